This is an optimization exercise on Yosys and OpenROAD, whose aim is small area, not a production implementation. RTL that was checked went through simulation tests only; none was proved equivalent to the original. Runs are listed by start time; runs that overlapped did not see each other's results, and the first one shown may already differ from the original design. Some runs may be left out. An edit can pass the tests and still lose a function that they never use. For runs 2, 7, 8 and 18, only the layout was checked, not whether the RTL still works. The clock cells of runs 14 to 23 come from the design's own scripts or RTL, not from TritonCTS. The clock port is modelled as an ideal driver, which makes a skipped or thinned clock tree look cheaper than it is; a real chip needs a root buffer or a tree. No activity file was given, so power comes from the tool's default toggle rates.

File: flow/config.mk
export PLATFORM = sky130hd
export DESIGN_NAME = ds18b20
export DESIGN_NICKNAME = ds18b20
export VERILOG_FILES = /design/flow/design.v
export SDC_FILE = /design/flow/constraint.sdc
export NUM_CORES = 4
export LEC_CHECK = 0
export CAP_MARGIN = 20
export CORE_MARGIN = 2
export CORE_UTILIZATION = 40
export SLEW_MARGIN = 20
File: flow/constraint.sdc
create_clock -name core_clock -period 10.0 [get_ports {CLOCK_50}]
set_input_delay 2.0000 -clock core_clock [delete_from_list [all_inputs] [get_ports {CLOCK_50}]]
set_output_delay 2.0000 -clock core_clock [all_outputs]
set_load 0.01 [all_outputs]
File: flow/design.v
`timescale 1ns / 1ps
module ds18b20_drive(
  input         clk,
  input         rst,
  input         one_wire_in,           
  output        one_wire_low,          
  output [15:0] temperature
);
reg [5:0] cnt;
always @ (posedge clk or posedge rst)
  if (rst)
    cnt <= 0;
  else
    if (cnt == 49)
      cnt <= 0;
    else
      cnt <= cnt + 1'b1;
wire tick_1us = (cnt == 25);
reg [19:0] cnt_1us;
reg cnt_1us_clear;
always @ (posedge clk or posedge rst)
  if (rst)
    cnt_1us <= 0;
  else if (tick_1us)
  begin
    if (cnt_1us_clear)
      cnt_1us <= 0;
    else
      cnt_1us <= cnt_1us + 1'b1;
  end
parameter S00     = 5'h00;
parameter S0      = 5'h01;
parameter S1      = 5'h03;
parameter S2      = 5'h02;
parameter S3      = 5'h06;
parameter S4      = 5'h07;
parameter S5      = 5'h05;
parameter S6      = 5'h04;
parameter S7      = 5'h0C;
parameter WRITE0  = 5'h0D;
parameter WRITE1  = 5'h0F;
parameter WRITE00 = 5'h0E;
parameter WRITE01 = 5'h0A;
parameter READ0   = 5'h0B;
parameter READ1   = 5'h09;
parameter READ2   = 5'h08;
parameter READ3   = 5'h18;
reg [4:0] state;
reg one_wire_buf;
reg [15:0] temperature_buf;
reg [5:0] step;
reg [3:0] bit_valid;
wire one_wire = one_wire_in;
always @(posedge clk, posedge rst)
begin
  if (rst)
  begin
    one_wire_buf    <= 1'b1;
    step            <= 0;
    state           <= S00;
    cnt_1us_clear   <= 0;
    temperature_buf <= 16'h001F;
    bit_valid       <= 0;
  end
  else if (tick_1us)
  begin
    case (state)
      S00 : begin
              temperature_buf <= 16'h001F;
              state           <= S0;
            end
      S0 :  begin
              cnt_1us_clear <= 1;
              one_wire_buf  <= 0;
              state         <= S1;
            end
      S1 :  begin
              cnt_1us_clear <= 0;
              if (cnt_1us == 500)
              begin
                cnt_1us_clear <= 1;
                one_wire_buf  <= 1'b1;
                state         <= S2;
              end
            end
      S2 :  begin
              cnt_1us_clear <= 0;
              if (cnt_1us == 100)
              begin
                cnt_1us_clear <= 1;
                state         <= S3;
              end
            end
      S3 :  if (~one_wire)
              state <= S4;
            else if (one_wire)
              state <= S0;
      S4 :  begin
              cnt_1us_clear <= 0;
              if (cnt_1us == 400)
              begin
                cnt_1us_clear <= 1;
                state         <= S5;
              end
            end
      S5 :  begin
              if      (step == 0)        
              begin
                step  <= step + 1'b1;
                state <= WRITE0;
              end
              else if (step == 1)
              begin
                step  <= step + 1'b1;
                state <= WRITE0;
              end
              else if (step == 2)
              begin
                one_wire_buf <= 0;
                step         <= step + 1'b1;
                state        <= WRITE01;
              end
              else if (step == 3)
              begin
                one_wire_buf <= 0;
                step         <= step + 1'b1;
                state        <= WRITE01;
              end
              else if (step == 4)
              begin
                step  <= step + 1'b1;
                state <= WRITE0;
              end
              else if (step == 5)
              begin
                step  <= step + 1'b1;
                state <= WRITE0;
              end
              else if (step == 6)
              begin
                one_wire_buf <= 0;
                step         <= step + 1'b1;
                state        <= WRITE01;
              end
              else if (step == 7)
              begin
                one_wire_buf <= 0;
                step         <= step + 1'b1;
                state        <= WRITE01;
              end
              else if (step == 8)        
              begin
                step  <= step + 1'b1;
                state <= WRITE0;
              end
              else if (step == 9)
              begin
                step  <= step + 1'b1;
                state <= WRITE0;
              end
              else if (step == 10)
              begin
                one_wire_buf <= 0;
                step         <= step + 1'b1;
                state        <= WRITE01;
              end
              else if (step == 11)
              begin
                step  <= step + 1'b1;
                state <= WRITE0;
              end
              else if (step == 12)
              begin
                step  <= step + 1'b1;
                state <= WRITE0;
              end
              else if (step == 13)
              begin
                step  <= step + 1'b1;
                state <= WRITE0;
              end
              else if (step == 14)
              begin
                one_wire_buf <= 0;
                step         <= step + 1'b1;
                state        <= WRITE01;
              end
              else if (step == 15)
              begin
                step  <= step + 1'b1;
                state <= WRITE0;
              end
              else if (step == 16)
              begin
                one_wire_buf <= 1'b1;
                step         <= step + 1'b1;
                state        <= S6;
              end
              else if (step == 17)       
              begin
                step  <= step + 1'b1;
                state <= WRITE0;
              end
              else if (step == 18)
              begin
                step  <= step + 1'b1;
                state <= WRITE0;
              end
              else if (step == 19)
              begin
                one_wire_buf <= 0;
                step         <= step + 1'b1;
                state        <= WRITE01;
              end
              else if (step == 20)
              begin
                step  <= step + 1'b1;
                state <= WRITE01;
                one_wire_buf <= 0;
              end
              else if (step == 21)
              begin
                step  <= step + 1'b1;
                state <= WRITE0;
              end
              else if (step == 22)
              begin
                step  <= step + 1'b1;
                state <= WRITE0;
              end
              else if (step == 23)
              begin
                one_wire_buf <= 0;
                step         <= step + 1'b1;
                state        <= WRITE01;
              end
              else if (step == 24)
              begin
                one_wire_buf <= 0;
                step         <= step + 1'b1;
                state        <= WRITE01;
              end
              else if (step == 25)       
              begin
                step  <= step + 1'b1;
                state <= WRITE0;
              end
              else if (step == 26)
              begin
                one_wire_buf <= 0;
                step         <= step + 1'b1;
                state        <= WRITE01;
              end
              else if (step == 27)
              begin
                one_wire_buf <= 0;
                step         <= step + 1'b1;
                state        <= WRITE01;
              end
              else if (step == 28)
              begin
                one_wire_buf <= 0;
                step         <= step + 1'b1;
                state        <= WRITE01;
              end
              else if (step == 29)
              begin
                one_wire_buf <= 0;
                step         <= step + 1'b1;
                state        <= WRITE01;
              end
              else if (step == 30)
              begin
                one_wire_buf <= 0;
                step         <= step + 1'b1;
                state        <= WRITE01;
              end
              else if (step == 31)
              begin
                step  <= step + 1'b1;
                state <= WRITE0;
              end
              else if (step == 32)
              begin
                one_wire_buf <= 0;
                step         <= step + 1'b1;
                state        <= WRITE01;
              end
              else if (step == 33)
              begin
                step  <= step + 1'b1;
                state <= S7;
              end
            end
      S6 :  begin
              cnt_1us_clear <= 0;
              if (cnt_1us == 20000 | one_wire)   
              begin
                cnt_1us_clear <= 1;
                state         <= S0;
              end
            end
      S7 :  begin
              if      (step == 34)
              begin
                bit_valid    <= 0;
                one_wire_buf <= 0;
                step         <= step + 1'b1;
                state        <= READ0;
              end
              else if (step == 35)
              begin
                bit_valid    <= bit_valid + 1'b1;
                one_wire_buf <= 0;
                step         <= step + 1'b1;
                state        <= READ0;
              end
              else if (step == 36)
              begin
                bit_valid    <= bit_valid + 1'b1;
                one_wire_buf <= 0;
                step         <= step + 1'b1;
                state        <= READ0;
              end
              else if (step == 37)
              begin
                bit_valid    <= bit_valid + 1'b1;
                one_wire_buf <= 0;
                step         <= step + 1'b1;
                state        <= READ0;
              end
              else if (step == 38)
              begin
                bit_valid    <= bit_valid + 1'b1;
                one_wire_buf <= 0;
                step         <= step + 1'b1;
                state        <= READ0;
              end
              else if (step == 39)
              begin
                bit_valid    <= bit_valid + 1'b1;
                one_wire_buf <= 0;
                step         <= step + 1'b1;
                state        <= READ0;
              end
              else if (step == 40)
              begin
                bit_valid    <= bit_valid + 1'b1;
                one_wire_buf <= 0;
                step         <= step + 1'b1;
                state        <= READ0;
              end
              else if (step == 41)
              begin
                bit_valid    <= bit_valid + 1'b1;
                one_wire_buf <= 0;
                step         <= step + 1'b1;
                state        <= READ0;
              end
              else if (step == 42)
              begin
                bit_valid    <= bit_valid + 1'b1;
                one_wire_buf <= 0;
                step         <= step + 1'b1;
                state        <= READ0;
              end
              else if (step == 43)
              begin
                bit_valid    <= bit_valid + 1'b1;
                one_wire_buf <= 0;
                step         <= step + 1'b1;
                state        <= READ0;
              end
              else if (step == 44)
              begin
                bit_valid    <= bit_valid + 1'b1;
                one_wire_buf <= 0;
                step         <= step + 1'b1;
                state        <= READ0;
              end
              else if (step == 45)
              begin
                bit_valid    <= bit_valid + 1'b1;
                one_wire_buf <= 0;
                step         <= step + 1'b1;
                state        <= READ0;
              end
              else if (step == 46)
              begin
                bit_valid    <= bit_valid + 1'b1;
                one_wire_buf <= 0;
                step         <= step + 1'b1;
                state        <= READ0;
              end
              else if (step == 47)
              begin
                bit_valid    <= bit_valid + 1'b1;
                one_wire_buf <= 0;
                step         <= step + 1'b1;
                state        <= READ0;
              end
              else if (step == 48)
              begin
                bit_valid    <= bit_valid + 1'b1;
                one_wire_buf <= 0;
                step         <= step + 1'b1;
                state        <= READ0;
              end
              else if (step == 49)
              begin
                bit_valid    <= bit_valid + 1'b1;
                one_wire_buf <= 0;
                step         <= step + 1'b1;
                state        <= READ0;
              end
              else if (step == 50)
              begin
                step  <= 0;
                state <= S0;
              end
            end
      WRITE0 :
            begin
              cnt_1us_clear <= 0;
              one_wire_buf  <= 0;
              if (cnt_1us == 80)
              begin
                cnt_1us_clear <= 1;
                one_wire_buf  <= 1'b1;
                state         <= WRITE00;
              end
            end
      WRITE00 :
              state <= S5;
      WRITE01 :
              state <= WRITE1;
      WRITE1 :
            begin
              cnt_1us_clear <= 0;
              one_wire_buf  <= 1'b1;
              if (cnt_1us == 80)
              begin
                cnt_1us_clear <= 1;
                state         <= S5;
              end
            end
      READ0 : state <= READ1;
      READ1 :
            begin
              cnt_1us_clear <= 0;
              one_wire_buf  <= 1'b1;
              if (cnt_1us == 10)
              begin
                cnt_1us_clear <= 1;
                state         <= READ2;
              end
            end
      READ2 :
            begin
              temperature_buf[bit_valid] <= one_wire;
              state                      <= READ3;
            end
      READ3 :
            begin
              cnt_1us_clear <= 0;
              if (cnt_1us == 55)
              begin
                cnt_1us_clear <= 1;
                state         <= S7;
              end
            end
      default : state <= S00;
    endcase
  end
end
assign one_wire_low = ~one_wire_buf;
reg [15:4] reg_temperature;
assign temperature[3 : 0] = (temperature_buf[3:0] * 10) >> 4;
assign temperature[15: 4] =  reg_temperature[15:4] ;
  wire[2:0] c_in;
  wire[2:0] c_out;
  reg [3:0] dec_sreg0;
  reg [3:0] dec_sreg1;
  reg [3:0] dec_sreg2;
  wire[3:0] next_sreg0,next_sreg1,next_sreg2;
  reg [3:0] bit_cnt;
  reg [7:0] bin_sreg;
wire load=~|bit_cnt;
wire convert_ready= (bit_cnt==4'h9);
wire convert_end= (bit_cnt==4'ha);
always @ (posedge clk or posedge rst)
begin
  if(rst) bit_cnt<=4'h0;
  else if(convert_end) bit_cnt<=4'h0;
  else bit_cnt<=bit_cnt+4'h1;
end
always @ (posedge clk or posedge rst)
begin
  if(rst) bin_sreg<=8'h0;
  else if(load) bin_sreg<=temperature_buf[11:4];
  else bin_sreg <={bin_sreg[6:0],1'b0};
end
assign c_in[0] =bin_sreg[7];
assign c_in[1] =(dec_sreg0>=5);
assign c_in[2] =(dec_sreg1>=5);
assign c_out[0]=c_in[1];
assign c_out[1]=c_in[2];
assign c_out[2]=(dec_sreg2>=5);
assign next_sreg0=c_out[0]? ({dec_sreg0[2:0],c_in[0]}+4'h6):({dec_sreg0[2:0],c_in[0]});
assign next_sreg1=c_out[1]? ({dec_sreg1[2:0],c_in[1]}+4'h6):({dec_sreg1[2:0],c_in[1]});
assign next_sreg2=c_out[2]? ({dec_sreg2[2:0],c_in[2]}+4'h6):({dec_sreg2[2:0],c_in[2]});
always @ (posedge clk or posedge rst)
begin
  if(rst)
    begin
      dec_sreg0<=4'h0;
      dec_sreg1<=4'h0;
      dec_sreg2<=4'h0;
    end
  else if(load)
    begin
      dec_sreg0<=4'h0;
      dec_sreg1<=4'h0;
      dec_sreg2<=4'h0;
    end
  else
    begin
      dec_sreg0<=next_sreg0;
      dec_sreg1<=next_sreg1;
      dec_sreg2<=next_sreg2;
    end
end
always @ (posedge clk or posedge rst)
begin
  if(rst)
    reg_temperature[15:4]<=12'h0;
  else if(convert_ready)
    begin
      reg_temperature[7:4]<=dec_sreg0;
      reg_temperature[11:8]<=dec_sreg1;
      reg_temperature[15:12]<=dec_sreg2;
    end
end
endmodule
`timescale 1ns / 1ps
module seg_drive(
  input         i_clk,
  input         i_rst,
  input  [3:0]  i_turn_off,
  input  [3:0]  i_dp,
  input  [15:0] i_data,
  output [7:0]  o_seg,
  output [3:0]  o_sel
);
reg [10:0] cnt;
always @ (posedge i_clk or posedge i_rst)
  if (i_rst)
    cnt <= 0;
  else cnt <= cnt + 1'b1;
reg [2:0]  seg7_addr;
always @ (posedge i_clk or posedge i_rst)
  if (i_rst)
    seg7_addr <= 0;
  else if (cnt == 11'h3FF)
    seg7_addr <= seg7_addr + 1'b1;
reg [3:0] o_sel_r;
always @ (seg7_addr)
	begin
        o_sel_r = 4'b1111;
  case (seg7_addr)
    0 : o_sel_r = 4'b1110;
    1 : o_sel_r = 4'b1101;
    2 : o_sel_r = 4'b1011;
    3 : o_sel_r = 4'b0111;
  endcase
  end
reg turn_off_r;
always @ (seg7_addr or i_turn_off)
begin
        turn_off_r = 1'b0;
  case (seg7_addr)
    0 : turn_off_r = i_turn_off[0];
    1 : turn_off_r = i_turn_off[1];
    2 : turn_off_r = i_turn_off[2];
    3 : turn_off_r = i_turn_off[3];
  endcase
end
reg dp_r;
always @ (seg7_addr or i_dp)
  begin
        dp_r = 1'b0;
  case (seg7_addr)
    0 : dp_r = i_dp[0];
    1 : dp_r = i_dp[1];
    2 : dp_r = i_dp[2];
    3 : dp_r = i_dp[3];
  endcase
  end
reg [3:0] seg_data_r;
always @ (seg7_addr or i_data)
  begin
        seg_data_r = 4'b0000;
  case (seg7_addr)
    0 : seg_data_r = i_data[3:0];
    1 : seg_data_r = i_data[7:4];
    2 : seg_data_r = i_data[11:8];
    3 : seg_data_r = i_data[15:12];
  endcase
  end
reg [7:0] o_seg_r;
always @ (posedge i_clk or posedge i_rst)
  if (i_rst)
    o_seg_r <= 8'hFF;
  else
    if(turn_off_r)
      o_seg_r <= 8'hFF;
    else
      if(!dp_r)
      begin
        case(seg_data_r)
          4'h0 : o_seg_r <= 8'hC0;
          4'h1 : o_seg_r <= 8'hF9;
          4'h2 : o_seg_r <= 8'hA4;
          4'h3 : o_seg_r <= 8'hB0;
          4'h4 : o_seg_r <= 8'h99;
          4'h5 : o_seg_r <= 8'h92;
          4'h6 : o_seg_r <= 8'h82;
          4'h7 : o_seg_r <= 8'hF8;
          4'h8 : o_seg_r <= 8'h80;
          4'h9 : o_seg_r <= 8'h90;
          4'hA : o_seg_r <= 8'hFE;
          4'hB : o_seg_r <= 8'hFD;
          4'hC : o_seg_r <= 8'hFB;
          4'hD : o_seg_r <= 8'hF7;
          4'hE : o_seg_r <= 8'hEF;
          4'hF : o_seg_r <= 8'hDF;
        endcase
      end
      else
      begin
        case(seg_data_r)
          4'h0 : o_seg_r <= 8'hC0 ^ 8'h80;
          4'h1 : o_seg_r <= 8'hF9 ^ 8'h80;
          4'h2 : o_seg_r <= 8'hA4 ^ 8'h80;
          4'h3 : o_seg_r <= 8'hB0 ^ 8'h80;
          4'h4 : o_seg_r <= 8'h99 ^ 8'h80;
          4'h5 : o_seg_r <= 8'h92 ^ 8'h80;
          4'h6 : o_seg_r <= 8'h82 ^ 8'h80;
          4'h7 : o_seg_r <= 8'hF8 ^ 8'h80;
          4'h8 : o_seg_r <= 8'h80 ^ 8'h80;
          4'h9 : o_seg_r <= 8'h90 ^ 8'h80;
          4'hA : o_seg_r <= 8'hFE ^ 8'h80;
          4'hB : o_seg_r <= 8'hFD ^ 8'h80;
          4'hC : o_seg_r <= 8'hFB ^ 8'h80;
          4'hD : o_seg_r <= 8'hF7 ^ 8'h80;
          4'hE : o_seg_r <= 8'hEF ^ 8'h80;
          4'hF : o_seg_r <= 8'hDF ^ 8'h80;
        endcase
      end
assign o_sel = o_sel_r;
assign o_seg = o_seg_r;
endmodule
`timescale 1ns / 1ps
module ds18b20(
  input        CLOCK_50,
  input        Q_KEY ,
  input        ds_in,        
  output       ds_pull_low,  
  output [7:0] SEG7_SEG,
  output [3:0] SEG7_SEL
);
wire [15:0] t_buf_inside;
ds18b20_drive ds18b20_inside(
  .clk(CLOCK_50),
  .rst(Q_KEY),
  .one_wire_in(ds_in),
  .one_wire_low(ds_pull_low),
  .temperature(t_buf_inside)
);
wire [3:0] dp_in,turn_off_in;
assign dp_in = 4'b0010;
assign turn_off_in =4'b0000;
seg_drive seg7_u0(
  .i_clk            (CLOCK_50),
  .i_rst            (Q_KEY),
  .i_turn_off       (turn_off_in),
  .i_dp             (dp_in),
  .i_data           (t_buf_inside),
  .o_seg            (SEG7_SEG),
  .o_sel            (SEG7_SEL)
);
endmodule
File: flow/run.sh
#!/bin/bash
# synth_recipe.tcl (not shown) runs the flow's synth.tcl, then flattens the netlist and writes it again
# the make line also repeats each setting of config.mk as NAME=value (left out here)
make -C /OpenROAD-flow-scripts/flow DESIGN_CONFIG=/design/flow/config.mk WORK_HOME=/design/flow/orfs CLKGATE_MAP_FILE= SYNTH_SCRIPT=/design/flow/synth_recipe.tcl finish
==> results of run 1 <==
-- cell usage after synthesis, drive strengths merged (4+ instances only) --
cell type	count	share of area, %
a41oi	4	0.50
nand4	12	1.1
ha	36	6.5
buf	14	1.3
and3	12	1.1
o211ai	4	0.43
dfstp	14	5.3
o21ai	67	4.8
nor2b	11	0.99
clkbuf	27	1.7
mux2	23	3.8
nor2	70	3.8
nand2b	13	1.2
o21a	5	0.54
nor3	22	1.9
inv	31	1.7
xnor2	17	2.1
xor2	13	1.6
nand3	35	2.5
nand3b	9	0.97
and2	7	0.63
dfrtp	99	36
a21boi	7	0.75
nor4	6	0.97
nor3b	5	0.54
a21oi	54	3.9
mux2i	4	0.58
a22oi	6	0.65
o22ai	6	0.63
or3	13	1.2
nand2	61	3.3
-- state kept, by name, indices dropped and copies added, names as in the netlist, 5 cells and up --
| signal | count |
|---|---|
| ds18b20_inside.bin_sreg | 8 |
| ds18b20_inside.temperature_buf | 12 |
| ds18b20_inside.state | 5 |
| ds18b20_inside.cnt | 6 |
| seg7_u0.cnt | 11 |
| ds18b20_inside.cnt_1us | 20 |
| ds18b20_inside.reg_temperature | 12 |
| seg7_u0.o_seg_r | 8 |
| ds18b20_inside.step | 6 |
-- kinds of logic (layout without fill, tap and decap cells) --
group	count (synthesis)	count (layout)	share of synthesized area, %
compound gates	191	191	17.1
xor+xnor	30	30	3.77
fa+ha+maj	37	37	6.76
buf+inv	73	83	4.74
flops	113	113	40.9
mux	28	28	4.73
simple gates	291	291	22.0
-- critical path, delay by kind of cell, from the launching register on --
family	cells	cell delay (ns)
buf+inv	2	0.70
simple gates	1	0.37
flops	1	0.55
fa+ha+maj	1	0.29
-- stage by stage --
| stage | hold slack (ns) | worst slack [ns] | cell area, um^2 |
|---|---|---|---|
| floorplan | 0.438 | 5.04 | 6960 |
| global placement | 0.453 | 6.20 | 7220 |
| detailed placement | 0.460 | 6.13 | 7220 |
| CTS | 0.471 | 5.68 | 7810 |
| global route | 0.481 | 5.57 | 7810 |
| finish | 0.470 | 5.68 | 7810 |
-- layout by cell type (no fill, tap or decap), drive strengths merged, types with 15 or more instances in the layout --
cell type,netlist,layout
nor3,22,22
clkbuf,27,18
inv,31,36
xnor2,17,17
nand3,35,35
o21ai,67,67
clkdlybuf4s50,0,15
a21oi,54,54
nand2,61,61
nor2,70,70
dfrtp,99,99
ha,36,36
mux2,23,23
-- metal layers --
metal  GRT usage (%)  routed length, um  up-vias
li1                -                  -     2721
met1            22.9               6970     2748
met2            29.2               7370      126
met3            3.47                536       20
met4            5.61                197        0
met5               0                  0        -
-- worst max-delay path by stage --
stage                                    start                         end  cells after the start  slack [ns]
after global placement    seg7_u0.seg7_addr[2]                 SEG7_SEL[2]                      4        6.20
after CTS                 seg7_u0.seg7_addr[2]                 SEG7_SEL[2]                      4        5.68
final                     seg7_u0.seg7_addr[2]                 SEG7_SEL[2]                      4        5.68
after detailed placement  seg7_u0.seg7_addr[2]                 SEG7_SEL[2]                      4        6.13
after floorplan                          Q_KEY  ds18b20_inside.bin_sreg[0]                      1        5.04
after global routing      seg7_u0.seg7_addr[2]                 SEG7_SEL[2]                      4        5.57
-- layout make-up --
type	count	area (um^2)	area share, %
multi-input combinational	577	3790	48.6
sequential	113	2850	36.4
clock buffer	18	439	5.62
tap	225	282	3.60
timing repair buffer	19	180	2.31
clock inverter	14	151	1.94
inverter	32	123	1.57
==> flow_summary.ini, run 1 <==
[cells_and_area]
drive_above_1_share_pct = 11.8
areaGrowthSynthToFinish_pct = 12.2
utilization_pct = 45.5
nNetsFinal = 800
final_cells = 998
n_antenna_cell = 0
fillerInstances = 1660

[min_path]
holdPathStages = 1
holdPathEnd = seg7_u0.cnt[8]
min_from = seg7_u0.cnt[8]
hold_path_class = register to register

[clock_tree]
clock-root-buffer = clkbuf_16
cts_resized = 0
clock_sinks = 113
htree_levels = 4
cts_tree = yes
cts_made_buffers = 17
insertion_delay_ns = 0.42
ctsHoldBuffers = 0
path_clk_slew_ns = 0.06
clock_path_buffers = 2
postCtsSetupBuffers = 0

[yosys]
syn_area_per_cell_um2 = 9.13
synthCells = 763
syn_nets = 803
ys_seq_area_share_pct = 40.9
synth_warnings = 2
mappedNetlistArea_mm2 = 0.00696
synthDistinctLibCells = 75
ys_ff_latch = 113
synth_top_flop_cell = dfrtp_1
synth_edf_count = 0
async_flop_share_pct = 100

[drt]
first_pass_iters = 5
vias = 5615
drc_errors = 0
wire_per_inst_um = 15.1
ant_nets = 0
vias_per_cell = 5.63
drt_iter0_drc = 307
totalWireLength_um = 15100

[placed_design]
dp_cells = 966
gp_congestion = 0.913
hpwl_um = 10500
io_buffers = 15

[floorplan]
fp.dieArea_mm2 = 0.0185
boundaryPins = 16
rows = 48
core_mm2 = 0.0172
start_util_pct = 40.5
fp.dieH_um = 136
die_w_um = 136

[grt]
grt_pass1_vias = 5490
grt_first_pass_wirelength_um = 26300
grt_util_all_layers_pct = 17.5
grt_overflow = 0
grt_max_degree = 75
antenna_found_initial = 0

[timing]
tns_ns = 0
min_period_over_period_pct = 43.2
fmax_mhz = 231
slew_headroom_pct = 32.3
drv_slew = 0
clock_skew_ns = 0.00989
rsz0062_at_grt = false
worst_pin_slew_ns = 1.01
finalSetupViolCount = 0
hold_violations = 0
fin_crit_ns = 4.32

[setup_path]
r2r_end = seg7_u0.o_seg_r[0]
worstRegToRegCells = 10
max_stage_delay_ns = 0.55
r2r-start = ds18b20_inside.temperature_buf[3]
cp_data_required_time_ns = 8.00
crit_path_top_delay_cell = dfrtp_1
cp.arrival_ns = 2.32
worst_setup_path_start_kind = register
path_class = register to output port
cp-end-kind = output port
critPathMaxFanout = 14
rrSetupSlack_ns = 6.66
worstPathCellList = inv_1 -> ha_1 -> or3_1 -> clkdlybuf4s50_1

[run]
cap_violations = 0

[status]
outcome = no timing/DRC/antenna violations
Power of run 1 is not shown: the default activity estimate is doubtful for this run.
==> run 2, diff against run 1 <==
==> flow/design.v (replaced) <==
`timescale 1ns / 1ps
module ds18b20(
  input        CLOCK_50,
  input        Q_KEY ,
  input        ds_in,        
  output       ds_pull_low,  
  output [7:0] SEG7_SEG,
  output [3:0] SEG7_SEL
);
wire clk = CLOCK_50;
wire rst = Q_KEY;
reg [13:0] scan;
reg [4:0]  c25;
reg [3:0]  bc;
always @(posedge clk or posedge rst)
  if (rst) begin
    scan <= 14'd1024;
    c25  <= 5'd0;
    bc   <= 4'd0;
  end else begin
    scan <= scan + 1'b1;
    c25  <= (c25 == 5'd24) ? 5'd0 : c25 + 1'b1;
    bc   <= (bc == 4'd10) ? 4'd0 : bc + 1'b1;
  end
wire tick = (c25 == 5'd0) & scan[0];
reg        rs, cv;
reg [5:0]  s;
reg [14:0] c;
reg        pl;             
reg [3:0]  t_lo;           
reg [7:0]  d;              
reg        v;              
wire [31:0] cmd = 32'hBECC44CC;
wire wbit = cmd[s[4:0]];
wire rd   = s[5];
wire [14:0] c1 = c + 1'b1;
always @(posedge clk or posedge rst)
  if (rst) begin
    rs <= 1'b1;
    cv <= 1'b0;
    s  <= 6'd0;
    c  <= 15'h7FFF;
    pl <= 1'b0;
  end else if (tick) begin
    c <= c1;
    if (rs) begin
      if (c == 15'd0)   pl <= 1'b1;
      if (c == 15'd502) pl <= 1'b0;
      if (c == 15'd605 && ds_in) c <= 15'd0;
      if (c == 15'd1007) begin
        rs <= 1'b0;
        c  <= 15'd0;
      end
    end else if (cv) begin
      if ((c != 15'd0 && ds_in) || c == 15'd20002) begin
        cv <= 1'b0;
        rs <= 1'b1;
        c  <= 15'd0;
      end
    end else if (!rd) begin
      if (wbit) begin
        if (c == 15'd0) pl <= 1'b1;
        if (c == 15'd2) pl <= 1'b0;
      end else begin
        if (c == 15'd1)  pl <= 1'b1;
        if (c == 15'd82) pl <= 1'b0;
      end
      if (c == 15'd83) begin
        s <= s + 1'b1;
        c <= (s == 6'd31) ? 15'h7FFF : 15'd0;
        if (s == 6'd15) cv <= 1'b1;
      end
    end else begin
      if (c == 15'd0) pl <= 1'b1;
      if (c == 15'd2) pl <= 1'b0;
      if (c == 15'd71) begin
        if (s == 6'd47) begin
          s  <= 6'd0;
          rs <= 1'b1;
          c  <= 15'h7FFF;
        end else begin
          s <= s + 1'b1;
          c <= 15'd0;
        end
      end
    end
  end
assign ds_pull_low = pl;
wire rd_sample = tick & ~rs & ~cv & rd & (c == 15'd14);
wire after_sample = ~rs & ~cv & rd & (c >= 15'd15) & (c <= 15'd71);
wire commit = after_sample & (bc == 4'd9) & (c25 >= 5'd10);
always @(posedge clk or posedge rst)
  if (rst) begin
    t_lo <= 4'hF;
    d    <= 8'h01;
  end else begin
    if (rd_sample && s[3:2] == 2'b00) t_lo[s[1:0]] <= ds_in;
    if (commit && s[3:0] >= 4'd4 && s[3:0] <= 4'd11) d[s[3:0] - 4'd4] <= v;
  end
always @(posedge clk)
  if (rd_sample) v <= ds_in;
wire [2:0] addr = scan[13:11];
reg [3:0] sel;
always @(*) begin
  sel = 4'b1111;
  if (!addr[2]) sel[addr[1:0]] = 1'b0;
end
assign SEG7_SEL = sel;
wire [7:0] frac10 = {4'd0, t_lo} * 8'd10;
wire [3:0] frac = frac10[7:4];
wire [3:0] ones = d % 8'd10;
wire [3:0] tens = (d / 8'd10) % 8'd10;
wire [3:0] hund = d / 8'd100;
reg [3:0] digit;
always @(*)
  case (addr)
    3'd0: digit = frac;
    3'd1: digit = ones;
    3'd2: digit = tens;
    3'd3: digit = hund;
    default: digit = 4'd0;
  endcase
reg [3:0] dq;        
reg       dpq;       
always @(posedge clk or posedge rst)
  if (rst) begin
    dq  <= 4'hF;
    dpq <= 1'b1;
  end else begin
    dq  <= digit;
    dpq <= (addr != 3'd1);
  end
reg [6:0] seg;
always @(*)
  case (dq)
    4'd0: seg = 7'h40;
    4'd1: seg = 7'h79;
    4'd2: seg = 7'h24;
    4'd3: seg = 7'h30;
    4'd4: seg = 7'h19;
    4'd5: seg = 7'h12;
    4'd6: seg = 7'h02;
    4'd7: seg = 7'h78;
    4'd8: seg = 7'h00;
    4'd9: seg = 7'h10;
    default: seg = 7'h7F;
  endcase
assign SEG7_SEG = {dpq, seg};
endmodule
==> run 2 against run 1 <==
  * Still clean
  * First-iteration DRC count is 20% higher
  * Die area is 26% lower
  * Utilization is 0.89 points lower
  * Worst setup slack better by 0.14 ns
  * Sequential share of layout area is 6.6 points lower
  * Register-to-register slack better by 0.10 ns
  * Via count is 24% lower
  * Final cell count is 23% lower
  * Critical path depth is 2 higher
  * Synthesized area is 27% lower
==> flow_summary.ini, run 2 <==
[status]
outcome = no timing/DRC/antenna violations

[timing]
min_period_over_period_pct = 41.8
slew_headroom_pct = 41.4
worst_pin_slew_ns = 0.879
whs_ns = 0.464
rsz0062_at_grt = false
clock_skew_ns = 0.00683
hold_violations = 0
fmax_mhz = 239
tns_ns = 0
fin_crit_ns = 4.18
drv_slew = 0
finalSetupViolCount = 0

[floorplan]
die_w_um = 117
rows = 41
fp.dieH_um = 117
boundaryPins = 16
core_mm2 = 0.0125
start_util_pct = 40.5
fp.dieArea_mm2 = 0.0136

[grt]
grt_pass1_vias = 4128
antenna_found_initial = 0
grt_util_all_layers_pct = 17.6
grt_first_pass_wirelength_um = 19500
grt_max_degree = 65
grt_overflow = 0

[cells_and_area]
largest_reg_flops = 15
utilization_pct = 44.6
areaGrowthSynthToFinish_pct = 10.2
layout_common_cells = 87 x nand2_1, 49 x o21ai_0, 37 x dfrtp_1, 34 x nor2_1, 30 x inv_1
fillerInstances = 1232
largestRegisters = c: 15 flops, scan: 14 flops, d: 8 flops
ff_latch_area_mm2 = 0.00167
multi_input_area_mm2 = 0.00311
drive_above_1_share_pct = 13.2
n_antenna_cell = 0
nNetsFinal = 626
regMostFlops = c
layout_commonest_cell = nand2_1

[setup_path]
path_class = register to output port
cp.arrival_ns = 2.18
critPathMaxFanout = 5
cp-end-kind = output port
worst_setup_path_start_kind = register
rrSetupSlack_ns = 6.76
cp_data_required_time_ns = 8.00

[yosys]
synth_warnings = 1
yosys-top-cells-area = dfrtp_1 18%, dfstp_2 14%, ha_1 7.2%
ys_top_cells_by_count = 87 x nand2_1, 49 x o21ai_0, 37 x dfrtp_1
synthDistinctLibCells = 83
mappedNetlistArea_mm2 = 0.00507
yosysTopAreaCell = dfrtp_1
synthCells = 598
yosysMostFrequentCell = nand2_1
ys_ff_latch = 65
synth_top_flop_cell = dfrtp_1
async_flop_share_pct = 98.5
syn_nets = 631
synth_edf_count = 1
synth_top_cell_area_share_pct = 18.3
syn_area_per_cell_um2 = 8.47
ys_seq_area_share_pct = 32.9

[drt]
drc_errors = 0
totalWireLength_um = 11000
wire_per_inst_um = 14.3
ant_nets = 0
drt_iter0_drc = 369
vias = 4266
first_pass_iters = 5
vias_per_cell = 5.54

[clock_tree]
htree_levels = 3
path_clk_slew_ns = 0.06
cts_resized = 0
clock_sinks = 65
ctsHoldBuffers = 0
postCtsSetupBuffers = 0
insertion_delay_ns = 0.33
cts_tree = yes
clock-root-buffer = clkbuf_16
cts_made_buffers = 9
clock_path_buffers = 2

[placed_design]
io_buffers = 15
hpwl_um = 7910
gp_congestion = 0.822

[min_path]
hold_path_class = register to register

[run]
cap_violations = 0
[run 2: changes by cell type after synthesis, moves of 5 or more]
cell,previous run,this run
dfrtp_1,99,37
ha_1,36,29
or3_1,12,7
o21ai_0,66,49
a21oi_1,54,24
nand3_1,35,26
mux2_2,21,3
a21boi_0,7,2
clkbuf_1,23,16
nor2_1,70,34
dfstp_2,14,27
nor2b_1,11,5
nand2_1,61,87
[run 2: worst paths after layout]
kind | from | to | cells past startpoint
max | dq[1] | SEG7_SEG[3] | 6
min | scan[8] | scan[8] | 1
max reg2reg | d[6] | dq[2] | 11
min reg2reg | scan[8] | scan[8] | 1
max in group asynchronous | Q_KEY | d[2] | 3
min in group asynchronous | Q_KEY | scan[0] | 3
[run 2: cell type report]
type | instances | area share, %
multi-input cells | 467 | 55.7
clock inverters | 7 | 1.46
clock buffers | 9 | 4.03
flip-flops and latches | 65 | 29.8
inverters | 33 | 2.22
well taps | 172 | 3.85
repair buffers | 17 | 2.91
[run 2: logic make-up after synthesis]
group	Yosys count	synth area share, %
AO/OA/AOI/OAI	143	20.3
XOR/XNOR	31	5.36
adder cells (fa/ha/maj)	30	7.56
buffers and inverters	66	5.88
flip-flops	65	32.9
multiplexers	9	1.88
AND/OR/NAND/NOR	254	26.2
[run 2: per-stage QoR]
stage | cells | cell area (um^2) | worst slack [ns]
floorplan | 598 | 5070 | 6.45
global placement | 753 | 5270 | 6.14
detailed placement | 754 | 5280 | 6.09
CTS | 770 | 5580 | 5.80
global route | 770 | 5580 | 5.71
finish | 770 | 5580 | 5.82
[run 2: worst max-delay path: stages, from the launching register on]
cell and delay [ns]:
dfstp_2 0.56, inv_1 0.10, ha_1 0.19, or2_2 0.26, a21oi_1 0.19, a31oi_1 0.06
clkdlybuf4s50_1 0.48
[run 2: layer usage]
layer | share of wire, % | global-route usage, %
met1 | 49 | 24.3
met2 | 46 | 28.4
met3 | 4.3 | 3.58
met4 | 1.1 | 4.47
met5 | 0 | 0
Power of run 2 is not shown: the default activity estimate is doubtful for this run.
==> run 3, diff against run 2 <==
==> flow/design.v (replaced) <==
`timescale 1ns / 1ps
module ds18b20(
  input        CLOCK_50,
  input        Q_KEY ,
  input        ds_in,        
  output       ds_pull_low,  
  output [7:0] SEG7_SEG,
  output [3:0] SEG7_SEL
);
wire clk = CLOCK_50;
wire rst = Q_KEY;
reg [13:0] scan;
reg [4:0]  c25;
reg [3:0]  bc;
wire [13:0] scan_nx = scan + 1'b1;
always @(posedge clk or posedge rst)
  if (rst) begin
    scan <= 14'd1023;
    c25  <= 5'd0;
    bc   <= 4'd0;
  end else begin
    scan <= scan_nx;
    c25  <= (c25 == 5'd24) ? 5'd0 : c25 + 1'b1;
    bc   <= (bc == 4'd10) ? 4'd0 : bc + 1'b1;
  end
wire tick = (c25 == 5'd0) & ~scan[0];
reg        rs, cv;
reg [5:0]  s;
reg [9:0]  c;
reg        pl;             
reg [3:0]  t_lo;           
reg [7:0]  d;              
reg        v;              
wire [31:0] cmd = 32'hBECC44CC;
wire wbit = cmd[s[4:0]];
wire rd   = s[5];
wire wr   = ~rs & ~cv & ~rd;
wire rdsl = ~rs & ~cv & rd;
wire [15:0] sc_nx = {s, c} + 1'b1;
always @(posedge clk or posedge rst)
  if (rst) begin
    rs <= 1'b1;
    cv <= 1'b0;
    s  <= 6'd63;
    c  <= 10'd1023;
    pl <= 1'b0;
  end else if (tick) begin
    {s, c} <= sc_nx;
    if (rs) begin
      if (c == 10'd0)   pl <= 1'b1;
      if (c == 10'd502) pl <= 1'b0;
      if ((c == 10'd605 && ds_in) || c == 10'd1007) c <= 10'd0;
      if (c == 10'd1007) begin
        rs <= 1'b0;
        s  <= s;
      end
      if (c == 10'd605 && ds_in) s <= s;
    end else if (cv) begin
      if ((ds_in && (s[5] | s[4])) || (s[5] && s[1:0] == 2'b11 && c == 10'd545)) begin
        cv <= 1'b0;
        rs <= 1'b1;
        s  <= 6'd16;
        c  <= 10'd0;
      end
    end else if (!rd) begin
      if (wbit) begin
        if (c == 10'd0) pl <= 1'b1;
        if (c == 10'd2) pl <= 1'b0;
      end else begin
        if (c == 10'd1)  pl <= 1'b1;
        if (c == 10'd82) pl <= 1'b0;
      end
      if (c == 10'd82) begin
        s <= s;
        if (s[3:0] == 4'd15) begin
          c <= 10'd1022;
          if (s[4]) s <= 6'd47;
          else      cv <= 1'b1;
        end else
          c <= 10'd1023;
      end
    end else begin
      if (c == 10'd0) pl <= 1'b1;
      if (c == 10'd2) pl <= 1'b0;
      if (c == 10'd70) begin
        s <= s;
        if (s[3:0] == 4'd15) begin
          rs <= 1'b1;
          c  <= 10'd1022;
        end else
          c <= 10'd1023;
      end
    end
  end
assign ds_pull_low = pl;
wire sample  = tick & rdsl & (c == 10'd14);
wire written = rdsl & (c == 10'd15);
wire commit  = written & (bc == 4'd10) & (c25 >= 5'd11);
always @(posedge clk)
  if (sample) v <= ds_in;
always @(posedge clk or posedge rst)
  if (rst) begin
    t_lo <= 4'hF;
    d    <= 8'h01;
  end else begin
    if (written && s[3:2] == 2'b00) t_lo[s[1:0]] <= v;
    if (commit && s[3:0] >= 4'd4 && s[3:0] <= 4'd11) d[s[3:0] - 4'd4] <= v;
  end
wire [2:0] addr_nx = scan_nx[13:11];    
wire [2:0] addr    = scan[13:11];       
reg [3:0] sel;
always @(*) begin
  sel = 4'b1111;
  if (!addr_nx[2]) sel[addr_nx[1:0]] = 1'b0;
end
assign SEG7_SEL = sel;
wire [7:0] frac10 = {4'd0, t_lo} * 8'd10;
wire [3:0] frac = frac10[7:4];
wire [3:0] ones = d % 8'd10;
wire [3:0] tens = (d / 8'd10) % 8'd10;
wire [3:0] hund = d / 8'd100;
reg [3:0] digit;
always @(*)
  case (addr)
    3'd0: digit = frac;
    3'd1: digit = ones;
    3'd2: digit = tens;
    3'd3: digit = hund;
    default: digit = 4'd0;
  endcase
reg blank;           
always @(posedge clk or posedge rst)
  if (rst) blank <= 1'b1;
  else     blank <= 1'b0;
reg [6:0] seg;
always @(*)
  case (digit)
    4'd0: seg = 7'h40;
    4'd1: seg = 7'h79;
    4'd2: seg = 7'h24;
    4'd3: seg = 7'h30;
    4'd4: seg = 7'h19;
    4'd5: seg = 7'h12;
    4'd6: seg = 7'h02;
    4'd7: seg = 7'h78;
    4'd8: seg = 7'h00;
    4'd9: seg = 7'h10;
    default: seg = 7'h7F;
  endcase
assign SEG7_SEG = blank ? 8'hFF : {addr != 3'd1, seg};
endmodule
--- a/flow/config.mk
+++ b/flow/config.mk
@@ -6,4 +6,5 @@
 export NUM_CORES = 4
 export LEC_CHECK = 0
+export ABC_AREA = 1
 export CAP_MARGIN = 20
 export CORE_MARGIN = 2
==> run 3 against run 2 <==
  * Still clean on timing, DRC and antenna
  * First-iteration DRC count is 59% lower
  * Non-clock buffer count decreased by 1
  * Worst setup slack worse by 2.3 ns
  * Via count is 5.8% lower
  * Critical endpoint is now SEG7_SEG[0]
==> flow_summary.ini, run 3 <==
[grt]
antenna_found_initial = 0
grt_max_degree = 56
grt_util_all_layers_pct = 17.4
grt_first_pass_wirelength_um = 17200
grt_pass1_vias = 3952
grt_overflow = 0

[timing]
drv_slew = 0
whs_ns = 0.470
slew_headroom_pct = 53.6
fin_crit_ns = 6.47
rsz0062_at_grt = false
worst_pin_slew_ns = 0.696
hold_violations = 0
min_period_over_period_pct = 64.7
clock_skew_ns = 0.00980
tns_ns = 0
finalSetupViolCount = 0
fmax_mhz = 154

[setup_path]
r2r-start = c[2]
cp-end-kind = output port
worstRegToRegCells = 12
worst_setup_path_start_kind = register
crit_path_top_delay_cell = clkdlybuf4s50_1
cp.arrival_ns = 4.47
path_class = register to output port
critPathMaxFanout = 7
cp_data_required_time_ns = 8.00
rrSetupSlack_ns = 7.39
r2r_end = s[5]
max_stage_delay_ns = 0.51
worst_path_most_repeated_cell = nand2_1

[clock_tree]
clock_sinks = 56
cts_resized = 0
clock-root-buffer = clkbuf_16
cts_made_buffers = 5
htree_levels = 2
cts_tree = yes
clock_path_buffers = 2
path_clk_slew_ns = 0.08
postCtsSetupBuffers = 0
insertion_delay_ns = 0.30
ctsHoldBuffers = 0

[yosys]
synth_edf_count = 1
synth_top_flop_cell = dfstp_2
syn_area_per_cell_um2 = 7.18
synthDistinctLibCells = 46
syn_nets = 660
yosysTopAreaCell = dfstp_2
ys_seq_area_share_pct = 32.1
synth_top_cell_area_share_pct = 19.2
ys_ff_latch = 56
ys_top_cells_by_count = 120 x nand2_1, 97 x inv_1, 65 x nand3_1
yosys-top-cells-area = dfstp_2 19%, dfrtp_1 12%, nand2_1 10%
async_flop_share_pct = 98.2
mappedNetlistArea_mm2 = 0.00451
synth_warnings = 1
yosysMostFrequentCell = nand2_1
synthCells = 628

[cells_and_area]
n_antenna_cell = 0
final_cells = 789
regMostFlops = scan
largest_reg_flops = 14
areaGrowthSynthToFinish_pct = 10.4
layout_commonest_cell = nand2_1
fillerInstances = 1113
drive_above_1_share_pct = 13.4
layout_common_cells = 120 x nand2_1, 96 x inv_1, 65 x nand3_1, 57 x nor2_1, 40 x o21ai_0
largestRegisters = scan: 14 flops, c: 10 flops, d: 8 flops
nNetsFinal = 680

[floorplan]
core_mm2 = 0.0109
die_w_um = 110
fp.dieH_um = 110
rows = 38
fp.dieArea_mm2 = 0.0121
start_util_pct = 41.2
boundaryPins = 16

[drt]
wire_per_inst_um = 12.5
ant_nets = 0
drt_iter0_drc = 153
totalWireLength_um = 9900
drc_errors = 0
vias_per_cell = 5.09
vias = 4019
first_pass_iters = 5

[placed_design]
dp_cells = 781
io_buffers = 15
gp_congestion = 0.900
hpwl_um = 7840

[run]
cap_violations = 0

[min_path]
min_from = t_lo[0]
hold_path_class = register to register
holdPathStages = 2
holdPathEnd = t_lo[0]

[status]
outcome = no timing/DRC/antenna violations
[run 3: cells by family after synthesis]
kind of cell | synth area share (%)
fa+ha+maj | 8.21
flops | 32.1
simple gates | 32.7
xor+xnor | 5.05
buf+inv | 8.74
other cells | 0.0832
compound gates | 13.1
[run 3: area by class of cell]
type | count | area (um^2) | area share [%]
repair buffers | 16 | 158 | 3.17
flip-flops and latches | 56 | 1450 | 29.1
multi-input cells | 467 | 2670 | 53.6
clock inverters | 3 | 21.3 | 0.427
clock buffers | 5 | 125 | 2.51
inverters | 102 | 383 | 7.69
well taps | 140 | 175 | 3.52
[run 3: critical path: cells and delay by family (launching register included)]
family / cells / cell delay (ns)
and+or+nand+nor: 22 / 2.24
buffers and inverters: 3 / 0.69
DFF: 1 / 0.44
adders and majority gates: 2 / 0.42
AOI/OAI and AO/OA: 2 / 0.38
[run 3: worst max path at each step]
stage                        to  startpoint  slack [ns]
global placement    SEG7_SEG[0]    scan[11]        4.17
global route        SEG7_SEG[0]        d[7]        3.19
finish              SEG7_SEG[0]        d[7]        3.53
detailed placement  SEG7_SEG[0]        d[7]        3.93
floorplan           SEG7_SEG[0]    scan[11]        4.78
CTS                 SEG7_SEG[0]        d[7]        3.58
[run 3: layer usage]
metal	routed length (um)	share of wire, %	vias to the layer above	track usage (%)
met1	4540	46	1860	20.4
li1	-	-	2094	-
met4	208	2.1	0	5.18
met5	0	0	-	0
met2	4970	50	43	32.9
met3	180	1.8	22	2.41
[run 3: metrics by stage]
step                utilization (%)  area [um^2]  worst slack [ns]
global route                   45.5         4980              3.19
global placement               44.2         4830              4.17
finish                         45.5         4980              3.53
floorplan                         -         4510              4.78
detailed placement             44.2         4830              3.93
CTS                            45.5         4980              3.58
Power of run 3 is not shown: the default activity estimate is doubtful for this run.
==> run 4, diff against run 3 <==
--- a/flow/config.mk
+++ b/flow/config.mk
@@ -9,4 +9,4 @@
 export CAP_MARGIN = 20
 export CORE_MARGIN = 2
-export CORE_UTILIZATION = 40
+export CORE_UTILIZATION = 75
 export SLEW_MARGIN = 20
==> run 4 against run 3 <==
  * Utilization up 37 points
  * Synthesized area did not move
  * Final area down 2.6%
  * Critical path type unchanged
  * Critical endpoint unchanged
==> flow_summary.ini, run 4 <==
[yosys]
synth_warnings = 1
syn_nets = 660
synth_edf_count = 1
synth_simple_gate_area_share_pct = 32.7
yosys-top-cells-area = dfstp_2 19%, dfrtp_1 12%, nand2_1 10%
synthCells = 628
ys_top_cells_by_count = 120 x nand2_1, 97 x inv_1, 65 x nand3_1
async_flop_share_pct = 98.2
synth-xor-area-share_pct = 5.05
synthMuxAreaShare_pct = 0
ys_seq_area_share_pct = 32.1
synth_top_cell_area_share_pct = 19.2
synth_top_flop_cell = dfstp_2
yosysTopAreaCell = dfstp_2
yosysMostFrequentCell = nand2_1
syn_area_per_cell_um2 = 7.18
mappedNetlistArea_mm2 = 0.00451
synthDistinctLibCells = 46
synth-compound-area-share_pct = 13.1
synth-adder-area-share_pct = 8.21
ys_ff_latch = 56
synth_top_family_by_area = simple AND/OR/NAND/NOR gates

[drt]
drc_errors = 0
drt_iter0_drc = 233
vias = 4273
ant_nets = 0
vias_per_cell = 5.90
totalWireLength_um = 10100
first_pass_iters = 7
wire_per_inst_um = 14.0

[placed_design]
place_area_mm2 = 0.00475
gp_congestion = 0.947
io_buffers = 15
dp_worst_setup_slack_ns = 3.96
hpwl_um = 7880

[cells_and_area]
regMostFlops = scan
nNetsFinal = 680
fin_area_mm2 = 0.00485
n_antenna_cell = 0
largestRegisters = scan: 14 flops, c: 10 flops, d: 8 flops
utilization_pct = 82.8
drive_above_1_share_pct = 13.4
layout_common_cells = 120 x nand2_1, 96 x inv_1, 65 x nand3_1, 57 x nor2_1, 40 x o21ai_0
layout_commonest_cell = nand2_1
areaGrowthSynthToFinish_pct = 7.46
largest_reg_flops = 14

[min_path]
hold_path_class = register to register

[setup_path]
cp_data_required_time_ns = 8.00
cp.arrival_ns = 4.43
critPathMaxFanout = 10
crit_path_top_delay_cell = clkdlybuf4s50_1
path_class = register to output port
worst_path_most_repeated_cell = nand2_2
cp-end-kind = output port
critical-path-top-delay-family = simple AND/OR/NAND/NOR gates
worst_setup_path_start_kind = register
crit_buf_inv = 3
max_stage_delay_ns = 0.50

[grt]
grt_max_degree = 46
grt_first_pass_wirelength_um = 16700
antenna_found_initial = 0
grt_pass1_vias = 3975
grt_util_all_layers_pct = 31.5
grt_overflow = 0

[floorplan]
die_w_um = 81.5
rows = 28
fp.dieH_um = 81.5
fp.dieArea_mm2 = 0.00665
boundaryPins = 16
core_mm2 = 0.00585
start_util_pct = 77.1

[run]
cap_violations = 0

[clock_tree]
path_clk_slew_ns = 0.11
ctsHoldBuffers = 0
htree_levels = 2
clock_sinks = 56
insertion_delay_ns = 0.32
cts_made_buffers = 5
clock_path_buffers = 2
cts_resized = 0
cts_tree = yes
postCtsSetupBuffers = 0
clock-root-buffer = clkbuf_8

[timing]
min_period_over_period_pct = 64.3
tns_ns = 0
fin_crit_ns = 6.43
clock_skew_ns = 0.00735
hold_violations = 0
worst_pin_slew_ns = 0.608
finalSetupViolCount = 0
rsz0062_at_grt = false
slew_headroom_pct = 59.1
postLayoutSetupSlackWorst_ns = 3.57
drv_slew = 0
fmax_mhz = 156

[status]
outcome = no timing/DRC/antenna violations
-- run 4: cell counts after synthesis --
Identical to the previous run, type by type.
-- run 4: routing by layer --
metal	track usage [%]	wire, um	up-vias
met5	0	0	-
met4	11.5	181	0
met3	3.63	394	24
met2	59.6	5310	143
met1	36.2	4250	2013
li1	-	-	2093
-- run 4: worst paths after layout --
kind / from / endpoint / slack [ns] / cells past startpoint
max in group asynchronous: Q_KEY / s[2] / 7.27 / 3
min in group asynchronous: Q_KEY / scan[10] / 1.90 / 2
min reg2reg: scan[10] / scan[10] / 0.48 / 1
max: scan[11] / SEG7_SEG[0] / 3.57 / 30
min: scan[10] / scan[10] / 0.48 / 1
max reg2reg: c[4] / s[5] / 7.27 / 12
-- run 4: layout make-up --
type / count / area [um^2]
clock buffer: 5 / 68.8
clock inverter: 3 / 27.5
fill: 384 / 1000
inverter: 102 / 383
multi-input combinational: 467 / 2670
sequential: 56 / 1450
tap: 75 / 93.8
timing repair buffer: 16 / 158
-- run 4: kinds of logic after synthesis --
family	count (synthesis)
other	1
DFF	56
and+or+nand+nor	312
adders and majority gates	29
xor gates and xnor gates	26
buffers and inverters	105
AOI/OAI and AO/OA	99
-- run 4: stage by stage --
step	hold slack (ns)	instances
after global placement	0.460	716
after floorplan	0.441	628
after detailed placement	0.461	716
after CTS	0.483	724
after global routing	0.493	724
final	0.478	724
Power of run 4 is not shown: the default activity estimate is doubtful for this run.
==> run 5, diff against run 4 <==
==> flow/flow/run.sh (new file) <==
#!/bin/bash
# Layout flow: the standard flow, with one change to synthesis: the ABC
# technology-mapping step uses an area-only script (flow/area.abc) instead of
# ORFS's script, whose buffering and up-sizing steps add area. Everything
# else (yosys passes, flop mapping, flatten and rename, floorplan, power grid,
# placement, CTS, routing) is the standard flow.
set -euo pipefail
W=$(pwd)
FD=$W/flow

# synthesis core: ORFS's synth.tcl with the abc call pointed at our script
sed "s#log_cmd abc {\*}\$abc_args#log_cmd abc -script $FD/area.abc {*}[lrange \$abc_args 2 end]#" \
  "$FLOW_HOME/scripts/synth.tcl" > $W/my_synth_core.tcl
grep -q "area.abc" $W/my_synth_core.tcl

# The standard flow's synthesis script, sourcing the modified core
sed "s#source \$::env(SCRIPTS_DIR)/synth.tcl#source $W/my_synth_core.tcl#" \
  $W/synth_recipe.tcl > $W/my_synth.tcl
grep -q "my_synth_core.tcl" $W/my_synth.tcl

# The standard flow, with the synthesis script swapped
sed "s#SYNTH_SCRIPT=[^ ]*synth_recipe.tcl#SYNTH_SCRIPT=$W/my_synth.tcl#" standard.sh > $W/my_standard.sh
grep -q "my_synth.tcl" $W/my_standard.sh

bash $W/my_standard.sh finish > $W/flow_make.log 2>&1
==> flow/flow/area.abc (new file) <==
strash
&get -n
&deepsyn -T 20
&put
dch
amap
==> flow/standard.sh (new file) <==
#!/bin/bash
# synth_recipe.tcl (not shown) runs the flow's synth.tcl, then flattens the netlist and writes it again
# the make line also repeats each setting of config.mk as NAME=value (left out here)
make -C /OpenROAD-flow-scripts/flow DESIGN_CONFIG=/design/flow/config.mk WORK_HOME=/design/flow/orfs CLKGATE_MAP_FILE= SYNTH_SCRIPT=/design/flow/synth_recipe.tcl "${@:-finish}"
--- a/flow/config.mk
+++ b/flow/config.mk
@@ -9,4 +9,4 @@
 export CAP_MARGIN = 20
 export CORE_MARGIN = 2
-export CORE_UTILIZATION = 75
+export CORE_UTILIZATION = 40
 export SLEW_MARGIN = 20
removed: flow/run.sh
==> run 5 against run 4 <==
  * Sequential share of layout area grew 4.3 points
  * Die area grew 55%
  * Utilization shrank 37 points
  * Highest routed layer unchanged
  * Clock-buffer cell count is the same
  * Final area shrank 13%
  * Final cell count shrank 12%
  * Worst setup slack lost 1.7 ns
  * Synthesized cell count shrank 23%
  * Flip-flop and latch count is the same
  * First-iteration DRC count shrank 48%
  * Global-route usage shrank 13 points
  * Register-to-register slack lost 0.64 ns
  * Critical endpoint is now SEG7_SEG[4]
==> flow_summary.ini, run 5 <==
[status]
outcome = no timing/DRC/antenna violations

[setup_path]
cp.arrival_ns = 6.15
critPathLaunch = d[6]
path_class = register to output port
cp_data_required_time_ns = 8.00
worst_setup_path_start_kind = register
cp-end-kind = output port
r2r-start = c[2]
critPathMaxFanout = 5

[drt]
drt_iter0_drc = 121
vias_per_cell = 5.34
first_pass_iters = 4
totalWireLength_um = 8780
vias = 3409
drc_errors = 0
wire_per_inst_um = 13.8
ant_nets = 0

[floorplan]
boundaryPins = 16
start_util_pct = 41.3
core_mm2 = 0.00924
die_w_um = 102
fp.dieH_um = 102
rows = 35
fp.dieArea_mm2 = 0.0103

[timing]
drv_slew = 0
fin_crit_ns = 8.15
hold_violations = 0
finalSetupViolCount = 0
tns_ns = 0
clock_skew_ns = 0.00988
rsz0062_at_grt = false
worst_pin_slew_ns = 0.725
slew_headroom_pct = 51.3
min_period_over_period_pct = 81.5
fmax_mhz = 123

[grt]
grt_max_degree = 56
grt_pass1_vias = 3335
grt_first_pass_wirelength_um = 15400
grt_overflow = 0
antenna_found_initial = 0
grt_util_all_layers_pct = 18.5

[yosys]
synth_top_cell_area_share_pct = 22.7
yosysTopAreaCell = dfstp_2
ys_top_cells_by_count = 84 x clkinv_1, 75 x nor2_1, 40 x o21ai_0
yosys-top-cells-area = dfstp_2 23%, dfrtp_1 14%, ha_1 9.2%
mappedNetlistArea_mm2 = 0.00381
synthDistinctLibCells = 42
yosysMostFrequentCell = clkinv_1
syn_nets = 516
synth_edf_count = 1
synth_warnings = 1
ys_ff_latch = 56
syn_area_per_cell_um2 = 7.88
async_flop_share_pct = 98.2
ys_seq_area_share_pct = 37.9
synth_top_flop_cell = dfstp_2
synthCells = 484

[clock_tree]
cts_resized = 0
clock_sinks = 56
postCtsSetupBuffers = 0
cts_tree = yes
clock_path_buffers = 2
cts_made_buffers = 5
clock-root-buffer = clkbuf_8
insertion_delay_ns = 0.32
htree_levels = 2
ctsHoldBuffers = 0
path_clk_slew_ns = 0.11

[cells_and_area]
nNetsFinal = 540
fin_area_mm2 = 0.00424
fillerInstances = 949
drive_above_1_share_pct = 8.64
areaGrowthSynthToFinish_pct = 11.0
regMostFlops = scan
largestRegisters = scan: 14 flops, c: 10 flops, d: 8 flops
layout_common_cells = 83 x clkinv_1, 75 x nor2_1, 40 x o21ai_0, 34 x nand2_1, 33 x dfstp_2
layout_commonest_cell = clkinv_1
largest_reg_flops = 14
n_antenna_cell = 0

[placed_design]
gp_congestion = 0.923
io_buffers = 15
place_area_mm2 = 0.00414
hpwl_um = 6720

[min_path]
min_from = scan[0]
hold_path_class = register to register

[run]
cap_violations = 0
-- run 5: path summary, 6_finish.rpt --
check	cells past startpoint	slack, ns	end
hold / removal	1	0.47	scan[0]
setup / recovery	27	1.86	SEG7_SEG[4]
max in group asynchronous	3	7.36	d[7]
min in group asynchronous	3	2.19	bc[3]
hold reg to reg	1	0.47	scan[0]
setup reg to reg	10	6.63	d[4]
-- run 5: cell families after synthesis --
logic type	count (synthesis)	synth area share, %
other	1	0.0983
adders and majority gates	29	9.71
AOI/OAI and AO/OA	125	21.0
DFF	56	37.9
buffers and inverters	84	8.26
and+or+nand+nor	189	23.0
-- run 5: through the flow --
stage	instances	hold WS, ns	util (%)	setup WS (ns)
global route	638	0.493	45.8	1.23
CTS	638	0.471	45.8	1.98
detailed placement	630	0.442	44.8	2.37
global placement	630	0.440	44.8	2.74
floorplan	484	0.426	-	3.54
finish	638	0.466	45.8	1.86
-- run 5: routing by layer --
layer	vias to the layer above	track usage, %	wire, um
met5	-	0	0
met4	0	5.41	109
met3	11	2.83	227
met2	53	30.6	4210
met1	1598	25.0	4230
li1	1747	-	-
-- run 5: area by class of cell --
type	count	area [um^2]	area share, %
Clock buffer	5	68.8	1.62
Clock inverter	3	25.0	0.591
Inverter	84	315	7.44
Multi-Input combinational cell	344	2050	48.4
Sequential cell	56	1450	34.2
Tap cell	129	161	3.81
Timing Repair Buffer	17	165	3.90
-- run 5: critical path: stages (launching register included) --
cell	delay [ns]
dfrtp_1	0.44
clkinv_1	0.09
nor2_1	0.08
o21ai_0	0.22
o21ai_0	0.20
nand2_1	0.15
nand3_1	0.08
o21ai_0	0.23
clkinv_1	0.18
nand2_1	0.14
nor2_1	0.07
a211oi_1	0.38
clkinv_1	0.23
ha_1	0.25
a311oi_1	0.25
o22ai_1	0.14
o22ai_1	0.31
clkinv_1	0.10
o21ai_0	0.15
o221ai_1	0.19
o22ai_1	0.20
a221oi_1	0.10
nor2_1	0.26
clkinv_1	0.20
ha_1	0.24
or2_0	0.22
a31oi_1	0.18
clkdlybuf4s50_1	0.56
Power of run 5 is not shown: the default activity estimate is doubtful for this run.
==> run 6, diff against run 5 <==
--- a/flow/design.v
+++ b/flow/design.v
@@ -25,4 +25,15 @@
   end
 wire tick = (c25 == 5'd0) & ~scan[0];
+function [9:0] T;
+  input integer k;
+  integer i;
+  reg [9:0] x;
+  begin
+    x = 10'd0;
+    for (i = 0; i < (k + 1023) % 1023; i = i + 1)
+      x = {x[8:0], ~(x[9] ^ x[6])};
+    T = x;
+  end
+endfunction
 reg        rs, cv;
 reg [5:0]  s;
@@ -37,5 +48,7 @@
 wire wr   = ~rs & ~cv & ~rd;
 wire rdsl = ~rs & ~cv & rd;
-wire [15:0] sc_nx = {s, c} + 1'b1;
+wire       wrap = (c == T(-1));
+wire [9:0] c_nx = {c[8:0], ~(c[9] ^ c[6])};
+wire [5:0] s_nx = s + wrap;
 always @(posedge clk or posedge rst)
   if (rst) begin
@@ -43,57 +56,52 @@
     cv <= 1'b0;
     s  <= 6'd63;
-    c  <= 10'd1023;
+    c  <= T(-1);
     pl <= 1'b0;
   end else if (tick) begin
-    {s, c} <= sc_nx;
+    s <= s_nx;
+    c <= c_nx;
     if (rs) begin
-      if (c == 10'd0)   pl <= 1'b1;
-      if (c == 10'd502) pl <= 1'b0;
-      if ((c == 10'd605 && ds_in) || c == 10'd1007) c <= 10'd0;
-      if (c == 10'd1007) begin
-        rs <= 1'b0;
-        s  <= s;
-      end
-      if (c == 10'd605 && ds_in) s <= s;
+      if (c == T(0))   pl <= 1'b1;
+      if (c == T(502)) pl <= 1'b0;
+      if ((c == T(605) && ds_in) || c == T(1007)) c <= T(0);
+      if (c == T(1007)) rs <= 1'b0;
     end else if (cv) begin
-      if ((ds_in && (s[5] | s[4])) || (s[5] && s[1:0] == 2'b11 && c == 10'd545)) begin
+      if ((ds_in && (s[5] | s[4])) || (s[5] && s[1:0] == 2'b11 && c == T(564))) begin
         cv <= 1'b0;
         rs <= 1'b1;
         s  <= 6'd16;
-        c  <= 10'd0;
+        c  <= T(0);
       end
     end else if (!rd) begin
       if (wbit) begin
-        if (c == 10'd0) pl <= 1'b1;
-        if (c == 10'd2) pl <= 1'b0;
+        if (c == T(0)) pl <= 1'b1;
+        if (c == T(2)) pl <= 1'b0;
       end else begin
-        if (c == 10'd1)  pl <= 1'b1;
-        if (c == 10'd82) pl <= 1'b0;
+        if (c == T(1))  pl <= 1'b1;
+        if (c == T(82)) pl <= 1'b0;
       end
-      if (c == 10'd82) begin
-        s <= s;
+      if (c == T(82)) begin
         if (s[3:0] == 4'd15) begin
-          c <= 10'd1022;
+          c <= T(-2);
           if (s[4]) s <= 6'd47;
           else      cv <= 1'b1;
         end else
-          c <= 10'd1023;
+          c <= T(-1);
       end
     end else begin
-      if (c == 10'd0) pl <= 1'b1;
-      if (c == 10'd2) pl <= 1'b0;
-      if (c == 10'd70) begin
-        s <= s;
+      if (c == T(0)) pl <= 1'b1;
+      if (c == T(2)) pl <= 1'b0;
+      if (c == T(70)) begin
         if (s[3:0] == 4'd15) begin
           rs <= 1'b1;
-          c  <= 10'd1022;
+          c  <= T(-2);
         end else
-          c <= 10'd1023;
+          c <= T(-1);
       end
     end
   end
 assign ds_pull_low = pl;
-wire sample  = tick & rdsl & (c == 10'd14);
-wire written = rdsl & (c == 10'd15);
+wire sample  = tick & rdsl & (c == T(14));
+wire written = rdsl & (c == T(15));
 wire commit  = written & (bc == 4'd10) & (c25 >= 5'd11);
 always @(posedge clk)
@@ -117,7 +125,21 @@
 wire [7:0] frac10 = {4'd0, t_lo} * 8'd10;
 wire [3:0] frac = frac10[7:4];
-wire [3:0] ones = d % 8'd10;
-wire [3:0] tens = (d / 8'd10) % 8'd10;
-wire [3:0] hund = d / 8'd100;
+function [3:0] a3(input [3:0] x);
+  case (x)
+    4'd5: a3 = 4'd8; 4'd6: a3 = 4'd9; 4'd7: a3 = 4'd10; 4'd8: a3 = 4'd11; 4'd9: a3 = 4'd12;
+    4'd0, 4'd1, 4'd2, 4'd3, 4'd4: a3 = x;
+    default: a3 = 4'bxxxx;
+  endcase
+endfunction
+wire [3:0] q1 = a3({1'b0, d[7:5]});
+wire [3:0] q2 = a3({q1[2:0], d[4]});
+wire [3:0] q3 = a3({q2[2:0], d[3]});
+wire [3:0] q4 = a3({q3[2:0], d[2]});
+wire [3:0] r1 = a3({1'b0, q1[3], q2[3], q3[3]});
+wire [3:0] q5 = a3({q4[2:0], d[1]});
+wire [3:0] r2 = a3({r1[2:0], q4[3]});
+wire [3:0] ones = {q5[2:0], d[0]};
+wire [3:0] tens = {r2[2:0], q5[3]};
+wire [3:0] hund = {2'b0, r1[3], r2[3]};
 reg [3:0] digit;
 always @(*)
--- a/flow/flow/run.sh
+++ b/flow/flow/run.sh
@@ -23,3 +23,3 @@
 grep -q "my_synth.tcl" $W/my_standard.sh
 
-bash $W/my_standard.sh finish > $W/flow_make.log 2>&1
+bash $W/my_standard.sh finish BUFFER_PORTS_ARGS="-buffer_cell sky130_fd_sc_hd__buf_1" > $W/flow_make.log 2>&1
==> run 6 against run 5 <==
  * Synthesized cell count down 8.1%
  * Wire length down 11%
  * Worst setup slack better by 1.8 ns
  * Via count down 5.8%
==> flow_summary.ini, run 6 <==
[cells_and_area]
n_antenna_cell = 0
areaGrowthSynthToFinish_pct = 8.55
regMostFlops = scan
largestRegisters = scan: 14 flops, c: 10 flops, d: 8 flops
final_cells = 578
layout_commonest_cell = clkinv_1
fillerInstances = 831
layout_common_cells = 84 x clkinv_1, 54 x nor2_1, 38 x o21ai_0, 31 x dfrtp_1, 25 x nand2_1
largest_reg_flops = 14
drive_above_1_share_pct = 7.66
nNetsFinal = 497

[yosys]
ys_ff_latch = 56
synth_top_flop_cell = dfrtp_1
synth_warnings = 1
ys_seq_area_share_pct = 39.9
ys_top_cells_by_count = 85 x clkinv_1, 54 x nor2_1, 38 x o21ai_0
synthDistinctLibCells = 42
async_flop_share_pct = 98.2
yosysMostFrequentCell = clkinv_1
syn_nets = 473
yosys-top-cells-area = dfrtp_1 22%, dfstp_2 18%, clkinv_1 8.9%
synth_edf_count = 1
yosysTopAreaCell = dfrtp_1
synth_top_cell_area_share_pct = 21.6
syn_area_per_cell_um2 = 8.09
synthCells = 445
mappedNetlistArea_mm2 = 0.00360

[drt]
drc_errors = 0
drt_iter0_drc = 148
vias = 3212
first_pass_iters = 5
ant_nets = 0
wire_per_inst_um = 13.6
totalWireLength_um = 7840
vias_per_cell = 5.56

[setup_path]
worst_setup_path_start_kind = register
path_class = register to output port
cp-end-kind = output port
critPathMaxFanout = 6
cp.arrival_ns = 4.39
cp_data_required_time_ns = 8.00

[clock_tree]
clock_sinks = 56
htree_levels = 2
clock_path_buffers = 2
path_clk_slew_ns = 0.10
cts_resized = 0
postCtsSetupBuffers = 0
insertion_delay_ns = 0.32
clock-root-buffer = clkbuf_8
cts_made_buffers = 5
ctsHoldBuffers = 0
cts_tree = yes

[timing]
min_period_over_period_pct = 63.9
finalSetupViolCount = 0
fmax_mhz = 156
clock_skew_ns = 0.00740
worst_pin_slew_ns = 0.765
slew_headroom_pct = 48.5
drv_slew = 0
fin_crit_ns = 6.39
hold_violations = 0
tns_ns = 0
rsz0062_at_grt = false

[grt]
grt_pass1_vias = 2872
grt_max_degree = 56
grt_util_all_layers_pct = 16.4
grt_first_pass_wirelength_um = 13300
antenna_found_initial = 0
grt_overflow = 0

[min_path]
hold_path_class = register to register

[status]
outcome = no timing/DRC/antenna violations

[power]
irDropWorstVdd_uv = 48.1
p_seq_share_pct = 62.1
finalPower_mw = 0.367
pwr-share-clk_pct = 35.6
swShare_pct = 23.4
power.leakage_nw = 1.46
internal_power_mw = 0.281
p_switching_mw = 0.0858
p_per_area_mw_per_mm2 = 94.0
power_frac_comb_pct = 2.3

[floorplan]
die_w_um = 98.9
fp.dieH_um = 98.9
core_mm2 = 0.00872
boundaryPins = 16
rows = 34
start_util_pct = 41.3
fp.dieArea_mm2 = 0.00977

[placed_design]
gp_congestion = 0.916
dp_cells = 570
io_buffers = 15
hpwl_um = 5990

[run]
cap_violations = 0
==> run 6: cell types whose count changed after synthesis, sizes merged, moves of 5 or more <==
cell / change
nor2: -21
a21oi: -9
a31oi: +9
dfrtp: +9
dfstp: -9
nand2: -9
or2: -9
nor3: +8
a211oi: -5
o32ai: +5
==> run 6: layer usage <==
layer  global-route usage [%]  routed length, um  vias to the layer above
met5                        0                  0                        -
met4                     4.53                134                        0
met3                     3.33                335                       12
met2                     25.9               3590                       84
met1                     23.0               3780                     1488
li1                         -                  -                     1628
==> run 6: final timing paths <==
| kind | endpoint | cells after the start | slack, ns | start |
|---|---|---|---|---|
| worst max-delay path | SEG7_SEG[4] | 19 | 3.61 | d[7] |
| worst min-delay path | c25[0] | 1 | 0.47 | c25[0] |
| worst max register to register | scan[12] | 14 | 6.70 | scan[0] |
| worst min register to register | c25[0] | 1 | 0.47 | c25[0] |
| max in group asynchronous | bc[1] | 3 | 7.73 | Q_KEY |
| min in group asynchronous | c[4] | 3 | 1.83 | Q_KEY |
==> run 6: final cells by class <==
| type | count | area (um^2) | share of cell area [%] |
|---|---|---|---|
| flip-flops and latches | 56 | 1440 | 36.8 |
| multi-input cells | 304 | 1850 | 47.4 |
| clock buffers | 5 | 68.8 | 1.76 |
| inverters | 85 | 319 | 8.17 |
| clock inverters | 3 | 26.3 | 0.672 |
| repair buffers | 17 | 71.3 | 1.83 |
| well taps | 108 | 135 | 3.46 |
==> run 6: logic make-up (layout without fill, tap and decap cells) <==
group                    Yosys count  after routing  synth area share, %
AND/OR/NAND/NOR                  161            161                 21.5
AO/OA/AOI/OAI                    116            116                 20.5
buffers and inverters             85            110                 8.86
flip-flops                        56             56                 39.9
adder cells (fa/ha/maj)           25             25                 8.90
other                              1              1                0.104
XOR/XNOR                           1              1                0.243
==> run 6: critical path, stage by stage (launching register included) <==
cell and delay (ns):
dfrtp_1 0.46, clkinv_1 0.11, nor2_1 0.29, clkinv_1 0.20, o21ai_0 0.28, nor2_1 0.07
nor2_1 0.11, o2111ai_1 0.18, clkinv_1 0.13, nand2_1 0.07, a31oi_1 0.21, o221ai_1 0.18
a31oi_1 0.25, a21oi_1 0.10, o21ai_0 0.48, clkinv_1 0.25, ha_1 0.28, o22ai_1 0.14
o22a_1 0.15, buf_1 0.15
==> run 6: metrics by stage <==
step	hold slack, ns	setup slack [ns]	util, %	area [um^2]
after floorplan	0.426	4.73	-	3600
after CTS	0.481	3.62	44.8	3910
after detailed placement	0.467	3.98	43.7	3810
final	0.474	3.61	44.8	3910
after global placement	0.456	4.16	43.7	3810
after global routing	0.503	3.01	44.8	3910
==> run 6: power by group through the flow <==
stage	clock network (mW)	registers (mW)	logic, mW
detailed placement	0	0.232	0.00891
finish	0.131	0.228	0.00845
floorplan	0	0.232	0.00578
CTS	0.137	0.228	0.00891
global placement	0	0.232	0.00889
global route	0.146	0.228	0.0100
==> run 7, diff against run 6 <==
--- a/flow/design.v
+++ b/flow/design.v
@@ -10,19 +10,35 @@
 wire clk = CLOCK_50;
 wire rst = Q_KEY;
-reg [13:0] scan;
-reg [4:0]  c25;
+function [10:0] U;
+  input integer k;
+  integer i;
+  reg [10:0] x;
+  begin
+    x = 11'd0;
+    for (i = 0; i < k % 2048; i = i + 1)
+      x = {x[9:0], x[10] ^ x[8] ^ (x[9:0] == 10'd0)};
+    U = x;
+  end
+endfunction
+reg [10:0] sl;
+reg [2:0]  pos;
+reg [5:0]  c50;
 reg [3:0]  bc;
-wire [13:0] scan_nx = scan + 1'b1;
+wire       sl_z   = (sl[9:0] == 10'd0);
+wire       step   = sl[10] & sl_z;           
+wire [2:0] pos_nx = pos + step;
 always @(posedge clk or posedge rst)
   if (rst) begin
-    scan <= 14'd1023;
-    c25  <= 5'd0;
-    bc   <= 4'd0;
+    sl  <= U(1023);
+    pos <= 3'd0;
+    c50 <= 6'd0;
+    bc  <= 4'd0;
   end else begin
-    scan <= scan_nx;
-    c25  <= (c25 == 5'd24) ? 5'd0 : c25 + 1'b1;
-    bc   <= (bc == 4'd10) ? 4'd0 : bc + 1'b1;
+    sl  <= {sl[9:0], sl[10] ^ sl[8] ^ sl_z};
+    pos <= pos_nx;
+    c50 <= (c50 == 6'd49) ? 6'd0 : c50 + 1'b1;
+    bc  <= (bc == 4'd10) ? 4'd0 : bc + 1'b1;
   end
-wire tick = (c25 == 5'd0) & ~scan[0];
+wire tick = (c50 == 6'd25);
 function [9:0] T;
   input integer k;
@@ -104,5 +120,5 @@
 wire sample  = tick & rdsl & (c == T(14));
 wire written = rdsl & (c == T(15));
-wire commit  = written & (bc == 4'd10) & (c25 >= 5'd11);
+wire commit  = written & (bc == 4'd10) & (c50 >= 6'd36);
 always @(posedge clk)
   if (sample) v <= ds_in;
@@ -115,6 +131,6 @@
     if (commit && s[3:0] >= 4'd4 && s[3:0] <= 4'd11) d[s[3:0] - 4'd4] <= v;
   end
-wire [2:0] addr_nx = scan_nx[13:11];    
-wire [2:0] addr    = scan[13:11];       
+wire [2:0] addr_nx = pos_nx;           
+wire [2:0] addr    = pos;              
 reg [3:0] sel;
 always @(*) begin
@@ -168,5 +184,5 @@
     4'd8: seg = 7'h00;
     4'd9: seg = 7'h10;
-    default: seg = 7'h7F;
+    default: seg = 7'bxxxxxxx;
   endcase
 assign SEG7_SEG = blank ? 8'hFF : {addr != 3'd1, seg};
--- a/flow/flow/run.sh
+++ b/flow/flow/run.sh
@@ -23,3 +23,3 @@
 grep -q "my_synth.tcl" $W/my_standard.sh
 
-bash $W/my_standard.sh finish BUFFER_PORTS_ARGS="-buffer_cell sky130_fd_sc_hd__buf_1" > $W/flow_make.log 2>&1
+bash $W/my_standard.sh finish BUFFER_PORTS_ARGS="-buffer_cell sky130_fd_sc_hd__buf_1" CTS_ARGS="-sink_clustering_enable -repair_clock_nets -dont_use_dummy_load" > $W/flow_make.log 2>&1
==> flow/flow/area.abc (replaced) <==
strash
&get -n
&deepsyn -T 60
&put
dch
amap
--- a/flow/config.mk
+++ b/flow/config.mk
@@ -9,4 +9,4 @@
 export CAP_MARGIN = 20
 export CORE_MARGIN = 2
-export CORE_UTILIZATION = 40
+export CORE_UTILIZATION = 70
 export SLEW_MARGIN = 20
==> run 7 against run 6 <==
  * Hold slack worse by 0.12 ns
  * Largest cell class unchanged
  * Sequential power up 2%
  * Power rose by 8.1%
  * Largest power group unchanged
  * Synthesized cell count fell by 7.9%
  * Highest routed layer unchanged
  * Critical endpoint is now SEG7_SEG[3]
  * Worst setup slack worse by 0.029 ns
  * Synthesized area fell by 5.6%
  * Still clean on timing, DRC and antenna
  * Maximum frequency is 0.46% lower
  * Clock power increased by about 20%
  * Global-route usage increased by 16 points
==> flow_summary.ini, run 7 <==
[status]
outcome = no timing/DRC/antenna violations

[power]
finalPower_mw = 0.397
power.leakage_nw = 1.40
p_seq_share_pct = 58.6
p_per_area_mw_per_mm2 = 109
pwr-share-clk_pct = 39.6
swShare_pct = 21.1
irDropWorstVdd_uv = 113
p_switching_mw = 0.0838
power_frac_comb_pct = 1.9
internal_power_mw = 0.313

[floorplan]
rows = 25
fp.dieH_um = 73.7
boundaryPins = 16
die_w_um = 73.7
start_util_pct = 72.5
core_mm2 = 0.00469
fp.dieArea_mm2 = 0.00543

[clock_tree]
htree_levels = 3
clock_path_buffers = 2
clock_sinks = 57
cts_made_buffers = 9
path_clk_slew_ns = 0.07
cts_tree = yes
cts_resized = 0
insertion_delay_ns = 0.34
ctsHoldBuffers = 0
postCtsSetupBuffers = 0
clock-root-buffer = clkbuf_8

[grt]
antenna_found_initial = 0
grt_max_degree = 57
grt_pass1_vias = 2925
grt_first_pass_wirelength_um = 13200
grt_util_all_layers_pct = 32.0
grt_overflow = 0

[cells_and_area]
areaGrowthSynthToFinish_pct = 7.55
drive_above_1_share_pct = 7.36
layout_common_cells = 72 x clkinv_1, 43 x nor2_1, 43 x o21ai_0, 41 x nand2_1, 35 x dfrtp_1
largest_reg_flops = 11
largestRegisters = sl: 11 flops, c: 10 flops, d: 8 flops
n_antenna_cell = 0
fin_area_mm2 = 0.00366
regMostFlops = sl
nNetsFinal = 466
fillerInstances = 322
layout_commonest_cell = clkinv_1

[yosys]
yosysTopAreaCell = dfrtp_1
async_flop_share_pct = 98.2
ys_top_cells_by_count = 73 x clkinv_1, 43 x nor2_1, 43 x o21ai_0
synth_warnings = 1
synth_top_cell_area_share_pct = 25.8
synthCells = 410
synth_edf_count = 1
synth_top_flop_cell = dfrtp_1
syn_area_per_cell_um2 = 8.29
syn_nets = 439
yosysMostFrequentCell = clkinv_1
mappedNetlistArea_mm2 = 0.00340
ys_ff_latch = 57
yosys-top-cells-area = dfrtp_1 26%, dfstp_2 16%, ha_1 9.2%
ys_seq_area_share_pct = 42.9
synthDistinctLibCells = 36

[setup_path]
cp-end-kind = output port
cp_data_required_time_ns = 8.00
critical-path-top-delay-family = compound AO/OA/AOI/OAI gates
max_stage_delay_ns = 0.43
critPathLaunch = d[7]
cp.arrival_ns = 4.42
r2r-start = s[2]
worst_setup_path_start_kind = register
crit_buf_inv = 6
crit_path_top_delay_cell = ha_1
path_class = register to output port
worstPathCellList = clkinv_1 -> nor2_1 -> nor2_1 -> clkinv_1 -> nand2_1 -> o21ai_0 -> o21ai_0 -> a221oi_1 -> nand2_1 -> o21ai_0 -> clkinv_1 -> nor2_1 -> o221ai_1 -> nor2_1 -> nand2_1 -> o21ai_0 -> clkinv_1 -> o221ai_1 -> o311ai_0 -> ha_1 -> clkinv_1 -> o21ai_0 -> buf_1
critPathMaxFanout = 5

[timing]
slew_headroom_pct = 30.1
fin_crit_ns = 6.42
hold_violations = 0
worst_pin_slew_ns = 1.04
tns_ns = 0
fmax_mhz = 156
clock_skew_ns = 0.0234
whs_ns = 0.353
drv_slew = 0
finalSetupViolCount = 0
rsz0062_at_grt = false
min_period_over_period_pct = 64.2

[drt]
drc_errors = 0
drt_iter0_drc = 353
first_pass_iters = 5
vias = 3121
vias_per_cell = 6.38
ant_nets = 0
wire_per_inst_um = 16.1
totalWireLength_um = 7850

[min_path]
min_from = sl[5]
hold_path_class = register to register

[placed_design]
io_buffers = 15
place_area_mm2 = 0.00353
gp_congestion = 0.924
hpwl_um = 5810

[run]
cap_violations = 0
## run 7: final cells by class
class / count / area, um^2 / share of cell area, %
repair buffers: 16 / 63.8 / 1.75
clock buffers: 9 / 124 / 3.39
flip-flops and latches: 57 / 1460 / 39.9
well taps: 54 / 67.6 / 1.85
inverters: 73 / 275 / 7.53
multi-input cells: 280 / 1670 / 45.6
## run 7: final timing paths
path | slack [ns] | depth (start not counted) | end
setup / recovery | 3.58 | 23 | SEG7_SEG[3]
hold / removal | 0.35 | 0 | sl[6]
setup reg to reg | 7.11 | 8 | d[5]
hold reg to reg | 0.35 | 0 | sl[6]
max in group asynchronous | 7.61 | 2 | d[3]
min in group asynchronous | 1.83 | 2 | sl[2]
## run 7: kinds of logic (layout without fill, tap and decap cells)
family                     after synthesis  after routing  synth area share, %
buffers and inverters                   73             98                 8.06
DFF                                     57             57                 42.9
AOI/OAI and AO/OA                       99             99                 17.6
adders and majority gates               26             26                 9.79
and+or+nand+nor                        154            154                 21.6
other                                    1              1                0.110
## run 7: power by group through the flow
stage	Combinational, mW	Clock (mW)	Sequential [mW]
final	0.00744	0.157	0.232
after global routing	0.00879	0.170	0.232
after CTS	0.00765	0.159	0.232
after detailed placement	0.00763	0	0.236
after global placement	0.00737	0	0.236
after floorplan	0.00507	0	0.236
## run 7: per-stage QoR
| step | util, % | instances | setup WS [ns] |
|---|---|---|---|
| final | 77.9 | 489 | 3.58 |
| after global routing | 77.9 | 489 | 3.07 |
| after CTS | 77.9 | 489 | 3.62 |
| after detailed placement | 75.3 | 480 | 3.99 |
| after global placement | 75.3 | 480 | 4.24 |
| after floorplan | - | 410 | 4.58 |
## run 7: layer usage
metal | share of wire, % | up-vias | global-route usage, %
li1 | - | 1488 | -
met3 | 7.8 | 17 | 8.50
met2 | 46 | 156 | 48.6
met1 | 44 | 1460 | 44.3
met5 | 0 | - | 0
met4 | 2.2 | 0 | 11.3
==> run 8, diff against run 7 <==
--- a/flow/config.mk
+++ b/flow/config.mk
@@ -9,4 +9,4 @@
 export CAP_MARGIN = 20
 export CORE_MARGIN = 2
-export CORE_UTILIZATION = 70
+export CORE_UTILIZATION = 40
 export SLEW_MARGIN = 20
==> run 8 against run 7 <==
  * Still clean
  * Clock power hardly changed
  * Sequential share of layout area is 0.75 points lower
  * First-iteration DRC count is 50% lower
  * Clock skew is 0.0048 ns lower
  * Global-route usage is 15 points lower
  * Worst setup slack worse by 0.19 ns
  * Wire length is 6.7% lower
  * Sequential power hardly changed
  * Utilization is 33 points lower
  * Critical path depth stayed put
  * Critical endpoint unchanged
  * Largest cell class unchanged
  * Largest power group unchanged
==> flow_summary.ini, run 8 <==
[setup_path]
crit_buf_inv = 6
crit_path_top_delay_cell = ha_1
critical-path-top-delay-family = compound AO/OA/AOI/OAI gates
cp_data_required_time_ns = 8.00
rrSetupSlack_ns = 7.21
worstRegToRegCells = 10
critPathMaxFanout = 5
max_stage_delay_ns = 0.42
path_class = register to output port
r2r_end = d[4]
worstPathCellList = clkinv_1 -> nor2_1 -> nor2_1 -> clkinv_1 -> nand2_1 -> o21ai_0 -> o21ai_0 -> a221oi_1 -> nand2_1 -> o21ai_0 -> clkinv_1 -> nor2_1 -> o221ai_1 -> nor2_1 -> nand2_1 -> o21ai_0 -> clkinv_1 -> o221ai_1 -> o311ai_0 -> ha_1 -> clkinv_1 -> o21ai_0 -> buf_1
worst_setup_path_start_kind = register
cp-end-kind = output port
r2r-start = s[2]
cp.arrival_ns = 4.60

[power]
irDropWorstVdd_uv = 85.2
p_seq_share_pct = 58.3
swShare_pct = 21.3
pwr-share-clk_pct = 39.7
power.leakage_nw = 1.40
internal_power_mw = 0.313
p_switching_mw = 0.0850
p_per_area_mw_per_mm2 = 107
power_frac_comb_pct = 2.0

[floorplan]
fp.dieH_um = 96.2
rows = 33
core_mm2 = 0.00822
die_w_um = 96.2
boundaryPins = 16
start_util_pct = 41.4
fp.dieArea_mm2 = 0.00925

[cells_and_area]
largest_reg_flops = 11
layout_commonest_cell = clkinv_1
largestRegisters = sl: 11 flops, c: 10 flops, d: 8 flops
n_antenna_cell = 0
drive_above_1_share_pct = 7.57
final_cells = 541
nNetsFinal = 467
regMostFlops = sl
layout_common_cells = 72 x clkinv_1, 43 x nor2_1, 43 x o21ai_0, 41 x nand2_1, 35 x dfrtp_1
areaGrowthSynthToFinish_pct = 9.61

[drt]
vias_per_cell = 5.42
first_pass_iters = 4
drt_iter0_drc = 178
vias = 2933
met3_length_um = 344
wl_met1_um = 3490
top_layer = met4
drc_errors = 0
totalWireLength_um = 7320
wire_per_inst_um = 13.5
ant_nets = 0
dr_wl_met2_um = 3380

[placed_design]
hpwl_um = 5590
dp_cells = 532
io_buffers = 15
gp_congestion = 0.900

[yosys]
synth_top_family_by_area = simple AND/OR/NAND/NOR gates
ys_top_cells_by_count = 73 x clkinv_1, 43 x nor2_1, 43 x o21ai_0
synth_edf_count = 1
synth-xor-area-share_pct = 0
yosysMostFrequentCell = clkinv_1
async_flop_share_pct = 98.2
ys_ff_latch = 57
syn_nets = 439
ys_seq_area_share_pct = 42.9
synth_warnings = 1
synth_top_cell_area_share_pct = 25.8
synth-compound-area-share_pct = 17.6
syn_area_per_cell_um2 = 8.29
yosysTopAreaCell = dfrtp_1
synth-adder-area-share_pct = 9.79
synthMuxAreaShare_pct = 0
synth_simple_gate_area_share_pct = 21.6
synthCells = 410
synthDistinctLibCells = 36
synth_top_flop_cell = dfrtp_1
mappedNetlistArea_mm2 = 0.00340
yosys-top-cells-area = dfrtp_1 26%, dfstp_2 16%, ha_1 9.2%

[min_path]
holdPathEnd = sl[6]
hold_path_class = register to register
holdPathStages = 0
min_from = sl[5]

[timing]
fmax_mhz = 151
drv_slew = 0
finalSetupViolCount = 0
worst_pin_slew_ns = 0.896
clock_skew_ns = 0.0187
rsz0062_at_grt = false
fin_crit_ns = 6.60
min_period_over_period_pct = 66.0
hold_violations = 0
slew_headroom_pct = 39.8
tns_ns = 0
whs_ns = 0.363

[status]
outcome = no timing/DRC/antenna violations

[grt]
grt_pass1_vias = 2735
grt_util_all_layers_pct = 17.4
antenna_found_initial = 0
grt_overflow = 0
grt_first_pass_wirelength_um = 12400
grt_max_degree = 57

[clock_tree]
cts_made_buffers = 9
insertion_delay_ns = 0.34
ctsHoldBuffers = 0
cts_resized = 0
clock_path_buffers = 2
clock_sinks = 57
cts_tree = yes
clock-root-buffer = clkbuf_8
path_clk_slew_ns = 0.07
htree_levels = 3
postCtsSetupBuffers = 0

[run]
cap_violations = 0
## run 8: cell counts after synthesis
Identical to the previous run, type by type.
## run 8: power groups by stage
stage | combinational (mW) | sequential [mW] | clock (mW)
final | 0.00778 | 0.232 | 0.158
after global routing | 0.00923 | 0.232 | 0.173
after CTS | 0.00823 | 0.232 | 0.164
after detailed placement | 0.00824 | 0.236 | 0
after global placement | 0.00805 | 0.236 | 0
after floorplan | 0.00507 | 0.236 | 0
## run 8: worst max path at each step
stage / depth (start not counted) / slack [ns] / startpoint / to
after floorplan: 22 / 4.58 / d[7] / SEG7_SEG[3]
after global placement: 23 / 4.17 / d[7] / SEG7_SEG[3]
after detailed placement: 23 / 3.85 / d[7] / SEG7_SEG[3]
after CTS: 23 / 3.48 / d[7] / SEG7_SEG[3]
after global routing: 23 / 2.97 / d[7] / SEG7_SEG[3]
final: 23 / 3.40 / d[7] / SEG7_SEG[3]
## run 8: final cells by class
class	count	area (um^2)
inverter	73	274
sequential	57	1460
multi-input combinational	280	1670
clock buffer	9	124
timing repair buffer	17	71.3
tap	105	131
fill	815	4490
## run 8: kinds of logic (layout without fill, tap and decap cells)
| kind of cell | after synthesis | in the layout |
|---|---|---|
| adder cells (fa/ha/maj) | 26 | 26 |
| flip-flops | 57 | 57 |
| other | 1 | 1 |
| AND/OR/NAND/NOR | 154 | 154 |
| buffers and inverters | 73 | 99 |
| AO/OA/AOI/OAI | 99 | 99 |
## run 8: layer usage
metal	track usage (%)	vias to the layer above
li1	-	1491
met2	28.0	73
met4	6.90	0
met1	22.5	1357
met5	0	-
met3	4.07	12
## run 8: metrics by stage
stage | area (um^2) | utilization, % | total power, mW | worst slack, ns
2_1_floorplan | 3400 | - | 0.241 | 4.58
3_3_place_gp | 3600 | 43.8 | 0.244 | 4.17
3_5_place_dp | 3600 | 43.8 | 0.244 | 3.85
4_1_cts | 3730 | 45.3 | 0.405 | 3.48
5_1_grt | 3730 | 45.3 | 0.414 | 2.97
6_report | 3730 | 45.3 | 0.398 | 3.40
==> run 9, diff against run 8 <==
--- a/flow/design.v
+++ b/flow/design.v
@@ -123,4 +123,5 @@
 always @(posedge clk)
   if (sample) v <= ds_in;
+integer i;
 always @(posedge clk or posedge rst)
   if (rst) begin
@@ -128,6 +129,8 @@
     d    <= 8'h01;
   end else begin
-    if (written && s[3:2] == 2'b00) t_lo[s[1:0]] <= v;
-    if (commit && s[3:0] >= 4'd4 && s[3:0] <= 4'd11) d[s[3:0] - 4'd4] <= v;
+    for (i = 0; i < 4; i = i + 1)
+      if (written && s[3:0] == i) t_lo[i] <= v;
+    for (i = 0; i < 8; i = i + 1)
+      if (commit && s[3:0] == i + 4) d[i] <= v;
   end
 wire [2:0] addr_nx = pos_nx;           
--- a/flow/flow/run.sh
+++ b/flow/flow/run.sh
@@ -23,3 +23,3 @@
 grep -q "my_synth.tcl" $W/my_standard.sh
 
-bash $W/my_standard.sh finish BUFFER_PORTS_ARGS="-buffer_cell sky130_fd_sc_hd__buf_1" CTS_ARGS="-sink_clustering_enable -repair_clock_nets -dont_use_dummy_load" > $W/flow_make.log 2>&1
+bash $W/my_standard.sh finish BUFFER_PORTS_ARGS="-buffer_cell sky130_fd_sc_hd__buf_1" > $W/flow_make.log 2>&1
--- a/flow/config.mk
+++ b/flow/config.mk
@@ -10,3 +10,4 @@
 export CORE_MARGIN = 2
 export CORE_UTILIZATION = 40
+export CTS_CLUSTER_SIZE = 30
 export SLEW_MARGIN = 20
==> run 9 against run 8 <==
  * Still clean on timing, DRC and antenna
  * Global-route usage decreased by 0.15 points
  * Final cell count shrank 7.6%
  * Register-to-register slack got worse by 0.14 ns
  * Wire length down 6.7%
  * Maximum frequency increased by 6.6%
  * Critical path type unchanged
  * Highest routed layer unchanged
==> flow_summary.ini, run 9 <==
[status]
outcome = no timing/DRC/antenna violations

[yosys]
yosysMostFrequentCell = clkinv_1
syn_area_per_cell_um2 = 8.61
synth_top_cell_area_share_pct = 27.8
yosys-top-cells-area = dfrtp_1 28%, dfstp_2 18%, o21ai_0 7.0%
ys_top_cells_by_count = 56 x clkinv_1, 44 x o21ai_0, 42 x nor2_1
synth_warnings = 1
ys_seq_area_share_pct = 46.2
async_flop_share_pct = 98.2
mappedNetlistArea_mm2 = 0.00315
synth_edf_count = 1
synthDistinctLibCells = 41
ys_ff_latch = 57
synthCells = 366
synth_top_flop_cell = dfrtp_1
syn_nets = 385
yosysTopAreaCell = dfrtp_1

[floorplan]
fp.dieH_um = 92.8
die_w_um = 92.8
fp.dieArea_mm2 = 0.00861
rows = 32
core_mm2 = 0.00769
boundaryPins = 16
start_util_pct = 41.0

[setup_path]
path_class = register to output port
r2r_end = c[0]
r2r-start = c50[1]
cp-end-kind = output port
worst_setup_path_start_kind = register
cp_data_required_time_ns = 8.00
worstRegToRegCells = 12
rrSetupSlack_ns = 7.07
cp.arrival_ns = 4.20
critPathMaxFanout = 5

[timing]
worst_pin_slew_ns = 0.863
fin_crit_ns = 6.20
slew_headroom_pct = 41.7
postLayoutSetupSlackWorst_ns = 3.80
finalSetupViolCount = 0
fmax_mhz = 161
drv_slew = 0
hold_violations = 0
clock_skew_ns = 0.00523
whs_ns = 0.364
min_period_over_period_pct = 62.0
tns_ns = 0
rsz0062_at_grt = false

[cells_and_area]
largest_reg_flops = 11
n_antenna_cell = 0
areaGrowthSynthToFinish_pct = 12.3
largestRegisters = sl: 11 flops, c: 10 flops, d: 8 flops
nNetsFinal = 412
layout_commonest_cell = clkinv_1
layout_common_cells = 55 x clkinv_1, 44 x o21ai_0, 42 x nor2_1, 35 x dfrtp_1, 26 x nand2_1
utilization_pct = 46.0
fillerInstances = 767
multi_input_area_mm2 = 0.00148
drive_above_1_share_pct = 9.80
ff_latch_area_mm2 = 0.00146
regMostFlops = sl

[grt]
antenna_found_initial = 0
grt_max_degree = 57
grt_pass1_vias = 2624
grt_first_pass_wirelength_um = 11800
grt_util_all_layers_pct = 17.2
grt_overflow = 0

[power]
irDropWorstVdd_uv = 66.4
power_frac_comb_pct = 1.7
p_per_area_mw_per_mm2 = 128
p_switching_mw = 0.104
swShare_pct = 23.0
p_seq_share_pct = 51.4
power.leakage_nw = 1.31
internal_power_mw = 0.348
finalPower_mw = 0.451
pwr-share-clk_pct = 46.9

[clock_tree]
htree_levels = 3
cts_resized = 0
clock_path_buffers = 2
path_clk_slew_ns = 0.07
clock_sinks = 57
ctsHoldBuffers = 0
cts_tree = yes
clock-root-buffer = clkbuf_8
cts_made_buffers = 9
insertion_delay_ns = 0.34
postCtsSetupBuffers = 0

[min_path]
min_from = sl[6]
holdPathEnd = sl[7]
hold_path_class = register to register
holdPathStages = 0

[drt]
wire_per_inst_um = 13.7
totalWireLength_um = 6840
drt_iter0_drc = 143
vias_per_cell = 5.52
first_pass_iters = 5
vias = 2761
ant_nets = 0
drc_errors = 0

[placed_design]
hpwl_um = 4970
gp_congestion = 0.895
dp_worst_setup_slack_ns = 4.30
io_buffers = 15

[run]
cap_violations = 0
-- run 9: changes by cell type in the layout (fill, tap and decap cells not counted), sizes merged, moves of 5 or more --
cell / before / now
o211ai: 0 / 5
ha: 25 / 15
nand2: 41 / 26
nor3: 17 / 12
clkinv: 72 / 58
-- run 9: how the worst max path moves through the flow --
stage | from | endpoint | slack [ns] | depth (start not counted)
3_3_place_gp | d[7] | SEG7_SEG[5] | 4.53 | 18
2_1_floorplan | d[7] | SEG7_SEG[5] | 4.88 | 17
3_5_place_dp | d[7] | SEG7_SEG[6] | 4.30 | 18
6_report | d[7] | SEG7_SEG[6] | 3.80 | 18
4_1_cts | d[7] | SEG7_SEG[6] | 3.91 | 18
5_1_grt | d[7] | SEG7_SEG[6] | 3.20 | 18
-- run 9: area by class of cell --
cell class                      instances  area share (%)
Sequential cell                        57            41.2
Multi-Input combinational cell        253            41.9
Timing Repair Buffer                   16            1.80
Clock buffer                            9            3.50
Tap cell                              102            3.61
Clock inverter                          7            2.02
Inverter                               56            5.94
-- run 9: logic make-up after synthesis --
logic type | after synthesis | synth area share, %
AOI/OAI and AO/OA | 105 | 20.5
other | 1 | 0.119
adders and majority gates | 16 | 6.59
DFF | 57 | 46.2
and+or+nand+nor | 131 | 19.8
buffers and inverters | 56 | 6.67
-- run 9: power groups by stage --
stage | Clock (mW) | Combinational [mW] | Sequential [mW]
2_1_floorplan | 0 | 0.00514 | 0.236
3_3_place_gp | 0 | 0.00802 | 0.236
3_5_place_dp | 0 | 0.00819 | 0.236
4_1_cts | 0.216 | 0.00827 | 0.232
5_1_grt | 0.227 | 0.00932 | 0.232
6_report | 0.212 | 0.00773 | 0.232
-- run 9: routing by layer --
layer | up-vias | routed length (um) | track usage (%)
li1 | 1383 | - | -
met4 | 0 | 179 | 9.56
met5 | - | 0 | 0
met3 | 19 | 281 | 3.50
met2 | 72 | 3110 | 27.5
met1 | 1287 | 3260 | 21.8
-- run 9: through the flow --
| stage | cell area [um^2] | cells |
|---|---|---|
| finish | 3540 | 500 |
| global route | 3540 | 500 |
| CTS | 3540 | 500 |
| detailed placement | 3340 | 484 |
| global placement | 3340 | 484 |
| floorplan | 3150 | 366 |
-- run 9: worst max-delay path, cell delays in order, from the launching register on --
cell      delay [ns]
dfrtp_1         0.40
clkinv_1        0.13
nor2_1          0.25
o21ai_0         0.19
o21ai_0         0.15
nand2_1         0.08
a32oi_1         0.20
a21boi_0        0.46
nand2_1         0.14
a21oi_1         0.22
a221o_1         0.21
nor3_1          0.06
a311oi_1        0.26
a21oi_1         0.15
o311ai_0        0.25
clkinv_1        0.23
a21oi_1         0.23
o21ai_0         0.11
buf_1           0.13
==> run 10, diff against run 9 <==
--- a/flow/config.mk
+++ b/flow/config.mk
@@ -10,4 +10,5 @@
 export CORE_MARGIN = 2
 export CORE_UTILIZATION = 40
-export CTS_CLUSTER_SIZE = 30
+export CTS_CLUSTER_DIAMETER = 200
+export CTS_CLUSTER_SIZE = 50
 export SLEW_MARGIN = 20
==> run 10 against run 9 <==
  * Largest cell class unchanged
  * Still clean on timing, DRC and antenna
  * Utilization unchanged
  * Sequential share of layout area stayed put
  * Wire length unchanged
==> flow_summary.ini, run 10 <==
[cells_and_area]
areaGrowthSynthToFinish_pct = 12.3
layout_commonest_cell = clkinv_1
largest_reg_flops = 11
utilization_pct = 46.0
n_antenna_cell = 0
layout_common_cells = 55 x clkinv_1, 44 x o21ai_0, 42 x nor2_1, 35 x dfrtp_1, 26 x nand2_1
largestRegisters = sl: 11 flops, c: 10 flops, d: 8 flops
nNetsFinal = 412
drive_above_1_share_pct = 9.80
final_cells = 500
regMostFlops = sl

[setup_path]
path_class = register to output port
cp-end-kind = output port
critPathMaxFanout = 5
cp_data_required_time_ns = 8.00
worst_setup_path_start_kind = register
critPathLaunch = d[7]
r2r-start = c50[1]
cp.arrival_ns = 4.20

[grt]
grt_overflow = 0
antenna_found_initial = 0
grt_first_pass_wirelength_um = 11800
grt_max_degree = 57
grt_util_all_layers_pct = 17.2
grt_pass1_vias = 2624

[power]
finalPower_mw = 0.451
p_per_area_mw_per_mm2 = 128
swShare_pct = 23.0
p_switching_mw = 0.104
irDropWorstVdd_uv = 66.4
p_seq_share_pct = 51.4
pwr-share-clk_pct = 46.9
power.leakage_nw = 1.31
power_frac_comb_pct = 1.7
internal_power_mw = 0.348

[clock_tree]
clock-root-buffer = clkbuf_8
clock_path_buffers = 2
cts_made_buffers = 9
path_clk_slew_ns = 0.07
postCtsSetupBuffers = 0
cts_resized = 0
cts_tree = yes
clock_sinks = 57
ctsHoldBuffers = 0
insertion_delay_ns = 0.34
htree_levels = 3

[timing]
finalSetupViolCount = 0
min_period_over_period_pct = 62.0
rsz0062_at_grt = false
tns_ns = 0
hold_violations = 0
postLayoutSetupSlackWorst_ns = 3.80
fin_crit_ns = 6.20
clock_skew_ns = 0.00523
worst_pin_slew_ns = 0.863
slew_headroom_pct = 41.7
fmax_mhz = 161
drv_slew = 0

[yosys]
yosysMostFrequentCell = clkinv_1
ys_top_cells_by_count = 56 x clkinv_1, 44 x o21ai_0, 42 x nor2_1
synth_top_cell_area_share_pct = 27.8
synth_warnings = 1
async_flop_share_pct = 98.2
ys_ff_latch = 57
yosysTopAreaCell = dfrtp_1
ys_seq_area_share_pct = 46.2
synth_top_flop_cell = dfrtp_1
synth_edf_count = 1
synthCells = 366
synthDistinctLibCells = 41
syn_area_per_cell_um2 = 8.61
mappedNetlistArea_mm2 = 0.00315
yosys-top-cells-area = dfrtp_1 28%, dfstp_2 18%, o21ai_0 7.0%
syn_nets = 385

[floorplan]
fp.dieH_um = 92.8
core_mm2 = 0.00769
start_util_pct = 41.0
die_w_um = 92.8
fp.dieArea_mm2 = 0.00861
boundaryPins = 16
rows = 32

[drt]
totalWireLength_um = 6840
first_pass_iters = 5
vias_per_cell = 5.52
vias = 2761
drc_errors = 0
drt_iter0_drc = 143
wire_per_inst_um = 13.7
ant_nets = 0

[placed_design]
hpwl_um = 4970
io_buffers = 15
gp_congestion = 0.895
dp_cells = 484
dp_worst_setup_slack_ns = 4.30

[min_path]
min_from = sl[6]
hold_path_class = register to register

[run]
cap_violations = 0

[status]
outcome = no timing/DRC/antenna violations
==> run 10: power groups by stage <==
stage / clock network, mW / registers, mW / logic [mW]
final: 0.212 / 0.232 / 0.00773
after global placement: 0 / 0.236 / 0.00802
after floorplan: 0 / 0.236 / 0.00514
after detailed placement: 0 / 0.236 / 0.00819
after global routing: 0.227 / 0.232 / 0.00932
after CTS: 0.216 / 0.232 / 0.00827
==> run 10: cell families after synthesis <==
| kind of cell | share of synthesized area, % |
|---|---|
| AND/OR/NAND/NOR | 19.8 |
| AO/OA/AOI/OAI | 20.5 |
| flip-flops | 46.2 |
| buffers and inverters | 6.67 |
| adder cells (fa/ha/maj) | 6.59 |
| other | 0.119 |
==> run 10: final cells by class <==
type	instances	area, um^2
inverter	56	210
multi-input combinational	253	1480
clock buffer	9	124
clock inverter	7	71.3
sequential	57	1460
tap	102	128
timing repair buffer	16	63.8
fill	767	4150
==> run 10: critical path: stages, from the launching register on <==
cell and delay (ns):
dfrtp_1 0.40, clkinv_1 0.13, nor2_1 0.25, o21ai_0 0.19
o21ai_0 0.15, nand2_1 0.08, a32oi_1 0.20, a21boi_0 0.46
nand2_1 0.14, a21oi_1 0.22, a221o_1 0.21, nor3_1 0.06
a311oi_1 0.26, a21oi_1 0.15, o311ai_0 0.25, clkinv_1 0.23
a21oi_1 0.23, o21ai_0 0.11, buf_1 0.13
==> run 10: routing by layer <==
layer	share of wire [%]	vias to the layer above	wire, um	GRT usage, %
li1	-	1383	-	-
met1	48	1287	3260	21.8
met5	0	-	0	0
met2	46	72	3110	27.5
met3	4.1	19	281	3.50
met4	2.6	0	179	9.56
==> run 10: per-stage QoR <==
step,hold slack [ns],area [um^2]
after floorplan,0.346,3150
after global placement,0.354,3340
after detailed placement,0.355,3340
after CTS,0.365,3540
after global routing,0.370,3540
final,0.364,3540
==> run 10: worst paths after layout <==
kind                               end  slack (ns)  depth (start not counted)
max                        SEG7_SEG[6]        3.80                         18
max in group asynchronous         d[7]        7.72                          3
max reg2reg                       c[0]        7.07                         12
min in group asynchronous        sl[0]        1.81                          3
min                              sl[7]        0.36                          0
min reg2reg                      sl[7]        0.36                          0
==> run 11, diff against run 10 <==
--- a/flow/flow/run.sh
+++ b/flow/flow/run.sh
@@ -23,3 +23,5 @@
 grep -q "my_synth.tcl" $W/my_standard.sh
 
-bash $W/my_standard.sh finish BUFFER_PORTS_ARGS="-buffer_cell sky130_fd_sc_hd__buf_1" > $W/flow_make.log 2>&1
+EXTRA=()
+if [[ -f $FD/cts_args.txt ]]; then EXTRA+=("CTS_ARGS=$(cat $FD/cts_args.txt)"); fi
+bash $W/my_standard.sh finish BUFFER_PORTS_ARGS="-buffer_cell sky130_fd_sc_hd__buf_1" "${EXTRA[@]}" > $W/flow_make.log 2>&1
==> flow/flow/cts_args.txt (new file) <==
-sink_clustering_enable -sink_clustering_size 30 -sink_clustering_max_diameter 400 -dont_use_dummy_load -buf_list sky130_fd_sc_hd__clkbuf_8
--- a/flow/config.mk
+++ b/flow/config.mk
@@ -10,5 +10,3 @@
 export CORE_MARGIN = 2
 export CORE_UTILIZATION = 40
-export CTS_CLUSTER_DIAMETER = 200
-export CTS_CLUSTER_SIZE = 50
 export SLEW_MARGIN = 20
==> run 11 against run 10 <==
  * Maximum frequency up 0.36%
  * Clock power down 25%
  * Largest cell class unchanged
  * Critical path type unchanged
  * Power is 12% lower
==> flow_summary.ini, run 11 <==
[status]
outcome = no timing/DRC/antenna violations

[drt]
vias = 2734
drt_iter0_drc = 162
vias_per_cell = 5.55
ant_nets = 0
wire_per_inst_um = 13.8
first_pass_iters = 5
drc_errors = 0
totalWireLength_um = 6820

[timing]
whs_ns = 0.359
finalSetupViolCount = 0
min_period_over_period_pct = 61.7
fin_crit_ns = 6.17
tns_ns = 0
worst_pin_slew_ns = 0.866
clock_skew_ns = 0.0191
drv_slew = 0
hold_violations = 0
slew_headroom_pct = 41.5
rsz0062_at_grt = false
fmax_mhz = 162

[setup_path]
r2r-start = c50[1]
cp_data_required_time_ns = 8.00
critical-path-top-delay-family = compound AO/OA/AOI/OAI gates
cp-end-kind = output port
worst_setup_path_start_kind = register
worstPathCellList = clkinv_1 -> nor2_1 -> o21ai_0 -> o21ai_0 -> nand2_1 -> a32oi_1 -> a21boi_0 -> nand2_1 -> a21oi_1 -> a221o_1 -> nor3_1 -> a311oi_1 -> a21oi_1 -> o311ai_0 -> clkinv_1 -> a21oi_1 -> o21ai_0 -> buf_1
cp.arrival_ns = 4.17
r2r_end = c[0]
critPathMaxFanout = 5
rrSetupSlack_ns = 7.10
crit_buf_inv = 3
max_stage_delay_ns = 0.46
crit_path_top_delay_cell = a21boi_0
worstRegToRegCells = 12
path_class = register to output port

[power]
p_per_area_mw_per_mm2 = 115
irDropWorstVdd_uv = 72.3
power.leakage_nw = 1.28
finalPower_mw = 0.398

[yosys]
synth_top_family_by_area = compound AO/OA/AOI/OAI gates
yosysMostFrequentCell = clkinv_1
synthCells = 366
synth_top_cell_area_share_pct = 27.8
yosys-top-cells-area = dfrtp_1 28%, dfstp_2 18%, o21ai_0 7.0%
async_flop_share_pct = 98.2
synth-xor-area-share_pct = 0
synthDistinctLibCells = 41
synthMuxAreaShare_pct = 0
yosysTopAreaCell = dfrtp_1
synth_top_flop_cell = dfrtp_1
syn_area_per_cell_um2 = 8.61
ys_top_cells_by_count = 56 x clkinv_1, 44 x o21ai_0, 42 x nor2_1
ys_ff_latch = 57
syn_nets = 385
synth_simple_gate_area_share_pct = 19.8
synth-adder-area-share_pct = 6.59
synth_warnings = 1
mappedNetlistArea_mm2 = 0.00315
synth-compound-area-share_pct = 20.5
ys_seq_area_share_pct = 46.2
synth_edf_count = 1

[clock_tree]
clock-root-buffer = clkbuf_8
ctsHoldBuffers = 0
clock_path_buffers = 2
cts_made_buffers = 9
insertion_delay_ns = 0.34
cts_tree = yes
path_clk_slew_ns = 0.07
clock_sinks = 57
htree_levels = 3
cts_resized = 0
postCtsSetupBuffers = 0

[cells_and_area]
largestRegisters = sl: 11 flops, c: 10 flops, d: 8 flops
largest_reg_flops = 11
n_antenna_cell = 0
final_cells = 493
regMostFlops = sl
drive_above_1_share_pct = 8.18
areaGrowthSynthToFinish_pct = 10.0
layout_common_cells = 55 x clkinv_1, 44 x o21ai_0, 42 x nor2_1, 35 x dfrtp_1, 26 x nand2_1
nNetsFinal = 412
utilization_pct = 45.1
layout_commonest_cell = clkinv_1

[grt]
grt_util_all_layers_pct = 17.2
grt_overflow = 0
antenna_found_initial = 0
grt_first_pass_wirelength_um = 11800
grt_max_degree = 57
grt_pass1_vias = 2628

[min_path]
holdPathEnd = sl[9]
holdPathStages = 0
min_from = sl[8]
hold_path_class = register to register

[placed_design]
hpwl_um = 4970
io_buffers = 15
dp_cells = 484
gp_congestion = 0.895

[floorplan]
start_util_pct = 41.0
fp.dieH_um = 92.8
rows = 32
die_w_um = 92.8
fp.dieArea_mm2 = 0.00861
core_mm2 = 0.00769
boundaryPins = 16

[run]
cap_violations = 0
## run 11: worst max path at each step
stage | start | endpoint | slack, ns | cells past startpoint
after floorplan | d[7] | SEG7_SEG[5] | 4.88 | 17
after global placement | d[7] | SEG7_SEG[5] | 4.53 | 18
after detailed placement | d[7] | SEG7_SEG[6] | 4.30 | 18
after CTS | d[7] | SEG7_SEG[6] | 3.93 | 18
after global routing | d[7] | SEG7_SEG[6] | 3.22 | 18
final | d[7] | SEG7_SEG[6] | 3.83 | 18
## run 11: cell families after synthesis
group / Yosys count
buffers and inverters: 56
AO/OA/AOI/OAI: 105
other: 1
flip-flops: 57
AND/OR/NAND/NOR: 131
adder cells (fa/ha/maj): 16
## run 11: cell type report
cell class	instances	area (um^2)
Clock buffer	9	124
Fill cell	776	4220
Inverter	56	210
Multi-Input combinational cell	253	1480
Sequential cell	57	1460
Tap cell	102	128
Timing Repair Buffer	16	63.8
## run 11: worst register-to-register path: stages (launching register included)
cell and delay (ns):
dfrtp_1 0.35, clkinv_1 0.11, ha_1 0.19, clkinv_1 0.05, nor3_1 0.04, nand3_1 0.30, clkinv_1 0.51, nand2_1 0.34
clkinv_1 0.16, o41ai_1 0.12, clkinv_1 0.12, o211ai_1 0.31, o22ai_1 0.16
## run 11: power breakdown
group	total (mW)	switching, mW	internal, mW
Sequential	0.232	0.000164	0.232
Clock	0.158	0.0781	0.0797
Combinational	0.00771	0.00628	0.00142
## run 11: stage by stage
stage,area (um^2),worst slack (ns)
floorplan,3150,4.88
global placement,3340,4.53
detailed placement,3340,4.30
CTS,3470,3.93
global route,3470,3.22
finish,3470,3.83
## run 11: metal layers
layer | GRT usage (%) | routed length, um
met5 | 0 | 0
met3 | 3.58 | 329
met4 | 9.56 | 177
met1 | 21.6 | 3200
met2 | 27.5 | 3110
==> run 12, diff against run 11 <==
==> flow/flow/cts_args.txt (replaced) <==
-dont_use_dummy_load -buf_list sky130_fd_sc_hd__clkbuf_16
==> run 12 against run 11 <==
  * Die area unchanged
  * Combinational power hardly changed
  * Sequential share of layout area down 1.2 points
  * Synthesized area did not move
  * Flip-flop and latch count unchanged
  * Highest routed layer unchanged
==> flow_summary.ini, run 12 <==
[clock_tree]
clock_sinks = 57
cts_resized = 0
cts_made_buffers = 9
ctsHoldBuffers = 0
path_clk_slew_ns = 0.05
htree_levels = 3
clock-root-buffer = clkbuf_16
insertion_delay_ns = 0.32
clock_path_buffers = 2
cts_tree = yes
postCtsSetupBuffers = 0

[drt]
vias = 2728
drc_errors = 0
wire_per_inst_um = 13.7
ant_nets = 0
drt_iter0_drc = 162
vias_per_cell = 5.53
first_pass_iters = 4
totalWireLength_um = 6740

[yosys]
synthDistinctLibCells = 41
ys_ff_latch = 57
synth_edf_count = 1
syn_area_per_cell_um2 = 8.61
syn_nets = 385
synthCells = 366
async_flop_share_pct = 98.2
yosysMostFrequentCell = clkinv_1
yosys-top-cells-area = dfrtp_1 28%, dfstp_2 18%, o21ai_0 7.0%
yosysTopAreaCell = dfrtp_1
synth_top_cell_area_share_pct = 27.8
ys_seq_area_share_pct = 46.2
mappedNetlistArea_mm2 = 0.00315
synth_warnings = 1
synth_top_flop_cell = dfrtp_1
ys_top_cells_by_count = 56 x clkinv_1, 44 x o21ai_0, 42 x nor2_1

[setup_path]
r2r_end = c[0]
max_stage_delay_ns = 0.46
cp_data_required_time_ns = 8.00
cp-end-kind = output port
worstRegToRegCells = 12
worstPathCellList = clkinv_1 -> nor2_1 -> o21ai_0 -> o21ai_0 -> nand2_1 -> a32oi_1 -> a21boi_0 -> nand2_1 -> a21oi_1 -> a221o_1 -> nor3_1 -> a311oi_1 -> a21oi_1 -> o311ai_0 -> clkinv_1 -> a21oi_1 -> o21ai_0 -> buf_1
r2r-start = c50[1]
path_class = register to output port
cp.arrival_ns = 4.16
crit_path_top_delay_cell = a21boi_0
worst_setup_path_start_kind = register
critPathMaxFanout = 5
rrSetupSlack_ns = 7.13

[grt]
grt_util_all_layers_pct = 17.0
use_met2_pct = 26.8
grt_first_pass_wirelength_um = 11800
grt_pass1_vias = 2612
use_met3_pct = 2.85
antenna_found_initial = 0
grt_max_degree = 57
busiest_layer = met2
use_met1_pct = 22.4
grt_overflow = 0

[cells_and_area]
final_cells = 493
layout_commonest_cell = clkinv_1
areaGrowthSynthToFinish_pct = 13.2
drive_above_1_share_pct = 8.18
fin_area_mm2 = 0.00357
largest_reg_flops = 11
utilization_pct = 46.4
regMostFlops = sl
largestRegisters = sl: 11 flops, c: 10 flops, d: 8 flops
nNetsFinal = 412
n_antenna_cell = 0
layout_common_cells = 55 x clkinv_1, 44 x o21ai_0, 42 x nor2_1, 35 x dfrtp_1, 26 x nand2_1

[min_path]
holdPathEnd = sl[7]
min_from = sl[6]
hold_path_class = register to register
holdPathStages = 0

[timing]
hold_violations = 0
fmax_mhz = 162
worst_pin_slew_ns = 0.863
postLayoutSetupSlackWorst_ns = 3.84
whs_ns = 0.362
clock_skew_ns = 0.0126
finalSetupViolCount = 0
drv_slew = 0
rsz0062_at_grt = false
fin_crit_ns = 6.16
min_period_over_period_pct = 61.6
slew_headroom_pct = 41.8
tns_ns = 0

[floorplan]
fp.dieArea_mm2 = 0.00861
die_w_um = 92.8
boundaryPins = 16
start_util_pct = 41.0
fp.dieH_um = 92.8
core_mm2 = 0.00769
rows = 32

[status]
outcome = no timing/DRC/antenna violations

[placed_design]
io_buffers = 15
hpwl_um = 4970
place_area_mm2 = 0.00334
dp_cells = 484
dp_worst_setup_slack_ns = 4.30
gp_congestion = 0.895

[power]
finalPower_mw = 0.484
irDropWorstVdd_uv = 72.6
power.leakage_nw = 1.33
p_per_area_mw_per_mm2 = 136

[run]
cap_violations = 0
-- run 12: cell counts after synthesis --
Identical to the previous run, type by type.
-- run 12: worst max-delay path: cells and delay by family (launching register included) --
family | cells | cell delay [ns]
buffers and inverters | 3 | 0.49
AND/OR/NAND/NOR | 4 | 0.53
AO/OA/AOI/OAI | 11 | 2.43
flip-flops | 1 | 0.39
-- run 12: where the power goes --
part           internal, mW  leakage [nW]  switching [mW]
registers             0.233         0.633        0.000164
clock network         0.156         0.111          0.0872
logic               0.00142         0.587         0.00629
total                 0.390          1.33          0.0936
-- run 12: routing by layer --
metal | wire length (um) | vias to the layer above
met3 | 224 | 13
met2 | 3120 | 76
met1 | 3270 | 1267
met4 | 117 | 0
li1 | - | 1372
met5 | 0 | -
-- run 12: cell type report --
class,count,area [um^2]
well taps,102,128
multi-input cells,253,1480
fillers,756,4120
clock buffers,9,225
flip-flops and latches,57,1460
inverters,56,210
repair buffers,16,63.8
-- run 12: worst max path at each step --
stage	slack, ns	depth (start not counted)	from	end
after CTS	3.95	18	d[7]	SEG7_SEG[6]
after global placement	4.53	18	d[7]	SEG7_SEG[5]
after detailed placement	4.30	18	d[7]	SEG7_SEG[6]
final	3.84	18	d[7]	SEG7_SEG[6]
after global routing	3.24	18	d[7]	SEG7_SEG[6]
after floorplan	4.88	17	d[7]	SEG7_SEG[5]
-- run 12: logic make-up after synthesis --
| kind of cell | Yosys count | synth area share [%] |
|---|---|---|
| buffers and inverters | 56 | 6.67 |
| adder cells (fa/ha/maj) | 16 | 6.59 |
| flip-flops | 57 | 46.2 |
| other | 1 | 0.119 |
| AND/OR/NAND/NOR | 131 | 19.8 |
| AO/OA/AOI/OAI | 105 | 20.5 |
==> run 13, diff against run 12 <==
--- a/flow/flow/run.sh
+++ b/flow/flow/run.sh
@@ -23,5 +23,3 @@
 grep -q "my_synth.tcl" $W/my_standard.sh
 
-EXTRA=()
-if [[ -f $FD/cts_args.txt ]]; then EXTRA+=("CTS_ARGS=$(cat $FD/cts_args.txt)"); fi
-bash $W/my_standard.sh finish BUFFER_PORTS_ARGS="-buffer_cell sky130_fd_sc_hd__buf_1" "${EXTRA[@]}" > $W/flow_make.log 2>&1
+bash $W/my_standard.sh finish BUFFER_PORTS_ARGS="-buffer_cell sky130_fd_sc_hd__buf_1" > $W/flow_make.log 2>&1
removed: flow/flow/cts_args.txt
==> run 13 against run 12 <==
  * Critical path depth did not move
  * Die area stayed put
  * Utilization is 0.39 points lower
  * Flip-flop and latch count did not move
  * Power is 6.7% lower
  * Wire length is 1.4% higher
  * Worst setup slack got worse by 0.038 ns
  * Combinational power hardly changed
  * Highest routed layer unchanged
  * Synthesized area unchanged
  * First-iteration DRC count down 12%
==> flow_summary.ini, run 13 <==
[status]
outcome = no timing/DRC/antenna violations

[yosys]
ys_ff_latch = 57
synthMuxAreaShare_pct = 0
synth-adder-area-share_pct = 6.59
yosys-top-cells-area = dfrtp_1 28%, dfstp_2 18%, o21ai_0 7.0%
mappedNetlistArea_mm2 = 0.00315
yosysMostFrequentCell = clkinv_1
syn_nets = 385
synth-xor-area-share_pct = 0
synthDistinctLibCells = 41
async_flop_share_pct = 98.2
ys_top_cells_by_count = 56 x clkinv_1, 44 x o21ai_0, 42 x nor2_1
synth_top_flop_cell = dfrtp_1
synth_top_cell_area_share_pct = 27.8
synthCells = 366
yosysTopAreaCell = dfrtp_1
synth-compound-area-share_pct = 20.5
synth_warnings = 1
synth_edf_count = 1
synth_simple_gate_area_share_pct = 19.8
synth_top_family_by_area = compound AO/OA/AOI/OAI gates
ys_seq_area_share_pct = 46.2
syn_area_per_cell_um2 = 8.61

[clock_tree]
clock_sinks = 57
clock_path_buffers = 2
path_clk_slew_ns = 0.07
cts_made_buffers = 9
insertion_delay_ns = 0.34
cts_tree = yes
cts_resized = 0
ctsHoldBuffers = 0
postCtsSetupBuffers = 0
clock-root-buffer = clkbuf_8
htree_levels = 3

[placed_design]
place_area_mm2 = 0.00334
io_buffers = 15
dp_worst_setup_slack_ns = 4.30
hpwl_um = 4970
gp_congestion = 0.895

[timing]
tns_ns = 0
fin_crit_ns = 6.20
postLayoutSetupSlackWorst_ns = 3.80
fmax_mhz = 161
finalSetupViolCount = 0
slew_headroom_pct = 41.7
drv_slew = 0
hold_violations = 0
clock_skew_ns = 0.00523
rsz0062_at_grt = false
min_period_over_period_pct = 62.0
whs_ns = 0.364
worst_pin_slew_ns = 0.863

[grt]
grt_first_pass_wirelength_um = 11800
grt_overflow = 0
grt_max_degree = 57
grt_pass1_vias = 2624
antenna_found_initial = 0
grt_util_all_layers_pct = 17.2

[drt]
totalWireLength_um = 6840
vias_per_cell = 5.52
drc_errors = 0
met3_length_um = 281
first_pass_iters = 5
ant_nets = 0
wire_per_inst_um = 13.7
wl_met1_um = 3260
drt_iter0_drc = 143
dr_wl_met2_um = 3110
vias = 2761
top_layer = met4

[cells_and_area]
fin_area_mm2 = 0.00354
layout_common_cells = 55 x clkinv_1, 44 x o21ai_0, 42 x nor2_1, 35 x dfrtp_1, 26 x nand2_1
regMostFlops = sl
ff_latch_area_mm2 = 0.00146
areaGrowthSynthToFinish_pct = 12.3
largest_reg_flops = 11
layout_commonest_cell = clkinv_1
fillerInstances = 767
largestRegisters = sl: 11 flops, c: 10 flops, d: 8 flops
drive_above_1_share_pct = 9.80
nNetsFinal = 412
n_antenna_cell = 0
multi_input_area_mm2 = 0.00148

[power]
finalPower_mw = 0.451
power.leakage_nw = 1.31
irDropWorstVdd_uv = 66.4
p_per_area_mw_per_mm2 = 128

[min_path]
holdPathEnd = sl[7]
min_from = sl[6]
holdPathStages = 0
hold_path_class = register to register

[setup_path]
path_class = register to output port
r2r_end = c[0]
cp.arrival_ns = 4.20
r2r-start = c50[1]
worstRegToRegCells = 12
cp_data_required_time_ns = 8.00
worst_setup_path_start_kind = register
rrSetupSlack_ns = 7.07
critPathMaxFanout = 5
cp-end-kind = output port

[floorplan]
boundaryPins = 16
fp.dieH_um = 92.8
core_mm2 = 0.00769
rows = 32
start_util_pct = 41.0
die_w_um = 92.8
fp.dieArea_mm2 = 0.00861

[run]
cap_violations = 0
[run 13: where the power goes]
| part | switching, mW | internal [mW] | total, mW | leakage, nW |
|---|---|---|---|---|
| clock network | 0.0973 | 0.114 | 0.212 | 0.0912 |
| registers | 0.000163 | 0.232 | 0.232 | 0.633 |
| logic | 0.00631 | 0.00142 | 0.00773 | 0.587 |
| total | 0.104 | 0.348 | 0.451 | 1.31 |
[run 13: per-stage QoR]
step	std cells	util (%)
5_1_grt	500	46.0
3_3_place_gp	484	43.5
6_report	500	46.0
2_1_floorplan	366	-
4_1_cts	500	46.0
3_5_place_dp	484	43.5
[run 13: worst max-delay path, cell delays in order (launching register included)]
cell      delay (ns)
dfrtp_1         0.40
clkinv_1        0.13
nor2_1          0.25
o21ai_0         0.19
o21ai_0         0.15
nand2_1         0.08
a32oi_1         0.20
a21boi_0        0.46
nand2_1         0.14
a21oi_1         0.22
a221o_1         0.21
nor3_1          0.06
a311oi_1        0.26
a21oi_1         0.15
o311ai_0        0.25
clkinv_1        0.23
a21oi_1         0.23
o21ai_0         0.11
buf_1           0.13
[run 13: logic make-up after synthesis]
kind of cell	Yosys count
compound gates	105
other cells	1
fa+ha+maj	16
simple gates	131
flops	57
buf+inv	56
[run 13: final cells by class]
cell class | instances | share of cell area, %
multi-input combinational | 253 | 41.9
sequential | 57 | 41.2
inverter | 56 | 5.94
tap | 102 | 3.61
clock buffer | 9 | 3.50
clock inverter | 7 | 2.02
timing repair buffer | 16 | 1.80
[run 13: worst max-delay path by stage]
stage,end,startpoint,slack (ns)
finish,SEG7_SEG[6],d[7],3.80
global route,SEG7_SEG[6],d[7],3.20
CTS,SEG7_SEG[6],d[7],3.91
detailed placement,SEG7_SEG[6],d[7],4.30
global placement,SEG7_SEG[5],d[7],4.53
floorplan,SEG7_SEG[5],d[7],4.88
[run 13: layer usage]
metal  GRT usage, %  vias up
met3           3.50       19
met1           21.8     1287
li1               -     1383
met4           9.56        0
met5              0        -
met2           27.5       72
==> run 14, diff against run 13 <==
--- a/flow/flow/run.sh
+++ b/flow/flow/run.sh
@@ -23,3 +23,6 @@
 grep -q "my_synth.tcl" $W/my_standard.sh
 
-bash $W/my_standard.sh finish BUFFER_PORTS_ARGS="-buffer_cell sky130_fd_sc_hd__buf_1" > $W/flow_make.log 2>&1
+EXTRA=()
+if [[ -f $FD/cts_args.txt ]]; then EXTRA+=("CTS_ARGS=$(cat $FD/cts_args.txt)"); fi
+if [[ -f $FD/cts.env ]]; then source $FD/cts.env; export MY_CTS_NBUF MY_CTS_BUF; EXTRA+=("POST_CTS_TCL=$FD/post_cts.tcl"); fi
+bash $W/my_standard.sh finish BUFFER_PORTS_ARGS="-buffer_cell sky130_fd_sc_hd__buf_1" "${EXTRA[@]}" > $W/flow_make.log 2>&1
==> flow/flow/cts.env (new file) <==
MY_CTS_NBUF=3
MY_CTS_BUF=sky130_fd_sc_hd__clkbuf_8
==> flow/flow/post_cts.tcl (new file) <==
# POST_CTS hook: replace the clock tree TritonCTS built with a one-level tree:
# the clock port drives NBUF clock buffers, each placed at the centre of a
# cluster of flip-flops and driving that cluster's clock pins. Every
# flip-flop's clock passes through exactly one buffer of the same type.
set nbuf  $::env(MY_CTS_NBUF)
set bufm  $::env(MY_CTS_BUF)
set db    [ord::get_db]
set block [ord::get_db_block]
set master [$db findMaster $bufm]
set root  [$block findNet CLOCK_50]

# clock sinks (flip-flop CLK pins) on the nets TritonCTS made, and the cells it added
set sinks {}
set old_insts {}
set old_nets {}
foreach net [$block getNets] {
  set name [$net getName]
  if {![string match "clknet_*" $name]} { continue }
  lappend old_nets $net
  foreach it [$net getITerms] {
    set inst [$it getInst]
    set mname [[$inst getMaster] getName]
    if {[string match "*clkbuf*" $mname] || [string match "clkload*" [$inst getName]] || [string match "clkbuf_*" [$inst getName]]} {
      if {[lsearch -exact $old_insts $inst] < 0} { lappend old_insts $inst }
    } else {
      lappend sinks $it
    }
  }
}
foreach it [$root getITerms] {
  set inst [$it getInst]
  if {[lsearch -exact $old_insts $inst] < 0} { lappend sinks $it }
}
puts "post_cts: [llength $sinks] clock sinks, removing [llength $old_insts] cells and [llength $old_nets] nets"
foreach it $sinks { $it disconnect }
foreach inst $old_insts {
  foreach it [$inst getITerms] { if {[$it getNet] ne "NULL"} { $it disconnect } }
  odb::dbInst_destroy $inst
}
foreach net $old_nets { odb::dbNet_destroy $net }

# k-means on the sink locations
set pts {}
foreach it $sinks {
  set bb [[$it getInst] getBBox]
  lappend pts [list [expr {([$bb xMin] + [$bb xMax]) / 2.0}] [expr {([$bb yMin] + [$bb yMax]) / 2.0}]]
}
set n [llength $pts]
set cap [expr {($n + $nbuf - 1) / $nbuf}]
set sorted [lsort -real -index 0 $pts]
set cent {}
for {set k 0} {$k < $nbuf} {incr k} {
  lappend cent [lindex $sorted [expr {int(($k + 0.5) * $n / $nbuf)}]]
}
# balanced k-means: each cluster takes at most cap sinks, nearest pairs first
for {set iter 0} {$iter < 30} {incr iter} {
  set pairs {}
  set i 0
  foreach p $pts {
    for {set k 0} {$k < $nbuf} {incr k} {
      set c [lindex $cent $k]
      lappend pairs [list [expr {abs([lindex $p 0] - [lindex $c 0]) + abs([lindex $p 1] - [lindex $c 1])}] $i $k]
    }
    incr i
  }
  set assign [lrepeat $n -1]
  set fill [lrepeat $nbuf 0]
  foreach pr [lsort -real -index 0 $pairs] {
    lassign $pr dd i k
    if {[lindex $assign $i] >= 0 || [lindex $fill $k] >= $cap} { continue }
    lset assign $i $k
    lset fill $k [expr {[lindex $fill $k] + 1}]
  }
  set newc {}
  for {set k 0} {$k < $nbuf} {incr k} {
    set sx 0; set sy 0; set m 0
    foreach p $pts a $assign { if {$a == $k} { set sx [expr {$sx + [lindex $p 0]}]; set sy [expr {$sy + [lindex $p 1]}]; incr m } }
    if {$m > 0} { lappend newc [list [expr {$sx / $m}] [expr {$sy / $m}]] } else { lappend newc [lindex $cent $k] }
  }
  set cent $newc
}

for {set k 0} {$k < $nbuf} {incr k} {
  set inst [odb::dbInst_create $block $master "clkbuf_my_$k"]
  set net  [odb::dbNet_create $block "clknet_my_$k"]
  $net setSigType CLOCK
  foreach it [$inst getITerms] {
    set mt [[$it getMTerm] getName]
    if {$mt eq "A"} { $it connect $root }
    if {$mt eq "X"} { $it connect $net }
  }
  set c [lindex $cent $k]
  $inst setLocation [expr {int([lindex $c 0])}] [expr {int([lindex $c 1])}]
  $inst setPlacementStatus PLACED
  set m 0
  foreach it $sinks a $assign { if {$a == $k} { $it connect $net; incr m } }
  puts "post_cts: clkbuf_my_$k ($bufm) drives $m sinks"
}
detailed_placement
check_placement -verbose
estimate_parasitics -placement
report_clock_skew
==> run 14 against run 13 <==
  * Synthesized cell count rose by 1.9%
  * First-iteration DRC count rose by 13%
  * Hold slack improved by 0.0061 ns
  * Final area fell by 3.3%
  * Via count fell by 3.3%
  * Flip-flop and latch count did not move
  * Sequential share of layout area rose by 1.4 points
  * Critical endpoint unchanged
==> flow_summary.ini, run 14 <==
[status]
outcome = no timing/DRC/antenna violations

[yosys]
synth_warnings = 1
ys_top_cells_by_count = 57 x clkinv_1, 52 x o21ai_0, 38 x nor2_1
synthDistinctLibCells = 41
mappedNetlistArea_mm2 = 0.00318
ys_seq_area_share_pct = 45.8
yosys-top-cells-area = dfrtp_1 28%, dfstp_2 17%, o21ai_0 8.2%
synthCells = 373
yosysMostFrequentCell = clkinv_1
synth_top_cell_area_share_pct = 27.5
syn_nets = 392
synth_edf_count = 1
synth_top_flop_cell = dfrtp_1
syn_area_per_cell_um2 = 8.53
yosysTopAreaCell = dfrtp_1
async_flop_share_pct = 98.2
ys_ff_latch = 57

[cells_and_area]
n_antenna_cell = 0
layout_commonest_cell = clkinv_1
fillerInstances = 774
layout_common_cells = 56 x clkinv_1, 52 x o21ai_0, 38 x nor2_1, 35 x dfrtp_1, 33 x nand2_1
largest_reg_flops = 11
areaGrowthSynthToFinish_pct = 7.55
drive_above_1_share_pct = 6.87
nNetsFinal = 414
largestRegisters = sl: 11 flops, c: 10 flops, d: 8 flops
regMostFlops = sl

[setup_path]
cp.arrival_ns = 3.68
worst_setup_path_start_kind = register
path_class = register to output port
cp_data_required_time_ns = 8.00
critPathMaxFanout = 9
cp-end-kind = output port

[grt]
grt_pass1_vias = 2639
antenna_found_initial = 0
grt_util_all_layers_pct = 16.4
grt_first_pass_wirelength_um = 11800
grt_max_degree = 57
grt_overflow = 0

[drt]
drt_iter0_drc = 161
dr_wl_met2_um = 3140
first_pass_iters = 4
wire_per_inst_um = 13.1
top_layer = met4
wl_met1_um = 3120
met3_length_um = 178
vias_per_cell = 5.39
drc_errors = 0
totalWireLength_um = 6500
vias = 2669
ant_nets = 0

[power]
swShare_pct = 19.7
irDropWorstVdd_uv = 57.8
p_per_area_mw_per_mm2 = 95.1
p_switching_mw = 0.0642
pwr-share-clk_pct = 26.4
p_seq_share_pct = 71.3
power.leakage_nw = 1.29
internal_power_mw = 0.261
power_frac_comb_pct = 2.4

[timing]
drv_slew = 0
slew_headroom_pct = 41.3
rsz0062_at_grt = false
clock_skew_ns = 0.0123
min_period_over_period_pct = 56.8
fmax_mhz = 176
postLayoutSetupSlackWorst_ns = 4.32
fin_crit_ns = 5.68
hold_violations = 0
tns_ns = 0
finalSetupViolCount = 0
worst_pin_slew_ns = 0.870

[floorplan]
die_w_um = 93.2
core_mm2 = 0.00773
start_util_pct = 41.2
fp.dieH_um = 93.2
boundaryPins = 16
rows = 32
fp.dieArea_mm2 = 0.00869

[clock_tree]
insertion_delay_ns = 0.17
path_clk_slew_ns = 0.11
clock_sinks = 57

[min_path]
hold_path_class = register to register

[placed_design]
io_buffers = 15
dp_worst_setup_slack_ns = 4.58
gp_congestion = 0.896
hpwl_um = 4980

[run]
cap_violations = 0
-- run 14: changes by cell type after synthesis, moves of 3 or more --
cell / before / now
or3_1: 8 / 13
nand3_1: 12 / 6
nor2_1: 42 / 38
nand2_1: 26 / 33
nor3_1: 12 / 9
o211ai_1: 5 / 2
o21ai_0: 44 / 52
-- run 14: per-stage QoR --
step	hold WS (ns)	power [mW]	util (%)	instances	cell area [um^2]
3_3_place_gp	0.355	0.244	43.8	492	3380
5_1_grt	0.377	0.340	44.3	495	3420
6_report	0.371	0.326	44.3	495	3420
2_1_floorplan	0.346	0.241	-	373	3180
3_5_place_dp	0.355	0.244	43.8	492	3380
-- run 14: power groups by stage --
stage               clock network (mW)  logic, mW  registers [mW]
finish                          0.0858    0.00774           0.232
global route                    0.0984    0.00931           0.232
detailed placement                   0    0.00814           0.236
global placement                     0    0.00804           0.236
floorplan                            0    0.00513           0.236
-- run 14: worst paths after layout --
kind | startpoint | to | slack, ns | cells past startpoint
worst min-delay path | sl[7] | sl[8] | 0.37 | 0
min in group asynchronous | Q_KEY | c[2] | 1.98 | 3
worst min register to register | sl[7] | sl[8] | 0.37 | 0
worst max-delay path | d[7] | SEG7_SEG[6] | 4.32 | 17
worst max register to register | s[1] | c[3] | 7.29 | 10
max in group asynchronous | Q_KEY | d[1] | 7.56 | 3
-- run 14: layout make-up --
type / instances / area (um^2) / share of cell area (%)
Buffer: 3 / 41.3 / 1.21
Multi-Input combinational cell: 259 / 1510 / 44.2
Sequential cell: 57 / 1460 / 42.6
Tap cell: 102 / 128 / 3.73
Inverter: 57 / 214 / 6.25
Timing Repair Buffer: 17 / 71.3 / 2.08
-- run 14: layer usage --
| metal | GRT usage (%) | vias up |
|---|---|---|
| met5 | 0 | - |
| met4 | 3.68 | 0 |
| met3 | 1.77 | 6 |
| met2 | 28.5 | 50 |
| met1 | 22.0 | 1236 |
| li1 | - | 1377 |
-- run 14: cell families (layout without fill, tap and decap cells) --
| group | count (synthesis) | after routing | synth area share (%) |
|---|---|---|---|
| compound gates | 110 | 110 | 20.7 |
| xor+xnor | 1 | 1 | 0.275 |
| fa+ha+maj | 16 | 16 | 6.53 |
| buf+inv | 57 | 77 | 6.72 |
| flops | 57 | 57 | 45.8 |
| other cells | 1 | 1 | 0.118 |
| simple gates | 131 | 131 | 19.9 |
-- run 14: critical path, stage by stage (launching register included) --
cell and delay (ns):
dfrtp_1 0.53, clkinv_1 0.16, o22ai_1 0.22, a22oi_1 0.15, clkinv_1 0.08, o21ai_0 0.09
o21a_1 0.13, nor2_1 0.30, a41oi_1 0.16, o31ai_1 0.11, clkinv_1 0.10, a221oi_1 0.34
a21oi_1 0.19, o311ai_0 0.26, clkinv_1 0.21, a21oi_1 0.21, o21ai_0 0.11, buf_1 0.16
==> run 15, diff against run 14 <==
--- a/flow/design.v
+++ b/flow/design.v
@@ -52,5 +52,5 @@
   end
 endfunction
-reg        rs, cv;
+reg        cv;
 reg [5:0]  s;
 reg [9:0]  c;
@@ -61,7 +61,8 @@
 wire [31:0] cmd = 32'hBECC44CC;
 wire wbit = cmd[s[4:0]];
+wire rs   = ~cv & s[5] & ~s[4];
 wire rd   = s[5];
-wire wr   = ~rs & ~cv & ~rd;
-wire rdsl = ~rs & ~cv & rd;
+wire wr   = ~cv & ~s[5];
+wire rdsl = ~cv & s[5] & s[4];
 wire       wrap = (c == T(-1));
 wire [9:0] c_nx = {c[8:0], ~(c[9] ^ c[6])};
@@ -69,7 +70,6 @@
 always @(posedge clk or posedge rst)
   if (rst) begin
-    rs <= 1'b1;
     cv <= 1'b0;
-    s  <= 6'd63;
+    s  <= 6'd32;
     c  <= T(-1);
     pl <= 1'b0;
@@ -77,15 +77,17 @@
     s <= s_nx;
     c <= c_nx;
-    if (rs) begin
+    if (cv) begin
+      if ((ds_in && (s[5] | s[4])) || (s[5] && s[1:0] == 2'b11 && c == T(564))) begin
+        cv <= 1'b0;
+        s  <= 6'd34;
+        c  <= T(0);
+      end
+    end else if (rs) begin
       if (c == T(0))   pl <= 1'b1;
       if (c == T(502)) pl <= 1'b0;
-      if ((c == T(605) && ds_in) || c == T(1007)) c <= T(0);
-      if (c == T(1007)) rs <= 1'b0;
-    end else if (cv) begin
-      if ((ds_in && (s[5] | s[4])) || (s[5] && s[1:0] == 2'b11 && c == T(564))) begin
-        cv <= 1'b0;
-        rs <= 1'b1;
-        s  <= 6'd16;
-        c  <= T(0);
+      if (c == T(605) && ds_in) c <= T(0);
+      if (c == T(1007)) begin
+        c <= T(0);
+        s <= {1'b0, s[1], 4'd0};
       end
     end else if (!rd) begin
@@ -110,6 +112,6 @@
       if (c == T(70)) begin
         if (s[3:0] == 4'd15) begin
-          rs <= 1'b1;
-          c  <= T(-2);
+          s <= 6'd32;
+          c <= T(-2);
         end else
           c <= T(-1);
==> flow/flow/run.sh (replaced) <==
#!/bin/bash
# Layout flow: the standard flow (standard.sh), with these changes:
#  - synthesis: ORFS's synthesis script unchanged except for the ABC
#    technology-mapping step, which uses an area-only script (deepsyn, then
#    area mapping) instead of ORFS's script, whose buffering and up-sizing
#    steps add area. Flip-flop mapping, flattening and renaming are as in
#    synth_recipe.tcl, so the registers are the standard synthesis's.
#    Synthesis runs NSEED times with different ABC seeds, in parallel, and
#    the netlist with the least cell area is laid out.
#  - every port gets a sky130_fd_sc_hd__buf_1 buffer (the standard flow uses
#    clkdlybuf4s50_1).
#  - after CTS, post_cts.tcl (if cts.env exists) replaces the clock tree with
#    a one-level tree of MY_CTS_NBUF buffers, one per cluster of flip-flops.
# Each make run's output goes to a log file in this folder; ORFS's own
# per-step logs are kept under orfs*/logs.
set -euo pipefail
W=$(pwd)
FD=$W/flow
NSEED=${NSEED:-4}

# synthesis core: ORFS's synth.tcl with the abc call pointed at our script
sed "s#log_cmd abc {\*}\$abc_args#log_cmd abc -script \$::env(MY_ABC_SCRIPT) {*}[lrange \$abc_args 2 end]#" \
  "$FLOW_HOME/scripts/synth.tcl" > $W/my_synth_core.tcl
grep -q "MY_ABC_SCRIPT" $W/my_synth_core.tcl

# The standard flow's synthesis script, sourcing the modified core
sed "s#source \$::env(SCRIPTS_DIR)/synth.tcl#source $W/my_synth_core.tcl#" \
  $W/synth_recipe.tcl > $W/my_synth.tcl
grep -q "my_synth_core.tcl" $W/my_synth.tcl

# The standard flow, with the synthesis script swapped
sed "s#SYNTH_SCRIPT=[^ ]*synth_recipe.tcl#SYNTH_SCRIPT=$W/my_synth.tcl#" standard.sh > $W/my_standard.sh
grep -q "my_synth.tcl" $W/my_standard.sh
grep -q "WORK_HOME=$W/orfs " $W/my_standard.sh

# synthesis trials
for i in $(seq 0 $((NSEED - 1))); do
  printf 'strash\n&get -n\n&deepsyn -T 60 -S %d\n&put\ndch\namap\n' $i > $W/abc_s$i.script
  sed "s#WORK_HOME=$W/orfs #WORK_HOME=$W/orfs_s$i #" $W/my_standard.sh > $W/my_standard_s$i.sh
  MY_ABC_SCRIPT=$W/abc_s$i.script bash $W/my_standard_s$i.sh synth > $W/synth_s$i.log 2>&1 &
done
wait
best=-1; best_area=1e30
for i in $(seq 0 $((NSEED - 1))); do
  a=$(grep -h "Chip area for module" $W/orfs_s$i/reports/*/ds18b20/base/synth_stat.txt | head -1 | awk '{print $NF}')
  echo "seed $i: synthesis cell area $a" | tee -a $W/synth_trials.log
  if [[ -n "$a" ]] && awk -v a="$a" -v b="$best_area" 'BEGIN {exit !(a < b)}'; then best=$i; best_area=$a; fi
done
echo "using seed $best ($best_area)" | tee -a $W/synth_trials.log
[[ $best -ge 0 ]]
mv $W/orfs_s$best $W/orfs

EXTRA=()
if [[ -f $FD/cts.env ]]; then
  source $FD/cts.env
  export MY_CTS_NBUF MY_CTS_BUF
  EXTRA+=("POST_CTS_TCL=$FD/post_cts.tcl")
fi
MY_ABC_SCRIPT=$W/abc_s$best.script bash $W/my_standard.sh finish \
  BUFFER_PORTS_ARGS="-buffer_cell sky130_fd_sc_hd__buf_1" "${EXTRA[@]}" > $W/flow_make.log 2>&1
==> flow/flow/cts.env (replaced) <==
MY_CTS_NBUF=4
MY_CTS_BUF=sky130_fd_sc_hd__clkbuf_8
removed: flow/flow/area.abc
==> run 15 against run 14 <==
  * Final area is 0.73% lower
  * Power is 1.3% higher
  * Die area is 0.94% lower
  * Sequential share of layout area is 0.64 points lower
  * Hold slack worse by 0.015 ns
  * Clock skew is 0.0057 ns higher
  * Largest cell class unchanged
  * Largest power group unchanged
  * Highest routed layer unchanged
==> flow_summary.ini, run 15 <==
[status]
outcome = no timing/DRC/antenna violations

[placed_design]
place_area_mm2 = 0.00334
hpwl_um = 5160
gp_congestion = 0.918
dp_cells = 487
io_buffers = 15

[cells_and_area]
ff_latch_area_mm2 = 0.00143
fin_area_mm2 = 0.00340
fillerInstances = 781
nNetsFinal = 410
largest_reg_flops = 11
utilization_pct = 44.2
multi_input_area_mm2 = 0.00154
layout_common_cells = 53 x o21ai_0, 50 x clkinv_1, 40 x dfrtp_1, 38 x nor2_1, 30 x nand2_1
n_antenna_cell = 0
layout_commonest_cell = o21ai_0
regMostFlops = sl
final_cells = 491
largestRegisters = sl: 11 flops, c: 10 flops, d: 8 flops
drive_above_1_share_pct = 5.40
areaGrowthSynthToFinish_pct = 7.82

[timing]
slew_headroom_pct = 55.8
finalSetupViolCount = 0
clock_skew_ns = 0.0180
rsz0062_at_grt = false
whs_ns = 0.356
hold_violations = 0
min_period_over_period_pct = 51.9
fmax_mhz = 192
worst_pin_slew_ns = 0.662
drv_slew = 0
tns_ns = 0
fin_crit_ns = 5.19

[yosys]
ys_top_cells_by_count = 53 x o21ai_0, 51 x clkinv_1, 40 x dfrtp_1
synth_top_flop_cell = dfrtp_1
synth_simple_gate_area_share_pct = 19.7
ys_ff_latch = 56
synthCells = 369
syn_nets = 388
ys_seq_area_share_pct = 45.2
synthMuxAreaShare_pct = 0
synth_top_cell_area_share_pct = 31.8
yosysMostFrequentCell = o21ai_0
synth-xor-area-share_pct = 0
async_flop_share_pct = 98.2
mappedNetlistArea_mm2 = 0.00315
synthDistinctLibCells = 43
synth_warnings = 1
synth_edf_count = 1
yosys-top-cells-area = dfrtp_1 32%, dfstp_2 13%, o21ai_0 8.4%
yosysTopAreaCell = dfrtp_1
synth-compound-area-share_pct = 22.3
synth-adder-area-share_pct = 6.59
synth_top_family_by_area = compound AO/OA/AOI/OAI gates
syn_area_per_cell_um2 = 8.54

[setup_path]
worst_path_most_repeated_cell = ha_1
cp.arrival_ns = 3.19
max_stage_delay_ns = 0.57
path_class = register to output port
cp_data_required_time_ns = 8.00
worst_setup_path_start_kind = register
critPathMaxFanout = 4
worstPathCellList = ha_1 -> ha_1 -> fa_1 -> a21oi_1 -> or3_1 -> a31oi_1 -> clkinv_1 -> ha_1 -> a21oi_1 -> o21ai_0 -> buf_1
cp-end-kind = output port
crit_path_top_delay_cell = dfstp_2

[floorplan]
fp.dieH_um = 92.8
rows = 32
die_w_um = 92.8
core_mm2 = 0.00769
boundaryPins = 16
fp.dieArea_mm2 = 0.00861
start_util_pct = 41.0

[run]
cap_violations = 0

[grt]
grt_first_pass_wirelength_um = 12100
grt_max_degree = 56
grt_util_all_layers_pct = 17.2
grt_overflow = 0
antenna_found_initial = 0
grt_pass1_vias = 2652

[drt]
drc_errors = 0
drt_iter0_drc = 136
vias = 2761
ant_nets = 0
first_pass_iters = 4
vias_per_cell = 5.62
totalWireLength_um = 6870
wire_per_inst_um = 14.0

[power]
power.leakage_nw = 1.31
p_per_area_mw_per_mm2 = 97.1
irDropWorstVdd_uv = 62.7

[min_path]
hold_path_class = register to register

[clock_tree]
insertion_delay_ns = 0.16
path_clk_slew_ns = 0.10
clock_sinks = 56
[run 15: cell families after synthesis]
logic type,after synthesis
fa+ha+maj,16
buf+inv,51
compound gates,116
other cells,1
flops,56
simple gates,129
[run 15: area by class of cell]
cell class,instances,share of cell area [%]
Buffer,4,1.62
Tap cell,102,3.76
Timing Repair Buffer,16,1.88
Inverter,51,5.63
Multi-Input combinational cell,262,45.2
Sequential cell,56,41.9
[run 15: path summary, 6_finish.rpt]
kind                          from          end  slack (ns)  cells after the start
hold reg to reg              sl[8]        sl[9]        0.36                      0
hold / removal               sl[8]        sl[9]        0.36                      0
setup / recovery           t_lo[3]  SEG7_SEG[3]        4.81                     11
min in group asynchronous    Q_KEY         s[2]        1.99                      3
setup reg to reg              c[1]         s[1]        6.17                     14
max in group asynchronous    Q_KEY         c[7]        7.57                      3
[run 15: stage by stage]
step,setup WS [ns],power (mW)
after floorplan,5.21,0.237
after detailed placement,4.99,0.240
final,4.81,0.330
after global placement,5.10,0.240
after global routing,4.54,0.343
[run 15: worst max-delay path: cells and delay by family (launching register included)]
family / cells / cell delay (ns)
adder cells (fa/ha/maj): 4 / 1.16
AO/OA/AOI/OAI: 4 / 0.64
flip-flops: 1 / 0.57
AND/OR/NAND/NOR: 1 / 0.35
buffers and inverters: 2 / 0.30
[run 15: where the power goes]
part | internal (mW) | leakage, nW | switching [mW] | total, mW
registers | 0.228 | 0.645 | 0.000218 | 0.228
clock network | 0.0369 | 0.0288 | 0.0577 | 0.0946
logic | 0.00147 | 0.635 | 0.00612 | 0.00759
[run 15: metal layers]
| metal | up-vias | share of wire (%) | global-route usage [%] |
|---|---|---|---|
| li1 | 1392 | - | - |
| met1 | 1300 | 48 | 23.5 |
| met2 | 55 | 48 | 28.3 |
| met3 | 14 | 2.8 | 2.52 |
| met4 | 0 | 1.5 | 5.27 |
| met5 | - | 0 | 0 |
==> run 16, diff against run 15 <==
--- a/flow/design.v
+++ b/flow/design.v
@@ -52,5 +52,5 @@
   end
 endfunction
-reg        cv;
+reg        rs, cv;
 reg [5:0]  s;
 reg [9:0]  c;
@@ -61,8 +61,7 @@
 wire [31:0] cmd = 32'hBECC44CC;
 wire wbit = cmd[s[4:0]];
-wire rs   = ~cv & s[5] & ~s[4];
 wire rd   = s[5];
-wire wr   = ~cv & ~s[5];
-wire rdsl = ~cv & s[5] & s[4];
+wire wr   = ~rs & ~cv & ~rd;
+wire rdsl = ~rs & ~cv & rd;
 wire       wrap = (c == T(-1));
 wire [9:0] c_nx = {c[8:0], ~(c[9] ^ c[6])};
@@ -70,6 +69,7 @@
 always @(posedge clk or posedge rst)
   if (rst) begin
+    rs <= 1'b1;
     cv <= 1'b0;
-    s  <= 6'd32;
+    s  <= 6'd63;
     c  <= T(-1);
     pl <= 1'b0;
@@ -77,17 +77,15 @@
     s <= s_nx;
     c <= c_nx;
-    if (cv) begin
+    if (rs) begin
+      if (c == T(0))   pl <= 1'b1;
+      if (c == T(502)) pl <= 1'b0;
+      if ((c == T(605) && ds_in) || c == T(1007)) c <= T(0);
+      if (c == T(1007)) rs <= 1'b0;
+    end else if (cv) begin
       if ((ds_in && (s[5] | s[4])) || (s[5] && s[1:0] == 2'b11 && c == T(564))) begin
         cv <= 1'b0;
-        s  <= 6'd34;
+        rs <= 1'b1;
+        s  <= 6'd16;
         c  <= T(0);
-      end
-    end else if (rs) begin
-      if (c == T(0))   pl <= 1'b1;
-      if (c == T(502)) pl <= 1'b0;
-      if (c == T(605) && ds_in) c <= T(0);
-      if (c == T(1007)) begin
-        c <= T(0);
-        s <= {1'b0, s[1], 4'd0};
       end
     end else if (!rd) begin
@@ -112,6 +110,6 @@
       if (c == T(70)) begin
         if (s[3:0] == 4'd15) begin
-          s <= 6'd32;
-          c <= T(-2);
+          rs <= 1'b1;
+          c  <= T(-2);
         end else
           c <= T(-1);
==> run 16 against run 15 <==
  * Sequential power is 2% higher
  * Critical path depth is 6 higher
  * Register-to-register slack better by 1.1 ns
  * Die area grew 0.95%
  * Synthesized area up 0.99%
  * Maximum frequency down 8.2%
  * Worst setup slack lost 0.47 ns
  * Utilization grew 0.27 points
  * Largest cell class unchanged
  * Largest power group unchanged
  * Via count fell by 2.5%
  * Clock skew fell by 0.0015 ns
  * First-iteration DRC count increased by 18%
  * Hold slack improved by 0.012 ns
==> flow_summary.ini, run 16 <==
[timing]
hold_violations = 0
clock_skew_ns = 0.0165
finalSetupViolCount = 0
postLayoutSetupSlackWorst_ns = 4.34
drv_slew = 0
worst_pin_slew_ns = 0.874
min_period_over_period_pct = 56.6
rsz0062_at_grt = false
slew_headroom_pct = 41.0
whs_ns = 0.368
fmax_mhz = 177
tns_ns = 0
fin_crit_ns = 5.66

[floorplan]
start_util_pct = 41.2
fp.dieH_um = 93.2
die_w_um = 93.2
rows = 32
core_mm2 = 0.00773
boundaryPins = 16
fp.dieArea_mm2 = 0.00869

[grt]
grt_first_pass_wirelength_um = 11900
grt_max_degree = 57
antenna_found_initial = 0
grt_overflow = 0
grt_util_all_layers_pct = 16.8
grt_pass1_vias = 2665

[cells_and_area]
final_cells = 496
largestRegisters = sl: 11 flops, c: 10 flops, d: 8 flops
nNetsFinal = 415
areaGrowthSynthToFinish_pct = 7.98
drive_above_1_share_pct = 7.11
fillerInstances = 772
regMostFlops = sl
layout_common_cells = 56 x clkinv_1, 52 x o21ai_0, 38 x nor2_1, 35 x dfrtp_1, 33 x nand2_1
ff_latch_area_mm2 = 0.00146
n_antenna_cell = 0
layout_commonest_cell = clkinv_1
largest_reg_flops = 11
multi_input_area_mm2 = 0.00151

[yosys]
ys_top_cells_by_count = 57 x clkinv_1, 52 x o21ai_0, 38 x nor2_1
synthCells = 373
synth_edf_count = 1
async_flop_share_pct = 98.2
ys_seq_area_share_pct = 45.8
syn_area_per_cell_um2 = 8.53
synth_top_cell_area_share_pct = 27.5
yosysMostFrequentCell = clkinv_1
yosys-top-cells-area = dfrtp_1 28%, dfstp_2 17%, o21ai_0 8.2%
synth_top_flop_cell = dfrtp_1
mappedNetlistArea_mm2 = 0.00318
synth_warnings = 1
synthDistinctLibCells = 41
syn_nets = 392
ys_ff_latch = 57
yosysTopAreaCell = dfrtp_1

[setup_path]
path_class = register to output port
critPathMaxFanout = 9
cp-end-kind = output port
worst_setup_path_start_kind = register
cp_data_required_time_ns = 8.00
cp.arrival_ns = 3.66

[drt]
vias = 2693
totalWireLength_um = 6560
vias_per_cell = 5.43
ant_nets = 0
wire_per_inst_um = 13.2
drc_errors = 0
drt_iter0_drc = 161
first_pass_iters = 4

[power]
p_per_area_mw_per_mm2 = 97.5
power.leakage_nw = 1.30
irDropWorstVdd_uv = 60.7
finalPower_mw = 0.335

[status]
outcome = no timing/DRC/antenna violations

[clock_tree]
insertion_delay_ns = 0.16
clock_sinks = 57
path_clk_slew_ns = 0.10

[placed_design]
dp_cells = 492
dp_worst_setup_slack_ns = 4.58
gp_congestion = 0.896
io_buffers = 15
hpwl_um = 4980

[run]
cap_violations = 0

[min_path]
hold_path_class = register to register
-- run 16: cell types whose count changed in the layout (fill, tap and decap cells not counted), sizes merged, moves of 4 or more --
cell    delta
clkinv     +6
dfrtp      -5
o22ai      +5
nor4       -4
a31oi      -7
or3        +5
dfstp      +6
-- run 16: per-stage QoR --
step,utilization (%),area (um^2)
final,44.5,3440
after global routing,44.5,3440
after global placement,43.8,3380
after detailed placement,43.8,3380
after floorplan,-,3180
-- run 16: final cells by class --
cell class / count / area share, %
Buffer: 4 / 1.60
Inverter: 57 / 6.22
Multi-Input combinational cell: 259 / 44.0
Sequential cell: 57 / 42.4
Tap cell: 102 / 3.71
Timing Repair Buffer: 17 / 2.07
-- run 16: critical path, stage by stage (launching register included) --
cell and delay, ns:
dfrtp_1 0.52, clkinv_1 0.16, o22ai_1 0.22, a22oi_1 0.15
clkinv_1 0.08, o21ai_0 0.09, o21a_1 0.13, nor2_1 0.29
a41oi_1 0.16, o31ai_1 0.11, clkinv_1 0.10, a221oi_1 0.35
a21oi_1 0.19, o311ai_0 0.26, clkinv_1 0.21, a21oi_1 0.21
o21ai_0 0.11, buf_1 0.16
-- run 16: final timing paths --
kind,start,to,slack [ns],cells past startpoint
setup / recovery,d[7],SEG7_SEG[6],4.34,17
hold / removal,sl[7],sl[8],0.37,0
setup reg to reg,s[0],c[3],7.28,10
hold reg to reg,sl[7],sl[8],0.37,0
max in group asynchronous,Q_KEY,c50[4],7.54,3
min in group asynchronous,Q_KEY,d[3],2.01,3
-- run 16: cells by family (layout without fill, tap and decap cells) --
logic type                 Yosys count  after routing  synth area share, %
AOI/OAI and AO/OA                  110            110                 20.7
xor gates and xnor gates             1              1                0.275
adders and majority gates           16             16                 6.53
buffers and inverters               57             78                 6.72
DFF                                 57             57                 45.8
other                                1              1                0.118
and+or+nand+nor                    131            131                 19.9
-- run 16: layer usage --
layer,part of all wire (%),GRT usage (%),vias to the layer above
li1,-,-,1380
met1,46,21.7,1252
met2,48,28.9,54
met3,3.8,3.30,7
met4,1.4,4.53,0
met5,0,0,-
-- run 16: power by group --
group          switching, mW  leakage (nW)  internal [mW]
sequential          0.000196         0.633          0.232
clock                 0.0587        0.0288         0.0370
combinational        0.00622         0.641        0.00144
total                 0.0651          1.30          0.270
==> run 17, diff against run 16 <==
--- a/flow/config.mk
+++ b/flow/config.mk
@@ -7,6 +7,6 @@
 export LEC_CHECK = 0
 export ABC_AREA = 1
-export CAP_MARGIN = 20
+export CAP_MARGIN = 0
 export CORE_MARGIN = 2
 export CORE_UTILIZATION = 40
-export SLEW_MARGIN = 20
+export SLEW_MARGIN = 0
==> run 17 against run 16 <==
  * Utilization unchanged
  * Clock power about the same
  * Via count unchanged
  * Die area unchanged
  * Largest power group unchanged
  * Register-to-register slack about the same
  * Synthesized area unchanged
  * Worst setup slack unchanged
  * Still clean on timing, DRC and antenna
  * Flip-flop and latch count unchanged
==> flow_summary.ini, run 17 <==
[cells_and_area]
largestRegisters = sl: 11 flops, c: 10 flops, d: 8 flops
regMostFlops = sl
final_cells = 496
largest_reg_flops = 11
n_antenna_cell = 0
areaGrowthSynthToFinish_pct = 7.98
layout_common_cells = 56 x clkinv_1, 52 x o21ai_0, 38 x nor2_1, 35 x dfrtp_1, 33 x nand2_1
fillerInstances = 772
nNetsFinal = 415
drive_above_1_share_pct = 7.11
fin_area_mm2 = 0.00344
layout_commonest_cell = clkinv_1

[timing]
finalSetupViolCount = 0
slew_headroom_pct = 41.0
clock_skew_ns = 0.0165
hold_violations = 0
tns_ns = 0
drv_slew = 0
fin_crit_ns = 5.66
worst_pin_slew_ns = 0.874
rsz0062_at_grt = false
min_period_over_period_pct = 56.6
postLayoutSetupSlackWorst_ns = 4.34
fmax_mhz = 177

[drt]
wire_per_inst_um = 13.2
vias = 2693
vias_per_cell = 5.43
ant_nets = 0
first_pass_iters = 4
drt_iter0_drc = 161
totalWireLength_um = 6560
drc_errors = 0

[clock_tree]
insertion_delay_ns = 0.16
clock_sinks = 57
path_clk_slew_ns = 0.10

[floorplan]
fp.dieH_um = 93.2
boundaryPins = 16
rows = 32
die_w_um = 93.2
start_util_pct = 41.2
fp.dieArea_mm2 = 0.00869
core_mm2 = 0.00773

[yosys]
synth_warnings = 1
mappedNetlistArea_mm2 = 0.00318
synth_top_cell_area_share_pct = 27.5
yosys-top-cells-area = dfrtp_1 28%, dfstp_2 17%, o21ai_0 8.2%
async_flop_share_pct = 98.2
syn_nets = 392
ys_seq_area_share_pct = 45.8
syn_area_per_cell_um2 = 8.53
yosysTopAreaCell = dfrtp_1
synth_edf_count = 1
synthCells = 373
ys_ff_latch = 57
ys_top_cells_by_count = 57 x clkinv_1, 52 x o21ai_0, 38 x nor2_1
yosysMostFrequentCell = clkinv_1
synthDistinctLibCells = 41
synth_top_flop_cell = dfrtp_1

[placed_design]
dp_cells = 492
io_buffers = 15
dp_worst_setup_slack_ns = 4.58
place_area_mm2 = 0.00338
gp_congestion = 0.896
hpwl_um = 4980

[setup_path]
cp_data_required_time_ns = 8.00
cp-end-kind = output port
cp.arrival_ns = 3.66
path_class = register to output port
critPathMaxFanout = 9
worst_setup_path_start_kind = register

[grt]
antenna_found_initial = 0
grt_first_pass_wirelength_um = 11900
grt_pass1_vias = 2665
grt_overflow = 0
grt_util_all_layers_pct = 16.8
grt_max_degree = 57

[run]
cap_violations = 0

[min_path]
hold_path_class = register to register

[power]
p_per_area_mw_per_mm2 = 97.5
irDropWorstVdd_uv = 60.7
power.leakage_nw = 1.30

[status]
outcome = no timing/DRC/antenna violations
-- run 17: path summary, 6_finish.rpt --
kind / startpoint / slack (ns) / cells past startpoint / to
min in group asynchronous: Q_KEY / 2.01 / 3 / d[3]
max in group asynchronous: Q_KEY / 7.54 / 3 / c50[4]
setup reg to reg: s[0] / 7.28 / 10 / c[3]
setup / recovery: d[7] / 4.34 / 17 / SEG7_SEG[6]
hold / removal: sl[7] / 0.37 / 0 / sl[8]
hold reg to reg: sl[7] / 0.37 / 0 / sl[8]
-- run 17: critical path: stages (launching register included) --
cell and delay (ns):
dfrtp_1 0.52, clkinv_1 0.16, o22ai_1 0.22, a22oi_1 0.15, clkinv_1 0.08, o21ai_0 0.09
o21a_1 0.13, nor2_1 0.29, a41oi_1 0.16, o31ai_1 0.11, clkinv_1 0.10, a221oi_1 0.35
a21oi_1 0.19, o311ai_0 0.26, clkinv_1 0.21, a21oi_1 0.21, o21ai_0 0.11, buf_1 0.16
-- run 17: kinds of logic after synthesis --
logic type	Yosys count	synth area share, %
AO/OA/AOI/OAI	110	20.7
flip-flops	57	45.8
AND/OR/NAND/NOR	131	19.9
buffers and inverters	57	6.72
XOR/XNOR	1	0.275
adder cells (fa/ha/maj)	16	6.53
other	1	0.118
-- run 17: final cells by class --
cell class                      count  area (um^2)  area share [%]
Buffer                              4         55.1            1.60
Inverter                           57          214            6.22
Multi-Input combinational cell    259         1510            44.0
Sequential cell                    57         1460            42.4
Tap cell                          102          128            3.71
Timing Repair Buffer               17         71.3            2.07
-- run 17: per-layer routing --
| metal | vias up | wire (um) | track usage [%] |
|---|---|---|---|
| met5 | - | 0 | 0 |
| met2 | 54 | 3170 | 28.9 |
| met1 | 1252 | 3040 | 21.7 |
| met4 | 0 | 93 | 4.53 |
| met3 | 7 | 252 | 3.30 |
| li1 | 1380 | - | - |
-- run 17: power by group --
group | total, mW | internal [mW] | switching [mW]
sequential | 0.232 | 0.232 | 0.000196
combinational | 0.00766 | 0.00144 | 0.00622
clock | 0.0956 | 0.0370 | 0.0587
-- run 17: per-stage QoR --
stage / util [%] / total power, mW / hold WS (ns)
3_3_place_gp: 43.8 / 0.244 / 0.355
2_1_floorplan: - / 0.241 / 0.346
5_1_grt: 44.5 / 0.352 / 0.374
3_5_place_dp: 43.8 / 0.244 / 0.355
6_report: 44.5 / 0.335 / 0.368
==> run 18, diff against run 17 <==
--- a/flow/design.v
+++ b/flow/design.v
@@ -118,5 +118,5 @@
   end
 assign ds_pull_low = pl;
-wire sample  = tick & rdsl & (c == T(14));
+wire sample  = rdsl & (c == T(14));    
 wire written = rdsl & (c == T(15));
 wire commit  = written & (bc == 4'd10) & (c50 >= 6'd36);
--- a/flow/flow/run.sh
+++ b/flow/flow/run.sh
@@ -17,5 +17,5 @@
 W=$(pwd)
 FD=$W/flow
-NSEED=${NSEED:-4}
+NSEED=${NSEED:-6}
 
 # synthesis core: ORFS's synth.tcl with the abc call pointed at our script
@@ -53,6 +53,7 @@
 EXTRA=()
 if [[ -f $FD/cts.env ]]; then
+  MY_CTS_ROOT=
   source $FD/cts.env
-  export MY_CTS_NBUF MY_CTS_BUF
+  export MY_CTS_NBUF MY_CTS_BUF MY_CTS_ROOT
   EXTRA+=("POST_CTS_TCL=$FD/post_cts.tcl")
 fi
==> flow/flow/cts.env (replaced) <==
MY_CTS_NBUF=4
MY_CTS_BUF=sky130_fd_sc_hd__clkinv_4
MY_CTS_ROOT=sky130_fd_sc_hd__clkinv_2
--- a/flow/flow/post_cts.tcl
+++ b/flow/flow/post_cts.tcl
@@ -81,4 +81,21 @@
 }
 
+# optional root cell (an inverter, with inverting leaves, keeps the polarity)
+set leaf_in $root
+if {[info exists ::env(MY_CTS_ROOT)] && $::env(MY_CTS_ROOT) ne ""} {
+  set rinst [odb::dbInst_create $block [$db findMaster $::env(MY_CTS_ROOT)] "clkroot_my"]
+  set leaf_in [odb::dbNet_create $block "clknet_my_root"]
+  $leaf_in setSigType CLOCK
+  foreach it [$rinst getITerms] {
+    set mt [[$it getMTerm] getName]
+    if {$mt eq "A"} { $it connect $root }
+    if {$mt eq "X" || $mt eq "Y"} { $it connect $leaf_in }
+  }
+  set sx 0; set sy 0
+  foreach c $cent { set sx [expr {$sx + [lindex $c 0]}]; set sy [expr {$sy + [lindex $c 1]}] }
+  $rinst setLocation [expr {int($sx / $nbuf)}] [expr {int($sy / $nbuf)}]
+  $rinst setPlacementStatus PLACED
+  puts "post_cts: root $::env(MY_CTS_ROOT)"
+}
 for {set k 0} {$k < $nbuf} {incr k} {
   set inst [odb::dbInst_create $block $master "clkbuf_my_$k"]
@@ -87,6 +104,6 @@
   foreach it [$inst getITerms] {
     set mt [[$it getMTerm] getName]
-    if {$mt eq "A"} { $it connect $root }
-    if {$mt eq "X"} { $it connect $net }
+    if {$mt eq "A"} { $it connect $leaf_in }
+    if {$mt eq "X" || $mt eq "Y"} { $it connect $net }
   }
   set c [lindex $cent $k]
--- a/flow/config.mk
+++ b/flow/config.mk
@@ -7,6 +7,6 @@
 export LEC_CHECK = 0
 export ABC_AREA = 1
-export CAP_MARGIN = 0
+export CAP_MARGIN = 20
 export CORE_MARGIN = 2
 export CORE_UTILIZATION = 40
-export SLEW_MARGIN = 0
+export SLEW_MARGIN = 20
==> run 18 against run 17 <==
  * Global-route usage is 0.47 points lower
  * Via count is 2.9% higher
  * Die area is 0.34% higher
  * Clock skew is 0.010 ns higher
  * Clock power is 9.2% lower
  * Power is 3.2% higher
  * Sequential power is 3% higher
  * Final cell count is 1.6% higher
  * Synthesized cell count is 1.9% higher
  * Sequential share of layout area hardly changed
  * Utilization hardly changed
  * Synthesized area is 0.35% higher
==> flow_summary.ini, run 18 <==
[status]
outcome = no timing/DRC/antenna violations

[cells_and_area]
largest_reg_flops = 11
regMostFlops = sl
ff_latch_area_mm2 = 0.00146
fillerInstances = 759
drive_above_1_share_pct = 7.46
n_antenna_cell = 0
layout_commonest_cell = clkinv_1
utilization_pct = 44.5
areaGrowthSynthToFinish_pct = 7.64
layout_common_cells = 53 x clkinv_1, 51 x o21ai_0, 48 x nor2_1, 35 x dfrtp_1, 29 x nand2_1
nNetsFinal = 423
largestRegisters = sl: 11 flops, c: 10 flops, d: 8 flops
multi_input_area_mm2 = 0.00154

[placed_design]
hpwl_um = 4970
gp_congestion = 0.926
io_buffers = 15

[timing]
hold_violations = 0
drv_slew = 0
min_period_over_period_pct = 71.0
clock_skew_ns = 0.0267
slew_headroom_pct = 42.1
finalSetupViolCount = 0
tns_ns = 0
fmax_mhz = 141
worst_pin_slew_ns = 0.847
fin_crit_ns = 7.10
rsz0062_at_grt = false

[drt]
vias = 2770
drc_errors = 0
wire_per_inst_um = 13.4
ant_nets = 0
vias_per_cell = 5.50
drt_iter0_drc = 142
totalWireLength_um = 6760
first_pass_iters = 4

[floorplan]
fp.dieArea_mm2 = 0.00872
die_w_um = 93.4
boundaryPins = 16
fp.dieH_um = 93.4
rows = 32
core_mm2 = 0.00773
start_util_pct = 41.3

[yosys]
syn_area_per_cell_um2 = 8.41
synth_top_flop_cell = dfrtp_1
yosys-top-cells-area = dfrtp_1 27%, dfstp_2 17%, o21ai_0 8.0%
synth_edf_count = 1
synth-adder-area-share_pct = 6.50
synthCells = 380
synth_top_family_by_area = simple AND/OR/NAND/NOR gates
synth_simple_gate_area_share_pct = 21.2
synth-xor-area-share_pct = 0
ys_top_cells_by_count = 54 x clkinv_1, 51 x o21ai_0, 48 x nor2_1
async_flop_share_pct = 98.2
ys_ff_latch = 57
yosysTopAreaCell = dfrtp_1
synth_warnings = 1
synthMuxAreaShare_pct = 0
synth_top_cell_area_share_pct = 27.4
syn_nets = 399
synth-compound-area-share_pct = 20.3
mappedNetlistArea_mm2 = 0.00319
yosysMostFrequentCell = clkinv_1
ys_seq_area_share_pct = 45.6
synthDistinctLibCells = 39

[setup_path]
worst_path_most_repeated_cell = clkinv_1
crit_buf_inv = 5
crit_end = SEG7_SEG[3]
worstRegToRegCells = 8
rrSetupSlack_ns = 7.28
r2r-start = rs
path_class = register to output port
cp_num_cells = 19
critPathMaxFanout = 8
cp_data_required_time_ns = 8.00
crit_path_top_delay_cell = a2111oi_0
critPathLaunch = d[3]
worst_setup_path_start_kind = register
cp.arrival_ns = 5.10
max_stage_delay_ns = 0.75
cp-end-kind = output port
r2r_end = d[7]
critical-path-top-delay-family = compound AO/OA/AOI/OAI gates
worstPathCellList = o311ai_0 -> nand3_1 -> o21ai_0 -> nor2_1 -> a21oi_1 -> clkinv_1 -> o32ai_1 -> nor3_1 -> clkinv_1 -> nand3_1 -> a21boi_0 -> nor2_1 -> a211oi_1 -> a2111oi_0 -> clkinv_1 -> ha_1 -> clkinv_1 -> o21ai_0 -> buf_1

[grt]
grt_pass1_vias = 2591
grt_max_degree = 57
antenna_found_initial = 0
grt_overflow = 0
grt_first_pass_wirelength_um = 12000
grt_util_all_layers_pct = 16.4

[power]
p_per_area_mw_per_mm2 = 101
power.leakage_nw = 1.29
irDropWorstVdd_uv = 46.6

[clock_tree]
clock_sinks = 57
path_clk_slew_ns = 0.12
insertion_delay_ns = 0.34

[run]
cap_violations = 0

[min_path]
min_from = sl[6]
hold_path_class = register to register
-- run 18: where the power goes --
part | switching (mW) | internal [mW] | total, mW
clock network | 0.0776 | 0.00925 | 0.0868
registers | 0.00422 | 0.236 | 0.240
logic | 0.0143 | 0.00463 | 0.0189
-- run 18: logic make-up (layout without fill, tap and decap cells) --
group	after synthesis	in the layout
AO/OA/AOI/OAI	109	109
adder cells (fa/ha/maj)	16	16
buffers and inverters	54	76
flip-flops	57	57
other	1	1
AND/OR/NAND/NOR	143	143
-- run 18: per-stage QoR --
step	power [mW]	setup WS, ns	hold slack [ns]	std cells	cell area, um^2
global placement	0.263	3.56	0.353	499	3400
floorplan	0.256	3.98	0.347	380	3190
global route	0.363	2.27	0.378	504	3440
detailed placement	0.263	3.32	0.355	499	3400
finish	0.346	2.90	0.371	504	3440
-- run 18: how the worst min path moves through the flow --
stage | endpoint | slack (ns) | cells past startpoint
after floorplan | sl[4] | 0.35 | 0
final | sl[7] | 0.37 | 0
after detailed placement | sl[5] | 0.36 | 0
after global placement | sl[5] | 0.35 | 0
after global routing | sl[7] | 0.38 | 0
-- run 18: metal layers --
metal / track usage [%] / share of wire [%]
met4: 3.06 / 1.2
met1: 22.6 / 47
met3: 2.01 / 4.4
met2: 27.9 / 47
met5: 0 / 0
-- run 18: final cells by class --
class | instances | area share, %
Sequential cell | 57 | 42.4
Timing Repair Buffer | 17 | 2.07
Multi-Input combinational cell | 269 | 44.8
Tap cell | 102 | 3.71
Inverter | 59 | 7.06
==> run 19, diff against run 18 <==
--- a/flow/design.v
+++ b/flow/design.v
@@ -52,5 +52,5 @@
   end
 endfunction
-reg        rs, cv;
+reg        cv;
 reg [5:0]  s;
 reg [9:0]  c;
@@ -61,7 +61,8 @@
 wire [31:0] cmd = 32'hBECC44CC;
 wire wbit = cmd[s[4:0]];
+wire rs   = ~cv & s[5] & ~s[4];
 wire rd   = s[5];
-wire wr   = ~rs & ~cv & ~rd;
-wire rdsl = ~rs & ~cv & rd;
+wire wr   = ~cv & ~s[5];
+wire rdsl = ~cv & s[5] & s[4];
 wire       wrap = (c == T(-1));
 wire [9:0] c_nx = {c[8:0], ~(c[9] ^ c[6])};
@@ -69,7 +70,6 @@
 always @(posedge clk or posedge rst)
   if (rst) begin
-    rs <= 1'b1;
     cv <= 1'b0;
-    s  <= 6'd63;
+    s  <= 6'd32;
     c  <= T(-1);
     pl <= 1'b0;
@@ -77,15 +77,17 @@
     s <= s_nx;
     c <= c_nx;
-    if (rs) begin
+    if (cv) begin
+      if ((ds_in && (s[5] | s[4])) || (s[5] && s[1:0] == 2'b11 && c == T(564))) begin
+        cv <= 1'b0;
+        s  <= 6'd34;
+        c  <= T(0);
+      end
+    end else if (rs) begin
       if (c == T(0))   pl <= 1'b1;
       if (c == T(502)) pl <= 1'b0;
-      if ((c == T(605) && ds_in) || c == T(1007)) c <= T(0);
-      if (c == T(1007)) rs <= 1'b0;
-    end else if (cv) begin
-      if ((ds_in && (s[5] | s[4])) || (s[5] && s[1:0] == 2'b11 && c == T(564))) begin
-        cv <= 1'b0;
-        rs <= 1'b1;
-        s  <= 6'd16;
-        c  <= T(0);
+      if (c == T(605) && ds_in) c <= T(0);
+      if (c == T(1007)) begin
+        c <= T(0);
+        s <= {1'b0, s[1], 4'd0};
       end
     end else if (!rd) begin
@@ -110,6 +112,6 @@
       if (c == T(70)) begin
         if (s[3:0] == 4'd15) begin
-          rs <= 1'b1;
-          c  <= T(-2);
+          s <= 6'd32;
+          c <= T(-2);
         end else
           c <= T(-1);
@@ -118,5 +120,5 @@
   end
 assign ds_pull_low = pl;
-wire sample  = rdsl & (c == T(14));    
+wire sample  = tick & rdsl & (c == T(14));
 wire written = rdsl & (c == T(15));
 wire commit  = written & (bc == 4'd10) & (c50 >= 6'd36);
--- a/flow/flow/run.sh
+++ b/flow/flow/run.sh
@@ -10,6 +10,9 @@
 #  - every port gets a sky130_fd_sc_hd__buf_1 buffer (the standard flow uses
 #    clkdlybuf4s50_1).
-#  - after CTS, post_cts.tcl (if cts.env exists) replaces the clock tree with
-#    a one-level tree of MY_CTS_NBUF buffers, one per cluster of flip-flops.
+#  - after CTS, post_cts.tcl (if cts.env exists) replaces the clock tree
+#    TritonCTS built with a smaller one: MY_CTS_NBUF cells of type MY_CTS_BUF,
+#    each driving one balanced cluster of flip-flops, fed by the clock port or
+#    by one MY_CTS_ROOT cell (two inverter levels keep the clock's polarity).
+#    Every flip-flop's clock passes through the same number and types of cells.
 # Each make run's output goes to a log file in this folder; ORFS's own
 # per-step logs are kept under orfs*/logs.
@@ -17,5 +20,5 @@
 W=$(pwd)
 FD=$W/flow
-NSEED=${NSEED:-6}
+NSEED=${NSEED:-8}
 
 # synthesis core: ORFS's synth.tcl with the abc call pointed at our script
==> flow/flow/cts.env (replaced) <==
MY_CTS_NBUF=4
MY_CTS_BUF=sky130_fd_sc_hd__clkbuf_8
--- a/flow/flow/post_cts.tcl
+++ b/flow/flow/post_cts.tcl
@@ -1,6 +1,7 @@
-# POST_CTS hook: replace the clock tree TritonCTS built with a one-level tree:
-# the clock port drives NBUF clock buffers, each placed at the centre of a
-# cluster of flip-flops and driving that cluster's clock pins. Every
-# flip-flop's clock passes through exactly one buffer of the same type.
+# POST_CTS hook: replace the clock tree TritonCTS built with a smaller tree:
+# NBUF cells of type MY_CTS_BUF, each placed at the centre of a balanced
+# cluster of flip-flops and driving that cluster's clock pins, fed by the clock
+# port directly or through one MY_CTS_ROOT cell. Every flip-flop's clock passes
+# through the same number and types of cells.
 set nbuf  $::env(MY_CTS_NBUF)
 set bufm  $::env(MY_CTS_BUF)
==> run 19 against run 18 <==
  * Clock power grew 3.8%
  * Hold slack lost 0.012 ns
  * Global-route usage is essentially flat
  * Critical endpoint is now SEG7_SEG[6]
  * Combinational power shrank 7%
  * Clock skew shrank 0.021 ns
  * Sequential power shrank 2%
  * Maximum frequency grew 18%
  * Synthesized area grew 0.27%
  * Still clean on timing, DRC and antenna
  * Final area grew 0.33%
  * Flip-flop and latch count shrank 1
==> flow_summary.ini, run 19 <==
[setup_path]
cp-end-kind = output port
worstRegToRegCells = 13
cp.arrival_ns = 4.04
r2r_end = c[0]
cp_data_required_time_ns = 8.00
rrSetupSlack_ns = 7.16
path_class = register to output port
critPathMaxFanout = 5
critPathLaunch = d[7]
worst_setup_path_start_kind = register
r2r-start = c[0]

[clock_tree]
path_clk_slew_ns = 0.09
clock_sinks = 56
insertion_delay_ns = 0.15

[timing]
tns_ns = 0
rsz0062_at_grt = false
clock_skew_ns = 0.00594
fin_crit_ns = 6.04
whs_ns = 0.359
finalSetupViolCount = 0
hold_violations = 0
worst_pin_slew_ns = 0.664
min_period_over_period_pct = 60.4
slew_headroom_pct = 55.7
fmax_mhz = 166
postLayoutSetupSlackWorst_ns = 3.96
drv_slew = 0

[grt]
use_met3_pct = 2.26
grt_first_pass_wirelength_um = 11800
grt_overflow = 0
grt_pass1_vias = 2688
use_met2_pct = 27.4
use_met1_pct = 22.4
grt_util_all_layers_pct = 16.4
busiest_layer = met2
grt_max_degree = 56
antenna_found_initial = 0

[yosys]
mappedNetlistArea_mm2 = 0.00320
synth_top_cell_area_share_pct = 31.3
synth_warnings = 1
syn_nets = 405
synth_top_flop_cell = dfrtp_1
synthCells = 386
yosysMostFrequentCell = clkinv_1
synth_edf_count = 1
ys_top_cells_by_count = 61 x clkinv_1, 53 x nor2_1, 47 x o21ai_0
ys_ff_latch = 56
syn_area_per_cell_um2 = 8.30
ys_seq_area_share_pct = 44.5
synthDistinctLibCells = 44
yosysTopAreaCell = dfrtp_1
yosys-top-cells-area = dfrtp_1 31%, dfstp_2 12%, o21ai_0 7.3%
async_flop_share_pct = 98.2

[cells_and_area]
fin_area_mm2 = 0.00345
areaGrowthSynthToFinish_pct = 7.70
drive_above_1_share_pct = 5.17
largest_reg_flops = 11
layout_common_cells = 60 x clkinv_1, 53 x nor2_1, 47 x o21ai_0, 40 x dfrtp_1, 29 x nand2_1
final_cells = 508
regMostFlops = sl
layout_commonest_cell = clkinv_1
largestRegisters = sl: 11 flops, c: 10 flops, d: 8 flops
nNetsFinal = 427
n_antenna_cell = 0
utilization_pct = 44.6

[min_path]
min_from = sl[6]
hold_path_class = register to register
holdPathStages = 0
holdPathEnd = sl[7]

[drt]
vias_per_cell = 5.53
vias = 2810
wire_per_inst_um = 13.1
drc_errors = 0
totalWireLength_um = 6670
drt_iter0_drc = 199
ant_nets = 0
first_pass_iters = 5

[floorplan]
core_mm2 = 0.00773
fp.dieH_um = 93.5
die_w_um = 93.5
fp.dieArea_mm2 = 0.00874
boundaryPins = 16
start_util_pct = 41.5
rows = 32

[status]
outcome = no timing/DRC/antenna violations

[placed_design]
dp_worst_setup_slack_ns = 4.21
io_buffers = 15
gp_congestion = 0.905
place_area_mm2 = 0.00339
dp_cells = 504
hpwl_um = 5090

[power]
p_per_area_mw_per_mm2 = 99.4
power.leakage_nw = 1.31
finalPower_mw = 0.343
irDropWorstVdd_uv = 78.9

[run]
cap_violations = 0
## run 19: cell count changes in the layout (fill, tap and decap cells not counted), sizes merged, moves of 3 or more
| cell | previous run | this run |
|---|---|---|
| a21oi | 21 | 18 |
| or2 | 7 | 4 |
| nand3 | 13 | 10 |
| clkbuf | 0 | 4 |
| a22oi | 1 | 4 |
| dfstp | 21 | 15 |
| nor2 | 48 | 53 |
| o21ai | 51 | 47 |
| dfrtp | 35 | 40 |
| or3 | 11 | 14 |
## run 19: critical path: stages, from the launching register on
cell      delay [ns]
dfrtp_1         0.42
clkinv_1        0.13
nor2_1          0.24
clkinv_1        0.12
nor2_1          0.17
nor3_1          0.08
a211oi_1        0.33
nor2_1          0.12
o21a_1          0.21
o21ai_0         0.29
clkinv_1        0.17
nor3_1          0.25
a21oi_1         0.07
a31o_1          0.25
o21ai_0         0.44
nor2_1          0.15
a21oi_1         0.21
o21ai_0         0.10
buf_1           0.14
## run 19: logic make-up after synthesis
| logic type | after synthesis | synth area share (%) |
|---|---|---|
| AO/OA/AOI/OAI | 107 | 20.3 |
| buffers and inverters | 61 | 7.15 |
| flip-flops | 56 | 44.5 |
| other | 1 | 0.117 |
| adder cells (fa/ha/maj) | 16 | 6.48 |
| AND/OR/NAND/NOR | 145 | 21.5 |
## run 19: report_power, final
part           switching [mW]  total, mW  internal (mW)
Sequential            0.00470      0.235          0.231
Clock                  0.0533     0.0901         0.0368
Combinational          0.0130     0.0176        0.00462
Total                  0.0710      0.343          0.272
## run 19: worst max-delay path by stage
stage / to / slack (ns)
global placement: SEG7_SEG[0] / 4.38
finish: SEG7_SEG[6] / 3.96
detailed placement: SEG7_SEG[0] / 4.21
global route: SEG7_SEG[0] / 3.49
floorplan: SEG7_SEG[5] / 4.72
## run 19: area by class of cell
cell class              count  area, um^2
plain buffers               4        55.1
fillers                   764        4280
inverters                  61         229
multi-input cells         269        1550
flip-flops and latches     56        1430
well taps                 102         128
repair buffers             16        63.8
## run 19: metal layers
layer / wire (um) / vias to the layer above
met5: 0 / -
met4: 25 / 0
met3: 321 / 4
met2: 3280 / 81
met1: 3040 / 1313
li1: - / 1412
==> run 20, diff against run 19 <==
--- a/flow/design.v
+++ b/flow/design.v
@@ -52,5 +52,5 @@
   end
 endfunction
-reg        cv;
+reg        rs, cv;
 reg [5:0]  s;
 reg [9:0]  c;
@@ -61,8 +61,7 @@
 wire [31:0] cmd = 32'hBECC44CC;
 wire wbit = cmd[s[4:0]];
-wire rs   = ~cv & s[5] & ~s[4];
 wire rd   = s[5];
-wire wr   = ~cv & ~s[5];
-wire rdsl = ~cv & s[5] & s[4];
+wire wr   = ~rs & ~cv & ~rd;
+wire rdsl = ~rs & ~cv & rd;
 wire       wrap = (c == T(-1));
 wire [9:0] c_nx = {c[8:0], ~(c[9] ^ c[6])};
@@ -70,6 +69,7 @@
 always @(posedge clk or posedge rst)
   if (rst) begin
+    rs <= 1'b1;
     cv <= 1'b0;
-    s  <= 6'd32;
+    s  <= 6'd63;
     c  <= T(-1);
     pl <= 1'b0;
@@ -77,17 +77,15 @@
     s <= s_nx;
     c <= c_nx;
-    if (cv) begin
+    if (rs) begin
+      if (c == T(0))   pl <= 1'b1;
+      if (c == T(502)) pl <= 1'b0;
+      if ((c == T(605) && ds_in) || c == T(1007)) c <= T(0);
+      if (c == T(1007)) rs <= 1'b0;
+    end else if (cv) begin
       if ((ds_in && (s[5] | s[4])) || (s[5] && s[1:0] == 2'b11 && c == T(564))) begin
         cv <= 1'b0;
-        s  <= 6'd34;
+        rs <= 1'b1;
+        s  <= 6'd16;
         c  <= T(0);
-      end
-    end else if (rs) begin
-      if (c == T(0))   pl <= 1'b1;
-      if (c == T(502)) pl <= 1'b0;
-      if (c == T(605) && ds_in) c <= T(0);
-      if (c == T(1007)) begin
-        c <= T(0);
-        s <= {1'b0, s[1], 4'd0};
       end
     end else if (!rd) begin
@@ -112,6 +110,6 @@
       if (c == T(70)) begin
         if (s[3:0] == 4'd15) begin
-          s <= 6'd32;
-          c <= T(-2);
+          rs <= 1'b1;
+          c  <= T(-2);
         end else
           c <= T(-1);
--- a/flow/flow/run.sh
+++ b/flow/flow/run.sh
@@ -6,6 +6,7 @@
 #    steps add area. Flip-flop mapping, flattening and renaming are as in
 #    synth_recipe.tcl, so the registers are the standard synthesis's.
-#    Synthesis runs NSEED times with different ABC seeds, in parallel, and
-#    the netlist with the least cell area is laid out.
+#    Synthesis runs once per ABC seed in SEEDS (flow/synth.env), in
+#    parallel; deepsyn is bounded by steps, not time, so each run is
+#    repeatable. The netlist with the least cell area is laid out.
 #  - every port gets a sky130_fd_sc_hd__buf_1 buffer (the standard flow uses
 #    clkdlybuf4s50_1).
@@ -20,5 +21,6 @@
 W=$(pwd)
 FD=$W/flow
-NSEED=${NSEED:-8}
+SEEDS="0 1 2 3"
+if [[ -f $FD/synth.env ]]; then source $FD/synth.env; fi
 
 # synthesis core: ORFS's synth.tcl with the abc call pointed at our script
@@ -38,6 +40,6 @@
 
 # synthesis trials
-for i in $(seq 0 $((NSEED - 1))); do
-  printf 'strash\n&get -n\n&deepsyn -T 60 -S %d\n&put\ndch\namap\n' $i > $W/abc_s$i.script
+for i in $SEEDS; do
+  printf 'strash\n&get -n\n&deepsyn -I 1 -J 300 -S %d\n&put\ndch\namap\n' $i > $W/abc_s$i.script
   sed "s#WORK_HOME=$W/orfs #WORK_HOME=$W/orfs_s$i #" $W/my_standard.sh > $W/my_standard_s$i.sh
   MY_ABC_SCRIPT=$W/abc_s$i.script bash $W/my_standard_s$i.sh synth > $W/synth_s$i.log 2>&1 &
@@ -45,5 +47,5 @@
 wait
 best=-1; best_area=1e30
-for i in $(seq 0 $((NSEED - 1))); do
+for i in $SEEDS; do
   a=$(grep -h "Chip area for module" $W/orfs_s$i/reports/*/ds18b20/base/synth_stat.txt | head -1 | awk '{print $NF}')
   echo "seed $i: synthesis cell area $a" | tee -a $W/synth_trials.log
==> flow/flow/synth.env (new file) <==
SEEDS="0 3 4 1"
==> run 20 against run 19 <==
  * Still clean on timing, DRC and antenna
  * Global-route usage increased by 0.19 points
  * Combinational power is 56% lower
  * Critical path type unchanged
  * Largest cell class unchanged
  * Synthesized cell count down 5.2%
  * Final area decreased by 1.5%
  * Power shrank 3.0%
==> flow_summary.ini, run 20 <==
[min_path]
hold_path_class = register to register

[yosys]
synthCells = 366
synth_warnings = 1
yosysMostFrequentCell = clkinv_1
synthMuxAreaShare_pct = 0
synth-xor-area-share_pct = 0
syn_area_per_cell_um2 = 8.61
synth_top_cell_area_share_pct = 27.8
synth-adder-area-share_pct = 6.59
synth_edf_count = 1
synth_top_family_by_area = compound AO/OA/AOI/OAI gates
async_flop_share_pct = 98.2
synth_top_flop_cell = dfrtp_1
ys_seq_area_share_pct = 46.2
syn_nets = 385
ys_ff_latch = 57
synthDistinctLibCells = 41
ys_top_cells_by_count = 56 x clkinv_1, 44 x o21ai_0, 42 x nor2_1
synth_simple_gate_area_share_pct = 19.8
synth-compound-area-share_pct = 20.5
mappedNetlistArea_mm2 = 0.00315
yosysTopAreaCell = dfrtp_1
yosys-top-cells-area = dfrtp_1 28%, dfstp_2 18%, o21ai_0 7.0%

[timing]
hold_violations = 0
finalSetupViolCount = 0
min_period_over_period_pct = 59.9
fmax_mhz = 167
slew_headroom_pct = 41.7
drv_slew = 0
rsz0062_at_grt = false
fin_crit_ns = 5.99
tns_ns = 0
clock_skew_ns = 0.00685
worst_pin_slew_ns = 0.863

[setup_path]
cp-end-kind = output port
critPathMaxFanout = 5
cp.arrival_ns = 3.99
path_class = register to output port
worst_setup_path_start_kind = register
cp_data_required_time_ns = 8.00

[drt]
wire_per_inst_um = 13.6
vias_per_cell = 5.50
drc_errors = 0
drt_iter0_drc = 126
first_pass_iters = 4
vias = 2684
totalWireLength_um = 6640
ant_nets = 0

[grt]
grt_util_all_layers_pct = 16.6
antenna_found_initial = 0
grt_pass1_vias = 2576
grt_first_pass_wirelength_um = 11700
grt_max_degree = 57
grt_overflow = 0

[clock_tree]
clock_sinks = 57
insertion_delay_ns = 0.15
path_clk_slew_ns = 0.09

[cells_and_area]
largestRegisters = sl: 11 flops, c: 10 flops, d: 8 flops
layout_commonest_cell = clkinv_1
largest_reg_flops = 11
areaGrowthSynthToFinish_pct = 7.82
fillerInstances = 779
regMostFlops = sl
drive_above_1_share_pct = 6.99
n_antenna_cell = 0
final_cells = 488
nNetsFinal = 407
layout_common_cells = 55 x clkinv_1, 44 x o21ai_0, 42 x nor2_1, 35 x dfrtp_1, 26 x nand2_1

[floorplan]
die_w_um = 92.8
start_util_pct = 41.0
fp.dieArea_mm2 = 0.00861
core_mm2 = 0.00769
fp.dieH_um = 92.8
boundaryPins = 16
rows = 32

[placed_design]
io_buffers = 15
dp_cells = 484
hpwl_um = 4970
gp_congestion = 0.895

[power]
irDropWorstVdd_uv = 53.5
p_per_area_mw_per_mm2 = 97.8
power.leakage_nw = 1.25

[run]
cap_violations = 0

[status]
outcome = no timing/DRC/antenna violations
==> run 20: cell types whose count changed after synthesis, sizes merged, moves of 2 or more <==
cell,previous run,this run
clkinv,61,56
o21ai,47,44
or3,14,8
nor4,3,8
dfstp,15,21
or2,4,6
and3,1,3
nand3,10,12
nor2,53,42
nand2,29,26
o211ai,1,5
o22ai,10,15
a21oi,18,12
dfrtp,40,35
==> run 20: where the power goes <==
| part | switching [mW] | leakage [nW] | internal [mW] |
|---|---|---|---|
| registers | 0.000191 | 0.633 | 0.232 |
| logic | 0.00631 | 0.587 | 0.00142 |
| clock network | 0.0560 | 0.0288 | 0.0369 |
==> run 20: final timing paths <==
check | from | to | slack, ns | depth (start not counted)
max | d[7] | SEG7_SEG[6] | 4.01 | 18
min | sl[7] | sl[8] | 0.37 | 0
max reg2reg | c50[1] | c[0] | 7.11 | 12
min in group asynchronous | Q_KEY | sl[0] | 2.00 | 3
min reg2reg | sl[7] | sl[8] | 0.37 | 0
max in group asynchronous | Q_KEY | d[7] | 7.55 | 3
==> run 20: final cells by class <==
type / count / area [um^2] / share of cell area (%)
multi-input combinational: 253 / 1480 / 43.7
sequential: 57 / 1460 / 42.9
inverter: 56 / 210 / 6.19
tap: 102 / 128 / 3.76
timing repair buffer: 16 / 63.8 / 1.88
buffer: 4 / 55.1 / 1.62
==> run 20: stage by stage <==
| stage | utilization, % | total power [mW] | area [um^2] | hold WS, ns | worst slack (ns) |
|---|---|---|---|---|---|
| finish | 44.2 | 0.332 | 3400 | 0.368 | 4.01 |
| global route | 44.2 | 0.348 | 3400 | 0.374 | 3.38 |
| detailed placement | 43.5 | 0.244 | 3340 | 0.355 | 4.30 |
| global placement | 43.5 | 0.244 | 3340 | 0.354 | 4.53 |
| floorplan | - | 0.241 | 3150 | 0.346 | 4.88 |
==> run 20: kinds of logic (layout without fill, tap and decap cells) <==
kind of cell,Yosys count,in the layout
flops,57,57
compound gates,105,105
simple gates,131,131
buf+inv,56,76
other cells,1,1
fa+ha+maj,16,16
==> run 20: critical path, cell delays in order (launching register included) <==
cell      delay [ns]
dfrtp_1         0.41
clkinv_1        0.13
nor2_1          0.25
o21ai_0         0.19
o21ai_0         0.15
nand2_1         0.08
a32oi_1         0.20
a21boi_0        0.46
nand2_1         0.14
a21oi_1         0.22
a221o_1         0.21
nor3_1          0.06
a311oi_1        0.26
a21oi_1         0.15
o311ai_0        0.25
clkinv_1        0.21
a21oi_1         0.24
o21ai_0         0.11
buf_1           0.14
==> run 20: metal layers <==
metal | part of all wire [%] | vias to the layer above | global-route usage (%)
met4 | 1.9 | 0 | 5.27
met3 | 3.6 | 14 | 3.25
li1 | - | 1361 | -
met5 | 0 | - | 0
met2 | 47 | 64 | 27.5
met1 | 48 | 1245 | 21.7
==> run 21, diff against run 20 <==
==> flow/flow/synth.env (replaced) <==
SEEDS="0"
--- a/flow/config.mk
+++ b/flow/config.mk
@@ -9,4 +9,4 @@
 export CAP_MARGIN = 20
 export CORE_MARGIN = 2
-export CORE_UTILIZATION = 40
+export CORE_UTILIZATION = 60
 export SLEW_MARGIN = 20
==> run 21 against run 20 <==
  * Still clean on timing, DRC and antenna
  * Via count rose by 1.9%
  * Worst setup slack got worse by 0.049 ns
  * Global-route usage rose by 8.0 points
  * Largest cell class unchanged
  * Largest power group unchanged
==> flow_summary.ini, run 21 <==
[yosys]
synthDistinctLibCells = 41
ys_top_cells_by_count = 56 x clkinv_1, 44 x o21ai_0, 42 x nor2_1
yosys-top-cells-area = dfrtp_1 28%, dfstp_2 18%, o21ai_0 7.0%
synth_top_cell_area_share_pct = 27.8
yosysTopAreaCell = dfrtp_1
syn_area_per_cell_um2 = 8.61
ys_ff_latch = 57
ys_seq_area_share_pct = 46.2
synth_warnings = 1
async_flop_share_pct = 98.2
synth_top_flop_cell = dfrtp_1
yosysMostFrequentCell = clkinv_1
synthCells = 366
syn_nets = 385
mappedNetlistArea_mm2 = 0.00315
synth_edf_count = 1

[setup_path]
path_class = register to output port
worstPathCellList = clkinv_1 -> nor2_1 -> o21ai_0 -> o21ai_0 -> nand2_1 -> a32oi_1 -> a21boi_0 -> nand2_1 -> o21ai_0 -> nor2_1 -> a21oi_1 -> nand2_1 -> a311oi_1 -> a21oi_1 -> o311ai_0 -> clkinv_1 -> a21oi_1 -> o21ai_0 -> buf_1
max_stage_delay_ns = 0.49
critPathMaxFanout = 5
cp_data_required_time_ns = 8.00
cp-end-kind = output port
critPathLaunch = d[7]
cp.arrival_ns = 4.04
crit_path_top_delay_cell = a21boi_0
r2r-start = c[4]
worst_path_most_repeated_cell = o21ai_0
worst_setup_path_start_kind = register

[drt]
met3_length_um = 290
ant_nets = 0
dr_wl_met2_um = 3290
first_pass_iters = 4
wire_per_inst_um = 14.6
top_layer = met4
vias = 2735
drc_errors = 0
vias_per_cell = 6.00
drt_iter0_drc = 135
totalWireLength_um = 6640
wl_met1_um = 2940

[floorplan]
fp.dieH_um = 76.5
die_w_um = 76.5
boundaryPins = 16
fp.dieArea_mm2 = 0.00585
rows = 26
core_mm2 = 0.00507
start_util_pct = 62.1

[timing]
min_period_over_period_pct = 60.4
slew_headroom_pct = 33.0
drv_slew = 0
worst_pin_slew_ns = 0.993
clock_skew_ns = 0.0118
rsz0062_at_grt = false
hold_violations = 0
finalSetupViolCount = 0
fmax_mhz = 166
fin_crit_ns = 6.04
tns_ns = 0

[clock_tree]
clock_sinks = 57
insertion_delay_ns = 0.15
path_clk_slew_ns = 0.09

[cells_and_area]
n_antenna_cell = 0
nNetsFinal = 407
largest_reg_flops = 11
layout_common_cells = 55 x clkinv_1, 44 x o21ai_0, 42 x nor2_1, 35 x dfrtp_1, 26 x nand2_1
fin_area_mm2 = 0.00336
regMostFlops = sl
largestRegisters = sl: 11 flops, c: 10 flops, d: 8 flops
layout_commonest_cell = clkinv_1
drive_above_1_share_pct = 6.99
ff_latch_area_mm2 = 0.00146
multi_input_area_mm2 = 0.00148
areaGrowthSynthToFinish_pct = 6.55
fillerInstances = 437

[grt]
grt_pass1_vias = 2606
grt_max_degree = 57
grt_overflow = 0
antenna_found_initial = 0
grt_first_pass_wirelength_um = 11800
grt_util_all_layers_pct = 24.6

[placed_design]
gp_congestion = 0.932
hpwl_um = 5000
io_buffers = 15
place_area_mm2 = 0.00330

[status]
outcome = no timing/DRC/antenna violations

[run]
cap_violations = 0

[power]
p_per_area_mw_per_mm2 = 98.6
power.leakage_nw = 1.25
finalPower_mw = 0.331
irDropWorstVdd_uv = 80.5

[min_path]
hold_path_class = register to register
min_from = sl[7]
==> run 21: cell counts after synthesis <==
Identical to the previous run, type by type.
==> run 21: per-stage QoR <==
step           util, %  worst slack, ns  hold WS [ns]  std cells
6_report          66.2             3.96         0.368        456
5_1_grt           66.2             3.33         0.374        456
3_5_place_dp      65.1             4.24         0.355        452
3_3_place_gp      65.1             4.53         0.350        452
2_1_floorplan        -             4.88         0.346        366
==> run 21: area by class of cell <==
class	instances	share of cell area, %
timing repair buffer	16	1.90
tap	70	2.61
inverter	56	6.26
sequential	57	43.4
buffer	4	1.64
multi-input combinational	253	44.2
==> run 21: cells by family (layout without fill, tap and decap cells) <==
family / Yosys count / count (layout) / synth area share, %
AOI/OAI and AO/OA: 105 / 105 / 20.5
adders and majority gates: 16 / 16 / 6.59
and+or+nand+nor: 131 / 131 / 19.8
DFF: 57 / 57 / 46.2
buffers and inverters: 56 / 76 / 6.67
other: 1 / 1 / 0.119
==> run 21: path summary, 6_finish.rpt <==
check	to	slack (ns)	cells after the start
worst min-delay path	sl[8]	0.37	0
worst max-delay path	SEG7_SEG[6]	3.96	19
worst min register to register	sl[8]	0.37	0
min in group asynchronous	c[3]	2.00	3
max in group asynchronous	cv	7.55	3
worst max register to register	c[6]	7.09	11
==> run 21: where the power goes <==
part           internal, mW  total, mW  switching (mW)
clock network        0.0368     0.0915          0.0547
registers             0.232      0.232        0.000177
logic               0.00143    0.00766         0.00623
==> run 21: critical path: cells and delay by family, from the launching register on <==
kind,cells,cell delay [ns]
and+or+nand+nor,5,0.61
AOI/OAI and AO/OA,11,2.35
buffers and inverters,3,0.50
DFF,1,0.42
==> run 21: layer usage <==
layer  up-vias  track usage [%]
met5         -                0
met1      1290             32.4
met2        77             41.9
li1       1355                -
met4         0             6.73
met3        13             4.50
==> run 22, diff against run 21 <==
--- a/flow/config.mk
+++ b/flow/config.mk
@@ -9,4 +9,4 @@
 export CAP_MARGIN = 20
 export CORE_MARGIN = 2
-export CORE_UTILIZATION = 60
+export CORE_UTILIZATION = 25
 export SLEW_MARGIN = 20
==> run 22 against run 21 <==
  * Wire length is 1.9% higher
  * Flip-flop and latch count stayed put
  * Sequential share of layout area is 1.6 points lower
  * Synthesized area stayed put
  * Highest routed layer unchanged
  * Worst setup slack better by 0.064 ns
  * Synthesized cell count stayed put
  * Final cell count is 22% higher
  * Still clean on timing, DRC and antenna
  * Final area is 3.8% higher
==> flow_summary.ini, run 22 <==
[floorplan]
fp.dieArea_mm2 = 0.0135
boundaryPins = 16
core_mm2 = 0.0125
fp.dieH_um = 116
die_w_um = 116
start_util_pct = 25.3
rows = 41

[yosys]
synth_top_cell_area_share_pct = 27.8
synthCells = 366
yosysMostFrequentCell = clkinv_1
synth-compound-area-share_pct = 20.5
ys_seq_area_share_pct = 46.2
syn_area_per_cell_um2 = 8.61
syn_nets = 385
synthDistinctLibCells = 41
async_flop_share_pct = 98.2
synth_top_flop_cell = dfrtp_1
mappedNetlistArea_mm2 = 0.00315
yosys-top-cells-area = dfrtp_1 28%, dfstp_2 18%, o21ai_0 7.0%
yosysTopAreaCell = dfrtp_1
synth_top_family_by_area = compound AO/OA/AOI/OAI gates
ys_ff_latch = 57
synth_simple_gate_area_share_pct = 19.8
ys_top_cells_by_count = 56 x clkinv_1, 44 x o21ai_0, 42 x nor2_1
synthMuxAreaShare_pct = 0
synth_warnings = 1
synth_edf_count = 1
synth-adder-area-share_pct = 6.59
synth-xor-area-share_pct = 0

[cells_and_area]
largest_reg_flops = 11
n_antenna_cell = 0
fin_area_mm2 = 0.00349
drive_above_1_share_pct = 6.99
layout_commonest_cell = clkinv_1
multi_input_area_mm2 = 0.00148
fillerInstances = 1321
largestRegisters = sl: 11 flops, c: 10 flops, d: 8 flops
utilization_pct = 28.0
layout_common_cells = 55 x clkinv_1, 44 x o21ai_0, 42 x nor2_1, 35 x dfrtp_1, 26 x nand2_1
regMostFlops = sl
nNetsFinal = 407
final_cells = 558
areaGrowthSynthToFinish_pct = 10.6
ff_latch_area_mm2 = 0.00146

[setup_path]
crit_buf_inv = 3
critPathMaxFanout = 5
max_stage_delay_ns = 0.47
critical-path-top-delay-family = compound AO/OA/AOI/OAI gates
worst_setup_path_start_kind = register
worstPathCellList = clkinv_1 -> nor2_1 -> o21ai_0 -> o21ai_0 -> nand2_1 -> a32oi_1 -> a21boi_0 -> nand2_1 -> a21oi_1 -> a221o_1 -> nor3_1 -> a311oi_1 -> a21oi_1 -> o311ai_0 -> clkinv_1 -> a21oi_1 -> o21ai_0 -> buf_1
cp.arrival_ns = 3.97
crit_path_top_delay_cell = a21boi_0
cp-end-kind = output port
cp_data_required_time_ns = 8.00
path_class = register to output port

[clock_tree]
clock_sinks = 57
path_clk_slew_ns = 0.09
insertion_delay_ns = 0.15

[placed_design]
dp_cells = 554
gp_congestion = 0.953
place_area_mm2 = 0.00343
hpwl_um = 5140
io_buffers = 15

[grt]
grt_max_degree = 57
grt_first_pass_wirelength_um = 11400
grt_overflow = 0
antenna_found_initial = 0
grt_util_all_layers_pct = 10.3
grt_pass1_vias = 2547

[min_path]
hold_path_class = register to register

[power]
pwr-share-clk_pct = 28.0
internal_power_mw = 0.270
swShare_pct = 18.9
irDropWorstVdd_uv = 43.2
finalPower_mw = 0.333
p_switching_mw = 0.0631
p_seq_share_pct = 69.6
power.leakage_nw = 1.25
p_per_area_mw_per_mm2 = 95.6
power_frac_comb_pct = 2.4

[status]
outcome = no timing/DRC/antenna violations

[timing]
drv_slew = 0
finalSetupViolCount = 0
slew_headroom_pct = 46.6
clock_skew_ns = 0.00859
rsz0062_at_grt = false
worst_pin_slew_ns = 0.791
fin_crit_ns = 5.97
hold_violations = 0
fmax_mhz = 167
tns_ns = 0
min_period_over_period_pct = 59.7

[drt]
vias_per_cell = 4.89
totalWireLength_um = 6760
wire_per_inst_um = 12.1
ant_nets = 0
drt_iter0_drc = 156
first_pass_iters = 5
drc_errors = 0
vias = 2726

[run]
cap_violations = 0
[run 22: cell counts after synthesis]
Identical to the previous run, type by type.
[run 22: stage by stage]
step | hold WS [ns] | setup WS, ns
6_report | 0.367 | 4.03
5_1_grt | 0.372 | 3.49
3_3_place_gp | 0.353 | 4.56
3_5_place_dp | 0.355 | 4.24
2_1_floorplan | 0.346 | 4.88
[run 22: layer usage]
metal	share of wire (%)	global-route usage, %	up-vias
li1	-	-	1348
met1	49	13.8	1314
met2	47	16.7	60
met3	3.7	2.59	4
met4	0.62	2.14	0
met5	0	0	-
[run 22: kinds of logic (layout without fill, tap and decap cells)]
kind of cell	count (synthesis)	after routing
flip-flops	57	57
adder cells (fa/ha/maj)	16	16
AO/OA/AOI/OAI	105	105
buffers and inverters	56	76
AND/OR/NAND/NOR	131	131
other	1	1
[run 22: cell type report]
type	count	area share, %
buffer	4	1.58
inverter	56	6.03
multi-input combinational	253	42.6
sequential	57	41.8
tap	172	6.17
timing repair buffer	16	1.83
[run 22: final timing paths]
kind / from / to / slack (ns) / cells after the start
max in group asynchronous: Q_KEY / c50[5] / 7.52 / 3
min: sl[6] / sl[7] / 0.37 / 0
max reg2reg: c50[1] / c[3] / 7.13 / 12
max: d[7] / SEG7_SEG[5] / 4.03 / 18
min reg2reg: sl[6] / sl[7] / 0.37 / 0
min in group asynchronous: Q_KEY / sl[3] / 2.01 / 3
[run 22: power groups by stage]
stage               logic (mW)  registers, mW  clock network (mW)
finish                 0.00791          0.232              0.0933
global route           0.00938          0.232               0.107
global placement       0.00811          0.236                   0
detailed placement     0.00832          0.236                   0
floorplan              0.00514          0.236                   0
==> run 23, diff against run 22 <==
--- a/flow/config.mk
+++ b/flow/config.mk
@@ -9,4 +9,5 @@
 export CAP_MARGIN = 20
 export CORE_MARGIN = 2
-export CORE_UTILIZATION = 25
+export CORE_UTILIZATION = 40
+export GPL_TIMING_DRIVEN = 0
 export SLEW_MARGIN = 20
==> run 23 against run 22 <==
  * Register-to-register slack worse by 0.02 ns
  * Clock power up 4.0%
  * Worst setup slack worse by 0.10 ns
  * Critical path depth unchanged
  * Synthesized cell count unchanged
  * Final cell count down 13%
  * Sequential share of layout area up 0.90 points
  * Wire length down 2.5%
  * Via count down 1.4%
  * Combinational power up 7.3%
  * Global-route usage up 6.4 points
  * Maximum frequency down 1.7%
  * Critical endpoint unchanged
==> flow_summary.ini, run 23 <==
[cells_and_area]
fillerInstances = 776
nNetsFinal = 407
drive_above_1_share_pct = 6.99
areaGrowthSynthToFinish_pct = 8.26
final_cells = 488
largestRegisters = sl: 11 flops, c: 10 flops, d: 8 flops
n_antenna_cell = 0
layout_common_cells = 55 x clkinv_1, 44 x o21ai_0, 42 x nor2_1, 35 x dfrtp_1, 26 x nand2_1
largest_reg_flops = 11
regMostFlops = sl
layout_commonest_cell = clkinv_1

[setup_path]
worst_setup_path_start_kind = register
path_class = register to output port
cp.arrival_ns = 4.07
critPathMaxFanout = 5
cp-end-kind = output port
rrSetupSlack_ns = 7.11
cp_data_required_time_ns = 8.00

[timing]
min_period_over_period_pct = 60.7
tns_ns = 0
finalSetupViolCount = 0
drv_slew = 0
worst_pin_slew_ns = 0.865
fmax_mhz = 165
slew_headroom_pct = 41.6
hold_violations = 0
clock_skew_ns = 0.0102
whs_ns = 0.367
rsz0062_at_grt = false
fin_crit_ns = 6.07

[grt]
antenna_found_initial = 0
grt_first_pass_wirelength_um = 11800
grt_pass1_vias = 2593
grt_max_degree = 38
grt_overflow = 0
grt_util_all_layers_pct = 16.6

[clock_tree]
clock_sinks = 57
path_clk_slew_ns = 0.10
insertion_delay_ns = 0.15

[yosys]
synthDistinctLibCells = 41
mappedNetlistArea_mm2 = 0.00315
async_flop_share_pct = 98.2
syn_nets = 385
synth_top_flop_cell = dfrtp_1
yosysTopAreaCell = dfrtp_1
yosysMostFrequentCell = clkinv_1
synth_edf_count = 1
synth_warnings = 1
ys_seq_area_share_pct = 46.2
synthCells = 366
syn_area_per_cell_um2 = 8.61
synth_top_cell_area_share_pct = 27.8
ys_ff_latch = 57
ys_top_cells_by_count = 56 x clkinv_1, 44 x o21ai_0, 42 x nor2_1
yosys-top-cells-area = dfrtp_1 28%, dfstp_2 18%, o21ai_0 7.0%

[drt]
ant_nets = 0
wire_per_inst_um = 13.5
vias = 2689
vias_per_cell = 5.51
drt_iter0_drc = 191
drc_errors = 0
totalWireLength_um = 6590
first_pass_iters = 4

[power]
irDropWorstVdd_uv = 64.2
finalPower_mw = 0.337
p_per_area_mw_per_mm2 = 98.9
power.leakage_nw = 1.25

[floorplan]
fp.dieArea_mm2 = 0.00861
boundaryPins = 16
fp.dieH_um = 92.8
start_util_pct = 41.0
core_mm2 = 0.00769
die_w_um = 92.8
rows = 32

[run]
cap_violations = 0

[min_path]
hold_path_class = register to register

[placed_design]
gp_congestion = 0.875
hpwl_um = 4990
io_buffers = 15
dp_cells = 484

[status]
outcome = no timing/DRC/antenna violations
-- run 23: cell types whose count changed in the layout (fill, tap and decap cells not counted) --
cell	delta
inv_2	-1
buf_12	+1
buf_4	-1
clkinv_2	+1
-- run 23: critical path, cell delays in order, from the launching register on --
cell and delay [ns]:
dfrtp_1 0.44, clkinv_1 0.15, nor2_1 0.25, o21ai_0 0.18, o21ai_0 0.14, nand2_1 0.09, a32oi_1 0.19, a21boi_0 0.46
nand2_1 0.13, a21oi_1 0.22, a221o_1 0.21, nor3_1 0.06, a311oi_1 0.26, a21oi_1 0.15, o311ai_0 0.25, clkinv_1 0.21
a21oi_1 0.26, o21ai_0 0.12, buf_1 0.14
-- run 23: final timing paths --
| path | startpoint | endpoint | cells after the start |
|---|---|---|---|
| max | d[7] | SEG7_SEG[5] | 18 |
| min | sl[6] | sl[7] | 0 |
| max reg2reg | c50[1] | c[2] | 12 |
| min reg2reg | sl[6] | sl[7] | 0 |
| max in group asynchronous | Q_KEY | t_lo[1] | 3 |
| min in group asynchronous | Q_KEY | pos[1] | 2 |
-- run 23: area by class of cell --
type | instances | area, um^2 | area share, %
Multi-Input combinational cell | 253 | 1480 | 43.5
Sequential cell | 57 | 1460 | 42.7
Inverter | 56 | 211 | 6.20
Tap cell | 102 | 128 | 3.74
Buffer | 4 | 55.1 | 1.61
Timing Repair Buffer | 16 | 76.3 | 2.24
-- run 23: power breakdown --
part           switching (mW)  total (mW)  internal, mW
sequential           0.000176       0.232         0.232
combinational         0.00651     0.00849       0.00197
clock                  0.0600      0.0970        0.0370
-- run 23: per-layer routing --
layer | wire length (um) | GRT usage [%] | share of wire (%)
met1 | 3220 | 22.2 | 49
met2 | 3090 | 28.0 | 47
met3 | 219 | 3.25 | 3.3
met4 | 67 | 3.55 | 1.0
met5 | 0 | 0 | 0
-- run 23: cell families after synthesis --
family,count (synthesis),share of synthesized area (%)
compound gates,105,20.5
flops,57,46.2
simple gates,131,19.8
buf+inv,56,6.67
other cells,1,0.119
fa+ha+maj,16,6.59
-- run 23: through the flow --
stage | util [%] | cell area, um^2 | setup WS (ns)
after floorplan | - | 3150 | 4.88
after global placement | 43.4 | 3340 | 4.25
after detailed placement | 43.7 | 3360 | 4.17
after global routing | 44.4 | 3410 | 3.27
final | 44.4 | 3410 | 3.93

-- separate check: timing with driven ports --
The flow's constraints put no driver on any port. The routed layouts listed below were extracted and timed again, unchanged, in two steps.
Step 1 sets driving cells, clkbuf_16 on the clock port and buf_2 on the other inputs (assumed; they add their load-dependent delay and slew).
Step 2 moves the port delays by t, midway between the first and last clock arrival at a register: inputs arrive t later, outputs are due t later. That takes back most of the time a late clock gives input paths.
a / b / c = no drivers / after step 1 / after step 2; a / b = the first two.
run | t, ns | slack for setup (ns) | worst setup path after step 2 | worst slew at a driven data input, ns | cell pins on the clock port's net
run 1 | 0.453 | 5.680 / 5.639 / 6.091 | register to output | 0.03 | 1
run 2 | 0.364 | 5.818 / 5.781 / 6.079 | input to register | 0.03 | 1
run 3 | 0.329 | 3.527 / 3.491 / 3.820 | register to output | 0.03 | 1
run 4 | 0.341 | 3.571 / 3.542 / 3.883 | register to output | 0.03 | 1
run 5 | 0.346 | 1.855 / 1.825 / 2.170 | register to output | 0.03 | 1
run 6 | 0.345 | 3.610 / 3.580 / 3.924 | register to output | 0.03 | 1
run 7 | 0.354 | 3.580 / 3.552 / 3.906 | register to output | 0.03 | 1
run 8 | 0.359 | 3.395 / 3.365 / 3.724 | register to output | 0.03 | 1
run 9 | 0.367 | 3.804 / 3.774 / 4.142 | register to output | 0.03 | 1
run 10 | 0.367 | 3.804 / 3.774 / 4.142 | register to output | 0.03 | 1
run 11 | 0.359 | 3.826 / 3.796 / 4.156 | register to output | 0.03 | 1
run 12 | 0.348 | 3.842 / 3.809 / 4.157 | register to output | 0.03 | 1
run 13 | 0.367 | 3.804 / 3.774 / 4.142 | register to output | 0.03 | 1
run 14 | 0.214 | 4.318 / 4.269 / 4.483 | register to output | 0.03 | 3
run 15 | 0.205 | 4.805 / 4.750 / 4.955 | register to output | 0.03 | 4
run 16 | 0.210 | 4.339 / 4.280 / 4.489 | register to output | 0.03 | 4
run 17 | 0.210 | 4.339 / 4.280 / 4.489 | register to output | 0.03 | 4
run 18 | 0.360 | 2.902 / 2.872 / 3.232 | register to output | 0.03 | 1
run 19 | 0.200 | 3.961 / 3.905 / 4.105 | register to output | 0.03 | 4
run 20 | 0.205 | 4.013 / 3.956 / 4.160 | register to output | 0.03 | 4
run 21 | 0.203 | 3.964 / 3.907 / 4.110 | register to output | 0.03 | 4
run 22 | 0.207 | 4.029 / 3.970 / 4.176 | register to output | 0.03 | 4
run 23 | 0.207 | 3.925 / 3.866 / 4.073 | register to output | 0.03 | 4
After both steps every run listed still meets setup and hold.
